This is an optimization exercise on Yosys and OpenROAD, whose aim is small area, not a production implementation. Where RTL was checked, it was by simulation tests only, not by an equivalence proof against the original. Runs are listed by start time; runs that overlapped did not see each other's results, and the first one shown may already differ from the original design. Some runs may be left out. An edit can pass the tests and still lose a function that they never use. Function not checked in runs 4 to 8 and 11: the RTL went through the layout flow alone. Power figures rest on the tool's default switching activity, not on a simulated workload.

`flow/design.v`:
```
module clock_converter(board_clk, rst, update_en, clk_en, clk);
input board_clk, rst;
output update_en, clk_en;
output reg clk;
reg update;
reg [21:0]count;	
reg a;
always@(posedge board_clk)
	begin
		if (rst == 1'b1)
			begin
				count <= 22'd0;
				update <= 1'b0;
			end
		else
			begin
				count <= count + 22'd1;
				if(count == 22'd12500)
				begin
					update <= ~update;
					count <= 22'd0;
				end
			end
	end
assign update_en = (count == 22'd12500) && (update == 1'b0);
always@(posedge board_clk)
	begin
		if (rst == 1'b1)
			begin
				a <= 1'b0;
				clk <= 1'b0;
			end
		else
			begin
				a <= ~a; 
				clk <= a;
			end
	end
assign clk_en = a | rst;
endmodule
module VGA_Controller(clk, clk_en, rst, xCount, yCount, ScreenArea, hsync, vsync, blank_n);
input clk, clk_en, rst;
output reg [9:0]xCount, yCount; 
output reg ScreenArea;  
output hsync, vsync, blank_n;
reg p_hSync, p_vSync; 
localparam [9:0] porchHF = 10'd640;  
localparam [9:0] syncH = 10'd655; 
localparam [9:0] porchHB = 10'd747;  
localparam [9:0] maxH = 10'd793;  
localparam [9:0] porchVF = 10'd480;  
localparam [9:0] syncV = 10'd490;  
localparam [9:0] porchVB = 10'd492;  
localparam [9:0] maxV = 10'd525;  
always@(posedge clk)
	if (rst == 1'b1)
		xCount <= 10'd0;
	else if (clk_en)
	begin
		if(xCount == maxH)
			xCount <= 10'd0;
		else
			xCount <= xCount + 10'd1;
	end
always@(posedge clk)
	if (rst == 1'b1)
		yCount <= 10'd0;
	else if (clk_en)
	begin
		if(xCount == maxH)
			begin
				if(yCount == maxV)
					yCount <= 10'd0;
				else
					yCount <= yCount + 10'd1;
			end
	end
always@(posedge clk) if (clk_en)  
	begin
		ScreenArea <= ((xCount < porchHF) && (yCount < porchVF)); 
	end
always@(posedge clk) if (clk_en)  
	begin
		p_hSync <= ((xCount >= syncH) && (xCount < porchHB)); 
		p_vSync <= ((yCount >= syncV) && (yCount < porchVB)); 
	end
assign vsync = ~p_vSync; 
assign hsync = ~p_hSync;
assign blank_n = ScreenArea;
endmodule 
module player_movement(clk, clk_en, update_en, rst, up, down, left, right, xCount, yCount, player);
input clk, clk_en, update_en, rst, up, down, left, right;
input [9:0]xCount;
input [9:0]yCount;
output player;
reg player;
wire rst;
reg [9:0] playerX[0:31];
reg [8:0] playerY[0:31];
wire [9:0] xCount;
wire [9:0] yCount;
always @(posedge clk) if (clk_en) 
	begin	
		player <= (xCount > playerX[0] && xCount < (playerX[0] + 10'd20)) && (yCount > playerY[0] && yCount < (playerY[0] + 10'd20));
	end
reg [2:0]S; 
reg [2:0]NS;
localparam UP = 3'd0, 
	DOWN = 3'd1,
	LEFT = 3'd2, 
	RIGHT = 3'd3, 
	STAY = 3'd4;
always @(posedge clk) if (rst || update_en) 
	begin
		if (rst == 1'b1)
			S <= STAY;
		else
			S <= NS;
	end
always @(*) 
	case (S)
		UP:
			begin
				if(up == 1'b0)
					NS = UP;
				else
					NS = STAY;
			end
		DOWN:
			begin
				if(down == 1'b0)
					NS = DOWN;
				else
					NS = STAY;
			end
		LEFT:
			begin
				if(left == 1'b0)
					NS = LEFT;
				else
					NS = STAY;
			end
		RIGHT:
			begin
				if(right == 1'b0)
					NS = RIGHT;
				else
					NS = STAY;
			end
		STAY: 
			begin
				if(up == 1'b0)
					NS = UP;
				else if (down == 1'b0)
					NS = DOWN;
				else if (left == 1'b0)
					NS = LEFT;
				else if (right == 1'b0)
					NS = RIGHT;
				else
					NS = STAY;
			end
		default:
			NS = STAY;
	endcase
always @(posedge clk) if (rst || update_en) 
	begin
	if (rst == 1'b1)
		begin  
			playerX[0] <= 10'd75;
			playerY[0] <= 9'd385;
		end
	else
		case(S)
			UP:
				playerY[0] <= (playerY[0] - 9'd4);
			DOWN:
				playerY[0] <= (playerY[0] + 9'd4);
			LEFT:
				playerX[0] <= (playerX[0] - 10'd4);
			RIGHT:
				playerX[0] <= (playerX[0] + 10'd4);
			STAY:
				begin
					playerX[0] <= playerX[0];
					playerY[0] <= playerY[0];
				end
		endcase
	end
endmodule 
module collision(clk, clk_en, rst, player, blocks, border, end_zone, xCount, yCount, win, game_over); 
input clk, clk_en, rst, player, border, end_zone;
input [15:0]blocks;
input [9:0]xCount;
input [9:0]yCount;
output win, game_over;  
wire player;
wire end_zone;
wire border;
wire [15:0]blocks;
wire [9:0] xCount;
wire [9:0] yCount;
reg game_over; 
reg win; 
wire hitbox;  
wire goal;  
assign goal = player && end_zone;
assign hitbox = (player && border) || (player && (blocks[0] || blocks[1] || blocks[2] || blocks[3] || blocks[4] || blocks[5] || blocks[6] || blocks[7] || blocks[8] || blocks[9] || blocks[10] || blocks [11] || blocks[12] || blocks[13] || blocks[14] || blocks[15]));
localparam RUN = 2'd0, WIN = 2'd1, LOSE = 2'd2;
reg [1:0]S;
reg [1:0]NS;
always @(posedge clk) if (clk_en)
	begin
		if (rst == 1'b1)
			S <= RUN;
		else
			S <= NS;
	end
always @(*) 
	case (S)
		RUN: 
			begin
				if (goal == 1'b1)
					NS = WIN;
				else if (hitbox == 1'b1)
					NS = LOSE;
				else
					NS = RUN;
			end
		WIN:	 
			NS = WIN;
		LOSE:
			NS = LOSE;
		default:
			NS = S;
	endcase
always @(posedge clk) if (clk_en) 
	begin
		if (rst == 1'b1)
			begin
				win <= 1'b0;
				game_over <= 1'b0;
			end
		else
			begin
				case (S)
					RUN:
						begin
							win <= 1'b0;
							game_over <= 1'b0;
						end
					WIN:
						win <= 1'b1;
					LOSE:
						game_over <= 1'b1;
				endcase
			end
	end
endmodule 
module level0_generator(clk, clk_en, update_en, rst, xCount, yCount, blocks);	 
input clk, clk_en, update_en, rst;
input [9:0]xCount;
input [9:0]yCount;
wire [9:0] xCount;
wire [9:0] yCount;
output [15:0]blocks;  
assign blocks[0] = blockV;
assign blocks[1] = blockH;
assign blocks[2] = blockS;
assign blocks[15:3] = 13'd0;
reg blockV;
reg blockH;
reg blockS;
reg [9:0] blockVX [0:31];
reg [8:0] blockVY [0:31];
reg [9:0] blockHX [0:31];
reg [8:0] blockHY [0:31];
reg [9:0] blockSX [0:31];
reg [8:0] blockSY [0:31];
always @(posedge clk) if (clk_en) 
	begin	
		blockV <= (xCount > blockVX[0] && xCount < (blockVX[0] + 10'd50)) && (yCount > blockVY[0] && yCount < (blockVY[0] + 10'd50));
		blockH <= (xCount > blockHX[0] && xCount < (blockHX[0] + 10'd50)) && (yCount > blockHY[0] && yCount < (blockHY[0] + 10'd50));
		blockS <= (xCount > blockSX[0] && xCount < (blockSX[0] + 10'd50)) && (yCount > blockSY[0] && yCount < (blockSY[0] + 10'd50));
	end
always @(posedge clk) if (rst || update_en)
	begin
		if (rst == 1'b1)  
			begin 
				blockVX[0] <= 10'd300;
				blockVY[0] <= 9'd75;
			end
		else if (blockVY[0] >= 9'd406)
			blockVY[0] <= 9'd25;  
		else
			blockVY[0] <= blockVY[0] + 9'd5;
	end
always @(posedge clk) if (rst || update_en)
	begin
		if (rst == 1'b1)  
			begin
				blockHX[0] <= 10'd566;
				blockHY[0] <= 9'd249;
			end
		else if (blockHX[0] == 10'd0)
			blockHX[0] <= 10'd616;  
		else
			blockHX[0] <= blockHX[0] - 10'd7;
	end
always @(posedge clk) if (rst || update_en)
	begin
		if (rst == 1'b1)  
			begin 
				blockSX[0] <= 10'd515;
				blockSY[0] <= 9'd100;
			end
	end
endmodule 
module level1_generator(clk, clk_en, update_en, rst, xCount, yCount, blocks);	 
input clk, clk_en, update_en, rst;
input [9:0]xCount;
input [9:0]yCount;
wire [9:0] xCount;
wire [9:0] yCount;
output [15:0]blocks; 
assign blocks[0] = blockS1;
assign blocks[1] = blockS2;
assign blocks[2] = blockS3;
assign blocks[3] = blockS4;
assign blocks[4] = blockS5;
assign blocks[5] = blockH1;
assign blocks[6] = blockH2;
assign blocks[7] = blockH3;
assign blocks[8] = blockH4;
assign blocks[9] = blockH5;
assign blocks[10] = blockV1;
assign blocks[11] = blockV2;
assign blocks[12] = blockV3;
assign blocks[13] = blockV4;
assign blocks[14] = blockV5;
assign blocks[15] = blockV6;
reg blockS1;
reg blockS2;
reg blockS3;
reg blockS4;
reg blockS5;
reg blockH1;
reg blockH2;
reg blockH3;
reg blockH4;
reg blockH5;
reg blockV1;
reg blockV2;
reg blockV3;
reg blockV4;
reg blockV5;
reg blockV6;
reg [9:0] blockS1X [0:31];
reg [8:0] blockS1Y [0:31];
reg [9:0] blockS2X [0:31];
reg [8:0] blockS2Y [0:31];
reg [9:0] blockS3X [0:31];
reg [8:0] blockS3Y [0:31];
reg [9:0] blockS4X [0:31];
reg [8:0] blockS4Y [0:31];
reg [9:0] blockS5X [0:31];
reg [8:0] blockS5Y [0:31];
reg [9:0] blockH1X [0:31];
reg [8:0] blockH1Y [0:31];
reg [9:0] blockH2X [0:31];
reg [8:0] blockH2Y [0:31];
reg [9:0] blockH3X [0:31];
reg [8:0] blockH3Y [0:31];
reg [9:0] blockH4X [0:31];
reg [8:0] blockH4Y [0:31];
reg [9:0] blockH5X [0:31];
reg [8:0] blockH5Y [0:31];
reg [9:0] blockV1X [0:31];
reg [8:0] blockV1Y [0:31];
reg [9:0] blockV2X [0:31];
reg [8:0] blockV2Y [0:31];
reg [9:0] blockV3X [0:31];
reg [8:0] blockV3Y [0:31];
reg [9:0] blockV4X [0:31];
reg [8:0] blockV4Y [0:31];
reg [9:0] blockV5X [0:31];
reg [8:0] blockV5Y [0:31];
reg [9:0] blockV6X [0:31];
reg [8:0] blockV6Y [0:31];
always @(posedge clk) if (clk_en) 
	begin	
		blockS1 <= (xCount > blockS1X[0] && xCount < (blockS1X[0] + 10'd75)) && (yCount > blockS1Y[0] && yCount < (blockS1Y[0] + 10'd75));
		blockS2 <= (xCount > blockS2X[0] && xCount < (blockS2X[0] + 10'd75)) && (yCount > blockS2Y[0] && yCount < (blockS2Y[0] + 10'd75));
		blockS3 <= (xCount > blockS3X[0] && xCount < (blockS3X[0] + 10'd75)) && (yCount > blockS3Y[0] && yCount < (blockS3Y[0] + 10'd75));
		blockS4 <= (xCount > blockS4X[0] && xCount < (blockS4X[0] + 10'd75)) && (yCount > blockS4Y[0] && yCount < (blockS4Y[0] + 10'd75));
		blockS5 <= (xCount > blockS5X[0] && xCount < (blockS5X[0] + 10'd75)) && (yCount > blockS5Y[0] && yCount < (blockS5Y[0] + 10'd75));
		blockH1 <= (xCount > blockH1X[0] && xCount < (blockH1X[0] + 10'd20)) && (yCount > blockH1Y[0] && yCount < (blockH1Y[0] + 10'd20));
		blockH2 <= (xCount > blockH2X[0] && xCount < (blockH2X[0] + 10'd20)) && (yCount > blockH2Y[0] && yCount < (blockH2Y[0] + 10'd20));
		blockH3 <= (xCount > blockH3X[0] && xCount < (blockH3X[0] + 10'd20)) && (yCount > blockH3Y[0] && yCount < (blockH3Y[0] + 10'd20));
		blockH4 <= (xCount > blockH4X[0] && xCount < (blockH4X[0] + 10'd20)) && (yCount > blockH4Y[0] && yCount < (blockH4Y[0] + 10'd20));
		blockH5 <= (xCount > blockH5X[0] && xCount < (blockH5X[0] + 10'd20)) && (yCount > blockH5Y[0] && yCount < (blockH5Y[0] + 10'd20)); 
		blockV1 <= (xCount > blockV1X[0] && xCount < (blockV1X[0] + 10'd20)) && (yCount > blockV1Y[0] && yCount < (blockV1Y[0] + 10'd20));
		blockV2 <= (xCount > blockV2X[0] && xCount < (blockV2X[0] + 10'd20)) && (yCount > blockV2Y[0] && yCount < (blockV2Y[0] + 10'd20));
		blockV3 <= (xCount > blockV3X[0] && xCount < (blockV3X[0] + 10'd20)) && (yCount > blockV3Y[0] && yCount < (blockV3Y[0] + 10'd20));
		blockV4 <= (xCount > blockV4X[0] && xCount < (blockV4X[0] + 10'd20)) && (yCount > blockV4Y[0] && yCount < (blockV4Y[0] + 10'd20));
		blockV5 <= (xCount > blockV5X[0] && xCount < (blockV5X[0] + 10'd20)) && (yCount > blockV5Y[0] && yCount < (blockV5Y[0] + 10'd20));
		blockV6 <= (xCount > blockV6X[0] && xCount < (blockV6X[0] + 10'd20)) && (yCount > blockV6Y[0] && yCount < (blockV6Y[0] + 10'd20));
	end
always @(posedge clk) if (rst || update_en)
	begin
		if (rst == 1'b1)
			begin  
				blockS1X[0] <= 10'd70;
				blockS1Y[0] <= 9'd70;
				blockS2X[0] <= 10'd200;
				blockS2Y[0] <= 9'd155;
				blockS3X[0] <= 10'd200;
				blockS3Y[0] <= 9'd331;
				blockS4X[0] <= 10'd455;
				blockS4Y[0] <= 9'd290;
				blockS5X[0] <= 10'd455;
				blockS5Y[0] <= 9'd70;
			end
	end
always @(posedge clk) if (rst || update_en)
	begin
		if (rst == 1'b1)  
			begin
				blockH1X[0] <= 10'd215;
				blockH1Y[0] <= 9'd165;
				blockH2X[0] <= 10'd215;
				blockH2Y[0] <= 9'd210;
				blockH3X[0] <= 10'd510;
				blockH3Y[0] <= 9'd340;
				blockH4X[0] <= 10'd510;
				blockH4Y[0] <= 9'd300;
				blockH5X[0] <= 10'd510;
				blockH5Y[0] <= 9'd120;
			end 
		else if (blockH1X[0] <= 10'd50)
			blockH1X[0] <= 10'd215;
		else if (blockH2X[0] <= 10'd50)
			blockH2X[0] <= 10'd215;
		else if (blockH3X[0] >= 10'd588)
			blockH3X[0] <= 10'd510;
		else if (blockH4X[0] >= 10'd588)
			blockH4X[0] <= 10'd510;
		else if (blockH5X[0] >= 10'd588)
			blockH5X[0] <= 10'd510;
		else  
			begin 
				blockH1X[0] <= blockH1X[0] - 10'd3;
				blockH2X[0] <= blockH2X[0] - 10'd3;
				blockH3X[0] <= blockH3X[0] + 10'd3;
				blockH4X[0] <= blockH4X[0] + 10'd3;
				blockH5X[0] <= blockH5X[0] + 10'd3;	
			end
		end
always @(posedge clk) if (rst || update_en)
	begin
		if (rst == 1'b1)  
				begin
				blockV1X[0] <= 10'd205;
				blockV1Y[0] <= 9'd336;
				blockV2X[0] <= 10'd250;
				blockV2Y[0] <= 9'd336;
				blockV3X[0] <= 10'd460;
				blockV3Y[0] <= 9'd336;
				blockV4X[0] <= 10'd505;
				blockV4Y[0] <= 9'd336;
				blockV5X[0] <= 10'd460;
				blockV5Y[0] <= 9'd300;
				blockV6X[0] <= 10'd505;
				blockV6Y[0] <= 9'd300;
			end
		else if (blockV1Y[0] <= 10'd205)
			blockV1Y[0] <= 10'd336;
		else if (blockV2Y[0] <= 10'd205)
			blockV2Y[0] <= 10'd336;
		else if (blockV3Y[0] >= 10'd426)
			blockV3Y[0] <= 10'd336;
		else if (blockV4Y[0] >= 10'd426)
			blockV4Y[0] <= 10'd336;
		else if (blockV5Y[0] <= 10'd125)
			blockV5Y[0] <= 10'd300;
		else if (blockV6Y[0] <= 10'd125)
			blockV6Y[0] <= 10'd300;
		else  
			begin
				blockV1Y[0] <= blockV1Y[0] - 10'd3;
				blockV2Y[0] <= blockV2Y[0] - 10'd3;
				blockV3Y[0] <= blockV3Y[0] + 10'd3;
				blockV4Y[0] <= blockV4Y[0] + 10'd3;
				blockV5Y[0] <= blockV5Y[0] - 10'd3;
				blockV6Y[0] <= blockV6Y[0] - 10'd3;
			end
		end
endmodule 
module level2_generator(clk, clk_en, update_en, rst, xCount, yCount, blocks);	 
input clk, clk_en, update_en, rst;
input [9:0]xCount;
input [9:0]yCount;
wire [9:0] xCount;
wire [9:0] yCount;
output [15:0]blocks; 
assign blocks[0] = blockS;
assign blocks[1] = blockH1;
assign blocks[2] = blockH2;
assign blocks[3] = blockH3;
assign blocks[4] = blockH4;
assign blocks[5] = blockH5;
assign blocks[6] = blockH6;
assign blocks[7] = blockV1;
assign blocks[8] = blockV2;
assign blocks[9] = blockV3;
assign blocks[10] = blockV4;
assign blocks[11] = blockV5;
assign blocks[15:12] = 4'd0;
reg blockS;
reg blockH1;
reg blockH2;
reg blockH3;
reg blockH4;
reg blockH5;
reg blockH6;
reg blockV1;
reg blockV2;
reg blockV3;
reg blockV4;
reg blockV5;
reg [9:0] blockSX [0:31];
reg [8:0] blockSY [0:31];
reg [9:0] blockH1X [0:31];
reg [8:0] blockH1Y [0:31];
reg [9:0] blockH2X [0:31];
reg [8:0] blockH2Y [0:31];
reg [9:0] blockH3X [0:31];
reg [8:0] blockH3Y [0:31];
reg [9:0] blockH4X [0:31];
reg [8:0] blockH4Y [0:31];
reg [9:0] blockH5X [0:31];
reg [8:0] blockH5Y [0:31];
reg [9:0] blockH6X [0:31];
reg [8:0] blockH6Y [0:31];
reg [9:0] blockV1X [0:31];
reg [8:0] blockV1Y [0:31];
reg [9:0] blockV2X [0:31];
reg [8:0] blockV2Y [0:31];
reg [9:0] blockV3X [0:31];
reg [8:0] blockV3Y [0:31];
reg [9:0] blockV4X [0:31];
reg [8:0] blockV4Y [0:31];
reg [9:0] blockV5X [0:31];
reg [8:0] blockV5Y [0:31];
always @(posedge clk) if (clk_en) 
	begin	
		blockS <= (xCount > blockSX[0] && xCount < (blockSX[0]+10'd412)) && (yCount > blockSY[0] && yCount < (blockSY[0]+10'd281));
		blockH1 <= (xCount > blockH1X[0] && xCount < (blockH1X[0] + 10'd15)) && (yCount > blockH1Y[0] && yCount < (blockH1Y[0] + 10'd15));
		blockH2 <= (xCount > blockH2X[0] && xCount < (blockH2X[0] + 10'd15)) && (yCount > blockH2Y[0] && yCount < (blockH2Y[0] + 10'd15));
		blockH3 <= (xCount > blockH3X[0] && xCount < (blockH3X[0] + 10'd15)) && (yCount > blockH3Y[0] && yCount < (blockH3Y[0] + 10'd15));
		blockH4 <= (xCount > blockH4X[0] && xCount < (blockH4X[0] + 10'd15)) && (yCount > blockH4Y[0] && yCount < (blockH4Y[0] + 10'd15));
		blockH5 <= (xCount > blockH5X[0] && xCount < (blockH5X[0] + 10'd25)) && (yCount > blockH5Y[0] && yCount < (blockH5Y[0] + 10'd25));
		blockH6 <= (xCount > blockH6X[0] && xCount < (blockH6X[0] + 10'd25)) && (yCount > blockH6Y[0] && yCount < (blockH6Y[0] + 10'd25));
		blockV1 <= (xCount > blockV1X[0] && xCount < (blockV1X[0] + 10'd10)) && (yCount > blockV1Y[0] && yCount < (blockV1Y[0] + 10'd10));
		blockV2 <= (xCount > blockV2X[0] && xCount < (blockV2X[0] + 10'd10)) && (yCount > blockV2Y[0] && yCount < (blockV2Y[0] + 10'd10)); 
		blockV3 <= (xCount > blockV3X[0] && xCount < (blockV3X[0] + 10'd20)) && (yCount > blockV3Y[0] && yCount < (blockV3Y[0] + 10'd20));
		blockV4 <= (xCount > blockV4X[0] && xCount < (blockV4X[0] + 10'd20)) && (yCount > blockV4Y[0] && yCount < (blockV4Y[0] + 10'd20));
		blockV5 <= (xCount > blockV5X[0] && xCount < (blockV5X[0] + 10'd10)) && (yCount > blockV5Y[0] && yCount < (blockV5Y[0] + 10'd10));
	end
always @(posedge clk) if (rst || update_en)
	begin
		if (rst == 1'b1)  
			begin
				blockSX[0] <= 10'd165;
				blockSY[0] <= 9'd125;
			end
	end
always @(posedge clk) if (rst || update_en)
	begin
		if (rst == 1'b1)
			begin  
				blockH1X[0] <= 10'd165;
				blockH1Y[0] <= 9'd350;
				blockH2X[0] <= 10'd165;
				blockH2Y[0] <= 9'd315;
				blockH3X[0] <= 10'd165;
				blockH3Y[0] <= 9'd280;
				blockH4X[0] <= 10'd165;
				blockH4Y[0] <= 9'd245;
				blockH5X[0] <= 10'd165;
				blockH5Y[0] <= 9'd75;
				blockH6X[0] <= 10'd455;
				blockH6Y[0] <= 9'd100;
			end
		else if (blockH1X[0] <= 10'd75)
			blockH1X[0] <= 10'd165;
		else if (blockH2X[0] <= 10'd75)
			blockH2X[0] <= 10'd165;
		else if (blockH3X[0] <= 10'd75)
			blockH3X[0] <= 10'd165;
		else if (blockH4X[0] <= 10'd75)
			blockH4X[0] <= 10'd165;
		else if (blockH5X[0] >= 10'd435)
			blockH5X[0] <= 10'd165;
		else if (blockH6X[0] <= 10'd165)
			blockH6X[0] <= 10'd455;
		else
			begin  
				blockH1X[0] <= blockH1X[0] - 10'd1;
				blockH2X[0] <= blockH2X[0] - 10'd2;
				blockH3X[0] <= blockH3X[0] - 10'd2;
				blockH4X[0] <= blockH4X[0] - 10'd2;
				blockH5X[0] <= blockH5X[0] + 10'd5;
				blockH6X[0] <= blockH6X[0] - 10'd4;
			end
	end
always @(posedge clk) if (rst || update_en)
	begin
		if (rst == 1'b1)  
			begin
				blockV1X[0] <= 10'd515;
				blockV1Y[0] <= 9'd125;
				blockV2X[0] <= 10'd490;
				blockV2Y[0] <= 9'd125;
				blockV3X[0] <= 10'd75;
				blockV3Y[0] <= 9'd340;
				blockV4X[0] <= 10'd105;
				blockV4Y[0] <= 9'd340;
				blockV5X[0] <= 10'd540;
				blockV5Y[0] <= 9'd125;
			end
		else if (blockV1Y[0] <= 10'd75)
			blockV1Y[0] <= 10'd125;
		else if (blockV2Y[0] <= 10'd75)
			blockV2Y[0] <= 10'd125;
		else if (blockV3Y[0] <= 10'd125)
			blockV3Y[0] <= 10'd340;
		else if (blockV4Y[0] <= 10'd125)
			blockV4Y[0] <= 10'd340;
		else if (blockV5Y[0] <= 10'd75)
			blockV5Y[0] <= 10'd125;	
		else  
			begin
				blockV1Y[0] <= blockV1Y[0] - 10'd3;
				blockV2Y[0] <= blockV2Y[0] - 10'd3;	
				blockV3Y[0] <= blockV3Y[0] - 10'd9;
				blockV4Y[0] <= blockV4Y[0] - 10'd9;
				blockV5Y[0] <= blockV5Y[0] - 10'd3;
			end
		end
endmodule 
module text(clk, clk_en, rst, xCount, yCount, game_over_text, win_text, level_text, level_num0_text, level_num1_text, level_num2_text);
input clk, clk_en, rst;
input [9:0]xCount;
input [9:0] yCount;
wire [9:0] xCount;
wire [9:0] yCount;
output game_over_text;
output win_text;
output level_text;
output level_num0_text;
output level_num1_text;
output level_num2_text;
wire game_over_text;
assign game_over_text = (go1 || go2 || go3 || go4 || go5 || go6 || go7 || go8 || go9 || go10);
reg [9:0] game_overX[0:31];
reg [8:0] game_overY[0:31];
reg go1, go2, go3, go4, go5;
reg go6, go7, go8, go9, go10;
always @(posedge clk) if (clk_en) 
	begin	
			if (rst == 1'b1)
				begin
					game_overX[0] <= 10'd200;
					game_overY[0] <= 9'd200;
				end
			else
				begin
					go1 <= ((yCount >= (game_overY[0] + 9'd0))  && (yCount < (game_overY[0] + 9'd10)))  &&  ( ( (xCount >= (game_overX[0] + 10'd10)) && (xCount < (game_overX[0] + 10'd50)) ) || ( (xCount >= (game_overX[0] + 10'd90)) && (xCount < (game_overX[0] + 10'd100)) ) || ( (xCount >= (game_overX[0] + 10'd140)) && (xCount < (game_overX[0] + 10'd150)) ) || ( (xCount >= (game_overX[0] + 10'd180)) && (xCount < (game_overX[0] + 10'd190)) ) || ( (xCount >= (game_overX[0] + 10'd210)) && (xCount < (game_overX[0] + 10'd260)) )  );
					go2 <= ((yCount >= (game_overY[0] + 9'd10)) && (yCount < (game_overY[0] + 9'd20)))  &&  ( ( (xCount >= (game_overX[0] + 10'd0)) && (xCount < (game_overX[0] + 10'd10)) ) || ( (xCount >= (game_overX[0] + 10'd80)) && (xCount < (game_overX[0] + 10'd90)) ) || ( (xCount >= (game_overX[0] + 10'd100)) && (xCount < (game_overX[0] + 10'd110)) ) || ( (xCount >= (game_overX[0] + 10'd140)) && (xCount < (game_overX[0] + 10'd160)) ) || ( (xCount >= (game_overX[0] + 10'd170)) && (xCount < (game_overX[0] + 10'd190)) ) || ( (xCount >= (game_overX[0] + 10'd210)) && (xCount < (game_overX[0] + 10'd220)) ) );
					go3 <= ((yCount >= (game_overY[0] + 9'd20)) && (yCount < (game_overY[0] + 9'd30)))  &&  ( ( (xCount >= (game_overX[0] + 10'd0)) && (xCount < (game_overX[0] + 10'd10)) ) || ( (xCount >= (game_overX[0] + 10'd30)) && (xCount < (game_overX[0] + 10'd50)) ) || ( (xCount >= (game_overX[0] + 10'd70)) && (xCount < (game_overX[0] + 10'd80)) ) || ( (xCount >= (game_overX[0] + 10'd110)) && (xCount < (game_overX[0] + 10'd120)) ) || ( (xCount >= (game_overX[0] + 10'd140)) && (xCount < (game_overX[0] + 10'd150)) ) || ( (xCount >= (game_overX[0] + 10'd160)) && (xCount < (game_overX[0] + 10'd170)) ) || ( (xCount >= (game_overX[0] + 10'd180)) && (xCount < (game_overX[0] + 10'd190)) ) || ( (xCount >= (game_overX[0] + 10'd210)) && (xCount < (game_overX[0] + 10'd240)) ) );
					go4 <= ((yCount >= (game_overY[0] + 9'd30)) && (yCount < (game_overY[0] + 9'd40)))  &&  ( ( (xCount >= (game_overX[0] + 10'd0)) && (xCount < (game_overX[0] + 10'd10)) ) || ( (xCount >= (game_overX[0] + 10'd40)) && (xCount < (game_overX[0] + 10'd50)) ) || ( (xCount >= (game_overX[0] + 10'd70)) && (xCount < (game_overX[0] + 10'd120)) ) || ( (xCount >= (game_overX[0] + 10'd140)) && (xCount < (game_overX[0] + 10'd150)) ) || ( (xCount >= (game_overX[0] + 10'd180)) && (xCount < (game_overX[0] + 10'd190)) ) || ( (xCount >= (game_overX[0] + 10'd210)) && (xCount < (game_overX[0] + 10'd220)) ) );
					go5 <= ((yCount >= (game_overY[0] + 9'd40)) && (yCount < (game_overY[0] + 9'd50)))  &&  ( ( (xCount >= (game_overX[0] + 10'd10)) && (xCount < (game_overX[0] + 10'd50)) ) || ( (xCount >= (game_overX[0] + 10'd70)) && (xCount < (game_overX[0] + 10'd80)) ) || ( (xCount >= (game_overX[0] + 10'd110)) && (xCount < (game_overX[0] + 10'd120)) ) || ( (xCount >= (game_overX[0] + 10'd140)) && (xCount < (game_overX[0] + 10'd150)) ) || ( (xCount >= (game_overX[0] + 10'd180)) && (xCount < (game_overX[0] + 10'd190)) ) || ( (xCount >= (game_overX[0] + 10'd210)) && (xCount < (game_overX[0] + 10'd260)) ) );
					go6 <=  ((yCount >= (game_overY[0] + 9'd60))  && (yCount < (game_overY[0] + 9'd70)))  &&  ( ( (xCount >= (game_overX[0] + 10'd10)) && (xCount < (game_overX[0] + 10'd40)) ) || ( (xCount >= (game_overX[0] + 10'd70)) && (xCount < (game_overX[0] + 10'd80)) ) || ( (xCount >= (game_overX[0] + 10'd110)) && (xCount < (game_overX[0] + 10'd120)) ) || ( (xCount >= (game_overX[0] + 10'd140)) && (xCount < (game_overX[0] + 10'd190)) ) || ( (xCount >= (game_overX[0] + 10'd210)) && (xCount < (game_overX[0] + 10'd250)) ) );
					go7 <=  ((yCount >= (game_overY[0] + 9'd70))  && (yCount < (game_overY[0] + 9'd80)))  &&  ( ( (xCount >= (game_overX[0] + 10'd0)) && (xCount < (game_overX[0] + 10'd10)) ) || ( (xCount >= (game_overX[0] + 10'd40)) && (xCount < (game_overX[0] + 10'd50)) ) || ( (xCount >= (game_overX[0] + 10'd70)) && (xCount < (game_overX[0] + 10'd80)) ) || ( (xCount >= (game_overX[0] + 10'd110)) && (xCount < (game_overX[0] + 10'd120)) ) || ( (xCount >= (game_overX[0] + 10'd140)) && (xCount < (game_overX[0] + 10'd150)) ) || ( (xCount >= (game_overX[0] + 10'd210)) && (xCount < (game_overX[0] + 10'd220)) ) || ( (xCount >= (game_overX[0] + 10'd250)) && (xCount < (game_overX[0] + 10'd260)) ) );
					go8 <=  ((yCount >= (game_overY[0] + 9'd80))  && (yCount < (game_overY[0] + 9'd90)))  &&  ( ( (xCount >= (game_overX[0] + 10'd0)) && (xCount < (game_overX[0] + 10'd10)) ) || ( (xCount >= (game_overX[0] + 10'd40)) && (xCount < (game_overX[0] + 10'd50)) ) || ( (xCount >= (game_overX[0] + 10'd70)) && (xCount < (game_overX[0] + 10'd80)) ) || ( (xCount >= (game_overX[0] + 10'd110)) && (xCount < (game_overX[0] + 10'd120)) ) || ( (xCount >= (game_overX[0] + 10'd140)) && (xCount < (game_overX[0] + 10'd170)) ) || ( (xCount >= (game_overX[0] + 10'd210)) && (xCount < (game_overX[0] + 10'd250)) ) );
					go9 <=  ((yCount >= (game_overY[0] + 9'd90))  && (yCount < (game_overY[0] + 9'd100))) &&  ( ( (xCount >= (game_overX[0] + 10'd0)) && (xCount < (game_overX[0] + 10'd10)) ) || ( (xCount >= (game_overX[0] + 10'd40)) && (xCount < (game_overX[0] + 10'd50)) ) || ( (xCount >= (game_overX[0] + 10'd80)) && (xCount < (game_overX[0] + 10'd90)) ) || ( (xCount >= (game_overX[0] + 10'd100)) && (xCount < (game_overX[0] + 10'd110)) ) || ( (xCount >= (game_overX[0] + 10'd140)) && (xCount < (game_overX[0] + 10'd150)) ) || ( (xCount >= (game_overX[0] + 10'd210)) && (xCount < (game_overX[0] + 10'd220)) ) || ( (xCount >= (game_overX[0] + 10'd250)) && (xCount < (game_overX[0] + 10'd260)) ) );
					go10 <= ((yCount >= (game_overY[0] + 9'd100)) && (yCount < (game_overY[0] + 9'd110))) &&  ( ( (xCount >= (game_overX[0] + 10'd10)) && (xCount < (game_overX[0] + 10'd40)) ) || ( (xCount >= (game_overX[0] + 10'd90)) && (xCount < (game_overX[0] + 10'd100)) ) || ( (xCount >= (game_overX[0] + 10'd140)) && (xCount < (game_overX[0] + 10'd190)) ) || ( (xCount >= (game_overX[0] + 10'd210)) && (xCount < (game_overX[0] + 10'd220)) ) || ( (xCount >= (game_overX[0] + 10'd250)) && (xCount < (game_overX[0] + 10'd260)) ) );
				end
	end
wire win_text;
assign win_text = (win1 || win2 || win3 || win4 || win5);
reg [9:0] wt_X[0:31];
reg [8:0] wt_Y[0:31];
reg win1, win2, win3, win4, win5;
always @(posedge clk) if (clk_en)
	begin
		if (rst == 1'b1)
			begin
				wt_X[0] <= 10'd230;
				wt_Y[0] <= 9'd230;
			end
		else
			begin
			win1 <= ((yCount >= (wt_Y[0] + 9'd0))  && (yCount < (wt_Y[0] + 9'd10)))  && ( ( (xCount >= (wt_X[0] + 10'd0)) && (xCount < (wt_X[0] + 10'd10)) ) || ( (xCount >= (wt_X[0] + 10'd40)) && (xCount < (wt_X[0] + 10'd50)) ) || ( (xCount >= (wt_X[0] + 10'd70)) && (xCount < (wt_X[0] + 10'd120)) ) || ( (xCount >= (wt_X[0] + 10'd140)) && (xCount < (wt_X[0] + 10'd150)) ) || ((xCount >= (wt_X[0] + 10'd180)) && (xCount < (wt_X[0] + 10'd190)) ) || ( (xCount >= (wt_X[0] + 10'd200)) && (xCount < (wt_X[0] + 10'd210)) ) );
			win2 <= ((yCount >= (wt_Y[0] + 9'd10)) && (yCount < (wt_Y[0] + 9'd20)))  && ( ( (xCount >= (wt_X[0] + 10'd0)) && (xCount < (wt_X[0] + 10'd10)) ) || ( (xCount >= (wt_X[0] + 10'd40)) && (xCount < (wt_X[0] + 10'd50)) ) || ( (xCount >= (wt_X[0] + 10'd90)) && (xCount < (wt_X[0] + 10'd100)) ) || ( (xCount >= (wt_X[0] + 10'd140)) && (xCount < (wt_X[0] + 10'd160)) ) || ((xCount >= (wt_X[0] + 10'd180)) && (xCount < (wt_X[0] + 10'd190)) ) || ( (xCount >= (wt_X[0] + 10'd200)) && (xCount < (wt_X[0] + 10'd210)) ) );
			win3 <= ((yCount >= (wt_Y[0] + 9'd20)) && (yCount < (wt_Y[0] + 9'd30)))  && ( ( (xCount >= (wt_X[0] + 10'd0)) && (xCount < (wt_X[0] + 10'd10)) ) || ( (xCount >= (wt_X[0] + 10'd20)) && (xCount < (wt_X[0] + 10'd30)) ) || ( (xCount >= (wt_X[0] + 10'd40)) && (xCount < (wt_X[0] + 10'd50)) ) || ( (xCount >= (wt_X[0] + 10'd90)) && (xCount < (wt_X[0] + 10'd100)) ) || ( (xCount >= (wt_X[0] + 10'd140)) && (xCount < (wt_X[0] + 10'd150)) ) || ((xCount >= (wt_X[0] + 10'd160)) && (xCount < (wt_X[0] + 10'd170)) ) || ( (xCount >= (wt_X[0] + 10'd180)) && (xCount < (wt_X[0] + 10'd190)) ) || ( (xCount >= (wt_X[0] + 10'd200)) && (xCount < (wt_X[0] + 10'd210)) ) );
			win4 <= ((yCount >= (wt_Y[0] + 9'd30)) && (yCount < (wt_Y[0] + 9'd40)))  && ( ( (xCount >= (wt_X[0] + 10'd0)) && (xCount < (wt_X[0] + 10'd20)) ) || ( (xCount >= (wt_X[0] + 10'd30)) && (xCount < (wt_X[0] + 10'd50)) ) || ( (xCount >= (wt_X[0] + 10'd90)) && (xCount < (wt_X[0] + 10'd100)) ) || ( (xCount >= (wt_X[0] + 10'd140)) && (xCount < (wt_X[0] + 10'd150)) ) || ((xCount >= (wt_X[0] + 10'd170)) && (xCount < (wt_X[0] + 10'd190)) ) );
			win5 <= ((yCount >= (wt_Y[0] + 9'd40)) && (yCount < (wt_Y[0] + 9'd50)))  && ( ( (xCount >= (wt_X[0] + 10'd0)) && (xCount < (wt_X[0] + 10'd10)) ) || ( (xCount >= (wt_X[0] + 10'd40)) && (xCount < (wt_X[0] + 10'd50)) ) || ( (xCount >= (wt_X[0] + 10'd70)) && (xCount < (wt_X[0] + 10'd120)) ) || ( (xCount >= (wt_X[0] + 10'd140)) && (xCount < (wt_X[0] + 10'd150)) ) || ((xCount >= (wt_X[0] + 10'd180)) && (xCount < (wt_X[0] + 10'd190)) ) || ( (xCount >= (wt_X[0] + 10'd200)) && (xCount < (wt_X[0] + 10'd210)) ) );
			end
	end
wire level_text;
wire level_num0_text;
wire level_num1_text;
wire level_num2_text;
reg [9:0] level_X[0:31];
reg [8:0] level_Y[0:31];
assign level_text = (lvl1 || lvl2 || lvl3 || lvl4 || lvl5);
assign level_num0_text = (lvnon1 || lvnon2 || lvnon3 || lvnon4);
assign level_num1_text = (lvone1 || lvone2 || lvone3);
assign level_num2_text = (lvtwo1 || lvtwo2 || lvtwo3 || lvtwo4 || lvtwo5);
reg lvl1, lvl2, lvl3, lvl4, lvl5;
reg lvnon1, lvnon2, lvnon3, lvnon4;
reg lvone1, lvone2, lvone3;
reg lvtwo1, lvtwo2, lvtwo3, lvtwo4, lvtwo5;
always @(posedge clk) if (clk_en)
	begin
		level_X[0] = 10'd300;
		level_Y[0] = 9'd35;
		lvl1 <= ((yCount >= (level_Y[0] + 9'd0))  && (yCount < (level_Y[0] + 9'd2)))  && ( ( (xCount >= (level_X[0] + 10'd0)) && (xCount < (level_X[0] + 10'd2)) )  || ( (xCount >= (level_X[0] + 10'd12)) && (xCount < (level_X[0] + 10'd22)) ) || ( (xCount >= (level_X[0] + 10'd24)) && (xCount < (level_X[0] + 10'd26)) ) || ( (xCount >= (level_X[0] + 10'd32)) && (xCount < (level_X[0] + 10'd34)) ) || ( (xCount >= (level_X[0] + 10'd36)) && (xCount < (level_X[0] + 10'd46)) ) || ( (xCount >= (level_X[0] + 10'd48)) && (xCount < (level_X[0] + 10'd50)) ) );
		lvl2 <= ((yCount >= (level_Y[0] + 9'd2))  && (yCount < (level_Y[0] + 9'd4)))  && ( ( (xCount >= (level_X[0] + 10'd0)) && (xCount < (level_X[0] + 10'd2)) )  || ( (xCount >= (level_X[0] + 10'd12)) && (xCount < (level_X[0] + 10'd14)) ) || ( (xCount >= (level_X[0] + 10'd24)) && (xCount < (level_X[0] + 10'd26)) ) || ( (xCount >= (level_X[0] + 10'd32)) && (xCount < (level_X[0] + 10'd34)) ) || ( (xCount >= (level_X[0] + 10'd36)) && (xCount < (level_X[0] + 10'd38)) ) || ( (xCount >= (level_X[0] + 10'd48)) && (xCount < (level_X[0] + 10'd50)) ) );
		lvl3 <= ((yCount >= (level_Y[0] + 9'd4))  && (yCount < (level_Y[0] + 9'd6)))  && ( ( (xCount >= (level_X[0] + 10'd0)) && (xCount < (level_X[0] + 10'd2)) )  || ( (xCount >= (level_X[0] + 10'd12)) && (xCount < (level_X[0] + 10'd18)) ) || ( (xCount >= (level_X[0] + 10'd24)) && (xCount < (level_X[0] + 10'd26)) ) || ( (xCount >= (level_X[0] + 10'd32)) && (xCount < (level_X[0] + 10'd34)) ) || ( (xCount >= (level_X[0] + 10'd36)) && (xCount < (level_X[0] + 10'd42)) ) || ( (xCount >= (level_X[0] + 10'd48)) && (xCount < (level_X[0] + 10'd50)) ) );
		lvl4 <= ((yCount >= (level_Y[0] + 9'd6))  && (yCount < (level_Y[0] + 9'd8)))  && ( ( (xCount >= (level_X[0] + 10'd0)) && (xCount < (level_X[0] + 10'd2)) )  || ( (xCount >= (level_X[0] + 10'd12)) && (xCount < (level_X[0] + 10'd14)) ) || ( (xCount >= (level_X[0] + 10'd26)) && (xCount < (level_X[0] + 10'd28)) ) || ( (xCount >= (level_X[0] + 10'd30)) && (xCount < (level_X[0] + 10'd32)) ) || ( (xCount >= (level_X[0] + 10'd36)) && (xCount < (level_X[0] + 10'd38)) ) || ( (xCount >= (level_X[0] + 10'd48)) && (xCount < (level_X[0] + 10'd50)) ) );
		lvl5 <= ((yCount >= (level_Y[0] + 9'd8))  && (yCount < (level_Y[0] + 9'd10))) && ( ( (xCount >= (level_X[0] + 10'd0)) && (xCount < (level_X[0] + 10'd10)) ) || ( (xCount >= (level_X[0] + 10'd12)) && (xCount < (level_X[0] + 10'd22)) ) || ( (xCount >= (level_X[0] + 10'd28)) && (xCount < (level_X[0] + 10'd30)) ) || ( (xCount >= (level_X[0] + 10'd36)) && (xCount < (level_X[0] + 10'd46)) ) || ( (xCount >= (level_X[0] + 10'd48)) && (xCount < (level_X[0] + 10'd58)) )  );
		lvnon1 <= ((yCount >= (level_Y[0] + 9'd0)) && (yCount < (level_Y[0] + 9'd2))) && ((xCount >= (level_X[0] + 10'd62)) && (xCount < (level_X[0] + 10'd66)));
		lvnon2 <= ((yCount >= (level_Y[0] + 9'd2)) && (yCount < (level_Y[0] + 9'd8))) && ((xCount >= (level_X[0] + 10'd60)) && (xCount < (level_X[0] + 10'd62)));
		lvnon3 <= ((yCount >= (level_Y[0] + 9'd2)) && (yCount < (level_Y[0] + 9'd8))) && ((xCount >= (level_X[0] + 10'd66)) && (xCount < (level_X[0] + 10'd68)));
		lvnon4 <= ((yCount >= (level_Y[0] + 9'd8)) && (yCount < (level_Y[0] + 9'd10))) && ((xCount >= (level_X[0] + 10'd62)) && (xCount < (level_X[0] + 10'd66)));
		lvone1 <= ((yCount >= (level_Y[0] + 9'd0))  && (yCount < (level_Y[0] + 9'd2)))   && ( (xCount >= (level_X[0] + 10'd62)) && (xCount < (level_X[0] + 10'd66)) );
		lvone2 <= ((yCount >= (level_Y[0] + 9'd2))  && (yCount < (level_Y[0] + 9'd8)))   && ( (xCount >= (level_X[0] + 10'd64)) && (xCount < (level_X[0] + 10'd66)) );
		lvone3 <= ((yCount >= (level_Y[0] + 9'd8))  && (yCount < (level_Y[0] + 9'd10)))  && ( (xCount >= (level_X[0] + 10'd62)) && (xCount < (level_X[0] + 10'd68)) );
		lvtwo1 <= ((yCount >= (level_Y[0] + 9'd0))  && (yCount < (level_Y[0] + 9'd2)))   && ( (xCount >= (level_X[0] + 10'd60)) && (xCount < (level_X[0] + 10'd68)) );
		lvtwo2 <= ((yCount >= (level_Y[0] + 9'd2))  && (yCount < (level_Y[0] + 9'd4)))   && ( (xCount >= (level_X[0] + 10'd68)) && (xCount < (level_X[0] + 10'd70)) );
		lvtwo3 <= ((yCount >= (level_Y[0] + 9'd4))  && (yCount < (level_Y[0] + 9'd6)))   && ( (xCount >= (level_X[0] + 10'd62)) && (xCount < (level_X[0] + 10'd68)) );
		lvtwo4 <= ((yCount >= (level_Y[0] + 9'd6))  && (yCount < (level_Y[0] + 9'd8)))   && ( (xCount >= (level_X[0] + 10'd60)) && (xCount < (level_X[0] + 10'd62)) );
		lvtwo5 <= ((yCount >= (level_Y[0] + 9'd8))  && (yCount < (level_Y[0] + 9'd10)))  && ( (xCount >= (level_X[0] + 10'd60)) && (xCount < (level_X[0] + 10'd70)) );
	end
endmodule 
module blockGame(board_clk, rst, VGA_R, VGA_G, VGA_B, hsync, vsync, clk, blank_n, up, down, left, right, levelselect1, levelselect2);
input board_clk, rst; 
input up,down, left, right;   
input levelselect1, levelselect2;  
output hsync, vsync, clk, blank_n;  
clock_converter clocks(board_clk, rst, update_en, clk_en, clk);  
wire clk; 
wire update_en;
wire clk_en;
player_movement move(board_clk, clk_en, update_en, rst, up, down, left, right, xCount, yCount, player);
wire player;
level0_generator lv0(board_clk, clk_en, update_en, rst, xCount, yCount, blocks1);
level1_generator lv1(board_clk, clk_en, update_en, rst, xCount, yCount, blocks2);
level2_generator lv2(board_clk, clk_en, update_en, rst, xCount, yCount, blocks3);
wire [15:0]blocks1;
wire [15:0]blocks2;
wire [15:0]blocks3;
reg [15:0]blocks;
always @(posedge board_clk) if (clk_en)
	begin
		if (levelselect1 == 1'b0 && levelselect2 == 1'b0)
			blocks <= blocks1;
		else if (levelselect1 == 1'b1 && levelselect2 == 1'b0)
			blocks <= blocks2;
		else
			blocks <= blocks3;
	end
collision WL(board_clk, clk_en, rst, player, blocks, border, end_zone, xCount, yCount, win, game_over);
wire game_over;
wire win;
reg end_zone;
always @(posedge board_clk) if (clk_en)
	begin
		end_zone <= ((xCount >= 540) && (xCount <= 565)) && ((yCount >= 75) && (yCount <= 100)) ;
	end
reg  border;
always @(posedge board_clk) if (clk_en) 
	begin
		border <= (((xCount >= 0) && (xCount < 75) || (xCount >= 566) && (xCount < 641)) || ((yCount >= 0) && (yCount < 75) || (yCount >= 406) && (yCount < 481)));
	end
wire game_over_text;
wire win_text;
wire level_text;
wire level_num0_text;
wire level_num1_text;
wire level_num2_text;
text words(board_clk, clk_en, rst, xCount, yCount, game_over_text, win_text,level_text, level_num0_text, level_num1_text, level_num2_text);
wire [9:0] xCount; 
wire [9:0] yCount;
wire ScreenArea;
VGA_Controller VGA(board_clk, clk_en, rst, xCount, yCount, ScreenArea, hsync, vsync, blank_n);
output reg [7:0]VGA_R, VGA_G, VGA_B;
reg R;
reg G;
reg B;
always @(posedge board_clk) if (clk_en)
	begin
		if (game_over == 1'b0)
			begin
				if (win == 1'b0)
					begin
						if (levelselect1 == 1'b0 && levelselect2 == 1'b0)
							begin
								R <= ((border && !level_text && !level_num0_text) || player || blocks[2]);
								G <= ((border && !level_text && !level_num0_text) || end_zone || blocks[0]);
								B <= (!player &&((border && !level_text && !level_num0_text) || blocks[0] || blocks[1] || blocks[2]));
							end
						else if (levelselect1 == 1'b1 && levelselect2 == 1'b0)
							begin
								R <= (( (border && !level_text && !level_num1_text) || player || blocks[0] || blocks[1] || blocks[2] || blocks[3] || blocks[4]));
								G <= ((border && !level_text && !level_num1_text) || end_zone || blocks[10] || blocks[11] || blocks[12] || blocks[13] || blocks[14] || blocks[15]);
								B <= (!player &&((border && !level_text && !level_num1_text) || blocks[0] || blocks[1]|| blocks[2] || blocks[3] || blocks[4] || blocks[5] || blocks[6] || blocks[7] || blocks[8] || blocks[9] || blocks[10] || blocks[11] || blocks[12] || blocks[13] || blocks[14] || blocks[15]));
							end
						else
							begin
								R <= (( (border && !level_text && !level_num2_text) || player || blocks[0]));
								G <= ((border && !level_text && !level_num2_text) || end_zone || blocks[7] || blocks[8] || blocks[9] || blocks[10] || blocks[11]);
								B <= (!player &&((border && !level_text && !level_num2_text) || blocks[0] || blocks[1]|| blocks[2] || blocks[3] || blocks[4] || blocks[5] || blocks[6] || blocks[7] || blocks[8] || blocks[9] || blocks[10] || blocks[11]));					
							end
					end
				else
					begin
						R <= 1'b0;
						G <= ScreenArea & !win_text;
						B <= 1'b0;
					end
			end
		else
			begin
				R <= ScreenArea & !game_over_text;
				G <= 1'b0;
				B <= 1'b0;
			end
	end
always @(posedge board_clk) if (clk_en)
	begin
		VGA_R <= {8{R}};
		VGA_G <= {8{G}};
		VGA_B <= {8{B}};
	end 
endmodule 
```
`flow/run.sh`:
```
#!/bin/bash
# synth_recipe.tcl (not shown) runs the flow's synth.tcl, then flattens the netlist and writes it again
# the make line also repeats each setting of config.mk as NAME=value (left out here)
make -C /OpenROAD-flow-scripts/flow DESIGN_CONFIG=/design/flow/config.mk WORK_HOME=/design/flow/orfs CLKGATE_MAP_FILE= SYNTH_SCRIPT=/design/flow/synth_recipe.tcl finish
```
`flow/config.mk`:
```
export PLATFORM = sky130hd
export DESIGN_NAME = blockGame
export DESIGN_NICKNAME = blockGame
export VERILOG_FILES = /design/flow/design.v
export SDC_FILE = /design/flow/constraint.sdc
export NUM_CORES = 4
export LEC_CHECK = 0
export CAP_MARGIN = 20
export CORE_MARGIN = 2
export CORE_UTILIZATION = 40
export SLEW_MARGIN = 20
```
`flow/constraint.sdc`:
```
create_clock -name core_clock -period 10.0 [get_ports {board_clk}]
set_input_delay 2.0000 -clock core_clock [delete_from_list [all_inputs] [get_ports {board_clk}]]
set_output_delay 2.0000 -clock core_clock [all_outputs]
set_load 0.01 [all_outputs]
```
==> results of run 1 <==
==> state kept, by name (all words and copies together), names as in the netlist, 10 cells and up <==
register	count
clocks.count	22
blocks	16
VGA.xCount	10
VGA.yCount	10
lv0.blockHX	10
lv1.blockH1X	10
lv1.blockH2X	10
lv1.blockH3X	10
lv1.blockH4X	10
lv1.blockH5X	10
lv2.blockH1X	10
lv2.blockH2X	10
lv2.blockH3X	10
lv2.blockH4X	10
lv2.blockH5X	10
lv2.blockH6X	10
==> worst max-delay path by stage <==
stage                                to  slack (ns)  cells after the start
after floorplan           VGA.xCount[8]        5.57                      7
after global placement                R        5.34                      5
after detailed placement              R        5.36                      5
after CTS                             R        5.98                      5
after global routing      VGA.xCount[8]        5.74                     10
final                     VGA.xCount[8]        5.96                     10
==> worst max-delay path, stage by stage <==
cell	delay, ns
buf_4	0.16
buf_4	0.50
nor2_1	0.26
clkinv_2	0.08
buf_4	0.73
nand2_1	0.20
nor2_1	0.20
nand2_1	0.10
xor2_1	0.16
nor2_1	0.05
==> logic make-up after synthesis <==
family / count (synthesis) / synth area share
compound gates: 782 / 0.146
other cells: 1 / 0.000108
mux: 5 / 0.00144
buf+inv: 453 / 0.0519
fa+ha+maj: 575 / 0.207
xor+xnor: 346 / 0.0869
simple gates: 1332 / 0.188
flops: 385 / 0.319
==> layout make-up <==
type / count / area [µm²] / share of cell area
clock inverter: 31 / 246 / 0.00652
sequential: 385 / 11100 / 0.294
multi-input combinational: 3041 / 22000 / 0.581
clock buffer: 55 / 1240 / 0.0327
inverter: 317 / 1190 / 0.0315
timing repair buffer: 68 / 596 / 0.0157
tap: 1155 / 1450 / 0.0382
==> stage by stage <==
step / instances / util / hold slack (ns) / setup slack [ns]
finish: 5052 / 0.437 / 0.438 / 5.96
global route: 5052 / 0.437 / 0.444 / 5.74
CTS: 5052 / 0.437 / 0.443 / 5.98
detailed placement: 4966 / 0.419 / 0.430 / 5.36
global placement: 4966 / 0.419 / 0.411 / 5.34
floorplan: 3879 / - / 0.400 / 5.57
==> power by group through the flow <==
| stage | registers (mW) | clock network [mW] | logic [mW] |
|---|---|---|---|
| 2_1_floorplan | 1.95 | 0 | 0.558 |
| 3_3_place_gp | 2.00 | 0 | 0.691 |
| 3_5_place_dp | 2.00 | 0 | 0.703 |
| 4_1_cts | 1.96 | 1.70 | 0.708 |
| 5_1_grt | 1.98 | 1.76 | 0.808 |
| 6_report | 1.96 | 1.66 | 0.705 |
==> cell usage in the layout (no fill, tap or decap), drive strengths merged, types with 73 or more instances in the layout <==
cell type | Yosys | routed
nand2 | 302 | 302
a21oi | 207 | 207
nor3 | 115 | 115
nand3 | 109 | 109
edfxtp | 340 | 340
xnor2 | 289 | 289
inv | 310 | 317
ha | 573 | 573
nor2b | 73 | 73
nand4 | 84 | 84
o21ai | 169 | 169
nor2 | 377 | 377
==> metal layers <==
metal	GRT usage	share of wire	vias up
li1	-	-	14021
met1	0.295	0.46	13455
met2	0.347	0.45	822
met3	0.0307	0.060	180
met4	0.0585	0.028	4
met5	0	0.00026	-
==> results by group, run 1 <==
Floorplan
  – Die area: 89600 µm²
  – DIE HEIGHT: 299 µm
  – Die X: 299 µm
  – Rows: 108
  – Core area: 86600 µm²
  – I/O Pins: 36
  – Initial Utilization: 0.403

Worst setup path
  – Crit path from: rst
  – CP Launch Type: primary input
  – FF-to-FF Start: VGA.yCount[0]
  – Critical Path End Type: register
  – CP required: 10.47 ns
  – Reg2reg path depth: 7
  – Worst r2r dst: lv2.blockH6
  – Reg-to-reg slack, setup: 6.36 ns
  – Worst EP arrival: 4.51 ns
  – Setup CP Type: primary input to register
  – CP max FO: 78

Synthesis
  – Syn Nets: 4462
  – Yosys top cell area share: 0.293
  – Post-synth top cells: 573 x ha_1, 376 x nor2_1, 340 x edfxtp_1
  – Count leader, synth: ha_1
  – Async set-reset flop share out of synthesis: 0
  – Register area share after synthesis: 0.319
  – Distinct cell type count after synthesis: 87
  – Number of synthesized flops with an enable pin: 340
  – Yosys top cell by area: edfxtp_1
  – Synth Register Bits: 385
  – Main flop type after synthesis: edfxtp_1
  – YS warnings: 79
  – Most area-consuming cells after synthesis: edfxtp_1 29%, ha_1 21%, xnor2_1 7.3%, nor2_1 4.0%, inv_1 3.3%
  – Cell count after synthesis: 3879
  – Synthesized area: 34900 µm²
  – Avg Inst Size Synth: 8.99 µm²

Routing
  – Pre-antenna DRT Iters: 8
  – ANT nets after route: 0
  – DR vias: 28482
  – DRC viols: 0
  – WL/cell: 19.0 µm
  – Final wirelength: 96000 µm
  – DR vias/cell: 5.64
  – Initial DRC count: 2294

CTS
  – Worst-skew pair later-pin latency: 0.59 ns
  – Clk root buf: clkbuf_16
  – Clk sink count: 385
  – CTS clk-pin slew, worst paths: 0.07 ns
  – Setup bufs post-CTS: 0
  – CTS Buf Count: 47
  – PostCTS Resize Cnt: 0
  – Clock H-tree levels: 2
  – CTS tree: done
  – Hold_buf cts: 0
  – Clock tree buffer depth: 3

Layout
  – Share of layout cells above drive strength 1: 0.0426
  – Layout Nets: 4443
  – Fin area: 37800 µm²
  – Fill cells: 8467
  – Area grow syn2layout: 8.45%
  – # diodes: 0

Global routing
  – Vias in the first global route: 27779
  – First-pass GRT wire length: 154000 µm
  – Global Route Usage Sum: 0.213
  – Largest net degree at the start of global routing: 79
  – Remaining Overflow, GRT: 0
  – Initial antenna violation count: 4

Power and ir drop
  – Static leakage: 16.1 nW
  – Clk pwr share: 0.384
  – Sequential power share: 0.453
  – Int Pwr: 3.11 mW
  – Combinational Power Share: 0.163
  – Psw: 1.23 mW
  – Cell area power density: 115 nW/µm²
  – Sw frac: 0.283
  – Max IR drop VDD: 121 µV
  – Tot Pwr: 4.33 mW

STA
  – Final period util: 0.404
  – Final Hold Viols: 0
  – Count of final setup violators: 0
  – Period minus WS final: 4.04 ns
  – Final TNS setup: 0 ns
  – Clock Skews: 0.0195 ns
  – Maximum clock frequency: 248 MHz
  – RSZ-0062 raised after global routing: no
  – Worst-Margin Slew: 0.989 ns
  – Worst slew margin: 0.334
  – Max Transition Viols Final: 0

Placed design
  – Final Wtd Congestion: 0.976
  – Port bufs: 35
  – Post-DP HPWL: 71100 µm
  – Dpl cell area: 36300 µm²

Min path
  – Hold wc startpoint: B
  – Hold worst-path end: VGA_B[0]
  – Hold Path Stages: 0
  – Hold crit path type: register to register

Job
  – Max_cap viols: 0

Status
  – Status: complete, no violations
==> run 2: changes to the inputs <==
==> flow/design.v (replaced) <==
module blockGame(board_clk, rst, VGA_R, VGA_G, VGA_B, hsync, vsync, clk, blank_n, up, down, left, right, levelselect1, levelselect2);
input board_clk, rst;
input up, down, left, right;
input levelselect1, levelselect2;
output hsync, vsync, clk, blank_n;
output [7:0] VGA_R, VGA_G, VGA_B;
function automatic inxc(input [9:0] xx, input [9:0] b, input [9:0] w);
	inxc = (xx > b) && (xx < b + w);
endfunction
function automatic inx(input [9:0] xx, input [9:0] b, input [9:0] w);
	reg [10:0] c; reg [9:0] d; integer i;
	begin
		c[0] = 1'b0;
		for (i = 0; i < 10; i = i + 1) begin
			d[i] = xx[i] ^ ~b[i] ^ c[i];
			c[i+1] = (xx[i] & ~b[i]) | (xx[i] & c[i]) | (~b[i] & c[i]);
		end
		inx = c[10] && (d < w - 10'd1);
	end
endfunction
function automatic [9:0] add10(input [9:0] p, input [9:0] q);
	reg c; integer i;
	begin
		c = 1'b0;
		for (i = 0; i < 10; i = i + 1) begin
			add10[i] = p[i] ^ q[i] ^ c;
			c = (p[i] & q[i]) | (p[i] & c) | (q[i] & c);
		end
	end
endfunction
function automatic [8:0] add9(input [8:0] p, input [8:0] q);
	reg c; integer i;
	begin
		c = 1'b0;
		for (i = 0; i < 9; i = i + 1) begin
			add9[i] = p[i] ^ q[i] ^ c;
			c = (p[i] & q[i]) | (p[i] & c) | (q[i] & c);
		end
	end
endfunction
function automatic [7:0] add8(input [7:0] p, input [7:0] q);
	reg c; integer i;
	begin
		c = 1'b0;
		for (i = 0; i < 8; i = i + 1) begin
			add8[i] = p[i] ^ q[i] ^ c;
			c = (p[i] & q[i]) | (p[i] & c) | (q[i] & c);
		end
	end
endfunction
function automatic [13:0] inc14(input [13:0] p);
	reg c; integer i;
	begin
		c = 1'b1;
		for (i = 0; i < 14; i = i + 1) begin
			inc14[i] = p[i] ^ c;
			c = p[i] & c;
		end
	end
endfunction
reg a, s;
always @(posedge board_clk) begin
	if (rst) begin a <= 1'b0; s <= 1'b0; end
	else begin a <= ~a; s <= s | a; end
end
wire clk_en = a | rst;
assign clk = s & ~a;
reg [13:0] h;
wire h_end = (h == 14'd12500);
always @(posedge board_clk) begin
	if (rst) h <= 14'd6250;
	else if (a) h <= h_end ? 14'd0 : inc14(h);
end
wire upd_s = h_end & ~a;	 
wire upd   = h_end & a;		 
reg [9:0] px, py;
wire px_end = (px == 10'd793);
always @(posedge board_clk) begin
	if (rst) begin px <= 10'd0; py <= 10'd0; end
	else if (a & s) begin
		px <= px_end ? 10'd0 : add10(px, 10'd1);
		if (px_end) py <= (py == 10'd525) ? 10'd0 : add10(py, 10'd1);
	end
end
wire [9:0] x = px;
wire [9:0] y = py;
assign blank_n = (x < 10'd640) && (y < 10'd480);
assign hsync = ~((x >= 10'd655) && (x < 10'd747));
assign vsync = ~((y >= 10'd490) && (y < 10'd492));
wire screen = blank_n;
wire border = (x < 10'd75) || ((x >= 10'd566) && (x < 10'd641)) || (y < 10'd75) || ((y >= 10'd406) && (y < 10'd481));
wire end_zone = (x >= 10'd540) && (x <= 10'd565) && (y >= 10'd75) && (y <= 10'd100);
wire go_text =
	(((y >= 10'd200) && (y < 10'd210)) && (((x >= 10'd210) && (x < 10'd250)) || ((x >= 10'd290) && (x < 10'd300)) || ((x >= 10'd340) && (x < 10'd350)) || ((x >= 10'd380) && (x < 10'd390)) || ((x >= 10'd410) && (x < 10'd460)))) ||
	(((y >= 10'd210) && (y < 10'd220)) && (((x >= 10'd200) && (x < 10'd210)) || ((x >= 10'd280) && (x < 10'd290)) || ((x >= 10'd300) && (x < 10'd310)) || ((x >= 10'd340) && (x < 10'd360)) || ((x >= 10'd370) && (x < 10'd390)) || ((x >= 10'd410) && (x < 10'd420)))) ||
	(((y >= 10'd220) && (y < 10'd230)) && (((x >= 10'd200) && (x < 10'd210)) || ((x >= 10'd230) && (x < 10'd250)) || ((x >= 10'd270) && (x < 10'd280)) || ((x >= 10'd310) && (x < 10'd320)) || ((x >= 10'd340) && (x < 10'd350)) || ((x >= 10'd360) && (x < 10'd370)) || ((x >= 10'd380) && (x < 10'd390)) || ((x >= 10'd410) && (x < 10'd440)))) ||
	(((y >= 10'd230) && (y < 10'd240)) && (((x >= 10'd200) && (x < 10'd210)) || ((x >= 10'd240) && (x < 10'd250)) || ((x >= 10'd270) && (x < 10'd320)) || ((x >= 10'd340) && (x < 10'd350)) || ((x >= 10'd380) && (x < 10'd390)) || ((x >= 10'd410) && (x < 10'd420)))) ||
	(((y >= 10'd240) && (y < 10'd250)) && (((x >= 10'd210) && (x < 10'd250)) || ((x >= 10'd270) && (x < 10'd280)) || ((x >= 10'd310) && (x < 10'd320)) || ((x >= 10'd340) && (x < 10'd350)) || ((x >= 10'd380) && (x < 10'd390)) || ((x >= 10'd410) && (x < 10'd460)))) ||
	(((y >= 10'd260) && (y < 10'd270)) && (((x >= 10'd210) && (x < 10'd240)) || ((x >= 10'd270) && (x < 10'd280)) || ((x >= 10'd310) && (x < 10'd320)) || ((x >= 10'd340) && (x < 10'd390)) || ((x >= 10'd410) && (x < 10'd450)))) ||
	(((y >= 10'd270) && (y < 10'd280)) && (((x >= 10'd200) && (x < 10'd210)) || ((x >= 10'd240) && (x < 10'd250)) || ((x >= 10'd270) && (x < 10'd280)) || ((x >= 10'd310) && (x < 10'd320)) || ((x >= 10'd340) && (x < 10'd350)) || ((x >= 10'd410) && (x < 10'd420)) || ((x >= 10'd450) && (x < 10'd460)))) ||
	(((y >= 10'd280) && (y < 10'd290)) && (((x >= 10'd200) && (x < 10'd210)) || ((x >= 10'd240) && (x < 10'd250)) || ((x >= 10'd270) && (x < 10'd280)) || ((x >= 10'd310) && (x < 10'd320)) || ((x >= 10'd340) && (x < 10'd370)) || ((x >= 10'd410) && (x < 10'd450)))) ||
	(((y >= 10'd290) && (y < 10'd300)) && (((x >= 10'd200) && (x < 10'd210)) || ((x >= 10'd240) && (x < 10'd250)) || ((x >= 10'd280) && (x < 10'd290)) || ((x >= 10'd300) && (x < 10'd310)) || ((x >= 10'd340) && (x < 10'd350)) || ((x >= 10'd410) && (x < 10'd420)) || ((x >= 10'd450) && (x < 10'd460)))) ||
	(((y >= 10'd300) && (y < 10'd310)) && (((x >= 10'd210) && (x < 10'd240)) || ((x >= 10'd290) && (x < 10'd300)) || ((x >= 10'd340) && (x < 10'd390)) || ((x >= 10'd410) && (x < 10'd420)) || ((x >= 10'd450) && (x < 10'd460))));
wire win_text =
	(((y >= 10'd230) && (y < 10'd240)) && (((x >= 10'd230) && (x < 10'd240)) || ((x >= 10'd270) && (x < 10'd280)) || ((x >= 10'd300) && (x < 10'd350)) || ((x >= 10'd370) && (x < 10'd380)) || ((x >= 10'd410) && (x < 10'd420)) || ((x >= 10'd430) && (x < 10'd440)))) ||
	(((y >= 10'd240) && (y < 10'd250)) && (((x >= 10'd230) && (x < 10'd240)) || ((x >= 10'd270) && (x < 10'd280)) || ((x >= 10'd320) && (x < 10'd330)) || ((x >= 10'd370) && (x < 10'd390)) || ((x >= 10'd410) && (x < 10'd420)) || ((x >= 10'd430) && (x < 10'd440)))) ||
	(((y >= 10'd250) && (y < 10'd260)) && (((x >= 10'd230) && (x < 10'd240)) || ((x >= 10'd250) && (x < 10'd260)) || ((x >= 10'd270) && (x < 10'd280)) || ((x >= 10'd320) && (x < 10'd330)) || ((x >= 10'd370) && (x < 10'd380)) || ((x >= 10'd390) && (x < 10'd400)) || ((x >= 10'd410) && (x < 10'd420)) || ((x >= 10'd430) && (x < 10'd440)))) ||
	(((y >= 10'd260) && (y < 10'd270)) && (((x >= 10'd230) && (x < 10'd250)) || ((x >= 10'd260) && (x < 10'd280)) || ((x >= 10'd320) && (x < 10'd330)) || ((x >= 10'd370) && (x < 10'd380)) || ((x >= 10'd400) && (x < 10'd420)))) ||
	(((y >= 10'd270) && (y < 10'd280)) && (((x >= 10'd230) && (x < 10'd240)) || ((x >= 10'd270) && (x < 10'd280)) || ((x >= 10'd300) && (x < 10'd350)) || ((x >= 10'd370) && (x < 10'd380)) || ((x >= 10'd410) && (x < 10'd420)) || ((x >= 10'd430) && (x < 10'd440))));
wire level_text =
	(((y >= 10'd35) && (y < 10'd37)) && (((x >= 10'd300) && (x < 10'd302)) || ((x >= 10'd312) && (x < 10'd322)) || ((x >= 10'd324) && (x < 10'd326)) || ((x >= 10'd332) && (x < 10'd334)) || ((x >= 10'd336) && (x < 10'd346)) || ((x >= 10'd348) && (x < 10'd350)))) ||
	(((y >= 10'd37) && (y < 10'd39)) && (((x >= 10'd300) && (x < 10'd302)) || ((x >= 10'd312) && (x < 10'd314)) || ((x >= 10'd324) && (x < 10'd326)) || ((x >= 10'd332) && (x < 10'd334)) || ((x >= 10'd336) && (x < 10'd338)) || ((x >= 10'd348) && (x < 10'd350)))) ||
	(((y >= 10'd39) && (y < 10'd41)) && (((x >= 10'd300) && (x < 10'd302)) || ((x >= 10'd312) && (x < 10'd318)) || ((x >= 10'd324) && (x < 10'd326)) || ((x >= 10'd332) && (x < 10'd334)) || ((x >= 10'd336) && (x < 10'd342)) || ((x >= 10'd348) && (x < 10'd350)))) ||
	(((y >= 10'd41) && (y < 10'd43)) && (((x >= 10'd300) && (x < 10'd302)) || ((x >= 10'd312) && (x < 10'd314)) || ((x >= 10'd326) && (x < 10'd328)) || ((x >= 10'd330) && (x < 10'd332)) || ((x >= 10'd336) && (x < 10'd338)) || ((x >= 10'd348) && (x < 10'd350)))) ||
	(((y >= 10'd43) && (y < 10'd45)) && (((x >= 10'd300) && (x < 10'd310)) || ((x >= 10'd312) && (x < 10'd322)) || ((x >= 10'd328) && (x < 10'd330)) || ((x >= 10'd336) && (x < 10'd346)) || ((x >= 10'd348) && (x < 10'd358))));
wire num0_text = (((y >= 10'd35) && (y < 10'd37)) && ((x >= 10'd362) && (x < 10'd366))) || (((y >= 10'd37) && (y < 10'd43)) && ((x >= 10'd360) && (x < 10'd362))) || (((y >= 10'd37) && (y < 10'd43)) && ((x >= 10'd366) && (x < 10'd368))) || (((y >= 10'd43) && (y < 10'd45)) && ((x >= 10'd362) && (x < 10'd366)));
wire num1_text = (((y >= 10'd35) && (y < 10'd37)) && ((x >= 10'd362) && (x < 10'd366))) || (((y >= 10'd37) && (y < 10'd43)) && ((x >= 10'd364) && (x < 10'd366))) || (((y >= 10'd43) && (y < 10'd45)) && ((x >= 10'd362) && (x < 10'd368)));
wire num2_text = (((y >= 10'd35) && (y < 10'd37)) && ((x >= 10'd360) && (x < 10'd368))) || (((y >= 10'd37) && (y < 10'd39)) && ((x >= 10'd368) && (x < 10'd370))) || (((y >= 10'd39) && (y < 10'd41)) && ((x >= 10'd362) && (x < 10'd368))) || (((y >= 10'd41) && (y < 10'd43)) && ((x >= 10'd360) && (x < 10'd362))) || (((y >= 10'd43) && (y < 10'd45)) && ((x >= 10'd360) && (x < 10'd370)));
reg pact, pact_d;
reg [1:0] pdir;
reg [9:0] plx;
reg [8:0] ply;
wire pu = ~up, pd = ~down, pl = ~left, pr = ~right;
always @(posedge board_clk) begin
	if (rst) begin
		pact <= 1'b0; pact_d <= 1'b0; pdir <= 2'd0;
	end else if (upd_s) begin
		pact_d <= pact;
		if (pact)
			pact <= (pdir == 2'd0) ? pu : (pdir == 2'd1) ? pd : (pdir == 2'd2) ? pl : pr;
		else begin
			pact <= pu | pd | pl | pr;
			pdir <= pu ? 2'd0 : pd ? 2'd1 : pl ? 2'd2 : 2'd3;
		end
	end
end
always @(posedge board_clk) begin
	if (rst) begin plx <= 10'd75; ply <= 9'd385; end
	else if (upd && pact_d) begin
		case (pdir)
			2'd0: ply <= add9(ply, -9'd4);
			2'd1: ply <= add9(ply, 9'd4);
			2'd2: plx <= add10(plx, -10'd4);
			2'd3: plx <= add10(plx, 10'd4);
		endcase
	end
end
wire player = inx(x, plx, 10'd20) && inx(y, {1'b0, ply}, 10'd20);
reg [8:0] l0vy;
reg [9:0] l0hx;
always @(posedge board_clk) begin
	if (rst) begin l0vy <= 9'd75; l0hx <= 10'd566; end
	else if (upd) begin
		l0vy <= (l0vy >= 9'd406) ? 9'd25 : add9(l0vy, 9'd5);
		l0hx <= (l0hx == 10'd0) ? 10'd616 : add10(l0hx, -10'd7);
	end
end
wire l0_v = inxc(x, 10'd300, 10'd50) && inx(y, {1'b0, l0vy}, 10'd50);
wire l0_h = inx(x, l0hx, 10'd50) && inxc(y, 10'd249, 10'd50);
wire l0_s = inxc(x, 10'd515, 10'd50) && inxc(y, 10'd100, 10'd50);
reg [7:0] l1h1x;
reg [9:0] l1h3x;
reg l1lag2, l1lag4, l1lag5;
always @(posedge board_clk) begin
	if (rst) begin l1h1x <= 8'd215; l1h3x <= 10'd510; l1lag2 <= 1'b0; l1lag4 <= 1'b0; l1lag5 <= 1'b0; end
	else if (upd) begin
		if (l1h1x <= 8'd50) begin l1h1x <= 8'd215; l1lag2 <= 1'b1; end
		else if (l1lag2) l1lag2 <= 1'b0;
		else if (l1h3x >= 10'd588) begin l1h3x <= 10'd510; l1lag4 <= 1'b1; l1lag5 <= 1'b1; end
		else if (l1lag4) l1lag4 <= 1'b0;
		else if (l1lag5) l1lag5 <= 1'b0;
		else begin l1h1x <= add8(l1h1x, -8'd3); l1h3x <= add10(l1h3x, 10'd3); end
	end
end
reg [8:0] l1v1y, l1v3y, l1v5y;
reg l1lagv2, l1lagv4, l1lagv6;
always @(posedge board_clk) begin
	if (rst) begin l1v1y <= 9'd336; l1v3y <= 9'd336; l1v5y <= 9'd300; l1lagv2 <= 1'b0; l1lagv4 <= 1'b0; l1lagv6 <= 1'b0; end
	else if (upd) begin
		if (l1v1y <= 9'd205) begin l1v1y <= 9'd336; l1lagv2 <= 1'b1; end
		else if (l1lagv2) l1lagv2 <= 1'b0;
		else if (l1v3y >= 9'd426) begin l1v3y <= 9'd336; l1lagv4 <= 1'b1; end
		else if (l1lagv4) l1lagv4 <= 1'b0;
		else if (l1v5y <= 9'd125) begin l1v5y <= 9'd300; l1lagv6 <= 1'b1; end
		else if (l1lagv6) l1lagv6 <= 1'b0;
		else begin l1v1y <= add9(l1v1y, -9'd3); l1v3y <= add9(l1v3y, 9'd3); l1v5y <= add9(l1v5y, -9'd3); end
	end
end
wire [9:0] l1h1 = {2'b0, l1h1x};
wire l1_s1 = inxc(x, 10'd70, 10'd75) && inxc(y, 10'd70, 10'd75);
wire l1_s2 = inxc(x, 10'd200, 10'd75) && inxc(y, 10'd155, 10'd75);
wire l1_s3 = inxc(x, 10'd200, 10'd75) && inxc(y, 10'd331, 10'd75);
wire l1_s4 = inxc(x, 10'd455, 10'd75) && inxc(y, 10'd290, 10'd75);
wire l1_s5 = inxc(x, 10'd455, 10'd75) && inxc(y, 10'd70, 10'd75);
wire l1_xh1 = inx(x, l1h1, 10'd20);
wire l1_xh3 = inx(x, l1h3x, 10'd20);
wire l1_h1 = l1_xh1 && inxc(y, 10'd165, 10'd20);
wire l1_h2 = (l1lag2 ? inxc(x, 10'd50, 10'd20) : l1_xh1) && inxc(y, 10'd210, 10'd20);
wire l1_h3 = l1_xh3 && inxc(y, 10'd340, 10'd20);
wire l1_h4 = (l1lag4 ? inxc(x, 10'd588, 10'd20) : l1_xh3) && inxc(y, 10'd300, 10'd20);
wire l1_h5 = (l1lag5 ? inxc(x, 10'd588, 10'd20) : l1_xh3) && inxc(y, 10'd120, 10'd20);
wire l1_yv1 = inx(y, {1'b0, l1v1y}, 10'd20);
wire l1_yv3 = inx(y, {1'b0, l1v3y}, 10'd20);
wire l1_yv5 = inx(y, {1'b0, l1v5y}, 10'd20);
wire l1_v1 = inxc(x, 10'd205, 10'd20) && l1_yv1;
wire l1_v2 = inxc(x, 10'd250, 10'd20) && (l1lagv2 ? inxc(y, 10'd204, 10'd20) : l1_yv1);
wire l1_v3 = inxc(x, 10'd460, 10'd20) && l1_yv3;
wire l1_v4 = inxc(x, 10'd505, 10'd20) && (l1lagv4 ? inxc(y, 10'd426, 10'd20) : l1_yv3);
wire l1_v5 = inxc(x, 10'd460, 10'd20) && l1_yv5;
wire l1_v6 = inxc(x, 10'd505, 10'd20) && (l1lagv6 ? inxc(y, 10'd123, 10'd20) : l1_yv5);
reg [7:0] l2h1x, l2h2x;
reg [8:0] l2h5x, l2h6x;
reg l2lag3, l2lag4;
always @(posedge board_clk) begin
	if (rst) begin l2h1x <= 8'd165; l2h2x <= 8'd165; l2h5x <= 9'd165; l2h6x <= 9'd455; l2lag3 <= 1'b0; l2lag4 <= 1'b0; end
	else if (upd) begin
		if (l2h1x <= 8'd75) l2h1x <= 8'd165;
		else if (l2h2x <= 8'd75) begin l2h2x <= 8'd165; l2lag3 <= 1'b1; l2lag4 <= 1'b1; end
		else if (l2lag3) l2lag3 <= 1'b0;
		else if (l2lag4) l2lag4 <= 1'b0;
		else if (l2h5x >= 9'd435) l2h5x <= 9'd165;
		else if (l2h6x <= 9'd165) l2h6x <= 9'd455;
		else begin l2h1x <= add8(l2h1x, -8'd1); l2h2x <= add8(l2h2x, -8'd2); l2h5x <= add9(l2h5x, 9'd5); l2h6x <= add9(l2h6x, -9'd4); end
	end
end
reg [8:0] l2v1y, l2v3y;
reg l2lagv2, l2lagv4, l2lagv5;
always @(posedge board_clk) begin
	if (rst) begin l2v1y <= 9'd125; l2v3y <= 9'd340; l2lagv2 <= 1'b0; l2lagv4 <= 1'b0; l2lagv5 <= 1'b0; end
	else if (upd) begin
		if (l2v1y <= 9'd75) begin l2v1y <= 9'd125; l2lagv2 <= 1'b1; l2lagv5 <= 1'b1; end
		else if (l2lagv2) l2lagv2 <= 1'b0;
		else if (l2v3y <= 9'd125) begin l2v3y <= 9'd340; l2lagv4 <= 1'b1; end
		else if (l2lagv4) l2lagv4 <= 1'b0;
		else if (l2lagv5) l2lagv5 <= 1'b0;
		else begin l2v1y <= add9(l2v1y, -9'd3); l2v3y <= add9(l2v3y, -9'd9); end
	end
end
wire [9:0] l2h1 = {2'b0, l2h1x};
wire [9:0] l2h2 = {2'b0, l2h2x};
wire l2_s  = inxc(x, 10'd165, 10'd412) && inxc(y, 10'd125, 10'd281);
wire l2_h1 = inx(x, l2h1, 10'd15) && inxc(y, 10'd350, 10'd15);
wire l2_xh2 = inx(x, l2h2, 10'd15);
wire l2_h2 = l2_xh2 && inxc(y, 10'd315, 10'd15);
wire l2_h3 = (l2lag3 ? inxc(x, 10'd75, 10'd15) : l2_xh2) && inxc(y, 10'd280, 10'd15);
wire l2_h4 = (l2lag4 ? inxc(x, 10'd75, 10'd15) : l2_xh2) && inxc(y, 10'd245, 10'd15);
wire l2_h5 = inx(x, {1'b0, l2h5x}, 10'd25) && inxc(y, 10'd75, 10'd25);
wire l2_h6 = inx(x, {1'b0, l2h6x}, 10'd25) && inxc(y, 10'd100, 10'd25);
wire l2_yv1 = inx(y, {1'b0, l2v1y}, 10'd10);
wire l2_yv3 = inx(y, {1'b0, l2v3y}, 10'd20);
wire l2_v1 = inxc(x, 10'd515, 10'd10) && l2_yv1;
wire l2_v2 = inxc(x, 10'd490, 10'd10) && (l2lagv2 ? inxc(y, 10'd74, 10'd10) : l2_yv1);
wire l2_v3 = inxc(x, 10'd75, 10'd20) && l2_yv3;
wire l2_v4 = inxc(x, 10'd105, 10'd20) && (l2lagv4 ? inxc(y, 10'd124, 10'd20) : l2_yv3);
wire l2_v5 = inxc(x, 10'd540, 10'd10) && (l2lagv5 ? inxc(y, 10'd74, 10'd10) : l2_yv1);
wire sel0 = ~levelselect1 & ~levelselect2;
wire sel1 = levelselect1 & ~levelselect2;
wire [15:0] v0 = {13'd0, l0_s, l0_h, l0_v};
wire [15:0] v1 = {l1_v6, l1_v5, l1_v4, l1_v3, l1_v2, l1_v1, l1_h5, l1_h4, l1_h3, l1_h2, l1_h1, l1_s5, l1_s4, l1_s3, l1_s2, l1_s1};
wire [15:0] v2 = {4'd0, l2_v5, l2_v4, l2_v3, l2_v2, l2_v1, l2_h6, l2_h5, l2_h4, l2_h3, l2_h2, l2_h1, l2_s};
wire [15:0] bv = sel0 ? v0 : sel1 ? v1 : v2;
reg fb0, fb1, fb2, fb34, fb56, fb79, fb1011, fb1215;
always @(posedge board_clk) if (clk_en) begin
	fb0 <= bv[0]; fb1 <= bv[1]; fb2 <= bv[2];
	fb34 <= bv[3] | bv[4];
	fb56 <= bv[5] | bv[6];
	fb79 <= bv[7] | bv[8] | bv[9];
	fb1011 <= bv[10] | bv[11];
	fb1215 <= |bv[15:12];
end
wire f012 = fb0 | fb1 | fb2;
wire f04 = f012 | fb34;
wire f011 = f04 | fb56 | fb79 | fb1011;
wire fall = f011 | fb1215;
wire f1015 = fb1011 | fb1215;
wire f711 = fb79 | fb1011;
reg [1:0] cs;	 
reg win, game_over;
wire goal = player & end_zone;
wire hitbox = player & (border | fall);
always @(posedge board_clk) if (clk_en) begin
	if (rst) begin
		cs <= 2'd0; win <= 1'b0; game_over <= 1'b0;
	end else begin
		if (cs == 2'd0) cs <= goal ? 2'd1 : hitbox ? 2'd2 : 2'd0;
		case (cs)
			2'd0: begin win <= 1'b0; game_over <= 1'b0; end
			2'd1: win <= 1'b1;
			2'd2: game_over <= 1'b1;
			default: ;
		endcase
	end
end
reg R, G, B;
always @(posedge board_clk) if (clk_en) begin
	if (game_over) begin
		R <= screen & ~go_text; G <= 1'b0; B <= 1'b0;
	end else if (win) begin
		R <= 1'b0; G <= screen & ~win_text; B <= 1'b0;
	end else if (sel0) begin
		R <= (border & ~level_text & ~num0_text) | player | fb2;
		G <= (border & ~level_text & ~num0_text) | end_zone | fb0;
		B <= ~player & ((border & ~level_text & ~num0_text) | f012);
	end else if (sel1) begin
		R <= (border & ~level_text & ~num1_text) | player | f04;
		G <= (border & ~level_text & ~num1_text) | end_zone | f1015;
		B <= ~player & ((border & ~level_text & ~num1_text) | fall);
	end else begin
		R <= (border & ~level_text & ~num2_text) | player | fb0;
		G <= (border & ~level_text & ~num2_text) | end_zone | f711;
		B <= ~player & ((border & ~level_text & ~num2_text) | f011);
	end
end
reg oR, oG, oB;
always @(posedge board_clk) if (clk_en) begin
	oR <= R; oG <= G; oB <= B;
end
assign VGA_R = {8{oR}};
assign VGA_G = {8{oG}};
assign VGA_B = {8{oB}};
endmodule
==> run 2 against run 1 <==
  * Utilization barely moved
  * Combinational power fell by 89%
  * Clock skew fell by 0.0069 ns
  * Synthesized cell count fell by 47%
  * Final cell count fell by 49%
  * Critical path type is now register to register
  * Critical endpoint is now fb79
  * Highest routed layer is now met4
==> results by group, run 2 <==
Routing
  – Initial DRC count: 1561 (-32%)
  – DRC viols: 0 (unchanged)
  – ANT nets after route: 0 (unchanged)
  – DR vias: 15250 (-46%)
  – DR vias/cell: 5.95 (+5.6%)
  – Final wirelength: 53700 µm (-44%)
  – WL/cell: 21.0 µm (+10%)
  – Pre-antenna DRT Iters: 6 (-2)

Worst setup path
  – CP required: 10.33 ns (-0.14 ns)
  – CP max FO: 10 (-87%)
  – Critical Path End Type: register
  – Worst EP arrival: 5.67 ns (+1.16 ns)
  – CP Launch Type: register
  – Setup CP Type: register to register

Synthesis
  – Yosys top cell area share: 0.212 (-0.0803)
  – Post-synth top cells: 227 x inv_1, 208 x nand2_1, 196 x nor2_1
  – Register area share after synthesis: 0.244 (-0.0742)
  – Most area-consuming cells after synthesis: dfxtp_1 21%, fa_1 13%, ha_1 13%, inv_1 5.0%, nand2_1 4.6%
  – Number of synthesized flops with an enable pin: 18 (-95%)
  – YS warnings: 1 (-99%)
  – Async set-reset flop share out of synthesis: 0 (unchanged)
  – Distinct cell type count after synthesis: 94 (+8.0%)
  – Cell count after synthesis: 2039 (-47%)
  – Avg Inst Size Synth: 8.32 µm² (-7.5%)
  – Syn Nets: 2330 (-48%)
  – Synthesized area: 17000 µm² (-51%)
  – Yosys top cell by area: dfxtp_1
  – Main flop type after synthesis: dfxtp_1
  – Synth Register Bits: 198 (-49%)
  – Count leader, synth: inv_1

Layout
  – # diodes: 0 (unchanged)
  – Area of the multi-input gates: 11400 µm² (-48%)
  – Most common cell after layout, fill and taps aside: inv_1
  – Max reg flops: 14 (-36%)
  – FF/Latch Area: 4150 µm² (-63%)
  – Fill cells: 4174 (-51%)
  – Area grow syn2layout: 7.75%
  – Share of layout cells above drive strength 1: 0.0529 (+0.0103)
  – Layout Nets: 2302 (-48%)
  – Commonest non-fill, non-tap cells in the layout: 226 x inv_1, 208 x nand2_1, 196 x nor2_1
  – Biggest register: h

Floorplan
  – Die area: 44100 µm² (-51%)
  – Rows: 75 (-31%)
  – Core area: 41900 µm² (-52%)
  – DIE HEIGHT: 210 µm (-30%)
  – Die X: 210 µm (-30%)
  – I/O Pins: 36 (unchanged)
  – Initial Utilization: 0.405 (+0.00255)

Global routing
  – GR Util met1: 0.343 (+0.0479)
  – Met3 Use GR: 0.0431 (+0.0124)
  – Met2 Use GR: 0.390 (+0.0434)
  – Vias in the first global route: 14889 (-46%)
  – First-pass GRT wire length: 85400 µm (-45%)
  – Global Route Usage Sum: 0.250 (+0.0367)
  – Remaining Overflow, GRT: 0 (unchanged)
  – Grt peak-use layer: met2
  – Largest net degree at the start of global routing: 54 (-32%)
  – Initial antenna violation count: 0 (-4)

CTS
  – PostCTS Resize Cnt: 0 (unchanged)
  – Clock H-tree levels: 4 (+2)
  – Clk root buf: clkbuf_16
  – Worst-skew pair later-pin latency: 0.48 ns (-0.11 ns)
  – CTS tree: done
  – Clock tree buffer depth: 2 (-1)
  – Setup bufs post-CTS: 0 (unchanged)
  – Hold_buf cts: 0 (unchanged)
  – Clk sink count: 198 (-49%)
  – CTS clk-pin slew, worst paths: 0.08 ns (about the same)
  – CTS Buf Count: 17 (-64%)

STA
  – Final TNS setup: 0 ns (unchanged)
  – Final Hold Viols: 0 (unchanged)
  – Maximum clock frequency: 187 MHz (-24%)
  – Worst slew margin: 0.253 (-0.0807)
  – Worst-Margin Slew: 1.09 ns (+0.103 ns)
  – Max Transition Viols Final: 0 (unchanged)
  – Final period util: 0.534 (+0.130)
  – Setup slack after layout: 4.66 ns (-1.30 ns)
  – RSZ-0062 raised after global routing: no
  – Count of final setup violators: 0 (unchanged)
  – Period minus WS final: 5.34 ns (+1.30 ns)
  – Clock Skews: 0.0126 ns (-0.00690 ns)

Power and ir drop
  – Max IR drop VDD: 109 µV (-9.7%)
  – Cell area power density: 85.9 nW/µm² (-25%)
  – Static leakage: 7.40 nW (-54%)
  – Tot Pwr: 1.57 mW (-64%)

Job
  – Max_cap viols: 0 (unchanged)

Placed design
  – Port bufs: 35 (unchanged)
  – Final Wtd Congestion: 0.988 (+1.3%)
  – Setup slack after placement: 4.72 ns (-0.639 ns)
  – Post-DP HPWL: 40000 µm (-44%)

Status
  – Status: complete, no violations

Min path
  – Hold crit path type: register to register
[run 2: cell types whose count changed after synthesis, moves of 111 or more]
cell / change
xnor2_1: -275
edfxtp_1: -322
fa_1: +111
nor2_1: -180
ha_1: -403
dfxtp_1: +135
[run 2: cells by family after synthesis]
logic type               count (synthesis)  share of synthesized area
adder cells (fa/ha/maj)                283                      0.259
flip-flops                             198                      0.244
XOR/XNOR                                20                     0.0103
buffers and inverters                  349                     0.0840
AO/OA/AOI/OAI                          462                      0.185
multiplexers                            17                     0.0111
AND/OR/NAND/NOR                        710                      0.207
[run 2: path summary, 6_finish.rpt]
path	from	end	slack, ns	cells after the start
hold reg to reg	R	oR	0.42	0
hold / removal	R	oR	0.42	0
setup / recovery	px[0]	fb79	4.66	22
setup reg to reg	px[0]	fb79	4.66	22
[run 2: critical path: stages (launching register included)]
cell and delay (ns):
dfxtp_1 0.46, ha_1 0.29, fa_1 0.36, inv_1 0.07, fa_1 0.15, inv_1 0.05, fa_1 0.39, fa_1 0.42
fa_1 0.37, inv_1 0.08, fa_1 0.15, inv_1 0.05, fa_1 0.35, inv_1 0.07, fa_1 0.15, inv_1 0.05
fa_1 0.41, or3_1 0.37, a21oi_1 0.32, mux2i_1 0.13, o31ai_1 0.20, o21ai_0 0.11, mux2i_1 0.17
[run 2: per-layer routing]
metal | share of wire | wire length (µm) | vias up
met4 | 0.034 | 1810 | 0
met1 | 0.45 | 24100 | 7322
met2 | 0.44 | 23600 | 692
met3 | 0.077 | 4120 | 128
li1 | - | - | 7108
met5 | 0 | 0 | -
[run 2: layout make-up]
| class | instances | share of cell area |
|---|---|---|
| multi-input cells | 1492 | 0.625 |
| inverters | 230 | 0.0472 |
| well taps | 539 | 0.0369 |
| repair buffers | 72 | 0.0342 |
| clock inverters | 10 | 0.00397 |
| clock buffers | 21 | 0.0257 |
| flip-flops and latches | 198 | 0.227 |
[run 2: power by group]
group,internal (mW),switching [mW]
clock network,0.338,0.340
logic,0.0290,0.0455
registers,0.808,0.00866
[run 2: through the flow]
step	area, µm²	util	hold slack, ns	cells
CTS	18300	0.436	0.425	2562
global placement	17700	0.423	0.408	2531
floorplan	17000	-	0.400	2039
global route	18300	0.437	0.432	2562
detailed placement	17700	0.423	0.407	2531
finish	18300	0.437	0.424	2562
==> run 3: changes to the inputs <==
--- a/flow/design.v
+++ b/flow/design.v
@@ -38,6 +38,16 @@
 		end
 	end
 endfunction
+function automatic [6:0] add7(input [6:0] p, input [6:0] q);
+	reg c; integer i;
+	begin
+		c = 1'b0;
+		for (i = 0; i < 7; i = i + 1) begin
+			add7[i] = p[i] ^ q[i] ^ c;
+			c = (p[i] & q[i]) | (p[i] & c) | (q[i] & c);
+		end
+	end
+endfunction
 function automatic [7:0] add8(input [7:0] p, input [7:0] q);
 	reg c; integer i;
 	begin
@@ -48,12 +58,22 @@
 		end
 	end
 endfunction
-function automatic [13:0] inc14(input [13:0] p);
+function automatic [13:0] inc14c(input [13:0] p, input ci);
 	reg c; integer i;
 	begin
-		c = 1'b1;
+		c = ci;
 		for (i = 0; i < 14; i = i + 1) begin
-			inc14[i] = p[i] ^ c;
+			inc14c[i] = p[i] ^ c;
+			c = p[i] & c;
+		end
+	end
+endfunction
+function automatic [9:0] inc10c(input [9:0] p, input ci);
+	reg c; integer i;
+	begin
+		c = ci;
+		for (i = 0; i < 10; i = i + 1) begin
+			inc10c[i] = p[i] ^ c;
 			c = p[i] & c;
 		end
 	end
@@ -66,20 +86,23 @@
 wire clk_en = a | rst;
 assign clk = s & ~a;
 reg [13:0] h;
-wire h_end = (h == 14'd12500);
+wire h_end = h[13] & h[12] & h[7] & h[6] & h[4] & h[2];	 
 always @(posedge board_clk) begin
 	if (rst) h <= 14'd6250;
-	else if (a) h <= h_end ? 14'd0 : inc14(h);
+	else h <= (h_end & a) ? 14'd0 : inc14c(h, a);
 end
 wire upd_s = h_end & ~a;	 
 wire upd   = h_end & a;		 
 reg [9:0] px, py;
-wire px_end = (px == 10'd793);
+wire pinc = a & s;
+wire px_end = px[9] & px[8] & px[4] & px[3] & px[0];	 
+wire py_end = py[9] & py[3] & py[2] & py[0];		 
+wire pyinc = pinc & px_end;
 always @(posedge board_clk) begin
 	if (rst) begin px <= 10'd0; py <= 10'd0; end
-	else if (a & s) begin
-		px <= px_end ? 10'd0 : add10(px, 10'd1);
-		if (px_end) py <= (py == 10'd525) ? 10'd0 : add10(py, 10'd1);
+	else begin
+		px <= pyinc ? 10'd0 : inc10c(px, pinc);
+		py <= (pyinc & py_end) ? 10'd0 : inc10c(py, pyinc);
 	end
 end
 wire [9:0] x = px;
@@ -118,8 +141,6 @@
 wire num2_text = (((y >= 10'd35) && (y < 10'd37)) && ((x >= 10'd360) && (x < 10'd368))) || (((y >= 10'd37) && (y < 10'd39)) && ((x >= 10'd368) && (x < 10'd370))) || (((y >= 10'd39) && (y < 10'd41)) && ((x >= 10'd362) && (x < 10'd368))) || (((y >= 10'd41) && (y < 10'd43)) && ((x >= 10'd360) && (x < 10'd362))) || (((y >= 10'd43) && (y < 10'd45)) && ((x >= 10'd360) && (x < 10'd370)));
 reg pact, pact_d;
 reg [1:0] pdir;
-reg [9:0] plx;
-reg [8:0] ply;
 wire pu = ~up, pd = ~down, pl = ~left, pr = ~right;
 always @(posedge board_clk) begin
 	if (rst) begin
@@ -134,125 +155,182 @@
 		end
 	end
 end
+reg u2;
+always @(posedge board_clk) u2 <= upd;
+wire u1 = upd;
+reg [9:0] x1a, x1b;	 
+reg [7:0] x2a, x2b;	 
+reg [8:0] x3a, x3b;	 
+reg [7:0] x4a, x4b;	 
+reg [8:0] y1a, y1b;	 
+reg [8:0] y2a, y2b;	 
+reg [8:0] y3a, y3b;	 
+reg [6:0] l2v1y;
+wire [9:0] l1h3x = x1b;
+wire [7:0] l1h1x_1 = x2a;
+wire [7:0] l2h2x = x2b;
+wire [8:0] l2h5x = x3b;
+wire [8:0] l2h1x_1 = x3a;
+wire [8:0] l2h6x = {x4b[6:0], 2'b11};
+wire [8:0] l1v3y = y1b;
+wire [8:0] l1v1y_1 = y1a;
+wire [8:0] l1v5y = y2b;
+wire [8:0] l2v3y = y3b;
+wire [9:0] l0hx = x1b;
+wire [7:0] l1h1x = x2b;
+wire [8:0] l2h1x = x3b;
+wire [7:0] plx_h = x4b;
+wire [8:0] l1v1y = y1b;
+wire [8:0] l0vy = y2b;
+wire [8:0] ply = y3b;
+reg l1lag2, l1lag4, l1lag5, l1lagv2, l1lagv4, l1lagv6, l2lag3, l2lag4, l2lagv2, l2lagv4, l2lagv5;
+wire c1 = (~l1h1x_1[0] & ~l1h1x_1[3] & ~l1h1x_1[6] & ~l1h1x_1[7]), c3 = (~l1h3x[1] & l1h3x[2] & l1h3x[6]);
+wire l1h_rs3 = ~c1 & ~l1lag2 & c3;
+wire l1h_mv = ~c1 & ~l1lag2 & ~c3 & ~l1lag4 & ~l1lag5;
+wire f1 = (~l1v1y_1[0] & ~l1v1y_1[4] & ~l1v1y_1[5] & l1v1y_1[7]), f3 = (l1v3y[3] & l1v3y[5] & ~l1v3y[6]), f5 = (l1v5y[0] & l1v5y[6] & ~l1v5y[7]);
+wire l1v_rs3 = ~f1 & ~l1lagv2 & f3;
+wire l1v_rs5 = ~f1 & ~l1lagv2 & ~f3 & ~l1lagv4 & f5;
+wire l1v_mv = ~f1 & ~l1lagv2 & ~f3 & ~l1lagv4 & ~f5 & ~l1lagv6;
+wire e1 = (~l2h1x_1[2] & ~l2h1x_1[4] & ~l2h1x_1[5] & l2h1x_1[6]), e2 = (~l2h2x[2] & ~l2h2x[4] & ~l2h2x[5] & l2h2x[6]), e5 = (l2h5x[4] & l2h5x[5] & l2h5x[7] & l2h5x[8]), e6 = (~x4b[0] & ~x4b[1] & ~x4b[2] & ~x4b[4] & ~x4b[6]);
+wire l2h_rs2 = ~e1 & e2;
+wire l2h_n = ~e1 & ~e2 & ~l2lag3 & ~l2lag4;
+wire l2h_rs5 = l2h_n & e5;
+wire l2h_rs6 = l2h_n & ~e5 & e6;
+wire l2h_mv = l2h_n & ~e5 & ~e6;
+wire g1 = (~l2v1y[0] & ~l2v1y[4] & ~l2v1y[5]), g3 = (~l2v3y[7] & ~l2v3y[8]);
+wire l2v_rs3 = ~g1 & ~l2lagv2 & g3;
+wire l2v_mv = ~g1 & ~l2lagv2 & ~g3 & ~l2lagv4 & ~l2lagv5;
+reg l1h_mv2, l2h_mv2, l1v_mv2;	 
+always @(posedge board_clk) begin
+	l1h_mv2 <= u1 & l1h_mv;
+	l2h_mv2 <= u1 & l2h_mv;
+	l1v_mv2 <= u1 & l1v_mv;
+end
+always @(posedge board_clk) begin
+	if (rst) begin
+		l1lag2 <= 1'b0; l1lag4 <= 1'b0; l1lag5 <= 1'b0; l1lagv2 <= 1'b0; l1lagv4 <= 1'b0; l1lagv6 <= 1'b0;
+		l2lag3 <= 1'b0; l2lag4 <= 1'b0; l2lagv2 <= 1'b0; l2lagv4 <= 1'b0; l2lagv5 <= 1'b0;
+		l2v1y <= 7'd125;
+	end else if (u1) begin
+		if (c1) l1lag2 <= 1'b1; else if (l1lag2) l1lag2 <= 1'b0;
+		if (l1h_rs3) begin l1lag4 <= 1'b1; l1lag5 <= 1'b1; end
+		else if (~c1 & ~l1lag2 & ~c3) begin
+			if (l1lag4) l1lag4 <= 1'b0; else if (l1lag5) l1lag5 <= 1'b0;
+		end
+		if (f1) l1lagv2 <= 1'b1; else if (l1lagv2) l1lagv2 <= 1'b0;
+		if (l1v_rs3) l1lagv4 <= 1'b1; else if (~f1 & ~l1lagv2 & ~f3 & l1lagv4) l1lagv4 <= 1'b0;
+		if (l1v_rs5) l1lagv6 <= 1'b1; else if (~f1 & ~l1lagv2 & ~f3 & ~l1lagv4 & ~f5 & l1lagv6) l1lagv6 <= 1'b0;
+		if (l2h_rs2) begin l2lag3 <= 1'b1; l2lag4 <= 1'b1; end
+		else if (~e1 & ~e2) begin
+			if (l2lag3) l2lag3 <= 1'b0; else if (l2lag4) l2lag4 <= 1'b0;
+		end
+		if (g1) begin l2v1y <= 7'd125; l2lagv2 <= 1'b1; l2lagv5 <= 1'b1; end
+		else if (l2lagv2) l2lagv2 <= 1'b0;
+		else if (~g3) begin
+			if (l2lagv4) l2lagv4 <= 1'b0;
+			else if (l2lagv5) l2lagv5 <= 1'b0;
+			else l2v1y <= add7(l2v1y, -7'd3);
+		end
+		if (l2v_rs3) l2lagv4 <= 1'b1;
+	end
+end
+wire px_l = pact_d & (pdir == 2'd2), px_r = pact_d & (pdir == 2'd3);
+wire py_u = pact_d & (pdir == 2'd0), py_d = pact_d & (pdir == 2'd1);
+wire [9:0] nx1 = (a ? l1h_rs3 : (~x1b[0] & ~x1b[1] & ~x1b[2] & ~x1b[3] & ~x1b[5] & ~x1b[6] & ~x1b[8] & ~x1b[9])) ? (a ? 10'd510 : 10'd616) :
+	(a ? l1h_mv : 1'b1) ? add10(x1b, a ? 10'd3 : -10'd7) : x1b;
+wire [7:0] nx2 = (a ? l2h_rs2 : (~x2b[0] & ~x2b[3] & ~x2b[6] & ~x2b[7])) ? (a ? 8'd165 : 8'd215) :
+	(a ? l2h_mv : l1h_mv2) ? add8(x2b, a ? -8'd2 : -8'd3) : x2b;
+wire [8:0] nx3 = (a ? l2h_rs5 : (~x3b[2] & ~x3b[4] & ~x3b[5] & x3b[6])) ? 9'd165 :
+	(a ? l2h_mv : l2h_mv2) ? add9(x3b, a ? 9'd5 : -9'd1) : x3b;
+wire [7:0] nx4 = (a & l2h_rs6) ? 8'd113 :
+	(a ? l2h_mv : (px_l | px_r)) ? add8(x4b, (a | px_l) ? -8'd1 : 8'd1) : x4b;
+wire [8:0] ny1 = (a ? l1v_rs3 : (~y1b[0] & ~y1b[4] & ~y1b[5] & y1b[7])) ? 9'd336 :
+	(a ? l1v_mv : l1v_mv2) ? add9(y1b, a ? 9'd3 : -9'd3) : y1b;
+wire [8:0] ny2 = (a ? l1v_rs5 : (~y2b[0] & y2b[3] & y2b[7] & y2b[8])) ? (a ? 9'd300 : 9'd25) :
+	(a ? l1v_mv : 1'b1) ? add9(y2b, a ? -9'd3 : 9'd5) : y2b;
+wire [8:0] ny3 = (a & l2v_rs3) ? 9'd340 :
+	(a ? l2v_mv : (py_u | py_d)) ? add9(y3b, a ? -9'd9 : py_u ? -9'd4 : 9'd4) : y3b;
+wire uu = u1 | u2;
 always @(posedge board_clk) begin
-	if (rst) begin plx <= 10'd75; ply <= 9'd385; end
-	else if (upd && pact_d) begin
-		case (pdir)
-			2'd0: ply <= add9(ply, -9'd4);
-			2'd1: ply <= add9(ply, 9'd4);
-			2'd2: plx <= add10(plx, -10'd4);
-			2'd3: plx <= add10(plx, 10'd4);
-		endcase
-	end
-end
-wire player = inx(x, plx, 10'd20) && inx(y, {1'b0, ply}, 10'd20);
-reg [8:0] l0vy;
-reg [9:0] l0hx;
-always @(posedge board_clk) begin
-	if (rst) begin l0vy <= 9'd75; l0hx <= 10'd566; end
-	else if (upd) begin
-		l0vy <= (l0vy >= 9'd406) ? 9'd25 : add9(l0vy, 9'd5);
-		l0hx <= (l0hx == 10'd0) ? 10'd616 : add10(l0hx, -10'd7);
+	if (rst) begin
+		x1a <= 10'd510; x1b <= 10'd566;
+		x2a <= 8'd165;  x2b <= 8'd215;
+		x3a <= 9'd165;  x3b <= 9'd165;
+		x4a <= 8'd113;  x4b <= 8'd18;
+		y1a <= 9'd336;  y1b <= 9'd336;
+		y2a <= 9'd300;  y2b <= 9'd75;
+		y3a <= 9'd340;  y3b <= 9'd385;
+	end else begin
+		x1b <= x1a; x2b <= x2a; x3b <= x3a; x4b <= x4a; y1b <= y1a; y2b <= y2a; y3b <= y3a;
+		if (uu) begin
+			x1a <= nx1; x2a <= nx2; x3a <= nx3; x4a <= nx4; y1a <= ny1; y2a <= ny2; y3a <= ny3;
+		end else begin
+			x1a <= x1b; x2a <= x2b; x3a <= x3b; x4a <= x4b; y1a <= y1b; y2a <= y2b; y3a <= y3b;
+		end
 	end
 end
-wire l0_v = inxc(x, 10'd300, 10'd50) && inx(y, {1'b0, l0vy}, 10'd50);
-wire l0_h = inx(x, l0hx, 10'd50) && inxc(y, 10'd249, 10'd50);
-wire l0_s = inxc(x, 10'd515, 10'd50) && inxc(y, 10'd100, 10'd50);
-reg [7:0] l1h1x;
-reg [9:0] l1h3x;
-reg l1lag2, l1lag4, l1lag5;
-always @(posedge board_clk) begin
-	if (rst) begin l1h1x <= 8'd215; l1h3x <= 10'd510; l1lag2 <= 1'b0; l1lag4 <= 1'b0; l1lag5 <= 1'b0; end
-	else if (upd) begin
-		if (l1h1x <= 8'd50) begin l1h1x <= 8'd215; l1lag2 <= 1'b1; end
-		else if (l1lag2) l1lag2 <= 1'b0;
-		else if (l1h3x >= 10'd588) begin l1h3x <= 10'd510; l1lag4 <= 1'b1; l1lag5 <= 1'b1; end
-		else if (l1lag4) l1lag4 <= 1'b0;
-		else if (l1lag5) l1lag5 <= 1'b0;
-		else begin l1h1x <= add8(l1h1x, -8'd3); l1h3x <= add10(l1h3x, 10'd3); end
-	end
-end
-reg [8:0] l1v1y, l1v3y, l1v5y;
-reg l1lagv2, l1lagv4, l1lagv6;
-always @(posedge board_clk) begin
-	if (rst) begin l1v1y <= 9'd336; l1v3y <= 9'd336; l1v5y <= 9'd300; l1lagv2 <= 1'b0; l1lagv4 <= 1'b0; l1lagv6 <= 1'b0; end
-	else if (upd) begin
-		if (l1v1y <= 9'd205) begin l1v1y <= 9'd336; l1lagv2 <= 1'b1; end
-		else if (l1lagv2) l1lagv2 <= 1'b0;
-		else if (l1v3y >= 9'd426) begin l1v3y <= 9'd336; l1lagv4 <= 1'b1; end
-		else if (l1lagv4) l1lagv4 <= 1'b0;
-		else if (l1v5y <= 9'd125) begin l1v5y <= 9'd300; l1lagv6 <= 1'b1; end
-		else if (l1lagv6) l1lagv6 <= 1'b0;
-		else begin l1v1y <= add9(l1v1y, -9'd3); l1v3y <= add9(l1v3y, 9'd3); l1v5y <= add9(l1v5y, -9'd3); end
+function automatic inxw(input [9:0] xx, input [9:0] b, input [9:0] wa, input [9:0] wb, input ph);
+	reg [10:0] c; reg [9:0] d; integer i;
+	begin
+		c[0] = 1'b0;
+		for (i = 0; i < 10; i = i + 1) begin
+			d[i] = xx[i] ^ ~b[i] ^ c[i];
+			c[i+1] = (xx[i] & ~b[i]) | (xx[i] & c[i]) | (~b[i] & c[i]);
+		end
+		inxw = c[10] && (ph ? (d < wb - 10'd1) : (d < wa - 10'd1));
 	end
+endfunction
+wire cx1 = inxw(x, x1a, 10'd20, 10'd50, a);
+wire cx2 = inxw(x, {2'b0, x2a}, 10'd15, 10'd20, a);
+wire cx3 = inxw(x, {1'b0, x3a}, 10'd25, 10'd15, a);
+wire cx4 = inxw(x, {x4a, 2'b11}, 10'd25, 10'd20, a);
+wire cy1 = inxw(y, {1'b0, y1a}, 10'd20, 10'd20, a);
+wire cy2 = inxw(y, {1'b0, y2a}, 10'd20, 10'd50, a);
+wire cy3 = inxw(y, {1'b0, y3a}, 10'd20, 10'd20, a);
+reg kx1, kx2, kx3, kx4, ky1, ky2, ky3;	 
+always @(posedge board_clk) begin
+	kx1 <= cx1; kx2 <= cx2; kx3 <= cx3; kx4 <= cx4; ky1 <= cy1; ky2 <= cy2; ky3 <= cy3;
 end
-wire [9:0] l1h1 = {2'b0, l1h1x};
+wire xl1h3 = kx1, xl0h = cx1;
+wire xl2h2 = kx2, xl1h1 = cx2;
+wire xl2h5 = kx3, xl2h1 = cx3;
+wire xl2h6 = kx4, xpl = cx4;
+wire yl1v3 = ky1, yl1v1 = cy1;
+wire yl1v5 = ky2, yl0v = cy2;
+wire yl2v3 = ky3, ypl = cy3;
+wire yl2v1 = inx(y, {3'b0, l2v1y}, 10'd10);
+wire player = xpl && ypl;
+wire l0_v = inxc(x, 10'd300, 10'd50) && yl0v;
+wire l0_h = xl0h && inxc(y, 10'd249, 10'd50);
+wire l0_s = inxc(x, 10'd515, 10'd50) && inxc(y, 10'd100, 10'd50);
 wire l1_s1 = inxc(x, 10'd70, 10'd75) && inxc(y, 10'd70, 10'd75);
 wire l1_s2 = inxc(x, 10'd200, 10'd75) && inxc(y, 10'd155, 10'd75);
 wire l1_s3 = inxc(x, 10'd200, 10'd75) && inxc(y, 10'd331, 10'd75);
 wire l1_s4 = inxc(x, 10'd455, 10'd75) && inxc(y, 10'd290, 10'd75);
 wire l1_s5 = inxc(x, 10'd455, 10'd75) && inxc(y, 10'd70, 10'd75);
-wire l1_xh1 = inx(x, l1h1, 10'd20);
-wire l1_xh3 = inx(x, l1h3x, 10'd20);
-wire l1_h1 = l1_xh1 && inxc(y, 10'd165, 10'd20);
-wire l1_h2 = (l1lag2 ? inxc(x, 10'd50, 10'd20) : l1_xh1) && inxc(y, 10'd210, 10'd20);
-wire l1_h3 = l1_xh3 && inxc(y, 10'd340, 10'd20);
-wire l1_h4 = (l1lag4 ? inxc(x, 10'd588, 10'd20) : l1_xh3) && inxc(y, 10'd300, 10'd20);
-wire l1_h5 = (l1lag5 ? inxc(x, 10'd588, 10'd20) : l1_xh3) && inxc(y, 10'd120, 10'd20);
-wire l1_yv1 = inx(y, {1'b0, l1v1y}, 10'd20);
-wire l1_yv3 = inx(y, {1'b0, l1v3y}, 10'd20);
-wire l1_yv5 = inx(y, {1'b0, l1v5y}, 10'd20);
-wire l1_v1 = inxc(x, 10'd205, 10'd20) && l1_yv1;
-wire l1_v2 = inxc(x, 10'd250, 10'd20) && (l1lagv2 ? inxc(y, 10'd204, 10'd20) : l1_yv1);
-wire l1_v3 = inxc(x, 10'd460, 10'd20) && l1_yv3;
-wire l1_v4 = inxc(x, 10'd505, 10'd20) && (l1lagv4 ? inxc(y, 10'd426, 10'd20) : l1_yv3);
-wire l1_v5 = inxc(x, 10'd460, 10'd20) && l1_yv5;
-wire l1_v6 = inxc(x, 10'd505, 10'd20) && (l1lagv6 ? inxc(y, 10'd123, 10'd20) : l1_yv5);
-reg [7:0] l2h1x, l2h2x;
-reg [8:0] l2h5x, l2h6x;
-reg l2lag3, l2lag4;
-always @(posedge board_clk) begin
-	if (rst) begin l2h1x <= 8'd165; l2h2x <= 8'd165; l2h5x <= 9'd165; l2h6x <= 9'd455; l2lag3 <= 1'b0; l2lag4 <= 1'b0; end
-	else if (upd) begin
-		if (l2h1x <= 8'd75) l2h1x <= 8'd165;
-		else if (l2h2x <= 8'd75) begin l2h2x <= 8'd165; l2lag3 <= 1'b1; l2lag4 <= 1'b1; end
-		else if (l2lag3) l2lag3 <= 1'b0;
-		else if (l2lag4) l2lag4 <= 1'b0;
-		else if (l2h5x >= 9'd435) l2h5x <= 9'd165;
-		else if (l2h6x <= 9'd165) l2h6x <= 9'd455;
-		else begin l2h1x <= add8(l2h1x, -8'd1); l2h2x <= add8(l2h2x, -8'd2); l2h5x <= add9(l2h5x, 9'd5); l2h6x <= add9(l2h6x, -9'd4); end
-	end
-end
-reg [8:0] l2v1y, l2v3y;
-reg l2lagv2, l2lagv4, l2lagv5;
-always @(posedge board_clk) begin
-	if (rst) begin l2v1y <= 9'd125; l2v3y <= 9'd340; l2lagv2 <= 1'b0; l2lagv4 <= 1'b0; l2lagv5 <= 1'b0; end
-	else if (upd) begin
-		if (l2v1y <= 9'd75) begin l2v1y <= 9'd125; l2lagv2 <= 1'b1; l2lagv5 <= 1'b1; end
-		else if (l2lagv2) l2lagv2 <= 1'b0;
-		else if (l2v3y <= 9'd125) begin l2v3y <= 9'd340; l2lagv4 <= 1'b1; end
-		else if (l2lagv4) l2lagv4 <= 1'b0;
-		else if (l2lagv5) l2lagv5 <= 1'b0;
-		else begin l2v1y <= add9(l2v1y, -9'd3); l2v3y <= add9(l2v3y, -9'd9); end
-	end
-end
-wire [9:0] l2h1 = {2'b0, l2h1x};
-wire [9:0] l2h2 = {2'b0, l2h2x};
+wire l1_h1 = xl1h1 && inxc(y, 10'd165, 10'd20);
+wire l1_h2 = (l1lag2 ? inxc(x, 10'd50, 10'd20) : xl1h1) && inxc(y, 10'd210, 10'd20);
+wire l1_h3 = xl1h3 && inxc(y, 10'd340, 10'd20);
+wire l1_h4 = (l1lag4 ? inxc(x, 10'd588, 10'd20) : xl1h3) && inxc(y, 10'd300, 10'd20);
+wire l1_h5 = (l1lag5 ? inxc(x, 10'd588, 10'd20) : xl1h3) && inxc(y, 10'd120, 10'd20);
+wire l1_v1 = inxc(x, 10'd205, 10'd20) && yl1v1;
+wire l1_v2 = inxc(x, 10'd250, 10'd20) && (l1lagv2 ? inxc(y, 10'd204, 10'd20) : yl1v1);
+wire l1_v3 = inxc(x, 10'd460, 10'd20) && yl1v3;
+wire l1_v4 = inxc(x, 10'd505, 10'd20) && (l1lagv4 ? inxc(y, 10'd426, 10'd20) : yl1v3);
+wire l1_v5 = inxc(x, 10'd460, 10'd20) && yl1v5;
+wire l1_v6 = inxc(x, 10'd505, 10'd20) && (l1lagv6 ? inxc(y, 10'd123, 10'd20) : yl1v5);
 wire l2_s  = inxc(x, 10'd165, 10'd412) && inxc(y, 10'd125, 10'd281);
-wire l2_h1 = inx(x, l2h1, 10'd15) && inxc(y, 10'd350, 10'd15);
-wire l2_xh2 = inx(x, l2h2, 10'd15);
-wire l2_h2 = l2_xh2 && inxc(y, 10'd315, 10'd15);
-wire l2_h3 = (l2lag3 ? inxc(x, 10'd75, 10'd15) : l2_xh2) && inxc(y, 10'd280, 10'd15);
-wire l2_h4 = (l2lag4 ? inxc(x, 10'd75, 10'd15) : l2_xh2) && inxc(y, 10'd245, 10'd15);
-wire l2_h5 = inx(x, {1'b0, l2h5x}, 10'd25) && inxc(y, 10'd75, 10'd25);
-wire l2_h6 = inx(x, {1'b0, l2h6x}, 10'd25) && inxc(y, 10'd100, 10'd25);
-wire l2_yv1 = inx(y, {1'b0, l2v1y}, 10'd10);
-wire l2_yv3 = inx(y, {1'b0, l2v3y}, 10'd20);
-wire l2_v1 = inxc(x, 10'd515, 10'd10) && l2_yv1;
-wire l2_v2 = inxc(x, 10'd490, 10'd10) && (l2lagv2 ? inxc(y, 10'd74, 10'd10) : l2_yv1);
-wire l2_v3 = inxc(x, 10'd75, 10'd20) && l2_yv3;
-wire l2_v4 = inxc(x, 10'd105, 10'd20) && (l2lagv4 ? inxc(y, 10'd124, 10'd20) : l2_yv3);
-wire l2_v5 = inxc(x, 10'd540, 10'd10) && (l2lagv5 ? inxc(y, 10'd74, 10'd10) : l2_yv1);
+wire l2_h1 = xl2h1 && inxc(y, 10'd350, 10'd15);
+wire l2_h2 = xl2h2 && inxc(y, 10'd315, 10'd15);
+wire l2_h3 = (l2lag3 ? inxc(x, 10'd75, 10'd15) : xl2h2) && inxc(y, 10'd280, 10'd15);
+wire l2_h4 = (l2lag4 ? inxc(x, 10'd75, 10'd15) : xl2h2) && inxc(y, 10'd245, 10'd15);
+wire l2_h5 = xl2h5 && inxc(y, 10'd75, 10'd25);
+wire l2_h6 = xl2h6 && inxc(y, 10'd100, 10'd25);
+wire l2_v1 = inxc(x, 10'd515, 10'd10) && yl2v1;
+wire l2_v2 = inxc(x, 10'd490, 10'd10) && (l2lagv2 ? inxc(y, 10'd74, 10'd10) : yl2v1);
+wire l2_v3 = inxc(x, 10'd75, 10'd20) && yl2v3;
+wire l2_v4 = inxc(x, 10'd105, 10'd20) && (l2lagv4 ? inxc(y, 10'd124, 10'd20) : yl2v3);
+wire l2_v5 = inxc(x, 10'd540, 10'd10) && (l2lagv5 ? inxc(y, 10'd74, 10'd10) : yl2v1);
 wire sel0 = ~levelselect1 & ~levelselect2;
 wire sel1 = levelselect1 & ~levelselect2;
 wire [15:0] v0 = {13'd0, l0_s, l0_h, l0_v};
==> run 3 against run 2 <==
  * Sequential share of layout area is 5.4 points higher
  * Utilization is 0.73 points higher
  * Critical path depth is 5 lower
  * Die area is 15% lower
  * Design area is 14% lower
  * Largest cell class unchanged
  * Flip-flop and latch count is 13 higher
  * Largest power group unchanged
  * Sequential power is 9.5% higher
  * Still clean on timing, DRC and antenna
==> results by group, run 3 <==
STA
  – Period minus WS final: 5.01 ns (-0.334 ns)
  – Worst hold slack: 0.427 ns (+0.00324 ns)
  – Worst slew margin: 0.323 (+0.0701)
  – Final period util: 0.501 (-0.0334)
  – RSZ-0062 raised after global routing: no
  – Max Transition Viols Final: 0 (unchanged)
  – Final TNS setup: 0 ns (unchanged)
  – Worst-Margin Slew: 1.01 ns (-0.0806 ns)
  – Maximum clock frequency: 200 MHz (+6.7%)
  – Final Hold Viols: 0 (unchanged)
  – Count of final setup violators: 0 (unchanged)
  – Clock Skews: 0.0180 ns (+0.00541 ns)

Synthesis
  – Count leader, synth: dfxtp_1
  – YS warnings: 1 (unchanged)
  – Synth Register Bits: 211 (+6.6%)
  – Most area-consuming cells after synthesis: dfxtp_1 27%, fa_1 14%, ha_1 5.7%, nor2_1 4.4%, inv_1 4.1%
  – Yosys top cell area share: 0.271 (+0.0580)
  – Avg Inst Size Synth: 8.57 µm² (+3.0%)
  – Number of synthesized flops with an enable pin: 18 (unchanged)
  – Register area share after synthesis: 0.308 (+0.0640)
  – Main flop type after synthesis: dfxtp_1
  – Cell count after synthesis: 1667 (-18%)
  – Distinct cell type count after synthesis: 93 (-1.1%)
  – Synthesized area: 14300 µm² (-16%)
  – Syn Nets: 1838 (-21%)
  – Yosys top cell by area: dfxtp_1
  – Async set-reset flop share out of synthesis: 0 (unchanged)
  – Post-synth top cells: 193 x dfxtp_1, 166 x nor2_1, 157 x inv_1

Global routing
  – First-pass GRT wire length: 67600 µm (-21%)
  – Largest net degree at the start of global routing: 66 (+22%)
  – Global Route Usage Sum: 0.233 (-0.0174)
  – Initial antenna violation count: 0 (unchanged)
  – Remaining Overflow, GRT: 0 (unchanged)
  – Vias in the first global route: 11992 (-19%)

Routing
  – Final wirelength: 42500 µm (-21%)
  – WL/cell: 20.0 µm (-4.8%)
  – Initial DRC count: 1340 (-14%)
  – Pre-antenna DRT Iters: 12 (+6)
  – DR vias/cell: 5.79 (-2.8%)
  – ANT nets after route: 0 (unchanged)
  – DRC viols: 0 (unchanged)
  – DR vias: 12329 (-19%)

CTS
  – CTS Buf Count: 25 (+8)
  – Setup bufs post-CTS: 0 (unchanged)
  – Clk root buf: clkbuf_16
  – PostCTS Resize Cnt: 0 (unchanged)
  – Hold_buf cts: 0 (unchanged)
  – Worst-skew pair later-pin latency: 0.54 ns (+0.06 ns)
  – Clock H-tree levels: 1 (-3)
  – CTS tree: done
  – Clock tree buffer depth: 3 (+1)
  – CTS clk-pin slew, worst paths: 0.06 ns (-0.02 ns)
  – Clk sink count: 211 (+6.6%)

Power and ir drop
  – Max IR drop VDD: 105 µV (-3.6%)
  – Int Pwr: 1.45 mW (+23%)
  – Psw: 0.476 mW (+21%)
  – Tot Pwr: 1.92 mW (+23%)
  – Sequential power share: 0.465 (-0.056)
  – Static leakage: 6.45 nW (-13%)
  – Cell area power density: 122 nW/µm² (+43%)
  – Sw frac: 0.248 (-0.00362)
  – Clk pwr share: 0.463 (+0.031)
  – Combinational Power Share: 0.072 (+0.025)

Floorplan
  – Die area: 37200 µm² (-15%)
  – I/O Pins: 36 (unchanged)
  – DIE HEIGHT: 193 µm (-8.1%)
  – Core area: 35400 µm² (-15%)
  – Rows: 69 (-8.0%)
  – Initial Utilization: 0.403 (-0.00171)
  – Die X: 193 µm (-8.1%)

Layout
  – Share of layout cells above drive strength 1: 0.0809 (+0.0280)
  – FF/Latch Area: 4410 µm² (+6.3%)
  – Final core utilization: 0.444 (+0.00731)
  – Layout Nets: 1824 (-21%)
  – Fin area: 15700 µm² (-14%)
  – Max reg flops: 14 (unchanged)
  – Area of the multi-input gates: 8780 µm² (-23%)
  – Most common cell after layout, fill and taps aside: dfxtp_1
  – Area grow syn2layout: 10.0%
  – Biggest register: h
  – Fill cells: 3398 (-19%)
  – # diodes: 0 (unchanged)
  – Commonest non-fill, non-tap cells in the layout: 192 x dfxtp_1, 166 x nor2_1, 157 x inv_1

Worst setup path
  – Setup CP Type: register to register
  – CP max FO: 28 (+18)
  – Critical Path End Type: register
  – Worst EP arrival: 5.46 ns (-0.21 ns)
  – CP Launch Type: register
  – CP required: 10.46 ns (+0.13 ns)

Status
  – Status: complete, no violations

Placed design
  – Post-DP HPWL: 31000 µm (-22%)
  – Port bufs: 35 (unchanged)
  – Dpl cell area: 14900 µm² (-16%)
  – Final Wtd Congestion: 0.993 (+0.47%)

Min path
  – Hold crit path type: register to register

Job
  – Max_cap viols: 0 (unchanged)
[run 3: changes by cell type in the layout (fill, tap and decap cells not counted), moves of 15 or more]
cell,change
ha_1,-105
inv_1,-69
a21oi_1,-36
fa_1,-15
nand2_1,-84
or2_2,+29
nor2_1,-30
and2_1,+26
[run 3: layer usage]
layer	vias to the layer above	track usage	part of all wire
li1	5772	-	-
met1	5897	0.326	0.45
met2	531	0.364	0.44
met3	129	0.0317	0.069
met4	0	0.0915	0.042
met5	-	0	0
[run 3: worst paths after layout]
| check | startpoint | end | slack, ns | cells past startpoint |
|---|---|---|---|---|
| worst max-delay path | a | x1a[9] | 4.99 | 17 |
| worst min-delay path | B | oB | 0.43 | 0 |
| worst max register to register | a | x1a[9] | 4.99 | 17 |
| worst min register to register | B | oB | 0.43 | 0 |
[run 3: cells by family after synthesis]
logic type / synth area share
buffers and inverters: 0.0773
XOR/XNOR: 0.00920
AND/OR/NAND/NOR: 0.226
AO/OA/AOI/OAI: 0.169
flip-flops: 0.308
adder cells (fa/ha/maj): 0.196
multiplexers: 0.0144
[run 3: through the flow]
stage,setup WS [ns],instances
global placement,5.05,2087
detailed placement,5.00,2087
floorplan,4.37,1667
global route,4.73,2130
finish,4.99,2130
CTS,4.97,2130
[run 3: critical path: stages (launching register included)]
cell and delay, ns:
dfxtp_4 0.66, inv_1 0.30, buf_4 0.30, fa_1 0.44, inv_1 0.06, ha_1 0.13
inv_1 0.05, fa_1 0.37, fa_1 0.39, fa_1 0.39, fa_1 0.39, fa_1 0.39
fa_1 0.38, xor2_1 0.18, nand2_1 0.08, nor3_1 0.18, o21ai_0 0.09, a21oi_1 0.14
[run 3: cell type report]
| cell class | count | share of cell area |
|---|---|---|
| Sequential cell | 211 | 0.281 |
| Multi-Input combinational cell | 1192 | 0.559 |
| Inverter | 161 | 0.0385 |
| Timing Repair Buffer | 62 | 0.0350 |
| Clock buffer | 32 | 0.0461 |
| Tap cell | 461 | 0.0367 |
| Clock inverter | 11 | 0.00438 |
[run 3: power by group through the flow]
stage,registers (mW),logic (mW),clock network (mW)
2_1_floorplan,0.907,0.103,0
3_3_place_gp,0.912,0.137,0
3_5_place_dp,0.913,0.140,0
4_1_cts,0.895,0.140,0.912
5_1_grt,0.898,0.160,0.941
6_report,0.895,0.138,0.891
==> run 4: changes to the inputs <==
--- a/flow/design.v
+++ b/flow/design.v
@@ -251,22 +251,19 @@
 wire [8:0] ny3 = (a & l2v_rs3) ? 9'd340 :
 	(a ? l2v_mv : (py_u | py_d)) ? add9(y3b, a ? -9'd9 : py_u ? -9'd4 : 9'd4) : y3b;
 wire uu = u1 | u2;
+wire first = ~a & ~s;
 always @(posedge board_clk) begin
+	x1b <= x1a; x2b <= x2a; x3b <= x3a; x4b <= x4a; y1b <= y1a; y2b <= y2a; y3b <= y3a;
 	if (rst) begin
-		x1a <= 10'd510; x1b <= 10'd566;
-		x2a <= 8'd165;  x2b <= 8'd215;
-		x3a <= 9'd165;  x3b <= 9'd165;
-		x4a <= 8'd113;  x4b <= 8'd18;
-		y1a <= 9'd336;  y1b <= 9'd336;
-		y2a <= 9'd300;  y2b <= 9'd75;
-		y3a <= 9'd340;  y3b <= 9'd385;
+		x1a <= 10'd510; x2a <= 8'd165; x3a <= 9'd165; x4a <= 8'd113;
+		y1a <= 9'd336;  y2a <= 9'd300; y3a <= 9'd340;
+	end else if (first) begin
+		x1a <= 10'd566; x2a <= 8'd215; x3a <= 9'd165; x4a <= 8'd18;
+		y1a <= 9'd336;  y2a <= 9'd75;  y3a <= 9'd385;
+	end else if (uu) begin
+		x1a <= nx1; x2a <= nx2; x3a <= nx3; x4a <= nx4; y1a <= ny1; y2a <= ny2; y3a <= ny3;
 	end else begin
-		x1b <= x1a; x2b <= x2a; x3b <= x3a; x4b <= x4a; y1b <= y1a; y2b <= y2a; y3b <= y3a;
-		if (uu) begin
-			x1a <= nx1; x2a <= nx2; x3a <= nx3; x4a <= nx4; y1a <= ny1; y2a <= ny2; y3a <= ny3;
-		end else begin
-			x1a <= x1b; x2a <= x2b; x3a <= x3b; x4a <= x4b; y1a <= y1b; y2a <= y2b; y3a <= y3b;
-		end
+		x1a <= x1b; x2a <= x2b; x3a <= x3b; x4a <= x4b; y1a <= y1b; y2a <= y2b; y3a <= y3b;
 	end
 end
 function automatic inxw(input [9:0] xx, input [9:0] b, input [9:0] wa, input [9:0] wb, input ph);
--- a/flow/config.mk
+++ b/flow/config.mk
@@ -8,4 +8,6 @@
 export CAP_MARGIN = 20
 export CORE_MARGIN = 2
 export CORE_UTILIZATION = 40
+export CTS_BUF_LIST = sky130_fd_sc_hd__clkbuf_4
+export CTS_CLUSTER_SIZE = 20
 export SLEW_MARGIN = 20
==> run 4 against run 3 <==
  * Clock skew is 0.046 ns higher
  * Largest power group unchanged
  * Clock power shrank 0.8%
  * Final cell count up 1.1%
  * Critical endpoint is now vsync
  * Area after synthesis down 0.87%
  * Still clean on timing, DRC and antenna
  * Fmax down 0.63%
  * First-iteration DRC count shrank 2.8%
  * Sequential power grew 1%
  * Critical path type is now register to output port
  * Count of clock-buffer cells in the layout rose by 49
==> results by group, run 4 <==
Synthesis
  – Post-synth top cells: 193 x dfxtp_1, 161 x inv_1, 134 x nor2_1
  – Distinct cell type count after synthesis: 86 (-7.5%)
  – Count leader, synth: dfxtp_1
  – Async set-reset flop share out of synthesis: 0 (unchanged)
  – Yosys top cell by area: dfxtp_1
  – Number of synthesized flops with an enable pin: 18 (unchanged)
  – Synth Register Bits: 211 (unchanged)
  – Synthesized area: 14200 µm² (-0.87%)
  – Register area share after synthesis: 0.311 (+0.00270)
  – Cell count after synthesis: 1636 (-1.9%)
  – Main flop type after synthesis: dfxtp_1
  – Yosys top cell area share: 0.273 (+0.00237)
  – YS warnings: 1 (unchanged)
  – Avg Inst Size Synth: 8.65 µm² (+1.0%)
  – Most area-consuming cells after synthesis: dfxtp_1 27%, fa_1 14%, ha_1 5.7%, inv_1 4.3%, edfxtp_1 3.8%
  – Syn Nets: 1807 (-1.7%)

Worst setup path
  – Cell count along the critical path: 5 (-12)
  – Critical Path End Type: output port
  – Reg-to-reg slack, setup: 4.99 ns (about the same)
  – Slowest cell on the critical path: or4_1
  – Worst path top cell family by delay: simple AND/OR/NAND/NOR gates
  – CP bufs+invs: 2 (-2)
  – Critical path cell sequence: buf_4 -> and2_1 -> nand2_1 -> or4_1 -> clkdlybuf4s50_1
  – Crit-path max cell delay: 0.55 ns (-0.11 ns)
  – FF-to-FF Start: py[2]
  – CP max FO: 38 (+36%)
  – Worst r2r dst: R
  – Crit path from: py[5]
  – CP required: 8.00 ns (-2.46 ns)
  – Reg2reg path depth: 20 (+3)
  – Setup CP Type: register to output port
  – Worst EP arrival: 3.04 ns (-2.42 ns)
  – CP Launch Type: register

STA
  – Period minus WS final: 5.04 ns (+0.0319 ns)
  – Count of final setup violators: 0 (unchanged)
  – Worst slew margin: 0.310 (-0.0131)
  – Max Transition Viols Final: 0 (unchanged)
  – Worst-Margin Slew: 1.03 ns (+0.0195 ns)
  – Worst hold slack: 0.318 ns (-0.109 ns)
  – Clock Skews: 0.0635 ns (+0.0455 ns)
  – RSZ-0062 raised after global routing: no
  – Setup slack after layout: 4.96 ns (-0.0319 ns)
  – Final TNS setup: 0 ns (unchanged)
  – Maximum clock frequency: 199 MHz (-0.63%)
  – Final Hold Viols: 0 (unchanged)
  – Final period util: 0.504 (+0.00319)

CTS
  – Setup bufs post-CTS: 0 (unchanged)
  – PostCTS Resize Cnt: 0 (unchanged)
  – CTS Buf Count: 59 (+140%)
  – Clock H-tree levels: 2 (+1)
  – Hold_buf cts: 0 (unchanged)
  – Worst-skew pair later-pin latency: 0.77 ns (+0.23 ns)
  – Clk sink count: 211 (unchanged)
  – CTS clk-pin slew, worst paths: 0.07 ns (about the same)
  – Clk root buf: clkbuf_4
  – Clock tree buffer depth: 3 (unchanged)
  – CTS tree: done

Min path
  – Hold worst-path end: x3b[5]
  – Hold crit path type: register to register
  – Hold wc startpoint: x3a[5]
  – Hold Path Stages: 0 (unchanged)

Floorplan
  – Die X: 192 µm (-0.42%)
  – Rows: 68 (-1.4%)
  – DIE HEIGHT: 192 µm (-0.42%)
  – Die area: 36900 µm² (-0.85%)
  – I/O Pins: 36 (unchanged)
  – Initial Utilization: 0.408 (+0.00437)
  – Core area: 34700 µm² (-1.9%)

Global routing
  – Remaining Overflow, GRT: 0 (unchanged)
  – Vias in the first global route: 12378 (+3.2%)
  – Global Route Usage Sum: 0.244 (+0.0118)
  – Initial antenna violation count: 1 (+1)
  – First-pass GRT wire length: 69600 µm (+2.8%)
  – Largest net degree at the start of global routing: 51 (-23%)

Placed design
  – Final Wtd Congestion: 0.970 (-2.3%)
  – Port bufs: 35 (unchanged)
  – Post-DP HPWL: 32000 µm (+3.1%)
  – Setup slack after placement: 4.86 ns (-0.137 ns)
  – Placed cells: 2045 (-2.0%)

Layout
  – Layout Nets: 1822 (-0.11%)
  – Post-Layout Cell Count: 2153 (+1.1%)
  – Biggest register: h
  – Share of layout cells above drive strength 1: 0.0860 (+0.00515)
  – Commonest non-fill, non-tap cells in the layout: 191 x dfxtp_1, 161 x inv_1, 134 x nor2_1
  – Fill cells: 3490 (+2.7%)
  – Area of the multi-input gates: 8600 µm² (-2.0%)
  – Area grow syn2layout: 10.0% (about the same)
  – Most common cell after layout, fill and taps aside: dfxtp_1
  – Max reg flops: 14 (unchanged)
  – FF/Latch Area: 4410 µm² (about the same)

Power and ir drop
  – Max IR drop VDD: 104 µV (-1.0%)
  – Static leakage: 6.29 nW (-2.5%)
  – Cell area power density: 124 nW/µm² (+1.7%)
  – Tot Pwr: 1.94 mW (+0.81%)

Routing
  – Final wirelength: 44000 µm (+3.6%)
  – ANT nets after route: 0 (unchanged)
  – WL/cell: 20.5 µm (+2.5%)
  – Pre-antenna DRT Iters: 5 (-7)
  – Initial DRC count: 1302 (-2.8%)
  – DR vias/cell: 5.80 (+0.14%)
  – DRC viols: 0 (unchanged)
  – DR vias: 12479 (+1.2%)

Job
  – Max_cap viols: 0 (unchanged)

Status
  – Status: complete, no violations
[run 4: changes by cell type after synthesis, sizes merged, moves of 11 or more]
cell,previous run,this run
a31oi,15,26
buf,44,60
clkbuf,59,47
nand3,65,48
nor2,167,134
o211ai,28,15
or2,39,8
[run 4: stage by stage]
| step | instance area [µm²] | util |
|---|---|---|
| final | 15600 | 0.449 |
| after global placement | 14700 | 0.425 |
| after detailed placement | 14700 | 0.425 |
| after global routing | 15600 | 0.449 |
| after CTS | 15600 | 0.449 |
| after floorplan | 14200 | - |
[run 4: layout make-up]
| cell class | instances | area share |
|---|---|---|
| antenna | 1 | 0.000161 |
| timing repair buffer | 61 | 0.0347 |
| tap | 455 | 0.0365 |
| clock buffer | 81 | 0.0390 |
| sequential | 211 | 0.283 |
| clock inverter | 26 | 0.0142 |
| inverter | 167 | 0.0402 |
| multi-input combinational | 1151 | 0.552 |
[run 4: how the worst max path moves through the flow]
stage,end,slack [ns]
floorplan,y1a[8],4.62
CTS,fb1011,4.85
global placement,fb1011,5.09
global route,R,4.56
finish,vsync,4.96
detailed placement,fb1011,4.86
[run 4: logic make-up (layout without fill, tap and decap cells)]
family / count (synthesis) / after routing / synth area share
multiplexers: 25 / 25 / 0.0186
other: 0 / 1 / 0
flip-flops: 211 / 211 / 0.311
buffers and inverters: 274 / 335 / 0.0815
AO/OA/AOI/OAI: 363 / 363 / 0.166
AND/OR/NAND/NOR: 578 / 578 / 0.213
adder cells (fa/ha/maj): 166 / 166 / 0.198
XOR/XNOR: 19 / 19 / 0.0118
[run 4: power breakdown]
group          switching, mW  leakage [nW]  total [mW]  internal, mW
Clock                  0.402         0.484       0.884         0.482
Combinational         0.0860          4.04       0.151        0.0649
Sequential            0.0257          1.76       0.905         0.879
Total                  0.514          6.29        1.94          1.43
[run 4: per-layer routing]
metal  routed length [µm]  track usage  share of wire  up-vias
met5                    0            0              0        -
met3                 3720       0.0519          0.084      145
met4                 1980        0.120          0.045        0
met1                18400        0.315           0.42     5970
li1                     -            -              -     5756
met2                20000        0.388           0.45      608
==> run 5: changes to the inputs <==
==> flow/config.mk (replaced) <==
export PLATFORM = sky130hd
export DESIGN_NAME = blockGame
export DESIGN_NICKNAME = blockGame
export VERILOG_FILES = /design/flow/design.v
export SDC_FILE = /design/flow/constraint.sdc
export NUM_CORES = 4
export LEC_CHECK = 0
export CAP_MARGIN = 0
export CORE_MARGIN = 2
export CORE_UTILIZATION = 60
export CTS_BUF_LIST = sky130_fd_sc_hd__clkbuf_8
export CTS_CLUSTER_SIZE = 30
export SLEW_MARGIN = 0
==> run 5 against run 4 <==
  * Count of clock-buffer cells in the layout is 33 lower
  * Utilization is 21 points higher
  * Flip-flop and latch count stayed put
  * Critical path depth is 16 higher
  * Via count hardly changed
  * Area after synthesis stayed put
  * Sequential power hardly changed
  * Critical path type is now register to register
  * Critical endpoint is now fb1011
  * Highest routed layer unchanged
==> results by group, run 5 <==
Worst setup path
  – Slowest cell on the critical path: a2111oi_0
  – Critical path cell sequence: buf_4 -> inv_1 -> fa_1 -> inv_1 -> fa_1 -> fa_1 -> inv_1 -> fa_1 -> inv_1 -> fa_1 -> inv_1 -> fa_1 -> ha_1 -> ha_1 -> ha_1 -> nand4b_1 -> a2111oi_0 -> mux2i_1 -> nor4b_1 -> o21ai_0 -> o21ai_0
  – CP max FO: 27 (-29%)
  – Crit-path max cell delay: 1.07 ns (+0.52 ns)
  – Worst EP arrival: 5.71 ns (+2.67 ns)
  – CP required: 10.39 ns (+2.39 ns)
  – Critical Path End Type: register
  – CP Launch Type: register
  – Crit path from: py[1]
  – Setup CP Type: register to register
  – Most frequent CP cell: fa_1
  – FF-to-FF Start: py[1]

Global routing
  – Initial antenna violation count: 0 (-1)
  – Global Route Usage Sum: 0.349 (+0.105)
  – Remaining Overflow, GRT: 0 (unchanged)
  – Vias in the first global route: 12061 (-2.6%)
  – First-pass GRT wire length: 66800 µm (-4.0%)
  – Largest net degree at the start of global routing: 62 (+22%)

Synthesis
  – Most area-consuming cells after synthesis: dfxtp_1 27%, fa_1 14%, ha_1 5.7%, inv_1 4.3%, edfxtp_1 3.8%
  – Count leader, synth: dfxtp_1
  – Async set-reset flop share out of synthesis: 0 (unchanged)
  – Main flop type after synthesis: dfxtp_1
  – Distinct cell type count after synthesis: 86 (unchanged)
  – Synthesized area: 14200 µm² (unchanged)
  – Post-Synth Adder-Cell Area: 0.198 (unchanged)
  – Synth Register Bits: 211 (unchanged)
  – Yosys top cell by area: dfxtp_1
  – Avg Inst Size Synth: 8.65 µm² (unchanged)
  – Share of synthesized cell area in and, or, nand and nor gates: 0.213 (unchanged)
  – Register area share after synthesis: 0.311 (unchanged)
  – Cell count after synthesis: 1636 (unchanged)
  – Yosys top cell area share: 0.273 (unchanged)
  – Post-synth top cells: 193 x dfxtp_1, 161 x inv_1, 134 x nor2_1
  – Number of synthesized flops with an enable pin: 18 (unchanged)
  – YS warnings: 1 (unchanged)
  – Syn Nets: 1807 (unchanged)
  – Main combinational cell family by area after synthesis: simple AND/OR/NAND/NOR gates
  – Post-synthesis xor/xnor area fraction: 0.0118 (unchanged)
  – Compound-Gate Fraction of Synth Area: 0.166 (unchanged)
  – Post-synthesis mux area share: 0.0186 (unchanged)

Placed design
  – Placed cells: 1908 (-6.7%)
  – Dpl cell area: 14600 µm² (-1.2%)
  – Final Wtd Congestion: 1.00 (+3.1%)
  – Port bufs: 35 (unchanged)
  – Post-DP HPWL: 30800 µm (-3.8%)

CTS
  – Setup bufs post-CTS: 0 (unchanged)
  – CTS clk-pin slew, worst paths: 0.06 ns (about the same)
  – Clk sink count: 211 (unchanged)
  – CTS Buf Count: 37 (-37%)
  – Worst-skew pair later-pin latency: 0.57 ns (-0.20 ns)
  – PostCTS Resize Cnt: 0 (unchanged)
  – Clock H-tree levels: 2 (unchanged)
  – CTS tree: done
  – Hold_buf cts: 0 (unchanged)
  – Clock tree buffer depth: 3 (unchanged)
  – Clk root buf: clkbuf_8

STA
  – Final TNS setup: 0 ns (unchanged)
  – Worst-Margin Slew: 1.28 ns (+0.251 ns)
  – Period minus WS final: 5.32 ns (+0.281 ns)
  – RSZ-0062 raised after global routing: no
  – Worst hold slack: 0.349 ns (+0.0304 ns)
  – Worst slew margin: 0.123 (-0.187)
  – Maximum clock frequency: 188 MHz (-5.3%)
  – Final period util: 0.532 (+0.0281)
  – Clock Skews: 0.0255 ns (-0.0380 ns)
  – Max Transition Viols Final: 0 (unchanged)
  – Final Hold Viols: 0 (unchanged)
  – Count of final setup violators: 0 (unchanged)

Routing
  – ANT nets after route: 0 (unchanged)
  – WL/cell: 21.7 µm (+6.0%)
  – Initial DRC count: 1208 (-7.2%)
  – DR vias: 12491 (+0.096%)
  – DR vias/cell: 6.32 (+9.1%)
  – Final wirelength: 42800 µm (-2.7%)
  – Pre-antenna DRT Iters: 8 (+3)
  – DRC viols: 0 (unchanged)

Layout
  – Layout Nets: 1799 (-1.3%)
  – Max reg flops: 14 (unchanged)
  – Post-Layout Cell Count: 1976 (-8.2%)
  – Share of layout cells above drive strength 1: 0.0658 (-0.0203)
  – Most common cell after layout, fill and taps aside: dfxtp_1
  – Area grow syn2layout: 9.23%
  – # diodes: 0 (-1)
  – Fin area: 15500 µm² (-0.75%)
  – Commonest non-fill, non-tap cells in the layout: 191 x dfxtp_1, 170 x inv_1, 134 x nor2_1
  – Biggest register: h

Power and ir drop
  – Max IR drop VDD: 141 µV (+36%)
  – Tot Pwr: 2.01 mW (+3.5%)
  – Cell area power density: 130 nW/µm² (+4.3%)
  – Static leakage: 6.30 nW (about the same)

Floorplan
  – Die X: 158 µm (-18%)
  – Initial Utilization: 0.607 (+0.199)
  – I/O Pins: 36 (unchanged)
  – Core area: 23300 µm² (-33%)
  – DIE HEIGHT: 158 µm (-18%)
  – Die area: 24800 µm² (-33%)
  – Rows: 56 (-18%)

Job
  – Max_cap viols: 0 (unchanged)

Status
  – Status: complete, no violations

Min path
  – Hold wc startpoint: y2a[1]
  – Hold crit path type: register to register
run 5: cell types whose count changed in the layout (fill, tap and decap cells not counted), moves of 2 or more:
cell / change
clkinv_2: -5
inv_1: +9
clkbuf_4: -81
a2111oi_1: -2
clkinv_1: -12
clkbuf_8: +48
a2111oi_0: +2
run 5: kinds of logic (layout without fill, tap and decap cells):
family                   after synthesis  count (layout)
adder cells (fa/ha/maj)              166             166
AND/OR/NAND/NOR                      578             578
AO/OA/AOI/OAI                        363             363
XOR/XNOR                              19              19
flip-flops                           211             211
multiplexers                          25              25
buffers and inverters                274             295
run 5: through the flow:
stage	utilization	worst slack, ns
4_1_cts	0.663	4.81
3_3_place_gp	0.624	5.06
2_1_floorplan	-	4.62
5_1_grt	0.663	4.42
3_5_place_dp	0.624	4.81
6_report	0.663	4.68
run 5: worst max-delay path, delay by kind of cell (launching register included):
family                     cells  cell delay, ns
AOI/OAI and AO/OA              3            1.30
adders and majority gates      9            2.28
buffers and inverters          6            0.69
DFF                            1            0.31
muxes                          1            0.17
and+or+nand+nor                2            0.40
run 5: final timing paths:
path | endpoint | slack (ns) | cells past startpoint
min | y2b[1] | 0.35 | 0
max reg2reg | fb1011 | 4.68 | 21
max | fb1011 | 4.68 | 21
min reg2reg | y2b[1] | 0.35 | 0
run 5: cell type report:
| type | instances | area, µm² |
|---|---|---|
| multi-input combinational | 1151 | 8600 |
| fill | 1966 | 7870 |
| inverter | 167 | 627 |
| timing repair buffer | 60 | 533 |
| tap | 319 | 399 |
| clock inverter | 20 | 235 |
| sequential | 211 | 4410 |
| clock buffer | 48 | 661 |
run 5: where the power goes:
group          switching [mW]  internal [mW]  total (mW)
clock network           0.388          0.566       0.954
registers              0.0248          0.879       0.904
logic                  0.0848         0.0653       0.150
total                   0.497           1.51        2.01
run 5: routing by layer:
layer	share of wire	up-vias	global-route usage
met5	0	-	0
met4	0.049	0	0.172
met3	0.084	157	0.0605
met2	0.45	675	0.548
met1	0.41	5986	0.468
li1	-	5673	-
==> run 6: changes to the inputs <==
==> flow/config.mk (replaced) <==
export PLATFORM = sky130hd
export DESIGN_NAME = blockGame
export DESIGN_NICKNAME = blockGame
export VERILOG_FILES = /design/flow/design.v
export SDC_FILE = /design/flow/constraint.sdc
export NUM_CORES = 4
export LEC_CHECK = 0
export CAP_MARGIN = 20
export CORE_MARGIN = 2
export CORE_UTILIZATION = 40
export CTS_CLUSTER_DIAMETER = 100
export CTS_CLUSTER_SIZE = 30
export SLEW_MARGIN = 20
==> run 6 against run 5 <==
  * Global-route usage is 11 points lower
  * Flip-flop and latch count is the same
  * Non-clock buffer count up 1
  * Die area grew 49%
  * Synthesized cell count is the same
  * Area after synthesis did not move
  * Worst setup slack improved by 0.28 ns
  * Combinational power hardly changed
  * Count of clock-buffer cells in the layout is 34 lower
  * Clock power down 36%
  * Clock skew barely moved
==> results by group, run 6 <==
Routing
  – Final wirelength: 43200 µm (+0.93%)
  – DR vias: 12127 (-2.9%)
  – DRC viols: 0 (unchanged)
  – Initial DRC count: 1269 (+5.0%)
  – Pre-antenna DRT Iters: 8 (unchanged)
  – DR vias/cell: 5.87 (-7.1%)
  – ANT nets after route: 0 (unchanged)
  – WL/cell: 20.9 µm (-3.4%)

CTS
  – Clk sink count: 211 (unchanged)
  – Worst-skew pair later-pin latency: 0.51 ns (-0.06 ns)
  – Setup bufs post-CTS: 0 (unchanged)
  – CTS tree: done
  – Hold_buf cts: 0 (unchanged)
  – Clk root buf: clkbuf_16
  – CTS clk-pin slew, worst paths: 0.12 ns (+0.06 ns)
  – Clock H-tree levels: 1 (-1)
  – Clock tree buffer depth: 3 (unchanged)
  – CTS Buf Count: 13 (-65%)
  – PostCTS Resize Cnt: 0 (unchanged)

Synthesis
  – Synthesized area: 14200 µm² (unchanged)
  – Main flop type after synthesis: dfxtp_1
  – Distinct cell type count after synthesis: 86 (unchanged)
  – Yosys top cell area share: 0.273 (unchanged)
  – YS warnings: 1 (unchanged)
  – Avg Inst Size Synth: 8.65 µm² (unchanged)
  – Count leader, synth: dfxtp_1
  – Post-synth top cells: 193 x dfxtp_1, 161 x inv_1, 134 x nor2_1
  – Async set-reset flop share out of synthesis: 0 (unchanged)
  – Cell count after synthesis: 1636 (unchanged)
  – Most area-consuming cells after synthesis: dfxtp_1 27%, fa_1 14%, ha_1 5.7%, inv_1 4.3%, edfxtp_1 3.8%
  – Number of synthesized flops with an enable pin: 18 (unchanged)
  – Yosys top cell by area: dfxtp_1
  – Register area share after synthesis: 0.311 (unchanged)
  – Synth Register Bits: 211 (unchanged)
  – Syn Nets: 1807 (unchanged)

Global routing
  – Global Route Usage Sum: 0.239 (-0.110)
  – Remaining Overflow, GRT: 0 (unchanged)
  – Largest net degree at the start of global routing: 51 (-18%)
  – Initial antenna violation count: 0 (unchanged)
  – Met2 Use GR: 0.384 (-0.164)
  – Vias in the first global route: 11979 (-0.68%)
  – Met3 Use GR: 0.0347 (-0.0258)
  – Grt peak-use layer: met2
  – First-pass GRT wire length: 68300 µm (+2.3%)
  – GR Util met1: 0.319 (-0.148)

Min path
  – Hold crit path type: register to register

Power and ir drop
  – Sequential power share: 0.543 (+0.093)
  – Sw frac: 0.275 (+0.0274)
  – Cell area power density: 110 nW/µm² (-16%)
  – Max IR drop VDD: 102 µV (-28%)
  – Static leakage: 6.01 nW (-4.5%)
  – Int Pwr: 1.21 mW (-20%)
  – Psw: 0.458 mW (-7.9%)
  – Combinational Power Share: 0.090 (+0.015)
  – Clk pwr share: 0.367 (-0.108)

Layout
  – Most common cell after layout, fill and taps aside: dfxtp_1
  – Area grow syn2layout: 7.24%
  – Max reg flops: 14 (unchanged)
  – Layout Nets: 1776 (-1.3%)
  – Share of layout cells above drive strength 1: 0.0435 (-0.0223)
  – # diodes: 0 (unchanged)
  – Biggest register: h
  – Fill cells: 3492 (+78%)
  – Final core utilization: 0.437 (-0.225)
  – Commonest non-fill, non-tap cells in the layout: 191 x dfxtp_1, 161 x inv_1, 134 x nor2_1
  – Fin area: 15200 µm² (-1.8%)

Floorplan
  – Die area: 36900 µm² (+49%)
  – Rows: 68 (+21%)
  – Initial Utilization: 0.408 (-0.199)
  – DIE HEIGHT: 192 µm (+22%)
  – I/O Pins: 36 (unchanged)
  – Die X: 192 µm (+22%)
  – Core area: 34700 µm² (+49%)

STA
  – Final TNS setup: 0 ns (unchanged)
  – Period minus WS final: 5.04 ns (-0.276 ns)
  – RSZ-0062 raised after global routing: no
  – Final period util: 0.504 (-0.0276)
  – Final Hold Viols: 0 (unchanged)
  – Count of final setup violators: 0 (unchanged)
  – Max Transition Viols Final: 0 (unchanged)
  – Worst-Margin Slew: 1.03 ns (-0.249 ns)
  – Worst hold slack: 0.352 ns (+0.00345 ns)
  – Worst slew margin: 0.308 (+0.185)
  – Maximum clock frequency: 198 MHz (+5.5%)
  – Clock Skews: 0.0255 ns (+0.0000437 ns)

Worst setup path
  – Worst EP arrival: 5.41 ns (-0.30 ns)
  – CP required: 10.36 ns (-0.03 ns)
  – CP Launch Type: register
  – Setup CP Type: register to register
  – Critical Path End Type: register
  – CP max FO: 28 (+3.7%)

Placed design
  – Port bufs: 35 (unchanged)
  – Final Wtd Congestion: 0.970 (-3.0%)
  – Dpl cell area: 14700 µm² (+1.2%)
  – Post-DP HPWL: 32000 µm (+3.9%)

Job
  – Max_cap viols: 0 (unchanged)

Status
  – Status: complete, no violations
## run 6: cell counts after synthesis
No cell type changed its count.
## run 6: layout make-up
class / count / area [µm²] / share of cell area
multi-input combinational: 1151 / 8600 / 0.567
inverter: 167 / 627 / 0.0413
timing repair buffer: 61 / 541 / 0.0356
sequential: 211 / 4410 / 0.290
tap: 455 / 569 / 0.0375
clock buffer: 14 / 329 / 0.0217
clock inverter: 6 / 105 / 0.00692
## run 6: logic make-up after synthesis
| kind of cell | after synthesis | share of synthesized area |
|---|---|---|
| xor gates and xnor gates | 19 | 0.0118 |
| AOI/OAI and AO/OA | 363 | 0.166 |
| buffers and inverters | 274 | 0.0815 |
| adders and majority gates | 166 | 0.198 |
| muxes | 25 | 0.0186 |
| DFF | 211 | 0.311 |
| and+or+nand+nor | 578 | 0.213 |
## run 6: worst max-delay path, stage by stage, from the launching register on
cell and delay, ns:
dfxtp_1 0.95, inv_1 0.36, fa_1 0.49, inv_1 0.07, fa_1 0.17, fa_1 0.18, fa_1 0.16, inv_1 0.05
fa_1 0.35, inv_1 0.07, fa_1 0.16, inv_1 0.05, fa_1 0.38, ha_1 0.28, nand4b_1 0.09, or3_1 0.31
a21oi_1 0.20, nand2_1 0.21, nand3_1 0.13, a211o_1 0.10, a32o_1 0.13
## run 6: final timing paths
kind	start	to	cells past startpoint	slack (ns)
setup / recovery	py[2]	R	20	4.96
hold / removal	y3a[0]	y3b[0]	0	0.35
setup reg to reg	py[2]	R	20	4.96
hold reg to reg	y3a[0]	y3b[0]	0	0.35
## run 6: layer usage
layer	up-vias	routed length, µm
li1	5614	-
met1	5844	18500
met2	545	19500
met3	124	3260
met4	0	1960
met5	-	0
## run 6: power groups by stage
stage	Combinational, mW	Clock [mW]	Sequential, mW
2_1_floorplan	0.108	0	0.915
3_3_place_gp	0.147	0	0.922
3_5_place_dp	0.151	0	0.923
4_1_cts	0.152	0.631	0.904
5_1_grt	0.173	0.650	0.908
6_report	0.151	0.611	0.904
## run 6: stage by stage
| step | cells | setup slack [ns] | total power, mW |
|---|---|---|---|
| after floorplan | 1636 | 4.62 | 1.02 |
| after global placement | 2045 | 5.09 | 1.07 |
| after detailed placement | 2045 | 4.86 | 1.07 |
| after CTS | 2065 | 4.87 | 1.69 |
| after global routing | 2065 | 4.54 | 1.73 |
| final | 2065 | 4.96 | 1.67 |
==> run 7: changes to the inputs <==
--- a/flow/design.v
+++ b/flow/design.v
@@ -349,23 +349,19 @@
 wire fall = f011 | fb1215;
 wire f1015 = fb1011 | fb1215;
 wire f711 = fb79 | fb1011;
-reg [1:0] cs;	 
-reg win, game_over;
+reg cw, cl, cd;
 wire goal = player & end_zone;
 wire hitbox = player & (border | fall);
 always @(posedge board_clk) if (clk_en) begin
 	if (rst) begin
-		cs <= 2'd0; win <= 1'b0; game_over <= 1'b0;
+		cw <= 1'b0; cl <= 1'b0; cd <= 1'b0;
 	end else begin
-		if (cs == 2'd0) cs <= goal ? 2'd1 : hitbox ? 2'd2 : 2'd0;
-		case (cs)
-			2'd0: begin win <= 1'b0; game_over <= 1'b0; end
-			2'd1: win <= 1'b1;
-			2'd2: game_over <= 1'b1;
-			default: ;
-		endcase
+		cw <= cw | (~cl & goal);
+		cl <= cl | (~cw & ~goal & hitbox);
+		cd <= cw | cl;
 	end
 end
+wire win = cw & cd, game_over = cl & cd;
 reg R, G, B;
 always @(posedge board_clk) if (clk_en) begin
 	if (game_over) begin
--- a/flow/config.mk
+++ b/flow/config.mk
@@ -8,6 +8,6 @@
 export CAP_MARGIN = 20
 export CORE_MARGIN = 2
 export CORE_UTILIZATION = 40
-export CTS_CLUSTER_DIAMETER = 100
-export CTS_CLUSTER_SIZE = 30
+export CTS_CLUSTER_DIAMETER = 90
+export CTS_CLUSTER_SIZE = 25
 export SLEW_MARGIN = 20
==> run 7 against run 6 <==
  * Clock skew up 0.011 ns
  * Largest power group unchanged
  * First-iteration DRC count up 9.8%
  * Global-route usage down 0.065 points
  * Clock power up 7.7%
  * Utilization up 0.15 points
  * Final cell count about the same
  * Sequential power down 0.6%
  * Register-to-register slack better by 0.14 ns
  * Via count down 0.14%
  * Die area about the same
  * Combinational power down 5%
  * Still clean on timing, DRC and antenna
==> results by group, run 7 <==
Min path
  – Hold crit path type: register to register

Synthesis
  – Synthesized area: 14100 µm² (about the same)
  – Cell count after synthesis: 1624 (-0.73%)
  – Post-Synth Adder-Cell Area: 0.198 (-0.000602)
  – Post-synth top cells: 193 x dfxtp_1, 166 x inv_1, 145 x nor2_1
  – Number of synthesized flops with an enable pin: 17 (-1)
  – Avg Inst Size Synth: 8.71 µm² (+0.69%)
  – Async set-reset flop share out of synthesis: 0 (unchanged)
  – Distinct cell type count after synthesis: 99 (+15%)
  – Compound-Gate Fraction of Synth Area: 0.182 (+0.0158)
  – Register area share after synthesis: 0.309 (-0.00196)
  – Yosys top cell area share: 0.273 (about the same)
  – Share of synthesized cell area in and, or, nand and nor gates: 0.198 (-0.0147)
  – Yosys top cell by area: dfxtp_1
  – YS warnings: 1 (unchanged)
  – Synth Register Bits: 210 (-0.47%)
  – Post-synthesis xor/xnor area fraction: 0.0118 (about the same)
  – Syn Nets: 1795 (-0.66%)
  – Main combinational cell family by area after synthesis: simple AND/OR/NAND/NOR gates
  – Post-synthesis mux area share: 0.0167 (-0.00194)
  – Most area-consuming cells after synthesis: dfxtp_1 27%, fa_1 14%, ha_1 5.7%, inv_1 4.4%, nor2_1 3.8%
  – Main flop type after synthesis: dfxtp_1
  – Count leader, synth: dfxtp_1

Worst setup path
  – CP max FO: 39 (+39%)
  – Most frequent CP cell: fa_1
  – Slowest cell on the critical path: fa_1
  – Critical Path End Type: register
  – Setup CP Type: register to register
  – CP Launch Type: register
  – Critical path cell sequence: buf_4 -> inv_1 -> fa_1 -> inv_1 -> fa_1 -> fa_1 -> inv_1 -> fa_1 -> inv_1 -> fa_1 -> inv_1 -> fa_1 -> inv_1 -> fa_1 -> nor4b_1 -> nand3_1 -> a21oi_1 -> nand2_1 -> nor4_1 -> nor2_1 -> nor2_1
  – CP required: 10.38 ns (+0.02 ns)
  – Crit-path max cell delay: 0.45 ns (-0.50 ns)
  – Worst EP arrival: 5.27 ns (-0.14 ns)

STA
  – Period minus WS final: 4.90 ns (-0.144 ns)
  – Final TNS setup: 0 ns (unchanged)
  – Maximum clock frequency: 204 MHz (+2.9%)
  – Final period util: 0.490 (-0.0144)
  – Setup slack after layout: 5.10 ns (+0.144 ns)
  – Max Transition Viols Final: 0 (unchanged)
  – Worst-Margin Slew: 1.11 ns (+0.0809 ns)
  – RSZ-0062 raised after global routing: no
  – Worst hold slack: 0.354 ns (+0.00140 ns)
  – Worst slew margin: 0.255 (-0.0533)
  – Clock Skews: 0.0365 ns (+0.0110 ns)
  – Count of final setup violators: 0 (unchanged)
  – Final Hold Viols: 0 (unchanged)

Global routing
  – First-pass GRT wire length: 68000 µm (-0.43%)
  – Initial antenna violation count: 0 (unchanged)
  – Global Route Usage Sum: 0.238 (-0.000649)
  – Vias in the first global route: 11774 (-1.7%)
  – Remaining Overflow, GRT: 0 (unchanged)
  – Largest net degree at the start of global routing: 41 (-20%)

Job
  – Max_cap viols: 0 (unchanged)

Layout
  – Area grow syn2layout: 7.68%
  – Biggest register: h
  – Most common cell after layout, fill and taps aside: dfxtp_1
  – Post-Layout Cell Count: 2066 (+0.048%)
  – Layout Nets: 1774 (-0.11%)
  – # diodes: 0 (unchanged)
  – Share of layout cells above drive strength 1: 0.0627 (+0.0192)
  – Fill cells: 3408 (-2.4%)
  – Commonest non-fill, non-tap cells in the layout: 192 x dfxtp_1, 166 x inv_1, 145 x nor2_1
  – Max reg flops: 14 (unchanged)

Floorplan
  – Rows: 68 (unchanged)
  – DIE HEIGHT: 192 µm (about the same)
  – Core area: 34700 µm² (unchanged)
  – Die X: 192 µm (about the same)
  – Initial Utilization: 0.408 (about the same)
  – Die area: 36900 µm² (about the same)
  – I/O Pins: 36 (unchanged)

Power and ir drop
  – Cell area power density: 112 nW/µm² (+1.7%)
  – Tot Pwr: 1.70 mW (+2.0%)
  – Static leakage: 6.13 nW (+1.8%)
  – Max IR drop VDD: 84.7 µV (-17%)

Status
  – Status: complete, no violations

CTS
  – Clk root buf: clkbuf_16
  – Setup bufs post-CTS: 0 (unchanged)
  – Clk sink count: 210 (-0.47%)
  – CTS Buf Count: 15 (+2)
  – Hold_buf cts: 0 (unchanged)
  – Clock tree buffer depth: 3 (unchanged)
  – Worst-skew pair later-pin latency: 0.52 ns (about the same)
  – CTS tree: done
  – CTS clk-pin slew, worst paths: 0.09 ns (-0.03 ns)
  – PostCTS Resize Cnt: 0 (unchanged)
  – Clock H-tree levels: 1 (unchanged)

Placed design
  – Placed cells: 2041 (-0.20%)
  – Port bufs: 35 (unchanged)
  – Post-DP HPWL: 31600 µm (-1.2%)
  – Setup slack after placement: 5.10 ns (+0.240 ns)
  – Final Wtd Congestion: 0.980 (+1.0%)

Routing
  – DR vias/cell: 5.86 (-0.19%)
  – DR vias: 12110 (-0.14%)
  – ANT nets after route: 0 (unchanged)
  – Final wirelength: 43000 µm (-0.49%)
  – Pre-antenna DRT Iters: 6 (-2)
  – DRC viols: 0 (unchanged)
  – Initial DRC count: 1393 (+9.8%)
  – WL/cell: 20.8 µm (-0.54%)
-- run 7: cell types whose count changed after synthesis, moves of 7 or more --
cell and change:
nand2b_1 -12, or3_1 -10, a31oi_1 -7, clkbuf_1 -13
buf_4 +8, nand3_1 -8, or2_2 +9, nor2_1 +11
-- run 7: cell type report --
| type | instances | area [µm²] | share of cell area |
|---|---|---|---|
| multi-input cells | 1142 | 8580 | 0.563 |
| flip-flops and latches | 210 | 4380 | 0.287 |
| clock inverters | 9 | 126 | 0.00829 |
| well taps | 455 | 569 | 0.0374 |
| repair buffers | 65 | 571 | 0.0374 |
| inverters | 169 | 634 | 0.0416 |
| clock buffers | 16 | 379 | 0.0249 |
-- run 7: cells by family (layout without fill, tap and decap cells) --
kind of cell / count (synthesis) / after routing
adder cells (fa/ha/maj): 165 / 165
AO/OA/AOI/OAI: 387 / 387
XOR/XNOR: 19 / 19
AND/OR/NAND/NOR: 549 / 549
flip-flops: 210 / 210
buffers and inverters: 272 / 259
multiplexers: 22 / 22
-- run 7: critical path, delay by kind of cell (launching register included) --
kind,cells,cell delay (ns)
buf+inv,7,0.94
simple gates,6,1.12
fa+ha+maj,7,2.08
flops,1,0.31
compound gates,1,0.31
-- run 7: where the power goes --
group | switching, mW | internal (mW) | leakage, nW | total [mW]
combinational | 0.0823 | 0.0606 | 4.14 | 0.143
clock | 0.357 | 0.301 | 0.240 | 0.658
sequential | 0.0260 | 0.873 | 1.75 | 0.899
total | 0.465 | 1.23 | 6.13 | 1.70
-- run 7: through the flow --
| stage | util | instance area [µm²] |
|---|---|---|
| after detailed placement | 0.424 | 14700 |
| after floorplan | - | 14100 |
| after global placement | 0.424 | 14700 |
| final | 0.439 | 15200 |
| after CTS | 0.439 | 15200 |
| after global routing | 0.439 | 15200 |
-- run 7: worst paths after layout --
check             slack [ns]    from  cells past startpoint  endpoint
setup / recovery        5.10   px[3]                     21        cl
hold / removal          0.35  x1a[7]                      0    x1b[7]
setup reg to reg        5.10   px[3]                     21        cl
hold reg to reg         0.35  x1a[7]                      0    x1b[7]
-- run 7: per-layer routing --
| metal | track usage | vias to the layer above | share of wire |
|---|---|---|---|
| met5 | 0 | - | 0 |
| met4 | 0.0966 | 0 | 0.044 |
| met3 | 0.0322 | 116 | 0.071 |
| met2 | 0.378 | 554 | 0.45 |
| met1 | 0.328 | 5822 | 0.43 |
| li1 | - | 5618 | - |
==> run 8: changes to the inputs <==
==> flow/flow/run.sh (new file) <==
#!/bin/bash
# The standard layout (standard.sh), with two changes to how it is made:
#  - the port buffers use the smallest buffer cell (buf_1) instead of ORFS's default choice;
#  - clock tree synthesis clusters up to 25 flip-flops per leaf buffer and inserts no
#    dummy loads (the same arguments ORFS passes otherwise).
# The make output goes to standard.log in this folder; ORFS keeps each step's own log
# under orfs/logs.
set -euo pipefail
export BUFFER_PORTS_ARGS="-buffer_cell sky130_fd_sc_hd__buf_1"
export CTS_ARGS="-sink_clustering_enable -repair_clock_nets -sink_clustering_size 25 -sink_clustering_max_diameter 90 -dont_use_dummy_load"
bash standard.sh > standard.log 2>&1
==> flow/standard.sh (new file) <==
#!/bin/bash
# synth_recipe.tcl (not shown) runs the flow's synth.tcl, then flattens the netlist and writes it again
# the make line also repeats each setting of config.mk as NAME=value (left out here)
make -C /OpenROAD-flow-scripts/flow DESIGN_CONFIG=/design/flow/config.mk WORK_HOME=/design/flow/orfs CLKGATE_MAP_FILE= SYNTH_SCRIPT=/design/flow/synth_recipe.tcl "${@:-finish}"
--- a/flow/config.mk
+++ b/flow/config.mk
@@ -8,6 +8,4 @@
 export CAP_MARGIN = 20
 export CORE_MARGIN = 2
 export CORE_UTILIZATION = 40
-export CTS_CLUSTER_DIAMETER = 90
-export CTS_CLUSTER_SIZE = 25
 export SLEW_MARGIN = 20
removed: flow/run.sh
==> run 8 against run 7 <==
  * Via count grew 0.84%
  * Total power is 6.0% lower
  * First-iteration DRC count fell by 5.2%
  * Wire length increased by 0.61%
  * Final cell count decreased by 0.58%
  * Sequential share of layout area is 0.69 points higher
  * Worst hold slack got worse by 0.021 ns
  * Global-route usage hardly changed
==> results by group, run 8 <==
Status
  – Status: complete, no violations

STA
  – Final Hold Viols: 0 (unchanged)
  – Maximum clock frequency: 194 MHz (-4.8%)
  – Final period util: 0.515 (+0.0248)
  – Count of final setup violators: 0 (unchanged)
  – Period minus WS final: 5.15 ns (+0.248 ns)
  – RSZ-0062 raised after global routing: no
  – Max Transition Viols Final: 0 (unchanged)
  – Worst slew margin: 0.317 (+0.0619)
  – Clock Skews: 0.0351 ns (-0.00147 ns)
  – Worst-Margin Slew: 1.01 ns (-0.103 ns)
  – Worst hold slack: 0.332 ns (-0.0214 ns)
  – Final TNS setup: 0 ns (unchanged)

Floorplan
  – DIE HEIGHT: 192 µm (unchanged)
  – Initial Utilization: 0.408 (unchanged)
  – Die X: 192 µm (unchanged)
  – I/O Pins: 36 (unchanged)
  – Die area: 36900 µm² (unchanged)
  – Core area: 34700 µm² (unchanged)
  – Rows: 68 (unchanged)

Global routing
  – Remaining Overflow, GRT: 0 (unchanged)
  – Vias in the first global route: 11680 (-0.80%)
  – First-pass GRT wire length: 68100 µm (about the same)
  – Global Route Usage Sum: 0.238 (about the same)
  – Largest net degree at the start of global routing: 41 (unchanged)
  – Initial antenna violation count: 0 (unchanged)

Placed design
  – Final Wtd Congestion: 0.974 (-0.58%)
  – Post-DP HPWL: 31700 µm (+0.25%)
  – Placed cells: 2039 (-0.098%)
  – Port bufs: 35 (unchanged)
  – Dpl cell area: 14500 µm² (-1.6%)

CTS
  – Clock tree buffer depth: 3 (unchanged)
  – Setup bufs post-CTS: 0 (unchanged)
  – PostCTS Resize Cnt: 0 (unchanged)
  – Hold_buf cts: 0 (unchanged)
  – Clk root buf: clkbuf_16
  – CTS tree: done
  – CTS clk-pin slew, worst paths: 0.10 ns (about the same)
  – Clock H-tree levels: 1 (unchanged)
  – Clk sink count: 210 (unchanged)
  – CTS Buf Count: 15 (unchanged)
  – Worst-skew pair later-pin latency: 0.50 ns (-0.02 ns)

Worst setup path
  – CP required: 10.34 ns (-0.04 ns)
  – Worst EP arrival: 5.49 ns (+0.22 ns)
  – Crit-path max cell delay: 0.57 ns (+0.12 ns)
  – Critical Path End Type: register
  – CP max FO: 20 (-49%)
  – Worst path top cell family by delay: adder cells
  – CP Launch Type: register
  – Most frequent CP cell: fa_1
  – Crit path from: py[0]
  – FF-to-FF Start: py[0]
  – CP bufs+invs: 5 (-2)
  – Critical path cell sequence: ha_1 -> fa_1 -> inv_1 -> fa_1 -> inv_1 -> fa_1 -> fa_1 -> fa_1 -> inv_1 -> fa_1 -> inv_1 -> fa_1 -> inv_1 -> fa_1 -> ha_1 -> nand4b_1 -> or3_1 -> a21oi_1 -> nand2_1 -> nor4_1 -> nor2_1 -> nor2_1
  – Slowest cell on the critical path: dfxtp_1
  – Setup CP Type: register to register

Synthesis
  – Post-Synth Adder-Cell Area: 0.198 (unchanged)
  – Async set-reset flop share out of synthesis: 0 (unchanged)
  – Post-synth top cells: 193 x dfxtp_1, 166 x inv_1, 145 x nor2_1
  – Register area share after synthesis: 0.309 (unchanged)
  – Syn Nets: 1795 (unchanged)
  – Avg Inst Size Synth: 8.71 µm² (unchanged)
  – Number of synthesized flops with an enable pin: 17 (unchanged)
  – Synthesized area: 14100 µm² (unchanged)
  – Distinct cell type count after synthesis: 99 (unchanged)
  – Yosys top cell by area: dfxtp_1
  – Post-synthesis xor/xnor area fraction: 0.0118 (unchanged)
  – Cell count after synthesis: 1624 (unchanged)
  – Share of synthesized cell area in and, or, nand and nor gates: 0.198 (unchanged)
  – Main flop type after synthesis: dfxtp_1
  – Synth Register Bits: 210 (unchanged)
  – Compound-Gate Fraction of Synth Area: 0.182 (unchanged)
  – Main combinational cell family by area after synthesis: simple AND/OR/NAND/NOR gates
  – Post-synthesis mux area share: 0.0167 (unchanged)
  – Count leader, synth: dfxtp_1
  – YS warnings: 1 (unchanged)
  – Yosys top cell area share: 0.273 (unchanged)
  – Most area-consuming cells after synthesis: dfxtp_1 27%, fa_1 14%, ha_1 5.7%, inv_1 4.4%, nor2_1 3.8%

Power and ir drop
  – Tot Pwr: 1.60 mW (-6.0%)
  – Cell area power density: 107 nW/µm² (-3.8%)
  – Static leakage: 5.96 nW (-2.7%)
  – Max IR drop VDD: 82.4 µV (-2.7%)

Layout
  – Share of layout cells above drive strength 1: 0.0563 (-0.00641)
  – Most common cell after layout, fill and taps aside: dfxtp_1
  – Area grow syn2layout: 5.14%
  – Fin area: 14900 µm² (-2.4%)
  – Post-Layout Cell Count: 2054 (-0.58%)
  – Commonest non-fill, non-tap cells in the layout: 192 x dfxtp_1, 166 x inv_1, 145 x nor2_1
  – Max reg flops: 14 (unchanged)
  – # diodes: 0 (unchanged)
  – Biggest register: h
  – Layout Nets: 1772 (-0.11%)

Routing
  – DR vias: 12212 (+0.84%)
  – ANT nets after route: 0 (unchanged)
  – DR vias/cell: 5.95 (+1.4%)
  – Final wirelength: 43300 µm (+0.61%)
  – Pre-antenna DRT Iters: 6 (unchanged)
  – Initial DRC count: 1321 (-5.2%)
  – WL/cell: 21.1 µm (+1.2%)
  – DRC viols: 0 (unchanged)

Min path
  – Hold crit path type: register to register
  – Hold wc startpoint: x2a[2]

Job
  – Max_cap viols: 0 (unchanged)
-- run 8: changes by cell type in the layout (fill, tap and decap cells not counted), sizes merged --
cell	change
buf	+31
clkdlybuf4s50	-34
clkinv	-4
clkinvlp	-1
inv	-4
-- run 8: worst paths after layout --
check / cells after the start / endpoint / slack (ns)
setup reg to reg: 22 / cl / 4.85
hold reg to reg: 0 / x2b[2] / 0.33
setup / recovery: 22 / cl / 4.85
hold / removal: 0 / x2b[2] / 0.33
-- run 8: cell families (layout without fill, tap and decap cells) --
kind of cell | Yosys count | in the layout
AO/OA/AOI/OAI | 387 | 387
XOR/XNOR | 19 | 19
adder cells (fa/ha/maj) | 165 | 165
buffers and inverters | 272 | 247
flip-flops | 210 | 210
multiplexers | 22 | 22
AND/OR/NAND/NOR | 549 | 549
-- run 8: routing by layer --
| layer | wire length (µm) | part of all wire | track usage |
|---|---|---|---|
| met5 | 0 | 0 | 0 |
| met4 | 2260 | 0.052 | 0.116 |
| met3 | 3280 | 0.076 | 0.0312 |
| met2 | 19000 | 0.44 | 0.368 |
| met1 | 18700 | 0.43 | 0.329 |
-- run 8: power by group --
| group | internal [mW] | switching, mW |
|---|---|---|
| clock | 0.268 | 0.298 |
| sequential | 0.873 | 0.0246 |
| combinational | 0.0500 | 0.0836 |
-- run 8: area by class of cell --
cell class                 instances  area, µm²
inverter                         169        634
multi-input combinational       1142       8580
clock buffer                      15        375
fill                            3510      19800
timing repair buffer              63        343
tap                              455        569
sequential                       210       4380
-- run 8: through the flow --
| stage | utilization | setup WS [ns] |
|---|---|---|
| floorplan | - | 4.53 |
| global placement | 0.418 | 4.99 |
| detailed placement | 0.418 | 4.87 |
| CTS | 0.428 | 4.88 |
| global route | 0.429 | 4.49 |
| finish | 0.429 | 4.85 |
==> run 9: changes to the inputs <==
--- a/flow/design.v
+++ b/flow/design.v
@@ -172,9 +172,9 @@
 wire [8:0] l2h5x = x3b;
 wire [8:0] l2h1x_1 = x3a;
 wire [8:0] l2h6x = {x4b[6:0], 2'b11};
-wire [8:0] l1v3y = y1b;
+wire [8:0] l1v5y = y1b;
 wire [8:0] l1v1y_1 = y1a;
-wire [8:0] l1v5y = y2b;
+wire [8:0] l1v3y = y2b;
 wire [8:0] l2v3y = y3b;
 wire [9:0] l0hx = x1b;
 wire [7:0] l1h1x = x2b;
@@ -244,10 +244,10 @@
 	(a ? l2h_mv : l2h_mv2) ? add9(x3b, a ? 9'd5 : -9'd1) : x3b;
 wire [7:0] nx4 = (a & l2h_rs6) ? 8'd113 :
 	(a ? l2h_mv : (px_l | px_r)) ? add8(x4b, (a | px_l) ? -8'd1 : 8'd1) : x4b;
-wire [8:0] ny1 = (a ? l1v_rs3 : (~y1b[0] & ~y1b[4] & ~y1b[5] & y1b[7])) ? 9'd336 :
-	(a ? l1v_mv : l1v_mv2) ? add9(y1b, a ? 9'd3 : -9'd3) : y1b;
-wire [8:0] ny2 = (a ? l1v_rs5 : (~y2b[0] & y2b[3] & y2b[7] & y2b[8])) ? (a ? 9'd300 : 9'd25) :
-	(a ? l1v_mv : 1'b1) ? add9(y2b, a ? -9'd3 : 9'd5) : y2b;
+wire [8:0] ny1 = (a ? l1v_rs5 : (~y1b[0] & ~y1b[4] & ~y1b[5] & y1b[7])) ? (a ? 9'd300 : 9'd336) :
+	(a ? l1v_mv : l1v_mv2) ? add9(y1b, -9'd3) : y1b;
+wire [8:0] ny2 = (a ? l1v_rs3 : (~y2b[0] & y2b[3] & y2b[7] & y2b[8])) ? (a ? 9'd336 : 9'd25) :
+	(a ? l1v_mv : 1'b1) ? add9(y2b, a ? 9'd3 : 9'd5) : y2b;
 wire [8:0] ny3 = (a & l2v_rs3) ? 9'd340 :
 	(a ? l2v_mv : (py_u | py_d)) ? add9(y3b, a ? -9'd9 : py_u ? -9'd4 : 9'd4) : y3b;
 wire uu = u1 | u2;
@@ -256,7 +256,7 @@
 	x1b <= x1a; x2b <= x2a; x3b <= x3a; x4b <= x4a; y1b <= y1a; y2b <= y2a; y3b <= y3a;
 	if (rst) begin
 		x1a <= 10'd510; x2a <= 8'd165; x3a <= 9'd165; x4a <= 8'd113;
-		y1a <= 9'd336;  y2a <= 9'd300; y3a <= 9'd340;
+		y1a <= 9'd300;  y2a <= 9'd336; y3a <= 9'd340;
 	end else if (first) begin
 		x1a <= 10'd566; x2a <= 8'd215; x3a <= 9'd165; x4a <= 8'd18;
 		y1a <= 9'd336;  y2a <= 9'd75;  y3a <= 9'd385;
@@ -292,8 +292,8 @@
 wire xl2h2 = kx2, xl1h1 = cx2;
 wire xl2h5 = kx3, xl2h1 = cx3;
 wire xl2h6 = kx4, xpl = cx4;
-wire yl1v3 = ky1, yl1v1 = cy1;
-wire yl1v5 = ky2, yl0v = cy2;
+wire yl1v5 = ky1, yl1v1 = cy1;
+wire yl1v3 = ky2, yl0v = cy2;
 wire yl2v3 = ky3, ypl = cy3;
 wire yl2v1 = inx(y, {3'b0, l2v1y}, 10'd10);
 wire player = xpl && ypl;
==> run 9 against run 8 <==
  * Global-route usage is 0.20 points higher
  * Still clean on timing, DRC and antenna
  * Critical path type unchanged
  * Worst setup slack better by 0.025 ns
  * Worst hold slack worse by 0.0021 ns
  * Count of clock-buffer cells in the layout stayed put
  * Synthesized cell count is 1.0% higher
  * Utilization is 0.30 points higher
  * Largest power group unchanged
  * Sequential share of layout area is 0.21 points lower
  * Sequential power hardly changed
  * Via count is 0.76% higher
==> results by group, run 9 <==
Global routing
  – Global Route Usage Sum: 0.240 (+0.00199)
  – Vias in the first global route: 11885 (+1.8%)
  – First-pass GRT wire length: 69100 µm (+1.5%)
  – Initial antenna violation count: 1 (+1)
  – Largest net degree at the start of global routing: 61 (+49%)
  – Remaining Overflow, GRT: 0 (unchanged)

Routing
  – DR vias: 12305 (+0.76%)
  – DR vias/cell: 5.94 (-0.11%)
  – WL/cell: 21.1 µm (+0.11%)
  – Pre-antenna DRT Iters: 6 (unchanged)
  – Final wirelength: 43700 µm (+0.99%)
  – Initial DRC count: 1112 (-16%)
  – DRC viols: 0 (unchanged)
  – ANT nets after route: 0 (unchanged)

Placed design
  – Port bufs: 35 (unchanged)
  – Post-DP HPWL: 32200 µm (+1.5%)
  – Final Wtd Congestion: 0.997 (+2.4%)

Power and ir drop
  – Combinational Power Share: 0.083 (about the same)
  – Max IR drop VDD: 104 µV (+27%)
  – Sequential power share: 0.562 (about the same)
  – Cell area power density: 107 nW/µm² (-0.49%)
  – Sw frac: 0.254 (-0.000361)
  – Clk pwr share: 0.354 (about the same)
  – Tot Pwr: 1.60 mW (+0.22%)
  – Psw: 0.407 mW (about the same)
  – Int Pwr: 1.19 mW (+0.27%)
  – Static leakage: 6.13 nW (+2.8%)

CTS
  – Clock tree buffer depth: 3 (unchanged)
  – Worst-skew pair later-pin latency: 0.51 ns (about the same)
  – Clk root buf: clkbuf_16
  – CTS Buf Count: 15 (unchanged)
  – PostCTS Resize Cnt: 0 (unchanged)
  – Clk sink count: 210 (unchanged)
  – CTS clk-pin slew, worst paths: 0.09 ns (about the same)
  – CTS tree: done
  – Setup bufs post-CTS: 0 (unchanged)
  – Hold_buf cts: 0 (unchanged)
  – Clock H-tree levels: 1 (unchanged)

Layout
  – Layout Nets: 1790 (+1.0%)
  – # diodes: 0 (unchanged)
  – Share of layout cells above drive strength 1: 0.0526 (-0.00372)
  – Area grow syn2layout: 5.71%
  – Commonest non-fill, non-tap cells in the layout: 192 x dfxtp_1, 157 x inv_1, 143 x nor2_1
  – Max reg flops: 14 (unchanged)
  – Biggest register: h
  – Final core utilization: 0.432 (+0.00303)
  – Most common cell after layout, fill and taps aside: dfxtp_1
  – Fill cells: 3526 (+0.46%)

Synthesis
  – YS warnings: 1 (unchanged)
  – Async set-reset flop share out of synthesis: 0 (unchanged)
  – Register area share after synthesis: 0.309 (-0.000491)
  – Most area-consuming cells after synthesis: dfxtp_1 27%, fa_1 12%, ha_1 6.6%, inv_1 4.2%, nor2_1 3.8%
  – Avg Inst Size Synth: 8.64 µm² (-0.88%)
  – Count leader, synth: dfxtp_1
  – Post-synth top cells: 193 x dfxtp_1, 157 x inv_1, 143 x nor2_1
  – Synthesized area: 14200 µm² (+0.16%)
  – Synth Register Bits: 210 (unchanged)
  – Yosys top cell by area: dfxtp_1
  – Cell count after synthesis: 1641 (+1.0%)
  – Distinct cell type count after synthesis: 91 (-8.1%)
  – Syn Nets: 1812 (+0.95%)
  – Yosys top cell area share: 0.273 (-0.000434)
  – Main flop type after synthesis: dfxtp_1
  – Number of synthesized flops with an enable pin: 17 (unchanged)

Floorplan
  – DIE HEIGHT: 192 µm (about the same)
  – Core area: 34700 µm² (unchanged)
  – I/O Pins: 36 (unchanged)
  – Die area: 37000 µm² (+0.16%)
  – Initial Utilization: 0.408 (+0.000649)
  – Die X: 192 µm (about the same)
  – Rows: 68 (unchanged)

Worst setup path
  – Worst EP arrival: 5.36 ns (-0.13 ns)
  – Setup CP Type: register to register
  – Reg2reg path depth: 22 (unchanged)
  – Critical Path End Type: register
  – CP required: 10.24 ns (-0.10 ns)
  – CP Launch Type: register
  – CP max FO: 24 (+20%)

STA
  – Count of final setup violators: 0 (unchanged)
  – Final TNS setup: 0 ns (unchanged)
  – Max Transition Viols Final: 0 (unchanged)
  – Period minus WS final: 5.12 ns (-0.0251 ns)
  – RSZ-0062 raised after global routing: no
  – Worst-Margin Slew: 1.02 ns (+0.00944 ns)
  – Final Hold Viols: 0 (unchanged)
  – Clock Skews: 0.0461 ns (+0.0111 ns)
  – Final period util: 0.512 (-0.00251)
  – Maximum clock frequency: 195 MHz (+0.49%)
  – Worst slew margin: 0.313 (-0.00401)

Status
  – Status: complete, no violations

Min path
  – Hold crit path type: register to register
  – Hold Path Stages: 0 (unchanged)

Job
  – Max_cap viols: 0 (unchanged)
[run 9: worst max-delay path: stages, from the launching register on]
cell and delay, ns:
dfxtp_1 0.58, ha_1 0.36, fa_1 0.35, inv_1 0.07, fa_1 0.15, inv_1 0.05, fa_1 0.37, fa_1 0.39
fa_1 0.37, inv_1 0.07, fa_1 0.15, inv_1 0.05, fa_1 0.35, inv_1 0.08, fa_1 0.16, ha_1 0.12
nand4b_1 0.08, or3_1 0.30, a21oi_1 0.22, nand2_1 0.23, nand3_1 0.17, a221oi_2 0.04, and2_1 0.15
[run 9: power groups by stage]
| stage | clock, mW | sequential (mW) | combinational (mW) |
|---|---|---|---|
| after floorplan | 0 | 0.912 | 0.104 |
| after detailed placement | 0 | 0.919 | 0.135 |
| after global routing | 0.609 | 0.905 | 0.155 |
| after global placement | 0 | 0.919 | 0.132 |
| final | 0.567 | 0.900 | 0.133 |
| after CTS | 0.585 | 0.900 | 0.135 |
[run 9: layout make-up]
type	count	area, µm²	share of cell area
clock buffer	15	375	0.0251
inverter	161	604	0.0403
multi-input combinational	1164	8680	0.580
sequential	210	4380	0.292
tap	455	569	0.0380
timing repair buffer	67	373	0.0249
[run 9: layer usage]
metal / global-route usage / wire (µm)
met4: 0.0910 / 1760
met2: 0.382 / 19500
met1: 0.329 / 19600
met3: 0.0354 / 2880
met5: 0 / 0
[run 9: cells by family (layout without fill, tap and decap cells)]
group / after synthesis / count (layout) / synth area share
buffers and inverters: 267 / 243 / 0.0788
AO/OA/AOI/OAI: 389 / 389 / 0.181
AND/OR/NAND/NOR: 575 / 575 / 0.215
adder cells (fa/ha/maj): 166 / 166 / 0.193
flip-flops: 210 / 210 / 0.309
XOR/XNOR: 15 / 15 / 0.00927
multiplexers: 19 / 19 / 0.0146
[run 9: final timing paths]
check | from | endpoint | slack [ns]
min | y3a[7] | y3b[7] | 0.33
max | py[0] | B | 4.88
max reg2reg | py[0] | B | 4.88
min reg2reg | y3a[7] | y3b[7] | 0.33
[run 9: stage by stage]
step	hold slack [ns]	instance area [µm²]	std cells	worst slack, ns
2_1_floorplan	0.331	14200	1641	5.16
6_report	0.330	15000	2072	4.88
4_1_cts	0.329	15000	2072	4.84
3_5_place_dp	0.336	14600	2057	4.85
5_1_grt	0.336	15000	2072	4.49
3_3_place_gp	0.335	14600	2057	4.90
==> run 10: changes to the inputs <==
==> flow/run.sh (new file) <==
#!/bin/bash
# synth_recipe.tcl (not shown) runs the flow's synth.tcl, then flattens the netlist and writes it again
# the make line also repeats each setting of config.mk as NAME=value (left out here)
make -C /OpenROAD-flow-scripts/flow DESIGN_CONFIG=/design/flow/config.mk WORK_HOME=/design/flow/orfs CLKGATE_MAP_FILE= SYNTH_SCRIPT=/design/flow/synth_recipe.tcl finish
--- a/flow/config.mk
+++ b/flow/config.mk
@@ -8,4 +8,6 @@
 export CAP_MARGIN = 20
 export CORE_MARGIN = 2
 export CORE_UTILIZATION = 40
+export CTS_CLUSTER_DIAMETER = 90
+export CTS_CLUSTER_SIZE = 25
 export SLEW_MARGIN = 20
removed: flow/flow/run.sh
removed: flow/standard.sh
==> run 10 against run 9 <==
  * Still clean
  * Clock skew down 0.011 ns
  * Synthesized cell count unchanged
  * Global-route usage up 0.13 points
  * Critical path type unchanged
  * Critical endpoint unchanged
  * Largest power group unchanged
  * Highest routed layer unchanged
==> results by group, run 10 <==
STA
  – Final TNS setup: 0 ns (unchanged)
  – Final period util: 0.490 (-0.0225)
  – Max Transition Viols Final: 0 (unchanged)
  – RSZ-0062 raised after global routing: no
  – Worst-Margin Slew: 1.09 ns (+0.0668 ns)
  – Worst slew margin: 0.265 (-0.0482)
  – Final Hold Viols: 0 (unchanged)
  – Count of final setup violators: 0 (unchanged)
  – Maximum clock frequency: 204 MHz (+4.6%)
  – Period minus WS final: 4.90 ns (-0.225 ns)
  – Clock Skews: 0.0353 ns (-0.0109 ns)

CTS
  – CTS tree: done
  – Clock tree buffer depth: 3 (unchanged)
  – Clock H-tree levels: 1 (unchanged)
  – Clk root buf: clkbuf_16
  – CTS Buf Count: 16 (+1)
  – Clk sink count: 210 (unchanged)
  – Hold_buf cts: 0 (unchanged)
  – Setup bufs post-CTS: 0 (unchanged)
  – CTS clk-pin slew, worst paths: 0.10 ns (about the same)
  – PostCTS Resize Cnt: 0 (unchanged)
  – Worst-skew pair later-pin latency: 0.53 ns (+0.02 ns)

Worst setup path
  – Most frequent CP cell: fa_1
  – CP max FO: 28 (+17%)
  – CP Launch Type: register
  – Crit-path max cell delay: 0.45 ns (-0.13 ns)
  – Crit path from: py[1]
  – Critical path cell sequence: buf_4 -> fa_1 -> inv_1 -> fa_1 -> inv_1 -> fa_1 -> fa_1 -> fa_1 -> inv_1 -> fa_1 -> inv_1 -> fa_1 -> inv_1 -> fa_1 -> ha_1 -> nand4b_1 -> or3_1 -> a21oi_1 -> nand2_1 -> nand3_1 -> a221oi_2 -> and2_1
  – CP required: 10.29 ns (+0.05 ns)
  – FF-to-FF Start: py[1]
  – Setup CP Type: register to register
  – Slowest cell on the critical path: fa_1
  – Worst EP arrival: 5.18 ns (-0.18 ns)
  – Critical Path End Type: register

Layout
  – Layout Nets: 1789 (-0.056%)
  – # diodes: 0 (unchanged)
  – Share of layout cells above drive strength 1: 0.0584 (+0.00582)
  – Commonest non-fill, non-tap cells in the layout: 192 x dfxtp_1, 157 x inv_1, 143 x nor2_1
  – Biggest register: h
  – Most common cell after layout, fill and taps aside: dfxtp_1
  – Max reg flops: 14 (unchanged)
  – Area grow syn2layout: 8.51%
  – Fill cells: 3475 (-1.4%)

Power and ir drop
  – Static leakage: 6.31 nW (+3.0%)
  – Sw frac: 0.275 (+0.0209)
  – Cell area power density: 115 nW/µm² (+8.1%)
  – Clk pwr share: 0.411 (+0.057)
  – Psw: 0.488 mW (+20%)
  – Max IR drop VDD: 98.1 µV (-6.0%)
  – Tot Pwr: 1.78 mW (+11%)
  – Int Pwr: 1.29 mW (+7.8%)
  – Combinational Power Share: 0.080 (-0.003)
  – Sequential power share: 0.509 (-0.053)

Synthesis
  – Most area-consuming cells after synthesis: dfxtp_1 27%, fa_1 12%, ha_1 6.6%, inv_1 4.2%, nor2_1 3.8%
  – Synthesized area: 14200 µm² (unchanged)
  – Yosys top cell by area: dfxtp_1
  – Number of synthesized flops with an enable pin: 17 (unchanged)
  – Post-synth top cells: 193 x dfxtp_1, 157 x inv_1, 143 x nor2_1
  – Register area share after synthesis: 0.309 (unchanged)
  – Main flop type after synthesis: dfxtp_1
  – Count leader, synth: dfxtp_1
  – YS warnings: 1 (unchanged)
  – Async set-reset flop share out of synthesis: 0 (unchanged)
  – Syn Nets: 1812 (unchanged)
  – Yosys top cell area share: 0.273 (unchanged)
  – Avg Inst Size Synth: 8.64 µm² (unchanged)
  – Cell count after synthesis: 1641 (unchanged)
  – Synth Register Bits: 210 (unchanged)
  – Distinct cell type count after synthesis: 91 (unchanged)

Global routing
  – Largest net degree at the start of global routing: 47 (-23%)
  – Remaining Overflow, GRT: 0 (unchanged)
  – Vias in the first global route: 11961 (+0.64%)
  – Initial antenna violation count: 0 (-1)
  – First-pass GRT wire length: 69600 µm (+0.73%)
  – Global Route Usage Sum: 0.242 (+0.00132)

Floorplan
  – DIE HEIGHT: 192 µm (unchanged)
  – Die area: 37000 µm² (unchanged)
  – I/O Pins: 36 (unchanged)
  – Rows: 68 (unchanged)
  – Core area: 34700 µm² (unchanged)
  – Initial Utilization: 0.408 (unchanged)
  – Die X: 192 µm (unchanged)

Routing
  – Initial DRC count: 1426 (+28%)
  – WL/cell: 21.1 µm (+0.12%)
  – ANT nets after route: 0 (unchanged)
  – Final wirelength: 44000 µm (+0.60%)
  – DR vias/cell: 5.97 (+0.60%)
  – DR vias: 12438 (+1.1%)
  – Pre-antenna DRT Iters: 6 (unchanged)
  – DRC viols: 0 (unchanged)

Placed design
  – Post-DP HPWL: 31900 µm (-0.74%)
  – Final Wtd Congestion: 0.972 (-2.5%)
  – Port bufs: 35 (unchanged)

Job
  – Max_cap viols: 0 (unchanged)

Status
  – Status: complete, no violations

Min path
  – Hold crit path type: register to register
  – Hold wc startpoint: x1a[0]
==> run 10: logic make-up (layout without fill, tap and decap cells) <==
kind of cell,Yosys count,in the layout,synth area share
AND/OR/NAND/NOR,575,575,0.215
AO/OA/AOI/OAI,389,389,0.181
buffers and inverters,267,253,0.0788
flip-flops,210,210,0.309
adder cells (fa/ha/maj),166,166,0.193
multiplexers,19,19,0.0146
XOR/XNOR,15,15,0.00927
==> run 10: routing by layer <==
metal | up-vias | global-route usage | wire length (µm)
li1 | 5749 | - | -
met4 | 0 | 0.100 | 1880
met1 | 5992 | 0.334 | 19300
met2 | 588 | 0.384 | 19800
met3 | 109 | 0.0265 | 3030
met5 | - | 0 | 0
==> run 10: power groups by stage <==
stage	sequential [mW]	combinational, mW	clock [mW]
2_1_floorplan	0.912	0.104	0
3_3_place_gp	0.922	0.140	0
3_5_place_dp	0.922	0.143	0
4_1_cts	0.903	0.144	0.752
5_1_grt	0.907	0.162	0.779
6_report	0.903	0.142	0.730
==> run 10: through the flow <==
step / area, µm² / utilization / instances / hold WS (ns) / setup slack, ns
2_1_floorplan: 14200 / - / 1641 / 0.331 / 5.16
3_3_place_gp: 14800 / 0.426 / 2055 / 0.336 / 5.21
3_5_place_dp: 14800 / 0.426 / 2055 / 0.338 / 5.13
4_1_cts: 15400 / 0.443 / 2082 / 0.327 / 5.08
5_1_grt: 15400 / 0.443 / 2082 / 0.333 / 4.87
6_report: 15400 / 0.443 / 2082 / 0.335 / 5.10
==> run 10: critical path, delay by kind of cell, from the launching register on <==
kind / cells / cell delay (ns)
AOI/OAI and AO/OA: 2 / 0.30
adders and majority gates: 9 / 2.52
buffers and inverters: 6 / 0.55
DFF: 1 / 0.31
and+or+nand+nor: 5 / 0.97
==> run 10: path summary, 6_finish.rpt <==
kind	slack (ns)	end	cells past startpoint
min reg2reg	0.33	x1b[0]	0
max	5.10	B	22
min	0.33	x1b[0]	0
max reg2reg	5.10	B	22
==> run 10: layout make-up <==
class / instances / area [µm²] / area share
clock buffers: 16 / 400 / 0.0260
clock inverters: 11 / 174 / 0.0113
inverters: 161 / 604 / 0.0393
multi-input cells: 1164 / 8680 / 0.565
flip-flops and latches: 210 / 4380 / 0.285
well taps: 455 / 569 / 0.0370
repair buffers: 65 / 571 / 0.0371
==> run 11: changes to the inputs <==
--- a/flow/design.v
+++ b/flow/design.v
@@ -236,35 +236,32 @@
 end
 wire px_l = pact_d & (pdir == 2'd2), px_r = pact_d & (pdir == 2'd3);
 wire py_u = pact_d & (pdir == 2'd0), py_d = pact_d & (pdir == 2'd1);
-wire [9:0] nx1 = (a ? l1h_rs3 : (~x1b[0] & ~x1b[1] & ~x1b[2] & ~x1b[3] & ~x1b[5] & ~x1b[6] & ~x1b[8] & ~x1b[9])) ? (a ? 10'd510 : 10'd616) :
-	(a ? l1h_mv : 1'b1) ? add10(x1b, a ? 10'd3 : -10'd7) : x1b;
-wire [7:0] nx2 = (a ? l2h_rs2 : (~x2b[0] & ~x2b[3] & ~x2b[6] & ~x2b[7])) ? (a ? 8'd165 : 8'd215) :
-	(a ? l2h_mv : l1h_mv2) ? add8(x2b, a ? -8'd2 : -8'd3) : x2b;
-wire [8:0] nx3 = (a ? l2h_rs5 : (~x3b[2] & ~x3b[4] & ~x3b[5] & x3b[6])) ? 9'd165 :
-	(a ? l2h_mv : l2h_mv2) ? add9(x3b, a ? 9'd5 : -9'd1) : x3b;
-wire [7:0] nx4 = (a & l2h_rs6) ? 8'd113 :
-	(a ? l2h_mv : (px_l | px_r)) ? add8(x4b, (a | px_l) ? -8'd1 : 8'd1) : x4b;
-wire [8:0] ny1 = (a ? l1v_rs5 : (~y1b[0] & ~y1b[4] & ~y1b[5] & y1b[7])) ? (a ? 9'd300 : 9'd336) :
-	(a ? l1v_mv : l1v_mv2) ? add9(y1b, -9'd3) : y1b;
-wire [8:0] ny2 = (a ? l1v_rs3 : (~y2b[0] & y2b[3] & y2b[7] & y2b[8])) ? (a ? 9'd336 : 9'd25) :
-	(a ? l1v_mv : 1'b1) ? add9(y2b, a ? 9'd3 : 9'd5) : y2b;
-wire [8:0] ny3 = (a & l2v_rs3) ? 9'd340 :
-	(a ? l2v_mv : (py_u | py_d)) ? add9(y3b, a ? -9'd9 : py_u ? -9'd4 : 9'd4) : y3b;
-wire uu = u1 | u2;
 wire first = ~a & ~s;
+wire ra = rst | a;
+wire fx1 = rst | first | (u1 & l1h_rs3) | (u2 & ~x1b[0] & ~x1b[1] & ~x1b[2] & ~x1b[3] & ~x1b[5] & ~x1b[6] & ~x1b[8] & ~x1b[9]);
+wire fx2 = rst | first | (u1 & l2h_rs2) | (u2 & ~x2b[0] & ~x2b[3] & ~x2b[6] & ~x2b[7]);
+wire fx3 = rst | first | (u1 & l2h_rs5) | (u2 & ~x3b[2] & ~x3b[4] & ~x3b[5] & x3b[6]);
+wire fx4 = rst | first | (u1 & l2h_rs6);
+wire fy1 = rst | first | (u1 & l1v_rs5) | (u2 & ~y1b[0] & ~y1b[4] & ~y1b[5] & y1b[7]);
+wire fy2 = rst | first | (u1 & l1v_rs3) | (u2 & ~y2b[0] & y2b[3] & y2b[7] & y2b[8]);
+wire fy3 = rst | first | (u1 & l2v_rs3);
+wire mvx1 = (u1 & l1h_mv) | u2;
+wire mvx2 = (u1 & l2h_mv) | (u2 & l1h_mv2);
+wire mvx3 = (u1 & l2h_mv) | (u2 & l2h_mv2);
+wire mvx4 = (u1 & l2h_mv) | (u2 & (px_l | px_r));
+wire mvy1 = (u1 & l1v_mv) | (u2 & l1v_mv2);
+wire mvy2 = (u1 & l1v_mv) | u2;
+wire mvy3 = (u1 & l2v_mv) | (u2 & (py_u | py_d));
+wire [9:0] nx1 = fx1 ? (ra ? 10'd510 : first ? 10'd566 : 10'd616) : mvx1 ? add10(x1b, a ? 10'd3 : -10'd7) : x1b;
+wire [7:0] nx2 = fx2 ? (ra ? 8'd165 : 8'd215) : mvx2 ? add8(x2b, a ? -8'd2 : -8'd3) : x2b;
+wire [8:0] nx3 = fx3 ? 9'd165 : mvx3 ? add9(x3b, a ? 9'd5 : -9'd1) : x3b;
+wire [7:0] nx4 = fx4 ? (ra ? 8'd113 : 8'd18) : mvx4 ? add8(x4b, (a | px_l) ? -8'd1 : 8'd1) : x4b;
+wire [8:0] ny1 = fy1 ? (ra ? 9'd300 : 9'd336) : mvy1 ? add9(y1b, -9'd3) : y1b;
+wire [8:0] ny2 = fy2 ? (ra ? 9'd336 : first ? 9'd75 : 9'd25) : mvy2 ? add9(y2b, a ? 9'd3 : 9'd5) : y2b;
+wire [8:0] ny3 = fy3 ? (ra ? 9'd340 : 9'd385) : mvy3 ? add9(y3b, a ? -9'd9 : py_u ? -9'd4 : 9'd4) : y3b;
 always @(posedge board_clk) begin
 	x1b <= x1a; x2b <= x2a; x3b <= x3a; x4b <= x4a; y1b <= y1a; y2b <= y2a; y3b <= y3a;
-	if (rst) begin
-		x1a <= 10'd510; x2a <= 8'd165; x3a <= 9'd165; x4a <= 8'd113;
-		y1a <= 9'd300;  y2a <= 9'd336; y3a <= 9'd340;
-	end else if (first) begin
-		x1a <= 10'd566; x2a <= 8'd215; x3a <= 9'd165; x4a <= 8'd18;
-		y1a <= 9'd336;  y2a <= 9'd75;  y3a <= 9'd385;
-	end else if (uu) begin
-		x1a <= nx1; x2a <= nx2; x3a <= nx3; x4a <= nx4; y1a <= ny1; y2a <= ny2; y3a <= ny3;
-	end else begin
-		x1a <= x1b; x2a <= x2b; x3a <= x3b; x4a <= x4b; y1a <= y1b; y2a <= y2b; y3a <= y3b;
-	end
+	x1a <= nx1; x2a <= nx2; x3a <= nx3; x4a <= nx4; y1a <= ny1; y2a <= ny2; y3a <= ny3;
 end
 function automatic inxw(input [9:0] xx, input [9:0] b, input [9:0] wa, input [9:0] wb, input ph);
 	reg [10:0] c; reg [9:0] d; integer i;
==> flow/flow/run.sh (new file) <==
#!/bin/bash
# The standard layout (standard.sh), with three changes to how it is made:
#  - the port buffers use the smallest buffer cell (buf_1) instead of ORFS's default choice;
#  - clock tree synthesis clusters up to 25 flip-flops per leaf buffer and inserts no
#    dummy loads (otherwise the arguments ORFS passes);
#  - after global routing, ORFS's power recovery downsizes gates that have slack to spare.
# The make output goes to standard.log in this folder; ORFS keeps each step's own log
# under orfs/logs.
set -euo pipefail
export BUFFER_PORTS_ARGS="-buffer_cell sky130_fd_sc_hd__buf_1"
export CTS_ARGS="-sink_clustering_enable -repair_clock_nets -sink_clustering_size 25 -sink_clustering_max_diameter 90 -dont_use_dummy_load"
export RECOVER_POWER=100
bash standard.sh > standard.log 2>&1
==> flow/standard.sh (new file) <==
#!/bin/bash
# synth_recipe.tcl (not shown) runs the flow's synth.tcl, then flattens the netlist and writes it again
# the make line also repeats each setting of config.mk as NAME=value (left out here)
make -C /OpenROAD-flow-scripts/flow DESIGN_CONFIG=/design/flow/config.mk WORK_HOME=/design/flow/orfs CLKGATE_MAP_FILE= SYNTH_SCRIPT=/design/flow/synth_recipe.tcl "${@:-finish}"
--- a/flow/config.mk
+++ b/flow/config.mk
@@ -7,7 +7,5 @@
 export LEC_CHECK = 0
 export CAP_MARGIN = 20
 export CORE_MARGIN = 2
-export CORE_UTILIZATION = 40
-export CTS_CLUSTER_DIAMETER = 90
-export CTS_CLUSTER_SIZE = 25
+export CORE_UTILIZATION = 65
 export SLEW_MARGIN = 20
removed: flow/run.sh
==> run 11 against run 10 <==
  * The layout now fails its checks (max-capacitance violations, max-slew violations)
  * Total power is 12% lower
  * Global-route usage increased by 12 points
  * Non-clock buffer count decreased by 3
  * Synthesized cell count is 2.2% lower
==> results by group, run 11 <==
STA
  – RSZ-0062 raised after global routing: no
  – Max Transition Viols Final: 123 (+123)
  – Period minus WS final: 6.91 ns (+2.01 ns)
  – Final TNS setup: 0 ns (unchanged)
  – Worst slew margin: -0.385 (-0.650)
  – Final period util: 0.691 (+0.201)
  – Final Hold Viols: 0 (unchanged)
  – Clock Skews: 0.0635 ns (+0.0282 ns)
  – Maximum clock frequency: 145 MHz (-29%)
  – Count of final setup violators: 0 (unchanged)
  – Worst-Margin Slew: 2.08 ns (+0.990 ns)
  – Worst hold slack: 0.351 ns (+0.0167 ns)
  – Setup slack after layout: 3.09 ns (-2.01 ns)

Global routing
  – Initial antenna violation count: 0 (unchanged)
  – Largest net degree at the start of global routing: 60 (+28%)
  – Global Route Usage Sum: 0.365 (+0.123)
  – Vias in the first global route: 11692 (-2.2%)
  – Remaining Overflow, GRT: 0 (unchanged)
  – First-pass GRT wire length: 64300 µm (-7.7%)

Synthesis
  – Synthesized area: 14000 µm² (-1.3%)
  – Most area-consuming cells after synthesis: dfxtp_1 28%, fa_1 13%, ha_1 6.8%, inv_1 4.3%, a21oi_1 3.7%
  – Main flop type after synthesis: dfxtp_1
  – Cell count after synthesis: 1605 (-2.2%)
  – Avg Inst Size Synth: 8.71 µm² (+0.90%)
  – Count leader, synth: dfxtp_1
  – Number of synthesized flops with an enable pin: 17 (unchanged)
  – Distinct cell type count after synthesis: 93 (+2.2%)
  – Yosys top cell by area: dfxtp_1
  – Synth Register Bits: 210 (unchanged)
  – Post-synth top cells: 193 x dfxtp_1, 160 x inv_1, 120 x nand2_1
  – Syn Nets: 1777 (-1.9%)
  – Yosys top cell area share: 0.276 (+0.00363)
  – YS warnings: 1 (unchanged)
  – Async set-reset flop share out of synthesis: 0 (unchanged)
  – Register area share after synthesis: 0.313 (+0.00411)

Layout
  – Share of layout cells above drive strength 1: 0.0363 (-0.0221)
  – Layout Nets: 1743 (-2.6%)
  – Commonest non-fill, non-tap cells in the layout: 191 x dfxtp_1, 160 x inv_1, 120 x nand2_1
  – Biggest register: h
  – Area grow syn2layout: 3.18%
  – Post-Layout Cell Count: 1844 (-11%)
  – Most common cell after layout, fill and taps aside: dfxtp_1
  – # diodes: 0 (unchanged)
  – Max reg flops: 14 (unchanged)

Floorplan
  – Die X: 151 µm (-22%)
  – Rows: 53 (-22%)
  – I/O Pins: 36 (unchanged)
  – DIE HEIGHT: 151 µm (-22%)
  – Core area: 21100 µm² (-39%)
  – Die area: 22700 µm² (-39%)
  – Initial Utilization: 0.663 (+0.255)

Power and ir drop
  – Psw: 0.390 mW (-20%)
  – Int Pwr: 1.17 mW (-9.2%)
  – Cell area power density: 108 nW/µm² (-6.4%)
  – Clk pwr share: 0.325 (-0.086)
  – Combinational Power Share: 0.090 (+0.010)
  – Sw frac: 0.250 (-0.0246)
  – Sequential power share: 0.585 (+0.076)
  – Static leakage: 5.78 nW (-8.4%)
  – Tot Pwr: 1.56 mW (-12%)
  – Max IR drop VDD: 151 µV (+53%)

Routing
  – Final wirelength: 41200 µm (-6.4%)
  – DR vias/cell: 6.64 (+11%)
  – WL/cell: 22.3 µm (+5.7%)
  – ANT nets after route: 0 (unchanged)
  – Initial DRC count: 1523 (+6.8%)
  – DRC viols: 0 (unchanged)
  – Pre-antenna DRT Iters: 6 (unchanged)
  – DR vias: 12250 (-1.5%)

Worst setup path
  – CP required: 10.37 ns (+0.08 ns)
  – CP Launch Type: register
  – Worst EP arrival: 7.28 ns (+2.10 ns)
  – CP max FO: 29 (+3.6%)
  – Critical Path End Type: register
  – Setup CP Type: register to register

Status
  – Status: failed layout checks
  – Violated checks: max-capacitance violations, max-slew violations

Placed design
  – Placed cells: 1831 (-11%)
  – Port bufs: 35 (unchanged)
  – Setup slack after placement: 4.81 ns (-0.318 ns)
  – Post-DP HPWL: 30500 µm (-4.6%)
  – Final Wtd Congestion: 1.06 (+8.7%)

CTS
  – CTS clk-pin slew, worst paths: 0.10 ns (about the same)
  – CTS tree: done
  – PostCTS Resize Cnt: 0 (unchanged)
  – Clk root buf: clkbuf_16
  – Worst-skew pair later-pin latency: 0.49 ns (-0.04 ns)
  – Clk sink count: 210 (unchanged)
  – CTS Buf Count: 13 (-3)
  – Hold_buf cts: 0 (unchanged)
  – Clock tree buffer depth: 3 (unchanged)
  – Clock H-tree levels: 1 (unchanged)
  – Setup bufs post-CTS: 0 (unchanged)

Job
  – Max_cap viols: 4 (+4)

Min path
  – Hold crit path type: register to register
[run 11: cell types whose count changed after synthesis, moves of 9 or more]
cell	previous run	this run
nor3_1	47	35
nor2_1	143	111
o21bai_1	14	4
nand2_1	103	120
a31oi_1	25	16
a21oi_1	92	102
[run 11: cell type report]
class                           count  area [µm²]
Tap cell                          275         344
Clock buffer                       13         325
Timing Repair Buffer               62         309
Fill cell                        1713        6660
Inverter                          164         616
Sequential cell                   210        4380
Multi-Input combinational cell   1120        8460
[run 11: cells by family (layout without fill, tap and decap cells)]
kind of cell,after synthesis,in the layout,synth area share
simple gates,537,537,0.205
compound gates,377,377,0.177
buf+inv,275,239,0.0824
flops,210,210,0.313
fa+ha+maj,166,166,0.195
xor+xnor,22,22,0.0138
mux,18,18,0.0140
[run 11: metrics by stage]
step	util	cell area, µm²
floorplan	-	14000
global placement	0.670	14100
detailed placement	0.670	14100
CTS	0.686	14500
global route	0.684	14400
finish	0.684	14400
[run 11: worst max-delay path, stage by stage (launching register included)]
cell      delay, ns
dfxtp_2        0.32
clkbuf_1       1.41
clkinv_1       1.13
fa_1           0.69
inv_1          0.07
ha_1           0.14
inv_1          0.05
fa_1           0.38
fa_1           0.39
fa_1           0.39
fa_1           0.39
fa_1           0.39
fa_1           0.39
xnor2_1        0.15
nor2_1         0.23
xnor2_1        0.16
a21oi_1        0.09
[run 11: per-layer routing]
layer | global-route usage | wire [µm] | part of all wire | vias to the layer above
li1 | - | - | - | 5549
met3 | 0.0655 | 3850 | 0.094 | 142
met4 | 0.166 | 2080 | 0.051 | 0
met1 | 0.499 | 17000 | 0.41 | 5878
met2 | 0.566 | 18300 | 0.44 | 681
met5 | 0 | 0 | 0 | -
[run 11: path summary, 6_finish.rpt]
kind,from,to,slack [ns],depth (start not counted)
min reg2reg,x2a[5],x2b[5],0.35,0
min,x2a[5],x2b[5],0.35,0
max reg2reg,a,x1a[9],3.09,16
max,a,x1a[9],3.09,16
[run 11: power by group through the flow]
stage,logic [mW],clock network [mW],registers (mW)
after floorplan,0.105,0,0.922
after global placement,0.131,0,0.930
after detailed placement,0.138,0,0.931
after CTS,0.140,0.514,0.912
after global routing,0.158,0.533,0.917
final,0.140,0.507,0.913
==> run 12: changes to the inputs <==
--- a/flow/design.v
+++ b/flow/design.v
@@ -167,20 +167,20 @@
 reg [8:0] y3a, y3b;	 
 reg [6:0] l2v1y;
 wire [9:0] l1h3x = x1b;
-wire [7:0] l1h1x_1 = x2a;
-wire [7:0] l2h2x = x2b;
+wire [7:0] l1h1x_1 = ~x2a;
+wire [7:0] l2h2x = ~x2b;
 wire [8:0] l2h5x = x3b;
 wire [8:0] l2h1x_1 = x3a;
 wire [8:0] l2h6x = {x4b[6:0], 2'b11};
-wire [8:0] l1v5y = y1b;
-wire [8:0] l1v1y_1 = y1a;
+wire [8:0] l1v5y = ~y1b;
+wire [8:0] l1v1y_1 = ~y1a;
 wire [8:0] l1v3y = y2b;
 wire [8:0] l2v3y = y3b;
 wire [9:0] l0hx = x1b;
-wire [7:0] l1h1x = x2b;
+wire [7:0] l1h1x = ~x2b;
 wire [8:0] l2h1x = x3b;
 wire [7:0] plx_h = x4b;
-wire [8:0] l1v1y = y1b;
+wire [8:0] l1v1y = ~y1b;
 wire [8:0] l0vy = y2b;
 wire [8:0] ply = y3b;
 reg l1lag2, l1lag4, l1lag5, l1lagv2, l1lagv4, l1lagv6, l2lag3, l2lag4, l2lagv2, l2lagv4, l2lagv5;
@@ -239,10 +239,10 @@
 wire first = ~a & ~s;
 wire ra = rst | a;
 wire fx1 = rst | first | (u1 & l1h_rs3) | (u2 & ~x1b[0] & ~x1b[1] & ~x1b[2] & ~x1b[3] & ~x1b[5] & ~x1b[6] & ~x1b[8] & ~x1b[9]);
-wire fx2 = rst | first | (u1 & l2h_rs2) | (u2 & ~x2b[0] & ~x2b[3] & ~x2b[6] & ~x2b[7]);
+wire fx2 = rst | first | (u1 & l2h_rs2) | (u2 & ~l1h1x[0] & ~l1h1x[3] & ~l1h1x[6] & ~l1h1x[7]);
 wire fx3 = rst | first | (u1 & l2h_rs5) | (u2 & ~x3b[2] & ~x3b[4] & ~x3b[5] & x3b[6]);
 wire fx4 = rst | first | (u1 & l2h_rs6);
-wire fy1 = rst | first | (u1 & l1v_rs5) | (u2 & ~y1b[0] & ~y1b[4] & ~y1b[5] & y1b[7]);
+wire fy1 = rst | first | (u1 & l1v_rs5) | (u2 & ~l1v1y[0] & ~l1v1y[4] & ~l1v1y[5] & l1v1y[7]);
 wire fy2 = rst | first | (u1 & l1v_rs3) | (u2 & ~y2b[0] & y2b[3] & y2b[7] & y2b[8]);
 wire fy3 = rst | first | (u1 & l2v_rs3);
 wire mvx1 = (u1 & l1h_mv) | u2;
@@ -253,11 +253,11 @@
 wire mvy2 = (u1 & l1v_mv) | u2;
 wire mvy3 = (u1 & l2v_mv) | (u2 & (py_u | py_d));
 wire [9:0] nx1 = fx1 ? (ra ? 10'd510 : first ? 10'd566 : 10'd616) : mvx1 ? add10(x1b, a ? 10'd3 : -10'd7) : x1b;
-wire [7:0] nx2 = fx2 ? (ra ? 8'd165 : 8'd215) : mvx2 ? add8(x2b, a ? -8'd2 : -8'd3) : x2b;
+wire [7:0] nx2 = fx2 ? ~(ra ? 8'd165 : 8'd215) : add8(x2b, mvx2 ? (a ? 8'd2 : 8'd3) : 8'd0);
 wire [8:0] nx3 = fx3 ? 9'd165 : mvx3 ? add9(x3b, a ? 9'd5 : -9'd1) : x3b;
 wire [7:0] nx4 = fx4 ? (ra ? 8'd113 : 8'd18) : mvx4 ? add8(x4b, (a | px_l) ? -8'd1 : 8'd1) : x4b;
-wire [8:0] ny1 = fy1 ? (ra ? 9'd300 : 9'd336) : mvy1 ? add9(y1b, -9'd3) : y1b;
-wire [8:0] ny2 = fy2 ? (ra ? 9'd336 : first ? 9'd75 : 9'd25) : mvy2 ? add9(y2b, a ? 9'd3 : 9'd5) : y2b;
+wire [8:0] ny1 = fy1 ? ~(ra ? 9'd300 : 9'd336) : add9(y1b, mvy1 ? 9'd3 : 9'd0);
+wire [8:0] ny2 = fy2 ? (ra ? 9'd336 : first ? 9'd75 : 9'd25) : add9(y2b, mvy2 ? (a ? 9'd3 : 9'd5) : 9'd0);
 wire [8:0] ny3 = fy3 ? (ra ? 9'd340 : 9'd385) : mvy3 ? add9(y3b, a ? -9'd9 : py_u ? -9'd4 : 9'd4) : y3b;
 always @(posedge board_clk) begin
 	x1b <= x1a; x2b <= x2a; x3b <= x3a; x4b <= x4a; y1b <= y1a; y2b <= y2a; y3b <= y3a;
@@ -275,10 +275,10 @@
 	end
 endfunction
 wire cx1 = inxw(x, x1a, 10'd20, 10'd50, a);
-wire cx2 = inxw(x, {2'b0, x2a}, 10'd15, 10'd20, a);
+wire cx2 = inxw(x, {2'b0, ~x2a}, 10'd15, 10'd20, a);
 wire cx3 = inxw(x, {1'b0, x3a}, 10'd25, 10'd15, a);
 wire cx4 = inxw(x, {x4a, 2'b11}, 10'd25, 10'd20, a);
-wire cy1 = inxw(y, {1'b0, y1a}, 10'd20, 10'd20, a);
+wire cy1 = inxw(y, {1'b0, ~y1a}, 10'd20, 10'd20, a);
 wire cy2 = inxw(y, {1'b0, y2a}, 10'd20, 10'd50, a);
 wire cy3 = inxw(y, {1'b0, y3a}, 10'd20, 10'd20, a);
 reg kx1, kx2, kx3, kx4, ky1, ky2, ky3;	 
==> flow/flow/run.sh (replaced) <==
#!/bin/bash
# The standard layout (standard.sh), with two changes to how it is made:
#  - the port buffers use the smallest buffer cell (buf_1) instead of ORFS's default choice;
#  - clock tree synthesis clusters up to 25 flip-flops per leaf buffer and inserts no
#    dummy loads (the same arguments ORFS passes otherwise).
# The make output goes to standard.log in this folder; ORFS keeps each step's own log
# under orfs/logs.
set -euo pipefail
export BUFFER_PORTS_ARGS="-buffer_cell sky130_fd_sc_hd__buf_1"
export CTS_ARGS="-sink_clustering_enable -repair_clock_nets -sink_clustering_size 25 -sink_clustering_max_diameter 90 -dont_use_dummy_load"
bash standard.sh > standard.log 2>&1
--- a/flow/config.mk
+++ b/flow/config.mk
@@ -7,5 +7,5 @@
 export LEC_CHECK = 0
 export CAP_MARGIN = 20
 export CORE_MARGIN = 2
-export CORE_UTILIZATION = 65
+export CORE_UTILIZATION = 60
 export SLEW_MARGIN = 20
==> run 12 against run 11 <==
  * Now clean on timing, DRC and antenna
  * Wire length about the same
  * Sequential power about the same
  * Final cell count decreased by 1.6%
  * Via count decreased by 3.5%
  * Critical path type unchanged
==> results by group, run 12 <==
Worst setup path
  – CP required: 10.29 ns (-0.08 ns)
  – Setup CP Type: register to register
  – Worst path top cell family by delay: adder cells
  – Worst EP arrival: 5.80 ns (-1.48 ns)
  – CP max FO: 23 (-21%)
  – Most frequent CP cell: fa_1
  – CP Launch Type: register
  – Crit path from: py[0]
  – Slowest cell on the critical path: dfxtp_1
  – FF-to-FF Start: py[0]
  – CP bufs+invs: 7 (+3)
  – Crit-path max cell delay: 0.92 ns (-0.49 ns)
  – Critical Path End Type: register

Routing
  – WL/cell: 22.7 µm (+1.6%)
  – Pre-antenna DRT Iters: 7 (+1)
  – ANT nets after route: 0 (unchanged)
  – DR vias: 11819 (-3.5%)
  – Final wirelength: 41200 µm (about the same)
  – DR vias/cell: 6.51 (-2.0%)
  – DRC viols: 0 (unchanged)
  – Initial DRC count: 1120 (-26%)

Floorplan
  – Initial Utilization: 0.607 (-0.0566)
  – Die area: 23900 µm² (+5.3%)
  – Die X: 155 µm (+2.6%)
  – Core area: 22400 µm² (+6.4%)
  – I/O Pins: 36 (unchanged)
  – Rows: 55 (+3.8%)
  – DIE HEIGHT: 155 µm (+2.6%)

Placed design
  – Final Wtd Congestion: 1.03 (-2.8%)
  – Placed cells: 1800 (-1.7%)
  – Dpl cell area: 13800 µm² (-2.3%)
  – Setup slack after placement: 4.65 ns (-0.160 ns)
  – Port bufs: 35 (unchanged)
  – Post-DP HPWL: 30300 µm (-0.61%)

Global routing
  – Vias in the first global route: 11501 (-1.6%)
  – Global Route Usage Sum: 0.347 (-0.0180)
  – Initial antenna violation count: 0 (unchanged)
  – Remaining Overflow, GRT: 0 (unchanged)
  – First-pass GRT wire length: 64400 µm (+0.26%)
  – Largest net degree at the start of global routing: 44 (-27%)

Synthesis
  – Post-Synth Adder-Cell Area: 0.204 (+0.00816)
  – Synth Register Bits: 210 (unchanged)
  – Main combinational cell family by area after synthesis: adder cells
  – Most area-consuming cells after synthesis: dfxtp_1 28%, fa_1 13%, ha_1 7.3%, inv_1 4.1%, edfxtp_1 3.8%
  – Register area share after synthesis: 0.321 (+0.00865)
  – Yosys top cell area share: 0.284 (+0.00764)
  – Main flop type after synthesis: dfxtp_1
  – Post-synthesis mux area share: 0.0137 (-0.000257)
  – Number of synthesized flops with an enable pin: 17 (unchanged)
  – Syn Nets: 1727 (-2.8%)
  – Distinct cell type count after synthesis: 85 (-8.6%)
  – Count leader, synth: dfxtp_1
  – Post-synth top cells: 193 x dfxtp_1, 150 x inv_1, 128 x nor2_1
  – Synthesized area: 13600 µm² (-2.7%)
  – Post-synthesis xor/xnor area fraction: 0.0135 (-0.000262)
  – Async set-reset flop share out of synthesis: 0 (unchanged)
  – Cell count after synthesis: 1552 (-3.3%)
  – YS warnings: 1 (unchanged)
  – Yosys top cell by area: dfxtp_1
  – Avg Inst Size Synth: 8.77 µm² (+0.63%)
  – Share of synthesized cell area in and, or, nand and nor gates: 0.201 (-0.00416)
  – Compound-Gate Fraction of Synth Area: 0.166 (-0.0104)

CTS
  – Clk sink count: 210 (unchanged)
  – PostCTS Resize Cnt: 0 (unchanged)
  – CTS clk-pin slew, worst paths: 0.10 ns (about the same)
  – Clock H-tree levels: 1 (unchanged)
  – Worst-skew pair later-pin latency: 0.50 ns (about the same)
  – Clock tree buffer depth: 3 (unchanged)
  – CTS tree: done
  – Hold_buf cts: 0 (unchanged)
  – CTS Buf Count: 15 (+2)
  – Clk root buf: clkbuf_16
  – Setup bufs post-CTS: 0 (unchanged)

STA
  – Worst slew margin: 0.302 (+0.688)
  – Period minus WS final: 5.51 ns (-1.40 ns)
  – Final Hold Viols: 0 (unchanged)
  – Final TNS setup: 0 ns (unchanged)
  – Final period util: 0.551 (-0.140)
  – Worst-Margin Slew: 1.02 ns (-1.06 ns)
  – RSZ-0062 raised after global routing: no
  – Maximum clock frequency: 182 MHz (+25%)
  – Count of final setup violators: 0 (unchanged)
  – Setup slack after layout: 4.49 ns (+1.40 ns)
  – Max Transition Viols Final: 0 (-100%)
  – Clock Skews: 0.0698 ns (+0.00635 ns)

Layout
  – Area grow syn2layout: 4.34%
  – # diodes: 0 (unchanged)
  – Share of layout cells above drive strength 1: 0.0529 (+0.0166)
  – Fin area: 14200 µm² (-1.6%)
  – Commonest non-fill, non-tap cells in the layout: 192 x dfxtp_1, 150 x inv_1, 128 x nor2_1
  – Most common cell after layout, fill and taps aside: dfxtp_1
  – Biggest register: h
  – Post-Layout Cell Count: 1815 (-1.6%)
  – Layout Nets: 1707 (-2.1%)
  – Max reg flops: 14 (unchanged)

Power and ir drop
  – Static leakage: 5.80 nW (+0.44%)
  – Cell area power density: 112 nW/µm² (+4.0%)
  – Max IR drop VDD: 135 µV (-11%)
  – Tot Pwr: 1.60 mW (+2.3%)

Min path
  – Hold wc startpoint: y1a[8]
  – Hold crit path type: register to register

Job
  – Max_cap viols: 0 (-4)

Status
  – Status: complete, no violations
-- run 12: layer usage --
metal | track usage | vias up | part of all wire
li1 | - | 5369 | -
met1 | 0.464 | 5602 | 0.41
met2 | 0.543 | 689 | 0.44
met3 | 0.0642 | 159 | 0.095
met4 | 0.173 | 0 | 0.055
met5 | 0 | - | 0
-- run 12: stage by stage --
step / hold slack (ns) / utilization
4_1_cts: 0.336 / 0.633
3_5_place_dp: 0.341 / 0.616
3_3_place_gp: 0.336 / 0.616
6_report: 0.339 / 0.633
2_1_floorplan: 0.331 / -
5_1_grt: 0.343 / 0.633
-- run 12: where the power goes --
group	switching [mW]	internal (mW)
Clock	0.288	0.267
Sequential	0.0271	0.884
Combinational	0.0793	0.0496
-- run 12: cell type report --
| class | instances | area, µm² |
|---|---|---|
| inverters | 155 | 582 |
| clock buffers | 15 | 375 |
| multi-input cells | 1085 | 8150 |
| repair buffers | 65 | 358 |
| well taps | 285 | 357 |
| flip-flops and latches | 210 | 4380 |
| fillers | 1929 | 8230 |
-- run 12: path summary, 6_finish.rpt --
path	end	slack (ns)	cells past startpoint
min	y1b[8]	0.34	0
max	fb1011	4.49	25
max reg2reg	fb1011	4.49	25
min reg2reg	y1b[8]	0.34	0
-- run 12: cells by family (layout without fill, tap and decap cells) --
kind of cell               Yosys count  count (layout)
muxes                               16              16
DFF                                210             210
xor gates and xnor gates            21              21
and+or+nand+nor                    532             532
buffers and inverters              257             235
adders and majority gates          169             169
AOI/OAI and AO/OA                  347             347
==> run 13: changes to the inputs <==
--- a/flow/config.mk
+++ b/flow/config.mk
@@ -7,5 +7,5 @@
 export LEC_CHECK = 0
 export CAP_MARGIN = 20
 export CORE_MARGIN = 2
-export CORE_UTILIZATION = 60
+export CORE_UTILIZATION = 40
 export SLEW_MARGIN = 20
==> run 13 against run 12 <==
  * Clock skew decreased by 0.048 ns
  * Count of clock-buffer cells in the layout decreased by 2
  * Synthesized cell count unchanged
  * Worst setup slack improved by 0.19 ns
  * Fmax increased by 3.7%
  * First-iteration DRC count decreased by 5.0%
  * Wire length increased by 1.5%
  * Largest cell class unchanged
  * Largest power group unchanged
==> results by group, run 13 <==
Global routing
  – Global Route Usage Sum: 0.237 (-0.109)
  – Vias in the first global route: 11394 (-0.93%)
  – First-pass GRT wire length: 66400 µm (+3.1%)
  – Remaining Overflow, GRT: 0 (unchanged)
  – Largest net degree at the start of global routing: 44 (unchanged)
  – Initial antenna violation count: 0 (unchanged)

Synthesis
  – Post-synth top cells: 193 x dfxtp_1, 150 x inv_1, 128 x nor2_1
  – Async set-reset flop share out of synthesis: 0 (unchanged)
  – Synthesized area: 13600 µm² (unchanged)
  – Register area share after synthesis: 0.321 (unchanged)
  – Number of synthesized flops with an enable pin: 17 (unchanged)
  – Most area-consuming cells after synthesis: dfxtp_1 28%, fa_1 13%, ha_1 7.3%, inv_1 4.1%, edfxtp_1 3.8%
  – Synth Register Bits: 210 (unchanged)
  – Count leader, synth: dfxtp_1
  – Syn Nets: 1727 (unchanged)
  – YS warnings: 1 (unchanged)
  – Avg Inst Size Synth: 8.77 µm² (unchanged)
  – Cell count after synthesis: 1552 (unchanged)
  – Yosys top cell by area: dfxtp_1
  – Main flop type after synthesis: dfxtp_1
  – Distinct cell type count after synthesis: 85 (unchanged)
  – Yosys top cell area share: 0.284 (unchanged)

Layout
  – Area grow syn2layout: 5.41%
  – # diodes: 0 (unchanged)
  – Post-Layout Cell Count: 1974 (+8.8%)
  – Biggest register: h
  – Max reg flops: 14 (unchanged)
  – Commonest non-fill, non-tap cells in the layout: 192 x dfxtp_1, 150 x inv_1, 128 x nor2_1
  – Layout Nets: 1703 (-0.23%)
  – Share of layout cells above drive strength 1: 0.0511 (-0.00183)
  – Most common cell after layout, fill and taps aside: dfxtp_1

STA
  – RSZ-0062 raised after global routing: no
  – Maximum clock frequency: 188 MHz (+3.7%)
  – Final Hold Viols: 0 (unchanged)
  – Worst-Margin Slew: 1.01 ns (-0.00964 ns)
  – Final period util: 0.531 (-0.0195)
  – Count of final setup violators: 0 (unchanged)
  – Clock Skews: 0.0221 ns (-0.0477 ns)
  – Period minus WS final: 5.31 ns (-0.195 ns)
  – Max Transition Viols Final: 0 (unchanged)
  – Final TNS setup: 0 ns (unchanged)
  – Worst slew margin: 0.325 (+0.0223)

Placed design
  – Port bufs: 35 (unchanged)
  – Placed cells: 1961 (+8.9%)
  – Post-DP HPWL: 31100 µm (+2.6%)
  – Final Wtd Congestion: 0.968 (-5.8%)

CTS
  – Hold_buf cts: 0 (unchanged)
  – Worst-skew pair later-pin latency: 0.47 ns (-0.03 ns)
  – Setup bufs post-CTS: 0 (unchanged)
  – CTS clk-pin slew, worst paths: 0.09 ns (about the same)
  – CTS Buf Count: 13 (-2)
  – Clk root buf: clkbuf_16
  – Clock tree buffer depth: 3 (unchanged)
  – Clock H-tree levels: 1 (unchanged)
  – CTS tree: done
  – Clk sink count: 210 (unchanged)
  – PostCTS Resize Cnt: 0 (unchanged)

Worst setup path
  – CP Launch Type: register
  – Slowest cell on the critical path: dfxtp_1
  – Critical path cell sequence: inv_1 -> fa_1 -> inv_1 -> fa_1 -> inv_1 -> fa_1 -> fa_1 -> fa_1 -> inv_1 -> fa_1 -> inv_1 -> fa_1 -> inv_1 -> fa_1 -> inv_1 -> ha_1 -> nand4b_1 -> nor3_1 -> o21ai_0 -> nor2_1 -> a31oi_1 -> nor3_1 -> a32oi_1 -> o21ai_0
  – CP required: 10.31 ns (+0.02 ns)
  – Crit-path max cell delay: 0.82 ns (-0.10 ns)
  – Critical Path End Type: register
  – CP max FO: 19 (-17%)
  – Setup CP Type: register to register
  – Worst EP arrival: 5.62 ns (-0.18 ns)
  – Most frequent CP cell: fa_1

Floorplan
  – Core area: 33500 µm² (+49%)
  – I/O Pins: 36 (unchanged)
  – Die X: 188 µm (+22%)
  – Die area: 35500 µm² (+49%)
  – DIE HEIGHT: 188 µm (+22%)
  – Initial Utilization: 0.406 (-0.201)
  – Rows: 67 (+22%)

Power and ir drop
  – Max IR drop VDD: 77.7 µV (-42%)
  – Cell area power density: 108 nW/µm² (-4.1%)
  – Static leakage: 5.77 nW (-0.59%)

Routing
  – WL/cell: 21.2 µm (-6.7%)
  – Final wirelength: 41800 µm (+1.5%)
  – ANT nets after route: 0 (unchanged)
  – Pre-antenna DRT Iters: 6 (-1)
  – Initial DRC count: 1064 (-5.0%)
  – DRC viols: 0 (unchanged)
  – DR vias/cell: 5.83 (-10%)
  – DR vias: 11505 (-2.7%)

Min path
  – Hold crit path type: register to register

Status
  – Status: complete, no violations

Job
  – Max_cap viols: 0 (unchanged)
-- run 13: cell counts after synthesis --
Identical to the previous run, type by type.
-- run 13: path summary, 6_finish.rpt --
path	startpoint	to	slack (ns)	cells after the start
setup / recovery	py[1]	fb1011	4.69	24
hold / removal	y3a[4]	y3b[4]	0.34	0
setup reg to reg	py[1]	fb1011	4.69	24
hold reg to reg	y3a[4]	y3b[4]	0.34	0
-- run 13: kinds of logic (layout without fill, tap and decap cells) --
group / Yosys count / in the layout / synth area share
AOI/OAI and AO/OA: 347 / 347 / 0.166
xor gates and xnor gates: 21 / 21 / 0.0135
adders and majority gates: 169 / 169 / 0.204
buffers and inverters: 257 / 231 / 0.0806
DFF: 210 / 210 / 0.321
muxes: 16 / 16 / 0.0137
and+or+nand+nor: 532 / 532 / 0.201
-- run 13: cell type report --
type / count / area (µm²)
Inverter: 155 / 582
Tap cell: 448 / 561
Fill cell: 3393 / 19200
Multi-Input combinational cell: 1085 / 8160
Clock buffer: 13 / 325
Sequential cell: 210 / 4380
Timing Repair Buffer: 63 / 343
-- run 13: stage by stage --
stage                     hold slack (ns)  area (µm²)  utilization  total power [mW]  setup slack (ns)
final                               0.343       14300        0.428              1.55              4.69
after global routing                0.350       14300        0.428              1.62              4.28
after CTS                           0.343       14300        0.427              1.56              4.66
after detailed placement            0.335       14000        0.418              1.06              4.68
after global placement              0.334       14000        0.418              1.06              4.87
after floorplan                     0.331       13600            -              1.02              5.23
-- run 13: critical path, delay by kind of cell (launching register included) --
kind	cells	cell delay [ns]
AND/OR/NAND/NOR	4	0.52
buffers and inverters	7	0.65
adder cells (fa/ha/maj)	9	2.66
flip-flops	1	0.82
AO/OA/AOI/OAI	4	0.52
-- run 13: routing by layer --
metal	vias up	wire length, µm	GRT usage
li1	5359	-	-
met2	505	18500	0.377
met4	0	1740	0.0913
met1	5532	18600	0.328
met5	-	0	0
met3	109	2980	0.0326
-- run 13: report_power, final --
part	internal (mW)	switching [mW]
logic	0.0493	0.0753
registers	0.884	0.0315
clock network	0.233	0.272
==> run 14: changes to the inputs <==
==> flow/flow/run.sh (replaced) <==
#!/bin/bash
# The standard layout (standard.sh), with two changes to how it is made:
#  - the port buffers use the smallest buffer cell (buf_1) instead of ORFS's default choice;
#  - clock tree synthesis clusters up to 10 flip-flops within 40 um per clkbuf_4 buffer and inserts no
#    dummy loads (the same arguments ORFS passes otherwise).
# The make output goes to standard.log in this folder; ORFS keeps each step's own log
# under orfs/logs.
set -euo pipefail
export BUFFER_PORTS_ARGS="-buffer_cell sky130_fd_sc_hd__buf_1"
export CTS_ARGS="-sink_clustering_enable -repair_clock_nets -sink_clustering_size 10 -sink_clustering_max_diameter 40 -dont_use_dummy_load -buf_list sky130_fd_sc_hd__clkbuf_4"
bash standard.sh > standard.log 2>&1
==> run 14 against run 13 <==
  * Still clean
  * Fmax fell by 2.0%
  * Clock power shrank 12%
  * Non-clock buffer count is the same
  * Critical path type unchanged
  * Largest power group unchanged
==> results by group, run 14 <==
Status
  – Status: complete, no violations

Floorplan
  – Initial Utilization: 0.406 (unchanged)
  – Die X: 188 µm (unchanged)
  – DIE HEIGHT: 188 µm (unchanged)
  – Die area: 35500 µm² (unchanged)
  – Core area: 33500 µm² (unchanged)
  – I/O Pins: 36 (unchanged)
  – Rows: 67 (unchanged)

Synthesis
  – Register area share after synthesis: 0.321 (unchanged)
  – Synth Register Bits: 210 (unchanged)
  – Async set-reset flop share out of synthesis: 0 (unchanged)
  – Number of synthesized flops with an enable pin: 17 (unchanged)
  – Yosys top cell by area: dfxtp_1
  – Most area-consuming cells after synthesis: dfxtp_1 28%, fa_1 13%, ha_1 7.3%, inv_1 4.1%, edfxtp_1 3.8%
  – Distinct cell type count after synthesis: 85 (unchanged)
  – Synthesized area: 13600 µm² (unchanged)
  – Main flop type after synthesis: dfxtp_1
  – Count leader, synth: dfxtp_1
  – Post-synth top cells: 193 x dfxtp_1, 150 x inv_1, 128 x nor2_1
  – Yosys top cell area share: 0.284 (unchanged)
  – Syn Nets: 1727 (unchanged)
  – Avg Inst Size Synth: 8.77 µm² (unchanged)
  – Cell count after synthesis: 1552 (unchanged)
  – YS warnings: 1 (unchanged)

Global routing
  – Initial antenna violation count: 1 (+1)
  – Remaining Overflow, GRT: 0 (unchanged)
  – First-pass GRT wire length: 66800 µm (+0.66%)
  – Global Route Usage Sum: 0.240 (+0.00306)
  – Largest net degree at the start of global routing: 44 (unchanged)
  – Vias in the first global route: 11486 (+0.81%)

Power and ir drop
  – Tot Pwr: 1.49 mW (-3.8%)
  – Static leakage: 5.77 nW (about the same)
  – Max IR drop VDD: 82.9 µV (+6.7%)
  – Cell area power density: 104 nW/µm² (-3.4%)

Layout
  – Layout Nets: 1724 (+1.2%)
  – Post-Layout Cell Count: 1996 (+1.1%)
  – Final core utilization: 0.426 (-0.00201)
  – Share of layout cells above drive strength 1: 0.0640 (+0.0129)
  – Biggest register: h
  – Area grow syn2layout: 4.91%
  – Most common cell after layout, fill and taps aside: dfxtp_1
  – Max reg flops: 14 (unchanged)
  – Fin area: 14300 µm² (-0.47%)
  – Commonest non-fill, non-tap cells in the layout: 192 x dfxtp_1, 150 x inv_1, 128 x nor2_1
  – Fill cells: 3415 (+0.65%)

Placed design
  – Port bufs: 35 (unchanged)
  – Final Wtd Congestion: 0.968 (unchanged)
  – Placed cells: 1961 (unchanged)
  – Dpl cell area: 14000 µm² (unchanged)
  – Post-DP HPWL: 31100 µm (unchanged)

Min path
  – Hold worst-path end: x1b[1]
  – Hold crit path type: register to register
  – Hold Path Stages: 0 (unchanged)
  – Hold wc startpoint: x1a[1]

CTS
  – Setup bufs post-CTS: 0 (unchanged)
  – CTS tree: done
  – Clk root buf: clkbuf_4
  – CTS Buf Count: 34 (+21)
  – PostCTS Resize Cnt: 0 (unchanged)
  – Hold_buf cts: 0 (unchanged)
  – Clk sink count: 210 (unchanged)
  – CTS clk-pin slew, worst paths: 0.11 ns (+0.02 ns)
  – Clock tree buffer depth: 3 (unchanged)
  – Worst-skew pair later-pin latency: 0.68 ns (+0.21 ns)
  – Clock H-tree levels: 2 (+1)

Worst setup path
  – FF-to-FF Start: py[1]
  – Reg2reg path depth: 24 (unchanged)
  – Critical Path End Type: register
  – Setup CP Type: register to register
  – CP required: 10.42 ns (+0.11 ns)
  – Worst EP arrival: 5.85 ns (+0.23 ns)
  – CP Launch Type: register
  – Reg-to-reg slack, setup: 4.57 ns (-0.11 ns)
  – Worst r2r dst: fb1011
  – CP max FO: 19 (unchanged)

Routing
  – DRC viols: 0 (unchanged)
  – Routed wl met3: 3100 µm (+4.3%)
  – Final wirelength: 42200 µm (+0.96%)
  – WL/cell: 21.1 µm (-0.16%)
  – Initial DRC count: 1115 (+4.8%)
  – Pre-antenna DRT Iters: 5 (-1)
  – Met1 WL: 18500 µm (-0.16%)
  – DR vias/cell: 5.85 (+0.39%)
  – DR vias: 11679 (+1.5%)
  – Uppermost layer routed: met4
  – ANT nets after route: 0 (unchanged)
  – Met2 wire len: 18700 µm (+0.83%)

STA
  – Final period util: 0.543 (+0.0111)
  – Worst slew margin: 0.318 (-0.00651)
  – Count of final setup violators: 0 (unchanged)
  – Final TNS setup: 0 ns (unchanged)
  – RSZ-0062 raised after global routing: no
  – Worst-Margin Slew: 1.02 ns (+0.00543 ns)
  – Final Hold Viols: 0 (unchanged)
  – Maximum clock frequency: 184 MHz (-2.0%)
  – Max Transition Viols Final: 0 (unchanged)
  – Period minus WS final: 5.43 ns (+0.111 ns)
  – Clock Skews: 0.152 ns (+0.130 ns)

Job
  – Max_cap viols: 0 (unchanged)
## run 14: report_power, final
part / internal, mW / switching [mW] / leakage [nW]
registers: 0.884 / 0.0313 / 1.75
logic: 0.0493 / 0.0751 / 3.86
clock network: 0.156 / 0.290 / 0.156
total: 1.09 / 0.397 / 5.77
## run 14: how the worst max path moves through the flow
stage / end / startpoint / slack (ns)
final: fb1011 / py[1] / 4.57
after CTS: fb1011 / py[1] / 4.57
after global routing: fb1011 / py[1] / 4.16
after detailed placement: fb1011 / py[1] / 4.68
after global placement: fb1011 / py[1] / 4.87
after floorplan: fb1011 / py[1] / 5.23
## run 14: per-stage QoR
step           worst slack (ns)  hold slack (ns)
6_report                   4.57            0.308
5_1_grt                    4.16            0.306
4_1_cts                    4.57            0.297
3_5_place_dp               4.68            0.335
3_3_place_gp               4.87            0.334
2_1_floorplan              5.23            0.331
## run 14: final cells by class
type | instances | area [µm²] | area share
Timing Repair Buffer | 63 | 343 | 0.0240
Inverter | 155 | 582 | 0.0408
Multi-Input combinational cell | 1085 | 8160 | 0.571
Tap cell | 448 | 561 | 0.0393
Clock buffer | 34 | 255 | 0.0179
Sequential cell | 210 | 4380 | 0.306
Antenna cell | 1 | 2.50 | 0.000175
## run 14: per-layer routing
metal	global-route usage	vias to the layer above
met5	0	-
met4	0.108	0
met3	0.0361	121
met2	0.375	542
met1	0.330	5594
li1	-	5422
## run 14: logic make-up after synthesis
| kind of cell | synth area share |
|---|---|
| AOI/OAI and AO/OA | 0.166 |
| xor gates and xnor gates | 0.0135 |
| DFF | 0.321 |
| adders and majority gates | 0.204 |
| buffers and inverters | 0.0806 |
| muxes | 0.0137 |
| and+or+nand+nor | 0.201 |
## run 14: critical path: stages (launching register included)
cell      delay (ns)
dfxtp_1         0.84
inv_1           0.29
fa_1            0.47
inv_1           0.08
fa_1            0.15
inv_1           0.05
fa_1            0.37
fa_1            0.38
fa_1            0.36
inv_1           0.07
fa_1            0.15
inv_1           0.05
fa_1            0.35
inv_1           0.07
fa_1            0.15
inv_1           0.04
ha_1            0.28
nand4b_1        0.09
nor3_1          0.14
o21ai_0         0.23
nor2_1          0.14
a31oi_1         0.06
nor3_1          0.15
a32oi_1         0.07
o21ai_0         0.17
==> run 15: changes to the inputs <==
==> flow/flow/run.sh (replaced) <==
#!/bin/bash
# The standard layout (standard.sh), with two changes to how it is made:
#  - the port buffers use the smallest buffer cell (buf_1) instead of ORFS's default choice;
#  - clock tree synthesis clusters up to 16 flip-flops within 60 um per clkbuf_8 buffer and inserts no
#    dummy loads (the same arguments ORFS passes otherwise).
# The make output goes to standard.log in this folder; ORFS keeps each step's own log
# under orfs/logs.
set -euo pipefail
export BUFFER_PORTS_ARGS="-buffer_cell sky130_fd_sc_hd__buf_1"
export CTS_ARGS="-sink_clustering_enable -repair_clock_nets -sink_clustering_size 16 -sink_clustering_max_diameter 60 -dont_use_dummy_load -buf_list sky130_fd_sc_hd__clkbuf_8"
bash standard.sh > standard.log 2>&1
==> run 15 against run 14 <==
  * Worst hold slack gained 0.0071 ns
  * Die area did not move
  * Highest routed layer unchanged
  * Flip-flop and latch count is the same
  * Critical path type unchanged
  * Non-clock buffer count unchanged
  * First-iteration DRC count rose by 6.0%
  * Via count down 0.49%
  * Still clean on timing, DRC and antenna
  * Global-route usage fell by 0.14 points
  * Combinational power is essentially flat
  * Wire length is 0.40% lower
  * Critical path depth unchanged
  * Largest cell class unchanged
==> results by group, run 15 <==
Status
  – Status: complete, no violations

Synthesis
  – Synthesized area: 13600 µm² (unchanged)
  – Cell count after synthesis: 1552 (unchanged)
  – Post-synth top cells: 193 x dfxtp_1, 150 x inv_1, 128 x nor2_1
  – Yosys top cell by area: dfxtp_1
  – Distinct cell type count after synthesis: 85 (unchanged)
  – Avg Inst Size Synth: 8.77 µm² (unchanged)
  – Synth Register Bits: 210 (unchanged)
  – Main flop type after synthesis: dfxtp_1
  – Register area share after synthesis: 0.321 (unchanged)
  – Number of synthesized flops with an enable pin: 17 (unchanged)
  – Count leader, synth: dfxtp_1
  – Syn Nets: 1727 (unchanged)
  – YS warnings: 1 (unchanged)
  – Most area-consuming cells after synthesis: dfxtp_1 28%, fa_1 13%, ha_1 7.3%, inv_1 4.1%, edfxtp_1 3.8%
  – Async set-reset flop share out of synthesis: 0 (unchanged)
  – Yosys top cell area share: 0.284 (unchanged)

CTS
  – CTS Buf Count: 25 (-26%)
  – CTS clk-pin slew, worst paths: 0.10 ns (about the same)
  – Clk root buf: clkbuf_8
  – Clk sink count: 210 (unchanged)
  – Clock tree buffer depth: 3 (unchanged)
  – PostCTS Resize Cnt: 0 (unchanged)
  – Setup bufs post-CTS: 0 (unchanged)
  – CTS tree: done
  – Hold_buf cts: 0 (unchanged)
  – Clock H-tree levels: 1 (-1)
  – Worst-skew pair later-pin latency: 0.59 ns (-0.09 ns)

Worst setup path
  – End point of the critical path: fb1011
  – FF-to-FF Start: py[1]
  – Setup CP Type: register to register
  – Most frequent CP cell: fa_1
  – CP required: 10.43 ns (about the same)
  – Reg-to-reg slack, setup: 4.62 ns (+0.05 ns)
  – CP max FO: 19 (unchanged)
  – Critical path cell sequence: inv_1 -> fa_1 -> inv_1 -> fa_1 -> inv_1 -> fa_1 -> fa_1 -> fa_1 -> inv_1 -> fa_1 -> inv_1 -> fa_1 -> inv_1 -> fa_1 -> inv_1 -> ha_1 -> nand4b_1 -> nor3_1 -> o21ai_0 -> nor2_1 -> a31oi_1 -> nor3_1 -> a32oi_1 -> o21ai_0
  – Worst r2r dst: fb1011
  – Crit-path max cell delay: 0.83 ns (about the same)
  – Crit path from: py[1]
  – CP Launch Type: register
  – Reg2reg path depth: 24 (unchanged)
  – Slowest cell on the critical path: dfxtp_1
  – Worst EP arrival: 5.80 ns (-0.05 ns)
  – Critical Path End Type: register

Placed design
  – Port bufs: 35 (unchanged)
  – Post-DP HPWL: 31100 µm (unchanged)
  – Placed cells: 1961 (unchanged)
  – Final Wtd Congestion: 0.968 (unchanged)
  – Setup slack after placement: 4.68 ns (unchanged)

STA
  – Worst slew margin: 0.291 (-0.0277)
  – RSZ-0062 raised after global routing: no
  – Worst-Margin Slew: 1.06 ns (+0.0458 ns)
  – Max Transition Viols Final: 0 (unchanged)
  – Maximum clock frequency: 186 MHz (+0.86%)
  – Count of final setup violators: 0 (unchanged)
  – Final period util: 0.538 (-0.00462)
  – Setup slack after layout: 4.62 ns (+0.0462 ns)
  – Period minus WS final: 5.38 ns (-0.0462 ns)
  – Final Hold Viols: 0 (unchanged)
  – Clock Skews: 0.0930 ns (-0.0587 ns)
  – Final TNS setup: 0 ns (unchanged)

Layout
  – Post-Layout Cell Count: 1986 (-0.50%)
  – Layout Nets: 1715 (-0.52%)
  – Most common cell after layout, fill and taps aside: dfxtp_1
  – # diodes: 0 (-1)
  – Biggest register: h
  – Commonest non-fill, non-tap cells in the layout: 192 x dfxtp_1, 150 x inv_1, 128 x nor2_1
  – Final core utilization: 0.428 (+0.00257)
  – Fill cells: 3389 (-0.76%)
  – Share of layout cells above drive strength 1: 0.0585 (-0.00548)
  – Area of the multi-input gates: 8160 µm² (unchanged)
  – Max reg flops: 14 (unchanged)
  – Area grow syn2layout: 5.54%
  – FF/Latch Area: 4380 µm² (unchanged)

Routing
  – DR vias: 11622 (-0.49%)
  – WL/cell: 21.2 µm (+0.11%)
  – Final wirelength: 42000 µm (-0.40%)
  – DRC viols: 0 (unchanged)
  – ANT nets after route: 0 (unchanged)
  – DR vias/cell: 5.85 (about the same)
  – Pre-antenna DRT Iters: 6 (+1)
  – Initial DRC count: 1182 (+6.0%)

Global routing
  – Initial antenna violation count: 0 (-1)
  – First-pass GRT wire length: 66700 µm (-0.22%)
  – Largest net degree at the start of global routing: 44 (unchanged)
  – Vias in the first global route: 11476 (-0.087%)
  – Remaining Overflow, GRT: 0 (unchanged)
  – Global Route Usage Sum: 0.239 (-0.00136)

Floorplan
  – DIE HEIGHT: 188 µm (unchanged)
  – Rows: 67 (unchanged)
  – Die area: 35500 µm² (unchanged)
  – Core area: 33500 µm² (unchanged)
  – Initial Utilization: 0.406 (unchanged)
  – Die X: 188 µm (unchanged)
  – I/O Pins: 36 (unchanged)

Power and ir drop
  – Tot Pwr: 1.55 mW (+4.3%)
  – Cell area power density: 108 nW/µm² (+3.6%)
  – Max IR drop VDD: 81.4 µV (-1.8%)
  – Static leakage: 5.79 nW (+0.40%)

Min path
  – Hold crit path type: register to register

Job
  – Max_cap viols: 0 (unchanged)
## run 15: worst max-delay path: cells and delay by family, from the launching register on
kind	cells	cell delay, ns
simple gates	4	0.52
fa+ha+maj	9	2.67
compound gates	4	0.53
buf+inv	7	0.66
flops	1	0.83
## run 15: layout make-up
type                    instances  area share
flip-flops and latches        210       0.305
multi-input cells            1085       0.568
well taps                     448      0.0390
inverters                     155      0.0405
clock buffers                  25      0.0240
repair buffers                 63      0.0239
## run 15: power by group
part	switching, mW	internal (mW)	total, mW	leakage, nW
Clock	0.289	0.220	0.509	0.180
Combinational	0.0752	0.0493	0.124	3.86
Sequential	0.0313	0.884	0.916	1.75
## run 15: how the worst min path moves through the flow
stage / cells past startpoint / endpoint / from / slack (ns)
6_report: 0 / y3b[0] / y3a[0] / 0.31
5_1_grt: 0 / y3b[0] / y3a[0] / 0.31
3_3_place_gp: 0 / y2b[0] / y2a[0] / 0.33
3_5_place_dp: 0 / y3b[5] / y3a[5] / 0.34
4_1_cts: 0 / y3b[0] / y3a[0] / 0.32
2_1_floorplan: 0 / x1b[0] / x1a[0] / 0.33
## run 15: cells by family after synthesis
logic type,Yosys count,synth area share
fa+ha+maj,169,0.204
simple gates,532,0.201
flops,210,0.321
buf+inv,257,0.0806
mux,16,0.0137
xor+xnor,21,0.0135
compound gates,347,0.166
## run 15: per-layer routing
metal,global-route usage,up-vias,share of wire
li1,-,5384,-
met1,0.327,5574,0.44
met2,0.378,551,0.45
met3,0.0376,113,0.078
met4,0.0971,0,0.040
met5,0,-,0
## run 15: per-stage QoR
step | area [µm²] | hold slack (ns)
3_5_place_dp | 14000 | 0.335
5_1_grt | 14400 | 0.314
3_3_place_gp | 14000 | 0.334
2_1_floorplan | 13600 | 0.331
4_1_cts | 14300 | 0.317
6_report | 14400 | 0.315
==> run 16: changes to the inputs <==
--- a/flow/design.v
+++ b/flow/design.v
@@ -160,25 +160,24 @@
 wire u1 = upd;
 reg [9:0] x1a, x1b;	 
 reg [7:0] x2a, x2b;	 
-reg [8:0] x3a, x3b;	 
+reg [9:0] x3a, x3b;	 
 reg [7:0] x4a, x4b;	 
 reg [8:0] y1a, y1b;	 
 reg [8:0] y2a, y2b;	 
 reg [8:0] y3a, y3b;	 
 reg [6:0] l2v1y;
-wire [9:0] l1h3x = x1b;
+wire [9:0] l1h3x = x1a;
 wire [7:0] l1h1x_1 = ~x2a;
 wire [7:0] l2h2x = ~x2b;
-wire [8:0] l2h5x = x3b;
-wire [8:0] l2h1x_1 = x3a;
+wire [8:0] l2h5x = x1b[8:0];
+wire [7:0] l2h1x = ~x3b[7:0];
 wire [8:0] l2h6x = {x4b[6:0], 2'b11};
 wire [8:0] l1v5y = ~y1b;
 wire [8:0] l1v1y_1 = ~y1a;
 wire [8:0] l1v3y = y2b;
 wire [8:0] l2v3y = y3b;
-wire [9:0] l0hx = x1b;
+wire [9:0] l0hx = ~x3b;
 wire [7:0] l1h1x = ~x2b;
-wire [8:0] l2h1x = x3b;
 wire [7:0] plx_h = x4b;
 wire [8:0] l1v1y = ~y1b;
 wire [8:0] l0vy = y2b;
@@ -191,7 +190,7 @@
 wire l1v_rs3 = ~f1 & ~l1lagv2 & f3;
 wire l1v_rs5 = ~f1 & ~l1lagv2 & ~f3 & ~l1lagv4 & f5;
 wire l1v_mv = ~f1 & ~l1lagv2 & ~f3 & ~l1lagv4 & ~f5 & ~l1lagv6;
-wire e1 = (~l2h1x_1[2] & ~l2h1x_1[4] & ~l2h1x_1[5] & l2h1x_1[6]), e2 = (~l2h2x[2] & ~l2h2x[4] & ~l2h2x[5] & l2h2x[6]), e5 = (l2h5x[4] & l2h5x[5] & l2h5x[7] & l2h5x[8]), e6 = (~x4b[0] & ~x4b[1] & ~x4b[2] & ~x4b[4] & ~x4b[6]);
+wire e1 = (~l2h1x[2] & ~l2h1x[4] & ~l2h1x[5] & l2h1x[6]), e2 = (~l2h2x[2] & ~l2h2x[4] & ~l2h2x[5] & l2h2x[6]), e5 = (l2h5x[4] & l2h5x[5] & l2h5x[7] & l2h5x[8]), e6 = (~x4b[0] & ~x4b[1] & ~x4b[2] & ~x4b[4] & ~x4b[6]);
 wire l2h_rs2 = ~e1 & e2;
 wire l2h_n = ~e1 & ~e2 & ~l2lag3 & ~l2lag4;
 wire l2h_rs5 = l2h_n & e5;
@@ -200,10 +199,10 @@
 wire g1 = (~l2v1y[0] & ~l2v1y[4] & ~l2v1y[5]), g3 = (~l2v3y[7] & ~l2v3y[8]);
 wire l2v_rs3 = ~g1 & ~l2lagv2 & g3;
 wire l2v_mv = ~g1 & ~l2lagv2 & ~g3 & ~l2lagv4 & ~l2lagv5;
-reg l1h_mv2, l2h_mv2, l1v_mv2;	 
+reg l1h_mv2, l1h_rs32, l1v_mv2;	 
 always @(posedge board_clk) begin
 	l1h_mv2 <= u1 & l1h_mv;
-	l2h_mv2 <= u1 & l2h_mv;
+	l1h_rs32 <= u1 & l1h_rs3;
 	l1v_mv2 <= u1 & l1v_mv;
 end
 always @(posedge board_clk) begin
@@ -238,23 +237,23 @@
 wire py_u = pact_d & (pdir == 2'd0), py_d = pact_d & (pdir == 2'd1);
 wire first = ~a & ~s;
 wire ra = rst | a;
-wire fx1 = rst | first | (u1 & l1h_rs3) | (u2 & ~x1b[0] & ~x1b[1] & ~x1b[2] & ~x1b[3] & ~x1b[5] & ~x1b[6] & ~x1b[8] & ~x1b[9]);
+wire fx1 = rst | first | (u1 & l2h_rs5) | (u2 & l1h_rs32);
 wire fx2 = rst | first | (u1 & l2h_rs2) | (u2 & ~l1h1x[0] & ~l1h1x[3] & ~l1h1x[6] & ~l1h1x[7]);
-wire fx3 = rst | first | (u1 & l2h_rs5) | (u2 & ~x3b[2] & ~x3b[4] & ~x3b[5] & x3b[6]);
+wire fx3 = rst | first | (u1 & e1) | (u2 & ~l0hx[0] & ~l0hx[1] & ~l0hx[2] & ~l0hx[3] & ~l0hx[5] & ~l0hx[6] & ~l0hx[8] & ~l0hx[9]);
 wire fx4 = rst | first | (u1 & l2h_rs6);
 wire fy1 = rst | first | (u1 & l1v_rs5) | (u2 & ~l1v1y[0] & ~l1v1y[4] & ~l1v1y[5] & l1v1y[7]);
 wire fy2 = rst | first | (u1 & l1v_rs3) | (u2 & ~y2b[0] & y2b[3] & y2b[7] & y2b[8]);
 wire fy3 = rst | first | (u1 & l2v_rs3);
-wire mvx1 = (u1 & l1h_mv) | u2;
+wire mvx1 = (u1 & l2h_mv) | (u2 & l1h_mv2);
 wire mvx2 = (u1 & l2h_mv) | (u2 & l1h_mv2);
-wire mvx3 = (u1 & l2h_mv) | (u2 & l2h_mv2);
+wire mvx3 = (u1 & l2h_mv) | u2;
 wire mvx4 = (u1 & l2h_mv) | (u2 & (px_l | px_r));
 wire mvy1 = (u1 & l1v_mv) | (u2 & l1v_mv2);
 wire mvy2 = (u1 & l1v_mv) | u2;
 wire mvy3 = (u1 & l2v_mv) | (u2 & (py_u | py_d));
-wire [9:0] nx1 = fx1 ? (ra ? 10'd510 : first ? 10'd566 : 10'd616) : mvx1 ? add10(x1b, a ? 10'd3 : -10'd7) : x1b;
+wire [9:0] nx1 = fx1 ? (ra ? 10'd165 : 10'd510) : add10(x1b, mvx1 ? (a ? 10'd5 : 10'd3) : 10'd0);
 wire [7:0] nx2 = fx2 ? ~(ra ? 8'd165 : 8'd215) : add8(x2b, mvx2 ? (a ? 8'd2 : 8'd3) : 8'd0);
-wire [8:0] nx3 = fx3 ? 9'd165 : mvx3 ? add9(x3b, a ? 9'd5 : -9'd1) : x3b;
+wire [9:0] nx3 = fx3 ? ~(ra ? 10'd165 : first ? 10'd566 : 10'd616) : add10(x3b, mvx3 ? (a ? 10'd1 : 10'd7) : 10'd0);
 wire [7:0] nx4 = fx4 ? (ra ? 8'd113 : 8'd18) : mvx4 ? add8(x4b, (a | px_l) ? -8'd1 : 8'd1) : x4b;
 wire [8:0] ny1 = fy1 ? ~(ra ? 9'd300 : 9'd336) : add9(y1b, mvy1 ? 9'd3 : 9'd0);
 wire [8:0] ny2 = fy2 ? (ra ? 9'd336 : first ? 9'd75 : 9'd25) : add9(y2b, mvy2 ? (a ? 9'd3 : 9'd5) : 9'd0);
@@ -274,9 +273,9 @@
 		inxw = c[10] && (ph ? (d < wb - 10'd1) : (d < wa - 10'd1));
 	end
 endfunction
-wire cx1 = inxw(x, x1a, 10'd20, 10'd50, a);
+wire cx1 = inxw(x, x1a, 10'd25, 10'd20, a);
 wire cx2 = inxw(x, {2'b0, ~x2a}, 10'd15, 10'd20, a);
-wire cx3 = inxw(x, {1'b0, x3a}, 10'd25, 10'd15, a);
+wire cx3 = inxw(x, ~x3a, 10'd15, 10'd50, a);
 wire cx4 = inxw(x, {x4a, 2'b11}, 10'd25, 10'd20, a);
 wire cy1 = inxw(y, {1'b0, ~y1a}, 10'd20, 10'd20, a);
 wire cy2 = inxw(y, {1'b0, y2a}, 10'd20, 10'd50, a);
@@ -285,9 +284,9 @@
 always @(posedge board_clk) begin
 	kx1 <= cx1; kx2 <= cx2; kx3 <= cx3; kx4 <= cx4; ky1 <= cy1; ky2 <= cy2; ky3 <= cy3;
 end
-wire xl1h3 = kx1, xl0h = cx1;
+wire xl2h5 = kx1, xl1h3 = cx1;
 wire xl2h2 = kx2, xl1h1 = cx2;
-wire xl2h5 = kx3, xl2h1 = cx3;
+wire xl2h1 = kx3, xl0h = cx3;
 wire xl2h6 = kx4, xpl = cx4;
 wire yl1v5 = ky1, yl1v1 = cy1;
 wire yl1v3 = ky2, yl0v = cy2;
==> flow/flow/run.sh (replaced) <==
#!/bin/bash
# The standard layout (standard.sh), with two changes to how it is made:
#  - the port buffers use the smallest buffer cell (buf_1) instead of ORFS's default choice;
#  - clock tree synthesis clusters up to 25 flip-flops per leaf buffer and inserts no
#    dummy loads (the same arguments ORFS passes otherwise).
# The make output goes to standard.log in this folder; ORFS keeps each step's own log
# under orfs/logs.
set -euo pipefail
export BUFFER_PORTS_ARGS="-buffer_cell sky130_fd_sc_hd__buf_1"
export CTS_ARGS="-sink_clustering_enable -repair_clock_nets -sink_clustering_size 25 -sink_clustering_max_diameter 90 -dont_use_dummy_load"
bash standard.sh > standard.log 2>&1
==> run 16 against run 15 <==
  * Largest cell class unchanged
  * Flip-flop and latch count up 2
  * Critical path depth decreased by 3
  * Design area fell by 1.4%
  * Combinational power fell by 3%
  * Total power is 3.6% higher
  * Via count decreased by 3.1%
==> results by group, run 16 <==
Status
  – Status: complete, no violations

Worst setup path
  – CP required: 10.32 ns (-0.11 ns)
  – End point of the critical path: fb1011
  – Reg2reg path depth: 21 (-13%)
  – Worst EP arrival: 5.76 ns (-0.04 ns)
  – Setup CP Type: register to register
  – CP Launch Type: register
  – Crit path from: py[1]
  – Worst r2r dst: fb1011
  – Critical Path End Type: register
  – Reg-to-reg slack, setup: 4.56 ns (-0.06 ns)
  – FF-to-FF Start: py[1]
  – CP max FO: 24 (+5)

Global routing
  – First-pass GRT wire length: 64500 µm (-3.3%)
  – Initial antenna violation count: 0 (unchanged)
  – Vias in the first global route: 11064 (-3.6%)
  – Remaining Overflow, GRT: 0 (unchanged)
  – Global Route Usage Sum: 0.233 (-0.00605)
  – Largest net degree at the start of global routing: 46 (+4.5%)

Synthesis
  – Distinct cell type count after synthesis: 86 (+1.2%)
  – Main flop type after synthesis: dfxtp_1
  – Synth Register Bits: 212 (+0.95%)
  – YS warnings: 1 (unchanged)
  – Yosys top cell area share: 0.291 (+0.00693)
  – Syn Nets: 1685 (-2.4%)
  – Register area share after synthesis: 0.329 (+0.00745)
  – Count leader, synth: dfxtp_1
  – Post-synth top cells: 195 x dfxtp_1, 130 x inv_1, 106 x nor2_1
  – Avg Inst Size Synth: 8.91 µm² (+1.6%)
  – Synthesized area: 13400 µm² (-1.4%)
  – Cell count after synthesis: 1506 (-3.0%)
  – Async set-reset flop share out of synthesis: 0 (unchanged)
  – Most area-consuming cells after synthesis: dfxtp_1 29%, fa_1 12%, ha_1 8.5%, edfxtp_1 3.8%, inv_1 3.6%
  – Number of synthesized flops with an enable pin: 17 (unchanged)
  – Yosys top cell by area: dfxtp_1

STA
  – Clock Skews: 0.0751 ns (-0.0179 ns)
  – RSZ-0062 raised after global routing: no
  – Period minus WS final: 5.44 ns (+0.0616 ns)
  – Maximum clock frequency: 184 MHz (-1.1%)
  – Max Transition Viols Final: 0 (unchanged)
  – Count of final setup violators: 0 (unchanged)
  – Final Hold Viols: 0 (unchanged)
  – Worst slew margin: 0.236 (-0.0549)
  – Final TNS setup: 0 ns (unchanged)
  – Worst-Margin Slew: 1.12 ns (+0.0561 ns)
  – Final period util: 0.544 (+0.00616)

Layout
  – Most common cell after layout, fill and taps aside: dfxtp_1
  – Fill cells: 3330 (-1.7%)
  – Max reg flops: 14 (unchanged)
  – Commonest non-fill, non-tap cells in the layout: 195 x dfxtp_1, 130 x inv_1, 106 x nor2_1
  – Biggest register: h
  – # diodes: 0 (unchanged)
  – Layout Nets: 1656 (-3.4%)
  – Area grow syn2layout: 5.49% (about the same)
  – Share of layout cells above drive strength 1: 0.0495 (-0.00903)

CTS
  – CTS clk-pin slew, worst paths: 0.10 ns (about the same)
  – Clock H-tree levels: 1 (unchanged)
  – CTS Buf Count: 15 (-40%)
  – Clk root buf: clkbuf_16
  – Clock tree buffer depth: 3 (unchanged)
  – Worst-skew pair later-pin latency: 0.52 ns (-0.07 ns)
  – CTS tree: done
  – Hold_buf cts: 0 (unchanged)
  – Clk sink count: 212 (+0.95%)
  – PostCTS Resize Cnt: 0 (unchanged)
  – Setup bufs post-CTS: 0 (unchanged)

Floorplan
  – Rows: 67 (unchanged)
  – Die area: 35000 µm² (-1.3%)
  – Die X: 187 µm (-0.67%)
  – Initial Utilization: 0.403 (-0.00253)
  – DIE HEIGHT: 187 µm (-0.67%)
  – I/O Pins: 36 (unchanged)
  – Core area: 33300 µm² (-0.75%)

Placed design
  – Final Wtd Congestion: 1.01 (+4.6%)
  – Port bufs: 35 (unchanged)
  – Post-DP HPWL: 30000 µm (-3.5%)

Routing
  – DR vias: 11262 (-3.1%)
  – DR vias/cell: 5.86 (about the same)
  – Initial DRC count: 1237 (+4.7%)
  – DRC viols: 0 (unchanged)
  – ANT nets after route: 0 (unchanged)
  – WL/cell: 21.2 µm (about the same)
  – Final wirelength: 40700 µm (-3.1%)
  – Pre-antenna DRT Iters: 5 (-1)

Min path
  – Hold crit path type: register to register

Power and ir drop
  – Cell area power density: 113 nW/µm² (+5.0%)
  – Static leakage: 5.70 nW (-1.6%)
  – Tot Pwr: 1.60 mW (+3.6%)
  – Max IR drop VDD: 84.0 µV (+3.2%)

Job
  – Max_cap viols: 0 (unchanged)
run 16: cell types whose count changed after synthesis, sizes merged, moves of 7 or more:
cell / before / now
inv: 151 / 133
nand2: 114 / 100
clkbuf: 41 / 58
nor2: 129 / 106
a21o: 13 / 23
ha: 79 / 91
a31oi: 26 / 19
fa: 88 / 80
and3: 14 / 7
buf: 61 / 47
run 16: kinds of logic after synthesis:
family                   after synthesis  synth area share
AND/OR/NAND/NOR                      502             0.197
AO/OA/AOI/OAI                        343             0.167
buffers and inverters                243            0.0767
flip-flops                           212             0.329
adder cells (fa/ha/maj)              173             0.206
XOR/XNOR                              19            0.0124
multiplexers                          14            0.0125
run 16: how the worst min path moves through the flow:
stage	depth (start not counted)	slack, ns	to	startpoint
after floorplan	0	0.33	x1b[0]	x1a[0]
after global placement	0	0.33	x1b[0]	x1a[0]
after detailed placement	0	0.34	y2b[7]	y2a[7]
after CTS	0	0.34	y2b[0]	y2a[0]
after global routing	0	0.34	y2b[0]	y2a[0]
final	0	0.34	y2b[0]	y2a[0]
run 16: layout make-up:
cell class	count	area [µm²]	share of cell area
Timing Repair Buffer	59	313	0.0221
Sequential cell	212	4410	0.312
Inverter	138	518	0.0366
Multi-Input combinational cell	1051	7980	0.563
Tap cell	448	561	0.0396
Clock buffer	15	375	0.0265
run 16: report_power, final:
part	internal, mW	leakage, nW	total (mW)	switching [mW]
clock	0.267	0.185	0.558	0.291
combinational	0.0468	3.75	0.120	0.0733
sequential	0.896	1.77	0.927	0.0301
run 16: through the flow:
step / worst slack (ns) / cells / hold slack (ns) / area, µm² / util
finish: 4.56 / 1923 / 0.335 / 14200 / 0.425
CTS: 4.60 / 1923 / 0.339 / 14200 / 0.425
global placement: 4.86 / 1908 / 0.335 / 13800 / 0.414
floorplan: 4.93 / 1506 / 0.331 / 13400 / -
global route: 4.07 / 1923 / 0.342 / 14200 / 0.425
detailed placement: 4.63 / 1908 / 0.338 / 13800 / 0.414
run 16: critical path, stage by stage, from the launching register on:
cell	delay [ns]
dfxtp_1	0.31
buf_4	0.29
clkinv_1	0.44
fa_1	0.54
inv_1	0.07
fa_1	0.18
fa_1	0.16
inv_1	0.05
fa_1	0.35
inv_1	0.07
fa_1	0.15
inv_1	0.05
fa_1	0.36
ha_1	0.19
ha_1	0.17
ha_1	0.27
nand4b_1	0.09
a2111oi_0	0.82
mux2i_1	0.20
a211oi_1	0.28
o21ai_0	0.11
o21ai_0	0.11
run 16: routing by layer:
metal  track usage  vias to the layer above  wire length [µm]
met3        0.0396                      112              2900
met1         0.321                     5457             17900
li1              -                     5205                 -
met5             0                        -                 0
met4         0.100                        0              1860
met2         0.362                      488             18100

-- what the ideal ports hide --
No port has a modelled driver above. Below, the same layouts with a new extraction and two added sets of constraints. Step 1, drivers: a clkbuf_16 drives board_clk and a buf_2 each remaining input, both assumed. Step 2 times the ports against the registers' clock, not the clock port: input delays grow and output delays shrink by t, the midpoint of the rising clock arrivals with the driver on. Three values: no drivers, after step 1, after step 2; two values: the first two.
run	t (ns)	setup slack, ns	latest minus earliest clock arrival (ns)	worst data-port slew with drivers (ns)
run 1	0.648	5.961 / 5.985 / 5.337	0.020 / 0.020	0.09
run 2	0.524	4.660 / 4.660 / 4.660	0.016 / 0.016	0.03
run 3	0.578	4.994 / 4.994 / 4.994	0.019 / 0.018	0.03
run 4	0.780	4.962 / 4.919 / 4.986	0.065 / 0.065	0.03
run 5	0.599	4.682 / 4.682 / 4.682	0.026 / 0.026	0.03
run 6	0.552	4.958 / 4.958 / 4.958	0.026 / 0.026	0.03
run 7	0.555	5.102 / 5.102 / 5.102	0.038 / 0.038	0.03
run 8	0.540	4.854 / 4.854 / 4.854	0.035 / 0.035	0.03
run 9	0.544	4.879 / 4.879 / 4.879	0.048 / 0.049	0.04
run 10	0.566	5.104 / 5.104 / 5.104	0.038 / 0.038	0.04
run 11	0.514	3.093 / 3.093 / 3.093	0.064 / 0.063	0.03
run 12	0.520	4.491 / 4.491 / 4.491	0.073 / 0.073	0.03
run 13	0.509	4.685 / 4.685 / 4.685	0.024 / 0.024	0.04
run 14	0.640	4.575 / 4.575 / 4.575	0.152 / 0.152	0.04
run 15	0.592	4.621 / 4.621 / 4.621	0.094 / 0.094	0.04
run 16	0.534	4.559 / 4.559 / 4.559	0.077 / 0.077	0.03
The setup slack of run 1, which loses most, moves by +0.024 ns with the drivers and by -0.624 ns with both steps.
